What follows belongs to an exercise in optimizing a design on an open flow for small area and a short achievable clock period; a production flow would make more cautious choices.
At most, simulation tests tie the RTL to the original design; equivalence was not proved.
Runs are listed by start time; runs that overlapped did not see each other's results, and the first one shown may already differ from the original design.
Some runs may be left out. An edit can pass the tests and still lose a function that they never use.
Function not checked in runs 4, 5, 7, 9, 13, 14, 16 and 17: the RTL went through the layout flow alone.
The clock port is modelled as an ideal driver; clocking choices that lean on that would not hold on a real chip.
No activity file was given, so power comes from the tool's default toggle rates.

[config.mk]
export PLATFORM = sky130hd
export DESIGN_NAME = sync_fifo_32x8
export DESIGN_NICKNAME = sync_fifo_32x8
export VERILOG_FILES = /design/flow/design.v
export SDC_FILE = /design/flow/constraint.sdc
export NUM_CORES = 4
export LEC_CHECK = 0
export CAP_MARGIN = 20
export CORE_MARGIN = 2
export CORE_UTILIZATION = 40
export PLACE_DENSITY = 0.6
export SETUP_SLACK_MARGIN = 0.2
export SLEW_MARGIN = 20
[constraint.sdc]
create_clock -name core_clock -period 3.3 [get_ports {clk}]
set_input_delay 0.6600 -clock core_clock [delete_from_list [all_inputs] [get_ports {clk}]]
set_output_delay 0.6600 -clock core_clock [all_outputs]
set_load 0.01 [all_outputs]
[design.v]
module sync_fifo_32x8 #(
  parameter DEPTH =32,
  parameter WIDTH = 8
) (
  input clk,rst,
  input wr_en,
  input wire [WIDTH-1:0] din,
  output full,
  input rd_en,
  output reg [WIDTH-1:0] dout,
  output empty
);
  reg [WIDTH-1:0] fifo [0:DEPTH-1];
  reg [$clog2(DEPTH):0] wr_ptr, rd_ptr;
  always @(posedge clk or posedge rst) begin
    if (rst) begin
      wr_ptr <= 0;
      rd_ptr <= 0;
      dout   <= 0;
    end
    else begin
      if (wr_en && !full) begin
        fifo[ wr_ptr[$clog2(DEPTH)-1:0] ] <= din;
        wr_ptr <= wr_ptr + 1;
      end
      if (rd_en && !empty) begin
        dout   <= fifo[ rd_ptr[$clog2(DEPTH)-1:0] ];
        rd_ptr <= rd_ptr + 1;
      end
    end
  end
  assign empty = (wr_ptr == rd_ptr);
  assign full  = ({ ~wr_ptr[$clog2(DEPTH)], wr_ptr[$clog2(DEPTH)-1:0] } == rd_ptr);
endmodule
[run.sh]
#!/bin/bash
# synth_recipe.tcl (not shown) runs the flow's synth.tcl, then flattens the netlist and writes it again
# the make line also repeats each setting of config.mk as NAME=value (left out here)
make -C /OpenROAD-flow-scripts/flow DESIGN_CONFIG=/design/flow/config.mk WORK_HOME=/design/flow/orfs CLKGATE_MAP_FILE= SYNTH_SCRIPT=/design/flow/synth_recipe.tcl finish
==> reports/qor.csv, run 1 <==
stage;metric;value;unit
job;max cap viols;0;
clock_tree;CTS tree;built;
die;Die H;171.8;µm
logic_synthesis;Synth top area share;68.22;%
clock_tree;TritonCTS Buffers;28;
route;post-route ant nets;0;
route;Detailed Route WL;35.99;mm
power;Cell Int Power;7.351;mW
final_layout;ratio of cells with drive above 1 in the final layout;16.61;%
die;total die area;29530;µm²
sta;final hold violations;0;
worst_setup_path;Worst Setup Start Kind;register;
clock_tree;H-tree levels;1;
final_layout;nets;841;
clock_tree;clock sinks;276;
logic_synthesis;Top FF cell, synth;edfxtp_1;
worst_setup_path;CP max-delay cell;a222oi_1;
worst_setup_path;critical path's largest stage delay;0.66;ns
logic_synthesis;EDFF count, synth;256;
logic_synthesis;synthesized area per cell;15.08;µm²
logic_synthesis;Yosys Warn Count;2;
logic_synthesis;largest area contributor in the netlist;edfxtp_1;
worst_setup_path;maximum fanout along the worst path;10;
clock_tree;clk buf depth;3;
sta;post-route setup TNS;0;ns
worst_setup_path;CP Cell Sequence;ha_1, buf_4, nor4bb_1, a222oi_1, o21ai_1, or4_4, nor3_4, o31ai_1;
global_routing;gr usage total;25.00;%
logic_synthesis;synth top area cells;edfxtp_1, dfrtp_1, mux2i_1;
placement;RePlAce Congestion;1.117;
logic_synthesis;post-synth cell types;59;
global_routing;largest net degree at the start of global routing;33;
die;Die X;171.8;µm
global_routing;vias in the first global route;7038;
die;Core ar.;27780;µm²
power;Sw Ratio;34.61;%
route;per-cell routed wire length;29.62;µm
final_layout;# diodes;0;
sta;RSZ-0062 raised after global routing;true;
sta;WHS;0.4769;ns
clock_tree;CTS Hold Bufs;0;
placement;DP HPWL;24.32;mm
power;P per Cell Area;845.9;nW/µm²
run_status;status;timing/DRC/antenna clean;
die;Ports;22;
power;logic gate share of total power;32.7;%
worst_hold_path;Tightest Hold Check Type;register to register;
sta;Final setup violation count;0;
power;sequential share of power;37.8;%
worst_setup_path;sum of buffers and inverters on the critical path;1;
logic_synthesis;post-synth net total;771;
sta;Slew Limit Fails;0;
worst_setup_path;CP top delay family;simple AND/OR/NAND/NOR gates;
logic_synthesis;Async SR Flop Fraction;7.246;%
clock_tree;Worst-path clk slew;0.06;ns
worst_setup_path;Crit Path Class;register to register;
sta;Fin Clk Skew;0.01117;ns
power;Clock power frac;29.4;%
route;Initial DRC Count;1201;
route;Vias/cell;6.017;
global_routing;initial antenna violation count;0;
logic_synthesis;Seq/Total Area, Yosys;72.66;%
worst_setup_path;CP required;3.71;ns
sta;Max Fclk;327.5;MHz
logic_synthesis;Post-Syn Instances;747;
power;Leak;4.482;nW
logic_synthesis;#FFs+latches synth;276;
die;Rows;61;
route;via count;7311;
die;starting density of the core;40.56;%
clock_tree;CTS root buffer;clkbuf_16;
logic_synthesis;Post-Synthesis Cell Area;11270;µm²
power;Sw Pwr;3.892;mW
route;1st-pass router iterations;7;
sta;minimum clock period;3.054;ns
sta;period utilisation layout;92.54;%
sta;worst-margin pin slew;1.158;ns
final_layout;synthesis-to-layout area growth;17.95;%
global_routing;first-pass GRT wire length;51.76;mm
route;Remaining DRCs;0;
worst_setup_path;CP endpoint kind;register;
global_routing;grt ovf;0;
clock_tree;Worst-Skew Late Latency;0.55;ns
power;peak supply drop;418.9;µV
placement;PortBufs;21;
worst_setup_path;Data arrival, critical path;3.47;ns
sta;Rel. slew slack;21.74;%
-- power groups by stage --
stage               clock network [mW]  registers (mW)  logic [mW]
detailed placement                   0            4.39        3.34
global route                      3.48            4.28        3.84
global placement                     0            4.39        3.34
finish                            3.31            4.25        3.68
floorplan                            0            4.25        2.00
CTS                               3.33            4.25        3.52
-- repair_timing --
item	4_1_cts	5_1_grt
endpoints found under the hold margin	0	0
setup endpoints to repair	2	2
setup buffers	6	0
resized for setup	4	6
pin swaps	1	1
cloned	0	0
-- sequential cells by signal, indices dropped and copies added (netlist names) --
register / flops
fifo: 256
dout: 8
wr_ptr: 6
rd_ptr: 6
-- per-stage QoR --
stage / instance area (µm²) / setup WS, ns / power [mW] / std cells / util, %
2_1_floorplan: 11270 / 0.4255 / 6.250 / 747 / -
3_3_place_gp: 12260 / 0.04829 / 7.729 / 1159 / 44.13
3_5_place_dp: 12260 / 0.03191 / 7.737 / 1159 / 44.13
4_1_cts: 13270 / 0.1847 / 11.10 / 1215 / 47.75
5_1_grt: 13290 / 0.1718 / 11.59 / 1215 / 47.84
6_report: 13290 / 0.2463 / 11.24 / 1215 / 47.84
-- worst register-to-register path: stages (launching register included) --
cell and delay [ns]:
dfrtp_1 0.47, ha_1 0.37, buf_4 0.24, nor4bb_1 0.17, a222oi_1 0.66, o21ai_1 0.17
or4_4 0.59, nor3_4 0.17, o31ai_1 0.10
-- layer usage --
| layer | up-vias | share of wire, % | GRT usage, % |
|---|---|---|---|
| met5 | - | 0 | 0 |
| met4 | 0 | 3.8 | 7.928 |
| met3 | 103 | 11 | 5.246 |
| met2 | 528 | 45 | 39.39 |
| met1 | 3603 | 40 | 34.84 |
| li1 | 3077 | - | - |
-- final timing paths --
check,from,endpoint,slack [ns],depth (start not counted)
setup / recovery,rd_ptr[0]$_DFFE_PP0P_,dout[4]$_DFFE_PP0P_,0.25,8
hold / removal,dout[1]$_DFFE_PP0P_,dout[1]$_DFFE_PP0P_,0.48,2
setup reg to reg,rd_ptr[0]$_DFFE_PP0P_,dout[4]$_DFFE_PP0P_,0.25,8
hold reg to reg,dout[1]$_DFFE_PP0P_,dout[1]$_DFFE_PP0P_,0.48,2
max in group asynchronous,rst,rd_ptr[3]$_DFFE_PP0P_,1.69,2
min in group asynchronous,rst,wr_ptr[1]$_DFFE_PP0N_,0.93,2
-- synthesized netlist by cell type (4+ instances only) --
master and instances:
edfxtp_1 256, nand3_1 43, nand2_1 42, nor2_1 35, a22oi_1 31, mux2i_1 28, clkbuf_1 22, dfrtp_1 20
buf_2 19, and2_1 18, mux2_2 15, a32oi_1 14, o21ai_0 14, inv_1 13, a22o_1 12, ha_1 12
nor3_1 12, a21oi_1 11, and3_1 10, nor4_1 10, xor2_1 10, nand4_1 8, nor2b_1 8, a32o_1 7
o22ai_1 7, o31ai_1 6, a31oi_1 5, a221oi_1 4, o211ai_1 4, xnor2_1 4
-- placed cells by master (no fill, tap or decap), types with 10 or more instances in the layout --
master and instances:
mux2_2 15, and3_1 10, xor2_1 10, ha_1 11
and2_1 18, mux2i_1 28, clkdlybuf4s50_1 21, nand3_1 43
clkbuf_16 29, a21oi_1 11, nand2_1 42, edfxtp_1 256
nor2_1 35, nor3_1 10, inv_1 13, a32oi_1 13
a22oi_1 31, o21ai_0 13, a22o_1 12, buf_4 63
dfrtp_1 16
-- logic make-up after synthesis --
group	count (synthesis)	synth area share [%]
AND/OR/NAND/NOR	207	9.549
XOR/XNOR	14	1.088
buffers and inverters	60	2.343
adder cells (fa/ha/maj)	12	1.332
AO/OA/AOI/OAI	135	9.039
flip-flops	276	72.66
multiplexers	43	3.986
-- cell type report --
class                           count  area (µm²)
Tap cell                          378       473.0
Fill cell                        2434       14490
Clock buffer                       32       737.0
Multi-Input combinational cell    411        2878
Sequential cell                   276        8198
Inverter                           13       48.80
Clock inverter                     18       214.0
Timing Repair Buffer               87       743.2
==> run 2, diff against run 1 <==
==> design.v (replaced) <==
module sync_fifo_32x8 #(
  parameter DEPTH = 32,
  parameter WIDTH = 8
) (
  input clk, rst,
  input wr_en,
  input wire [WIDTH-1:0] din,
  output full,
  input rd_en,
  output reg [WIDTH-1:0] dout,
  output empty
);
  reg [WIDTH-1:0] fifo [0:DEPTH-1];
  reg [4:0] wr_ptr, rd_ptr;
  reg full_r, empty_r;
  function [4:0] succ;
    input [4:0] p;
    succ = {p[3:0], p[4] ^ p[2] ^ (p[3:0] == 4'b0000)};
  endfunction
  wire [4:0] wr_nxt = succ(wr_ptr);
  wire [4:0] rd_nxt = succ(rd_ptr);
  wire almost_full  = (wr_nxt == rd_ptr);    
  wire almost_empty = (rd_nxt == wr_ptr);    
  wire wa = wr_en & ~full_r;
  wire ra = rd_en & ~empty_r;
  always @(posedge clk or posedge rst) begin
    if (rst) begin
      wr_ptr  <= 5'd0;
      rd_ptr  <= 5'd0;
      full_r  <= 1'b0;
      empty_r <= 1'b1;
      dout    <= {WIDTH{1'b0}};
    end else begin
      if (wa) wr_ptr <= wr_nxt;
      if (ra) rd_ptr <= rd_nxt;
      if (ra) dout <= fifo[rd_ptr];
      full_r  <= full_r  ? ~ra : (almost_full  & wa & ~ra);
      empty_r <= empty_r ? ~wa : (almost_empty & ra & ~wa);
    end
  end
  always @(posedge clk) begin
    if (wa) fifo[wr_ptr] <= din;
  end
  assign full  = full_r;
  assign empty = empty_r;
endmodule
==> reports/qor.csv, run 2 <==
stage;metric;value;unit
die;Die X;169.8;µm
logic_synthesis;most frequent cells after synthesis;edfxtp_1, mux4_2, nor2_1;
logic_synthesis;Top FF cell, synth;edfxtp_1;
logic_synthesis;largest area contributor in the netlist;edfxtp_1;
run_status;status;timing/DRC/antenna clean;
global_routing;gr usage total;17.61;%
logic_synthesis;Seq/Total Area, Yosys;74.51;%
die;total die area;28820;µm²
final_layout;utilization after layout;46.52;%
worst_setup_path;sum of buffers and inverters on the critical path;1;
logic_synthesis;Post-Synthesis Cell Area;10990;µm²
final_layout;commonest cells after routing, fill and taps aside;edfxtp_1, mux4_2, nor2_1;
clock_tree;Worst-path clk slew;0.06;ns
logic_synthesis;Async SR Flop Fraction;7.246;%
sta;final setup margin;0.8556;ns
logic_synthesis;Synth top area share;69.95;%
clock_tree;clock sinks;276;
route;Remaining DRCs;0;
die;Rows;60;
final_layout;Largest register FFs;256;
clock_tree;CTS root buffer;clkbuf_16;
worst_setup_path;CP max-delay cell;dfrtp_4;
route;Vias/cell;5.656;
logic_synthesis;post-synth net total;601;
sta;final hold violations;0;
worst_setup_path;critical path's largest stage delay;0.81;ns
final_layout;most common cell after layout, fill and taps aside;edfxtp_1;
worst_setup_path;Worst Setup Start Kind;register;
clock_tree;CTS Hold Bufs;0;
placement;PortBufs;21;
worst_hold_path;Tightest Hold Check Type;register to register;
final_layout;area of the multi-input gates;2557;µm²
power;overall power;10.32;mW
die;Core ar.;26950;µm²
sta;minimum clock period;2.444;ns
route;post-route ant nets;0;
worst_setup_path;Data arrival, critical path;2.86;ns
final_layout;# diodes;0;
logic_synthesis;post-synth cell types;34;
worst_setup_path;CP endpoint kind;register;
worst_setup_path;CP Cell Sequence;buf_12, mux4_2, nand2_1, a21oi_1, o31a_1;
global_routing;first-pass GRT wire length;37.16;mm
placement;dpl ws;0.3809;ns
final_layout;post-route cell area;12540;µm²
die;Ports;22;
global_routing;vias in the first global route;5706;
sta;Final setup violation count;0;
placement;Area after DPL;11690;µm²
die;starting density of the core;40.78;%
power;peak supply drop;498.2;µV
job;max cap viols;0;
die;Die H;169.8;µm
logic_synthesis;synth top area cells;edfxtp_1, mux4_2, dfrtp_1;
sta;Fin Clk Skew;0.009945;ns
sta;Max Fclk;409.1;MHz
sta;RSZ-0062 raised after global routing;false;
placement;DP HPWL;15.29;mm
worst_setup_path;CP top delay family;flip-flops;
clock_tree;Worst-Skew Late Latency;0.53;ns
power;Leak;4.030;nW
clock_tree;clk buf depth;3;
power;Cell Int Power;7.177;mW
final_layout;synthesis-to-layout area growth;14.07;%
clock_tree;Post-CTS Setup Bufs;0;
logic_synthesis;#FFs+latches synth;276;
logic_synthesis;cell with the most instances after synthesis;edfxtp_1;
worst_setup_path;Crit Path Class;register to register;
worst_setup_path;maximum fanout along the worst path;34;
global_routing;initial antenna violation count;0;
logic_synthesis;EDFF count, synth;256;
route;per-cell routed wire length;24.95;µm
logic_synthesis;Post-Syn Instances;589;
route;Detailed Route WL;24.83;mm
placement;RePlAce Congestion;0.8193;
sta;Rel. slew slack;27.37;%
sta;post-route setup TNS;0;ns
clock_tree;H-tree levels;1;
route;via count;5628;
sta;Slew Limit Fails;0;
worst_setup_path;CP required;3.71;ns
clock_tree;CTS tree;built;
power;Sw Ratio;30.45;%
clock_tree;post-CTS sizing;0;
sta;worst-margin pin slew;1.081;ns
final_layout;FILL cells;2225;
route;1st-pass router iterations;5;
logic_synthesis;synthesized area per cell;18.66;µm²
power;sequential share of power;44.8;%
final_layout;ratio of cells with drive above 1 in the final layout;22.63;%
power;P per Cell Area;823.1;nW/µm²
final_layout;nets;649;
final_layout;Seq. cell area;8194;µm²
global_routing;largest net degree at the start of global routing;50;
global_routing;grt ovf;0;
power;Clock power frac;28.5;%
logic_synthesis;Yosys Warn Count;1;
route;Initial DRC Count;679;
power;Sw Pwr;3.142;mW
clock_tree;TritonCTS Buffers;28;
power;logic gate share of total power;26.7;%
sta;period utilisation layout;74.07;%
[run 2: changes by cell type after synthesis, moves of 12 or more]
cell,change
a22o_1,-12
mux4_2,+55
mux2i_1,-20
nand3_1,-41
ha_1,-12
nor2_1,+13
and2_1,-16
a32oi_1,-14
a22oi_1,-31
[run 2: per-layer routing]
metal / share of wire (%) / routed length (µm) / vias up / track usage, %
li1: - / - / 2445 / -
met1: 43 / 10640 / 2929 / 25.04
met2: 49 / 12060 / 221 / 28.38
met3: 6.8 / 1679 / 33 / 3.032
met4: 1.8 / 439 / 0 / 4.682
met5: 0 / 0 / - / 0
[run 2: layout make-up]
class                   count  share of cell area [%]
multi-input cells         272                   20.40
clock inverters            13                   1.008
inverters                   3                 0.08982
clock buffers              34                   5.768
repair buffers             56                   3.972
flip-flops and latches    276                   65.36
well taps                 341                   3.403
[run 2: stage by stage]
step | hold slack (ns) | std cells
finish | 0.6049 | 995
global route | 0.6416 | 995
CTS | 0.6050 | 995
detailed placement | 0.5927 | 948
global placement | 0.5658 | 948
floorplan | 0.5637 | 589
[run 2: power by group through the flow]
stage / Combinational (mW) / Clock [mW] / Sequential, mW
2_1_floorplan: 2.25 / 0 / 4.32
3_3_place_gp: 2.73 / 0 / 4.68
3_5_place_dp: 2.78 / 0 / 4.70
4_1_cts: 2.79 / 2.99 / 4.63
5_1_grt: 2.97 / 3.13 / 4.67
6_report: 2.76 / 2.94 / 4.62
[run 2: final timing paths]
path | from | end | slack (ns) | depth (start not counted)
setup / recovery | rd_ptr[0]$_DFFE_PP0P_ | dout[4]$_DFFE_PP0P_ | 0.86 | 5
hold / removal | empty_r$_DFF_PP1_ | empty_r$_DFF_PP1_ | 0.60 | 2
setup reg to reg | rd_ptr[0]$_DFFE_PP0P_ | dout[4]$_DFFE_PP0P_ | 0.86 | 5
hold reg to reg | empty_r$_DFF_PP1_ | empty_r$_DFF_PP1_ | 0.60 | 2
max in group asynchronous | rst | rd_ptr[0]$_DFFE_PP0P_ | 2.01 | 2
min in group asynchronous | rst | dout[5]$_DFFE_PP0P_ | 0.68 | 2
[run 2: cell families after synthesis]
group	after synthesis	share of synthesized area [%]
DFF	276	74.51
and+or+nand+nor	120	4.850
muxes	80	13.88
AOI/OAI and AO/OA	62	3.745
buffers and inverters	41	2.220
xor gates and xnor gates	10	0.7969
[run 2: tightest hold or removal path, cell delays in order, from the launching register on]
cell	delay [ns]
dfstp_2	0.39
a41oi_1	0.16
nor2_1	0.05
==> run 3, diff against run 2 <==
--- a/config.mk
+++ b/config.mk
@@ -10,4 +10,4 @@
 export CORE_UTILIZATION = 40
 export PLACE_DENSITY = 0.6
-export SETUP_SLACK_MARGIN = 0.2
+export SETUP_SLACK_MARGIN = 1.8
 export SLEW_MARGIN = 20
==> reports/qor.csv, run 3 <==
stage;metric;value;unit
run_status;status;timing/DRC/antenna clean;
worst_setup_path;Crit Path Class;register to register;
global_routing;first-pass GRT wire length;38.70;mm
power;Cell Int Power;7.873;mW
sta;Final setup violation count;0;
route;per-cell routed wire length;25.26;µm
power;Leak;4.469;nW
worst_setup_path;CP endpoint;dout[4]$_DFFE_PP0P_;
route;Detailed Route WL;26.63;mm
global_routing;grt ovf;0;
placement;DP HPWL;15.23;mm
worst_setup_path;maximum fanout along the worst path;8;
sta;Max Fclk;512.6;MHz
worst_setup_path;reg2reg start;rd_ptr[0]$_DFFE_PP0P_;
route;Remaining DRCs;0;
sta;post-route setup TNS;0;ns
global_routing;gr usage total;18.42;%
logic_synthesis;post-synth net total;601;
worst_setup_path;FF-to-FF path depth;6;
die;Ports;22;
sta;final setup margin;1.349;ns
global_routing;largest net degree at the start of global routing;33;
die;Die H;169.8;µm
logic_synthesis;EDFF count, synth;256;
power;logic gate share of total power;36.8;%
logic_synthesis;Seq/Total Area, Yosys;74.51;%
die;total die area;28820;µm²
final_layout;most common cell after layout, fill and taps aside;edfxtp_1;
power;sequential share of power;38.2;%
final_layout;Finished Layout Cells;1054;
power;Sw Pwr;3.818;mW
sta;final hold violations;0;
placement;dpl ws;0.5152;ns
clock_tree;Worst-Skew Late Latency;0.53;ns
route;post-route ant nets;0;
logic_synthesis;synthesized area per cell;18.66;µm²
route;Vias/cell;5.656;
sta;RSZ-0062 raised after global routing;true;
sta;Slew Limit Fails;0;
route;Initial DRC Count;640;
logic_synthesis;Post-Synthesis Cell Area;10990;µm²
die;Rows;60;
clock_tree;clock sinks;276;
final_layout;ratio of cells with drive above 1 in the final layout;43.62;%
clock_tree;TritonCTS Buffers;27;
clock_tree;H-tree levels;1;
die;Core ar.;26950;µm²
clock_tree;CTS Hold Bufs;0;
logic_synthesis;largest area contributor in the netlist;edfxtp_1;
logic_synthesis;Async SR Flop Fraction;7.246;%
placement;PortBufs;21;
clock_tree;Worst-path clk slew;0.06;ns
power;peak supply drop;429.3;µV
final_layout;commonest cells after routing, fill and taps aside;edfxtp_1, mux4_2, buf_4;
logic_synthesis;Yosys Warn Count;1;
route;1st-pass router iterations;4;
die;starting density of the core;40.78;%
final_layout;Largest register FFs;256;
clock_tree;CTS tree;built;
global_routing;vias in the first global route;5957;
placement;RePlAce Congestion;0.8731;
worst_setup_path;CP required;3.72;ns
power;P per Cell Area;844.9;nW/µm²
worst_hold_path;Tightest Hold Check Type;input port to asynchronous set/reset pin;
logic_synthesis;most frequent cells after synthesis;edfxtp_1, mux4_2, nor2_1;
worst_setup_path;FF-to-FF End;dout[4]$_DFFE_PP0P_;
clock_tree;CTS root buffer;clkbuf_16;
sta;Rel. slew slack;45.40;%
logic_synthesis;post-synth cell types;34;
power;Sw Ratio;32.65;%
sta;period utilisation layout;59.12;%
clock_tree;clk buf depth;3;
worst_setup_path;Worst Setup Start Kind;register;
sta;Fin Clk Skew;0.01581;ns
final_layout;synthesis-to-layout area growth;25.90;%
sta;worst-margin pin slew;0.8181;ns
route;via count;5961;
logic_synthesis;synth top area cells;edfxtp_1, mux4_2, dfrtp_1;
final_layout;# diodes;0;
worst_setup_path;beginning of the critical path;rd_ptr[0]$_DFFE_PP0P_;
worst_setup_path;Data arrival, critical path;2.37;ns
worst_setup_path;R2R setup slack;1.35;ns
global_routing;initial antenna violation count;0;
placement;Inst Count DP;938;
worst_setup_path;CP endpoint kind;register;
final_layout;nets;705;
logic_synthesis;Post-Syn Instances;589;
logic_synthesis;#FFs+latches synth;276;
logic_synthesis;Top FF cell, synth;edfxtp_1;
power;Clock power frac;25.1;%
job;max cap viols;0;
logic_synthesis;Synth top area share;69.95;%
sta;minimum clock period;1.951;ns
logic_synthesis;cell with the most instances after synthesis;edfxtp_1;
die;Die X;169.8;µm
run 3: cell counts after synthesis:
No cell type changed its count.
run 3: kinds of logic after synthesis:
logic type / count (synthesis) / share of synthesized area, %
AOI/OAI and AO/OA: 62 / 3.745
xor gates and xnor gates: 10 / 0.7969
buffers and inverters: 41 / 2.220
muxes: 80 / 13.88
DFF: 276 / 74.51
and+or+nand+nor: 120 / 4.850
run 3: final cells by class:
| type | count | area (µm²) |
|---|---|---|
| clock buffers | 32 | 694.4 |
| clock inverters | 17 | 145.1 |
| fillers | 2076 | 13110 |
| inverters | 3 | 15.01 |
| multi-input cells | 272 | 3100 |
| flip-flops and latches | 276 | 8202 |
| well taps | 341 | 426.7 |
| repair buffers | 112 | 1246 |
| repair inverters | 1 | 7.507 |
run 3: worst min path at each step:
stage | to | slack (ns) | from
final | wr_ptr[3]$_DFFE_PP0P_ | 0.59 | rst
after global routing | full_r$_DFF_PP0_ | 0.66 | rst
after CTS | wr_ptr[3]$_DFFE_PP0P_ | 0.60 | rst
after detailed placement | full_r$_DFF_PP0_ | 0.57 | full_r$_DFF_PP0_
after global placement | full_r$_DFF_PP0_ | 0.56 | full_r$_DFF_PP0_
after floorplan | full_r$_DFF_PP0_ | 0.57 | full_r$_DFF_PP0_
run 3: timing repair:
item	in CTS	in global routing
setup endpoints to repair	278	277
buffers inserted	51	11
resized for setup	127	22
pin swaps	30	19
gates cloned	3	2
run 3: layer usage:
metal  up-vias  GRT usage (%)  wire length (µm)
li1       2572              -                 -
met2       246          29.67             12840
met3        41          2.146              1969
met5         -              0                 0
met4         0          5.909               714
met1      3102          26.43             11110
run 3: power groups by stage:
stage                     clock network (mW)  registers (mW)  logic, mW
after floorplan                            0            4.33       2.53
after global placement                     0            4.66       3.01
after detailed placement                   0            4.68       3.05
after CTS                               2.98            4.45       4.08
after global routing                    3.11            4.48       4.50
final                                   2.93            4.46       4.30
run 3: worst max-delay path, cell delays in order, from the launching register on:
cell	delay, ns
dfrtp_4	0.44
buf_6	0.14
buf_12	0.15
mux4_2	0.54
o22ai_2	0.21
nor2_2	0.07
o31a_1	0.29
run 3: per-stage QoR:
step	total power, mW	util (%)	hold slack, ns	cell area [µm²]
detailed placement	7.734	44.13	0.5658	11890
global placement	7.675	44.13	0.5551	11890
CTS	11.51	50.62	0.6039	13640
floorplan	6.856	-	0.5716	11340
finish	11.69	51.34	0.5949	13840
global route	12.10	51.34	0.6648	13840
==> run 4, diff against run 3 <==
==> design.v (replaced) <==
module sync_fifo_32x8 #(
  parameter DEPTH = 32,
  parameter WIDTH = 8
) (
  input clk, rst,
  input wr_en,
  input wire [WIDTH-1:0] din,
  output full,
  input rd_en,
  output reg [WIDTH-1:0] dout,
  output empty
);
  reg [WIDTH-1:0] fifo [0:DEPTH-1];
  reg [4:0] wr_ptr, rd_ptr;
  reg [7:0] rd_lo;    
  reg [3:0] rd_hi;    
  reg full_r, nempty_r;
  function [4:0] succ;
    input [4:0] p;
    succ = {p[3:0], p[4] ^ p[2] ^ (p[3:0] == 4'b0000)};
  endfunction
  wire [4:0] wr_nxt = succ(wr_ptr);
  wire [4:0] rd_nxt = succ(rd_ptr);
  wire almost_full  = (wr_nxt == rd_ptr);    
  wire almost_empty = (rd_nxt == wr_ptr);    
  wire wa = wr_en & ~full_r;
  wire ra = rd_en & nempty_r;
  reg [WIDTH-1:0] rdata;
  integer i;
  always @* begin
    rdata = {WIDTH{1'b0}};
    for (i = 0; i < DEPTH; i = i + 1)
      rdata = rdata | (fifo[i] & {WIDTH{rd_hi[i >> 3] & rd_lo[i & 7]}});
  end
  always @(posedge clk or posedge rst) begin
    if (rst) begin
      wr_ptr   <= 5'd0;
      rd_ptr   <= 5'd0;
      rd_lo    <= 8'd1;
      rd_hi    <= 4'd1;
      full_r   <= 1'b0;
      nempty_r <= 1'b0;
      dout     <= {WIDTH{1'b0}};
    end else begin
      if (wa) wr_ptr <= wr_nxt;
      if (ra) begin
        rd_ptr <= rd_nxt;
        rd_lo  <= 8'd1 << rd_nxt[2:0];
        rd_hi  <= 4'd1 << rd_nxt[4:3];
        dout   <= rdata;
      end
      full_r   <= full_r ? ~ra : (almost_full & wa & ~ra);
      nempty_r <= nempty_r ? ~(almost_empty & ra & ~wa) : wa;
    end
  end
  always @(posedge clk) begin
    if (wa) fifo[wr_ptr] <= din;
  end
  assign full  = full_r;
  assign empty = ~nempty_r;
endmodule
==> reports/qor.csv, run 4 <==
stage;metric;value;unit
global_routing;gr usage total;25.38;%
sta;period utilisation layout;60.15;%
global_routing;Top Usage Layer GRT;met2;
final_layout;# diodes;0;
die;Die H;170.1;µm
placement;PortBufs;21;
worst_setup_path;CP top delay family;compound AO/OA/AOI/OAI gates;
worst_setup_path;critical path depth;5;
worst_setup_path;CP endpoint;dout[1]$_DFFE_PP0P_;
worst_setup_path;critical path's largest stage delay;0.60;ns
final_layout;Finished Layout Cells;1174;
sta;Fin Clk Skew;0.02104;ns
global_routing;vias in the first global route;7162;
clock_tree;CTS root buffer;clkbuf_16;
clock_tree;H-tree levels;1;
job;max cap viols;0;
global_routing;GR Util met1;34.68;%
die;total die area;28950;µm²
worst_setup_path;beginning of the critical path;rd_lo[2]$_DFFE_PP0P_;
worst_setup_path;CP max-delay cell;a222oi_1;
power;peak supply drop;424.0;µV
worst_setup_path;FF-to-FF End;dout[1]$_DFFE_PP0P_;
final_layout;Largest register FFs;256;
die;Rows;60;
worst_setup_path;Worst Setup Start Kind;register;
sta;minimum clock period;1.985;ns
final_layout;commonest cells after routing, fill and taps aside;edfxtp_1, buf_4, nand2_1;
logic_synthesis;#FFs+latches synth;288;
worst_setup_path;reg2reg start;rd_lo[2]$_DFFE_PP0P_;
route;Remaining DRCs;0;
route;1st-pass router iterations;6;
worst_setup_path;maximum fanout along the worst path;4;
logic_synthesis;post-synth cell types;34;
placement;dpl ws;0.7364;ns
run_status;status;timing/DRC/antenna clean;
final_layout;area of the multi-input gates;2731;µm²
clock_tree;Worst-path clk slew;0.07;ns
power;Leak;4.811;nW
logic_synthesis;cell with the most instances after synthesis;edfxtp_1;
global_routing;met2 global-route usage;40.47;%
worst_hold_path;Tightest Hold Check Type;input port to asynchronous set/reset pin;
logic_synthesis;Post-Syn Instances;704;
clock_tree;Worst-Skew Late Latency;0.55;ns
final_layout;most common cell after layout, fill and taps aside;edfxtp_1;
clock_tree;TritonCTS Buffers;28;
logic_synthesis;synth top area cells;edfxtp_1, dfrtp_1, a22oi_1;
global_routing;met3 GRT Util;4.581;%
route;via count;7363;
die;Core ar.;27030;µm²
sta;Slew Limit Fails;0;
clock_tree;CTS tree;built;
logic_synthesis;Seq/Total Area, Yosys;76.90;%
worst_setup_path;CP endpoint kind;register;
route;per-cell routed wire length;31.14;µm
worst_setup_path;R2R setup slack;1.32;ns
sta;post-route setup TNS;0;ns
route;post-route ant nets;0;
logic_synthesis;Top FF cell, synth;edfxtp_1;
logic_synthesis;most frequent cells after synthesis;edfxtp_1, a22oi_1, nand2_1;
sta;Max Fclk;503.8;MHz
sta;Final setup violation count;0;
worst_setup_path;FF-to-FF path depth;5;
logic_synthesis;post-synth net total;716;
logic_synthesis;Async SR Flop Fraction;11.11;%
power;overall power;12.60;mW
logic_synthesis;Yosys Warn Count;1;
sta;final setup margin;1.315;ns
clock_tree;clk buf depth;3;
final_layout;ratio of cells with drive above 1 in the final layout;30.73;%
sta;worst-margin pin slew;0.6126;ns
die;starting density of the core;40.86;%
worst_setup_path;Crit Path Class;register to register;
worst_setup_path;sum of buffers and inverters on the critical path;0;
route;Vias/cell;6.272;
sta;Rel. slew slack;59.16;%
global_routing;first-pass GRT wire length;52.04;mm
final_layout;nets;824;
final_layout;synthesis-to-layout area growth;26.78;%
final_layout;Seq. cell area;8538;µm²
placement;Inst Count DP;1044;
sta;final hold violations;0;
global_routing;grt ovf;0;
worst_setup_path;CP required;3.70;ns
logic_synthesis;synthesized area per cell;15.68;µm²
worst_setup_path;CP Cell Sequence;a22o_1, a222oi_1, nand3_1, a21oi_2, a41oi_2;
sta;RSZ-0062 raised after global routing;true;
clock_tree;clock sinks;288;
power;P per Cell Area;900.2;nW/µm²
logic_synthesis;largest area contributor in the netlist;edfxtp_1;
placement;RePlAce Congestion;0.8948;
final_layout;FILL cells;2149;
global_routing;largest net degree at the start of global routing;33;
logic_synthesis;EDFF count, synth;256;
placement;DP HPWL;20.43;mm
worst_setup_path;Data arrival, critical path;2.39;ns
die;Ports;22;
logic_synthesis;Synth top area share;69.62;%
die;Die X;170.1;µm
global_routing;initial antenna violation count;0;
route;Detailed Route WL;36.56;mm
route;Initial DRC Count;1212;
logic_synthesis;Post-Synthesis Cell Area;11040;µm²
-- run 4: cell count changes in the layout (fill, tap and decap cells not counted), moves of 8 or more --
cell	delta
o32ai_2	-8
buf_4	+27
a22o_1	+43
nand3_1	+20
mux2_2	-16
a31oi_1	+8
o22ai_2	-8
a222oi_1	+26
mux4_2	-56
a22oi_1	+63
nand2_1	+34
o31a_1	-8
-- run 4: cell families after synthesis --
group,count (synthesis),share of synthesized area (%)
flip-flops,288,76.90
XOR/XNOR,13,1.099
buffers and inverters,63,2.810
AO/OA/AOI/OAI,178,12.78
AND/OR/NAND/NOR,162,6.414
-- run 4: worst register-to-register path: stages (launching register included) --
cell	delay [ns]
dfrtp_4	0.55
a22o_1	0.24
a222oi_1	0.60
nand3_1	0.19
a21oi_2	0.17
a41oi_2	0.11
-- run 4: routing by layer --
| layer | vias up | wire (µm) |
|---|---|---|
| met5 | - | 0 |
| met4 | 0 | 1866 |
| met3 | 109 | 3924 |
| met2 | 576 | 17010 |
| met1 | 3668 | 13760 |
| li1 | 3010 | - |
-- run 4: metrics by stage --
step / instance area, µm² / utilization (%) / hold slack, ns
detailed placement: 11920 / 44.12 / 0.5608
CTS: 13730 / 50.80 / 0.5291
global placement: 11920 / 44.12 / 0.5453
global route: 14000 / 51.80 / 0.5909
finish: 14000 / 51.80 / 0.5206
floorplan: 11350 / - / 0.5595
-- run 4: worst min path at each step --
stage	slack, ns	end	cells after the start	from
after floorplan	0.56	rd_hi[0]$_DFFE_PP1P_	2	rd_ptr[3]$_DFFE_PP0P_
after global placement	0.55	full_r$_DFF_PP0_	2	full_r$_DFF_PP0_
after detailed placement	0.56	full_r$_DFF_PP0_	2	full_r$_DFF_PP0_
after CTS	0.53	dout[4]$_DFFE_PP0P_	3	rst
after global routing	0.59	dout[4]$_DFFE_PP0P_	3	rst
final	0.52	dout[4]$_DFFE_PP0P_	3	rst
-- run 4: where the power goes --
part | switching (mW) | internal [mW]
Sequential | 0.542 | 4.40
Combinational | 2.43 | 1.81
Clock | 1.33 | 2.09
-- run 4: repair_timing --
action                                  4_1_cts  5_1_grt
hold buffers                                  0        0
resized for setup                           116       34
buffers inserted                             63       15
cloned                                        1        0
endpoints found under the setup margin      280      286
pin swaps                                    36       41
-- run 4: cell type report --
class / count / area share [%]
clock buffer: 42 / 5.819
inverter: 9 / 0.2413
clock inverter: 9 / 1.225
timing repair buffer: 132 / 9.162
tap: 341 / 3.048
sequential: 288 / 60.99
multi-input combinational: 353 / 19.51
==> run 5, diff against run 4 <==
--- a/config.mk
+++ b/config.mk
@@ -6,8 +6,11 @@
 export NUM_CORES = 4
 export LEC_CHECK = 0
+export ABC_CLOCK_PERIOD_IN_PS = 1200
 export CAP_MARGIN = 20
 export CORE_MARGIN = 2
-export CORE_UTILIZATION = 40
-export PLACE_DENSITY = 0.6
-export SETUP_SLACK_MARGIN = 1.8
+export CORE_UTILIZATION = 60
+export CTS_CLUSTER_DIAMETER = 60
+export CTS_CLUSTER_SIZE = 30
+export PLACE_DENSITY = 0.75
+export SETUP_SLACK_MARGIN = 1.3
 export SLEW_MARGIN = 20
==> reports/qor.csv, run 5 <==
stage;metric;value;unit
run_status;status;timing/DRC/antenna clean;
final_layout;commonest cells after routing, fill and taps aside;edfxtp_1, buf_4, a22oi_1;
final_layout;FILL cells;1146;
clock_tree;TritonCTS Buffers;19;
placement;Inst Count DP;962;
die;Die X;139.7;µm
logic_synthesis;largest family of logic cells by synthesized area;compound AO/OA/AOI/OAI gates;
sta;Slew Limit Fails;0;
route;post-route ant nets;0;
global_routing;first-pass GRT wire length;43.90;mm
clock_tree;clk buf depth;3;
global_routing;gr usage total;30.67;%
worst_setup_path;Data arrival, critical path;2.53;ns
worst_setup_path;sum of buffers and inverters on the critical path;1;
clock_tree;clock sinks;288;
logic_synthesis;Compound-Gate Fraction of Synth Area;12.78;%
worst_setup_path;critical path depth;5;
placement;Area after DPL;11730;µm²
logic_synthesis;Synth Area in Simple Gates;6.414;%
logic_synthesis;post-synthesis mux area share;0;%
worst_setup_path;maximum fanout along the worst path;24;
global_routing;initial antenna violation count;1;
route;Initial DRC Count;1363;
clock_tree;CTS Hold Bufs;0;
die;Rows;49;
global_routing;largest net degree at the start of global routing;33;
placement;RePlAce Congestion;0.9508;
final_layout;nets;782;
sta;minimum clock period;2.184;ns
die;Ports;22;
final_layout;most common cell after layout, fill and taps aside;edfxtp_1;
logic_synthesis;Synth top area share;69.62;%
worst_setup_path;CP Cell Sequence;buf_4, a22oi_1, nand2_1, a222oi_1, a21oi_1;
worst_setup_path;CP max-delay cell;dfrtp_1;
placement;DP HPWL;17.99;mm
worst_setup_path;FF-to-FF path depth;5;
global_routing;vias in the first global route;6912;
final_layout;post-route cell area;12600;µm²
worst_setup_path;Worst Setup Start Kind;register;
global_routing;grt ovf;0;
route;Vias/cell;7.031;
sta;period utilisation layout;66.17;%
sta;final hold violations;0;
logic_synthesis;Post-Syn Instances;704;
sta;post-route setup TNS;0;ns
final_layout;Largest register FFs;256;
final_layout;Finished Layout Cells;1011;
sta;worst-margin pin slew;0.8125;ns
placement;PortBufs;21;
power;peak supply drop;801.4;µV
sta;Max Fclk;457.9;MHz
sta;Rel. slew slack;45.83;%
clock_tree;CTS root buffer;clkbuf_16;
logic_synthesis;EDFF count, synth;256;
sta;WHS;0.5489;ns
logic_synthesis;synth top area cells;edfxtp_1, dfrtp_1, a22oi_1;
final_layout;synthesis-to-layout area growth;14.09;%
clock_tree;CTS tree;built;
logic_synthesis;cell with the most instances after synthesis;edfxtp_1;
route;Remaining DRCs;0;
logic_synthesis;Top FF cell, synth;edfxtp_1;
power;Leak;4.370;nW
logic_synthesis;largest area contributor in the netlist;edfxtp_1;
die;starting density of the core;61.26;%
sta;Fin Clk Skew;0.01469;ns
worst_setup_path;CP top delay family;compound AO/OA/AOI/OAI gates;
sta;Final setup violation count;0;
final_layout;# diodes;0;
final_layout;Seq. cell area;8522;µm²
logic_synthesis;Adder-Cell Fraction of Synth Area;0;%
worst_setup_path;critical path's largest stage delay;0.58;ns
logic_synthesis;post-synth net total;716;
logic_synthesis;Async SR Flop Fraction;11.11;%
power;P per Cell Area;819.2;nW/µm²
final_layout;ratio of cells with drive above 1 in the final layout;17.65;%
logic_synthesis;synthesized area per cell;15.68;µm²
clock_tree;Worst-path clk slew;0.09;ns
worst_hold_path;Tightest Hold Check Type;input port to asynchronous set/reset pin;
worst_setup_path;CP endpoint kind;register;
sta;RSZ-0062 raised after global routing;true;
logic_synthesis;Post-Synthesis Cell Area;11040;µm²
worst_setup_path;Crit Path Class;register to register;
logic_synthesis;post-synth cell types;34;
clock_tree;Worst-Skew Late Latency;0.51;ns
die;Core ar.;18020;µm²
clock_tree;H-tree levels;1;
final_layout;area of the multi-input gates;2307;µm²
route;via count;7108;
logic_synthesis;xor and xnor area share after synthesis;1.099;%
route;1st-pass router iterations;8;
die;Die H;139.7;µm
worst_setup_path;CP required;3.65;ns
logic_synthesis;Seq/Total Area, Yosys;76.90;%
die;total die area;19500;µm²
job;max cap viols;0;
route;per-cell routed wire length;29.65;µm
logic_synthesis;#FFs+latches synth;288;
route;Detailed Route WL;29.98;mm
logic_synthesis;most frequent cells after synthesis;edfxtp_1, a22oi_1, nand2_1;
logic_synthesis;Yosys Warn Count;1;
## run 5: cell counts after synthesis
Identical to the previous run, type by type.
## run 5: logic make-up after synthesis
group           after synthesis
flops                       288
compound gates              178
simple gates                162
buf+inv                      63
xor+xnor                     13
## run 5: repair_timing
action / CTS / global route
setup endpoints to repair: 186 / 226
buffers inserted: 11 / 5
gates resized for setup: 31 / 18
pin swaps: 5 / 8
gates cloned: 0 / 0
## run 5: worst reg2reg max path: stages, from the launching register on
cell	delay, ns
dfrtp_1	0.58
buf_4	0.34
a22oi_1	0.23
nand2_1	0.12
a222oi_1	0.57
a21oi_1	0.18
## run 5: cell type report
cell class                      instances  area share, %
Tap cell                              229          2.275
Timing Repair Buffer                   99          6.555
Inverter                                9         0.2682
Clock inverter                         13          1.132
Sequential cell                       288          67.65
Multi-Input combinational cell        353          18.32
Clock buffer                           20          3.804
## run 5: final timing paths
| path | start | endpoint | slack (ns) |
|---|---|---|---|
| worst max-delay path | rd_hi[3]$_DFFE_PP0P_ | dout[3]$_DFFE_PP0P_ | 1.12 |
| worst min-delay path | rst | rd_ptr[1]$_DFFE_PP0P_ | 0.55 |
| worst max register to register | rd_hi[3]$_DFFE_PP0P_ | dout[3]$_DFFE_PP0P_ | 1.12 |
| worst min register to register | dout[0]$_DFFE_PP0P_ | dout[0]$_DFFE_PP0P_ | 0.56 |
| max in group asynchronous | rst | rd_lo[0]$_DFFE_PP1P_ | 1.97 |
| min in group core_clock | dout[0]$_DFFE_PP0P_ | dout[0]$_DFFE_PP0P_ | 0.56 |
## run 5: metrics by stage
step	power [mW]	utilization [%]	setup WS [ns]
after floorplan	6.465	-	1.270
after global placement	7.483	65.06	0.5931
after detailed placement	7.567	65.06	0.5064
after CTS	10.11	69.33	1.276
after global routing	10.63	69.89	1.100
final	10.32	69.89	1.116
## run 5: layer usage
metal / track usage (%) / share of wire (%) / vias to the layer above
li1: - / - / 2908
met3: 7.536 / 13 / 109
met2: 47.55 / 46 / 596
met1: 42.66 / 36 / 3493
met5: 0 / 0.057 / -
met4: 12.21 / 4.1 / 2
## run 5: report_power, final
part           switching, mW  internal [mW]
combinational           1.70           1.12
sequential             0.652           4.37
clock                   1.28           1.20
total                   3.63           6.69
==> run 6, diff against run 5 <==
==> design.v (replaced) <==
module sync_fifo_32x8 #(
  parameter DEPTH = 32,
  parameter WIDTH = 8
) (
  input clk, rst,
  input wr_en,
  input wire [WIDTH-1:0] din,
  output full,
  input rd_en,
  output reg [WIDTH-1:0] dout,
  output empty
);
  reg [WIDTH-1:0] fifo [0:DEPTH-1];
  reg [4:0] wr_ptr, rd_ptr;
  reg full_r, empty_r;
  function [4:0] succ;
    input [4:0] p;
    succ = {p[3:0], p[4] ^ p[2] ^ (p[3:0] == 4'b0000)};
  endfunction
  wire [4:0] wr_nxt = succ(wr_ptr);
  wire [4:0] rd_nxt = succ(rd_ptr);
  wire almost_full  = (wr_nxt == rd_ptr);    
  wire almost_empty = (rd_nxt == wr_ptr);    
  wire wa = wr_en & ~full_r;
  wire ra = rd_en & ~empty_r;
  always @(posedge clk or posedge rst) begin
    if (rst) begin
      wr_ptr  <= 5'd0;
      rd_ptr  <= 5'd0;
      full_r  <= 1'b0;
      empty_r <= 1'b1;
      dout    <= {WIDTH{1'b0}};
    end else begin
      if (wa) wr_ptr <= wr_nxt;
      if (ra) rd_ptr <= rd_nxt;
      if (ra) dout <= fifo[rd_ptr];
      full_r  <= full_r  ? ~ra : (almost_full  & wa & ~ra);
      empty_r <= empty_r ? ~wa : (almost_empty & ra & ~wa);
    end
  end
  always @(posedge clk) begin
    if (wa) fifo[wr_ptr] <= din;
  end
  assign full  = full_r;
  assign empty = empty_r;
endmodule
==> reports/qor.csv, run 6 <==
stage;metric;value;unit
logic_synthesis;EDFF count, synth;256;
global_routing;grt ovf;0;
worst_setup_path;beginning of the critical path;rd_ptr[0]$_DFFE_PP0P_;
global_routing;first-pass GRT wire length;35.67;mm
worst_hold_path;Tightest Hold Check Type;input port to register;
route;met3 wire length;2.137;mm
placement;Area after DPL;11540;µm²
final_layout;synthesis-to-layout area growth;14.70;%
worst_setup_path;Crit Path Class;register to register;
global_routing;vias in the first global route;5656;
route;1st-pass router iterations;5;
final_layout;commonest cells after routing, fill and taps aside;edfxtp_1, mux4_2, nand2_1;
die;Core ar.;17960;µm²
final_layout;FILL cells;1083;
route;Remaining DRCs;0;
logic_synthesis;post-synth cell types;34;
die;starting density of the core;61.18;%
placement;PortBufs;21;
clock_tree;CTS root buffer;clkbuf_16;
clock_tree;Worst-Skew Late Latency;0.50;ns
logic_synthesis;Post-Syn Instances;589;
logic_synthesis;Synth top area share;69.95;%
logic_synthesis;Seq/Total Area, Yosys;74.51;%
logic_synthesis;#FFs+latches synth;276;
clock_tree;H-tree levels;1;
final_layout;ratio of cells with drive above 1 in the final layout;29.04;%
final_layout;Largest register FFs;256;
placement;DP HPWL;14.52;mm
logic_synthesis;post-synth net total;601;
worst_setup_path;maximum fanout along the worst path;6;
worst_hold_path;worst hold start;wr_en;
worst_setup_path;reg2reg start;rd_ptr[0]$_DFFE_PP0P_;
die;Die X;139.3;µm
die;Ports;22;
logic_synthesis;Top FF cell, synth;edfxtp_1;
route;via count;5740;
logic_synthesis;synthesized area per cell;18.66;µm²
sta;Slew Limit Fails;0;
sta;final hold violations;0;
final_layout;most common cell after layout, fill and taps aside;edfxtp_1;
sta;Max Fclk;490.9;MHz
die;Rows;49;
logic_synthesis;synth top area cells;edfxtp_1, mux4_2, dfrtp_1;
global_routing;gr usage total;24.73;%
job;max cap viols;0;
route;Vias/cell;6.575;
power;Leak;4.030;nW
clock_tree;CTS Hold Bufs;0;
clock_tree;clk buf depth;3;
run_status;status;timing/DRC/antenna clean;
sta;Rel. slew slack;43.99;%
final_layout;post-route cell area;12610;µm²
final_layout;nets;646;
worst_hold_path;Worst Hold Path Cells;3;
logic_synthesis;Yosys Warn Count;1;
placement;RePlAce Congestion;0.9216;
route;Detailed Route WL;24.22;mm
sta;worst-margin pin slew;0.8392;ns
placement;dpl ws;0.3946;ns
route;Initial DRC Count;773;
worst_setup_path;FF-to-FF path depth;5;
worst_setup_path;Worst Setup Start Kind;register;
route;WL met1;10.15;mm
route;post-route ant nets;0;
power;P per Cell Area;810.9;nW/µm²
route;per-cell routed wire length;27.74;µm
sta;WHS;0.6102;ns
logic_synthesis;Async SR Flop Fraction;7.246;%
logic_synthesis;largest area contributor in the netlist;edfxtp_1;
clock_tree;CTS tree;built;
sta;Final setup violation count;0;
power;peak supply drop;918.5;µV
worst_setup_path;Data arrival, critical path;2.42;ns
sta;period utilisation layout;61.73;%
logic_synthesis;cell with the most instances after synthesis;edfxtp_1;
sta;final setup margin;1.263;ns
sta;minimum clock period;2.037;ns
clock_tree;TritonCTS Buffers;17;
die;Die H;139.3;µm
global_routing;initial antenna violation count;0;
route;WL met2;11.35;mm
worst_setup_path;CP required;3.68;ns
logic_synthesis;Post-Synthesis Cell Area;10990;µm²
sta;Fin Clk Skew;0.02108;ns
logic_synthesis;most frequent cells after synthesis;edfxtp_1, mux4_2, nor2_1;
sta;RSZ-0062 raised after global routing;true;
clock_tree;clock sinks;276;
global_routing;largest net degree at the start of global routing;33;
worst_setup_path;CP endpoint kind;register;
die;total die area;19420;µm²
sta;post-route setup TNS;0;ns
route;top layer reached by signal wires;met4;
final_layout;# diodes;0;
clock_tree;Worst-path clk slew;0.09;ns
[run 6: final cells by class]
class / instances / area, µm² / share of cell area [%]
flip-flops and latches: 276 / 8199 / 65.04
clock buffers: 17 / 425.4 / 3.375
multi-input cells: 272 / 2805 / 22.25
inverters: 3 / 15.01 / 0.1191
repair buffers: 64 / 693.2 / 5.499
clock inverters: 12 / 181.4 / 1.439
well taps: 229 / 286.5 / 2.273
[run 6: cell families after synthesis]
family	Yosys count	share of synthesized area [%]
AOI/OAI and AO/OA	62	3.745
DFF	276	74.51
buffers and inverters	41	2.220
muxes	80	13.88
xor gates and xnor gates	10	0.7969
and+or+nand+nor	120	4.850
[run 6: what timing repair did]
item,4_1_cts,5_1_grt
cloned,0,3
gates resized for setup,41,23
setup endpoints to repair,267,233
pin swaps,2,2
buffers inserted,10,4
[run 6: stage by stage]
step                      util (%)  instances  total power [mW]
final                        70.17        873             10.22
after global placement       64.24        827             7.341
after floorplan                  -        589             6.626
after CTS                    68.96        866             9.891
after detailed placement     64.24        827             7.412
after global routing         70.17        873             10.60
[run 6: worst paths after layout]
kind,slack (ns),endpoint
setup / recovery,1.26,dout[3]$_DFFE_PP0P_
hold / removal,0.61,empty_r$_DFF_PP1_
setup reg to reg,1.26,dout[3]$_DFFE_PP0P_
hold reg to reg,0.61,empty_r$_DFF_PP1_
max in group asynchronous,2.05,rd_ptr[2]$_DFFE_PP0P_
min in group asynchronous,0.64,dout[0]$_DFFE_PP0P_
[run 6: report_power, final]
group          leakage (nW)  internal (mW)  switching, mW
clock                 0.284           1.05           1.24
combinational          1.21           1.59           1.82
sequential             2.54           4.14          0.381
[run 6: worst max-delay path, cell delays in order, from the launching register on]
cell and delay (ns):
dfrtp_4 0.50, buf_4 0.22, mux4_1 0.57, o32ai_1 0.33, a211oi_2 0.14, o31a_1 0.16
[run 6: metal layers]
layer,vias up,track usage (%)
li1,2435,-
met1,2910,37.80
met2,339,38.75
met3,56,3.889
met4,0,5.742
met5,-,0
==> run 7, diff against run 6 <==
==> design.v (replaced) <==
module sync_fifo_32x8 #(
  parameter DEPTH = 32,
  parameter WIDTH = 8
) (
  input clk, rst,
  input wr_en,
  input wire [WIDTH-1:0] din,
  output full,
  input rd_en,
  output reg [WIDTH-1:0] dout,
  output empty
);
  reg [WIDTH-1:0] fifo [0:DEPTH-1];
  reg [4:0] wr_ptr, rd_ptr;
  reg [7:0] rd_lo;             
  reg [3:0] rd_hi;             
  reg full_r, nempty_r;
  reg wr_pend, rd_byp;
  reg [WIDTH-1:0] wr_data;
  function [4:0] succ;
    input [4:0] p;
    succ = {p[3:0], p[4] ^ p[2] ^ (p[3:0] == 4'b0000)};
  endfunction
  function [4:0] pred;
    input [4:0] p;
    pred = {p[0] ^ p[3] ^ (p[4:1] == 4'b0000), p[4:1]};
  endfunction
  wire [4:0] wr_nxt = succ(wr_ptr);
  wire [4:0] rd_nxt = succ(rd_ptr);
  wire almost_full  = (wr_nxt == rd_ptr);    
  wire almost_empty = (rd_nxt == wr_ptr);    
  wire wa = wr_en & ~full_r;
  wire ra = rd_en & nempty_r;
  wire [4:0] rd_new  = ra ? rd_nxt : rd_ptr;
  wire       byp_new = wa & (~nempty_r | (almost_empty & ra));
  reg [WIDTH-1:0] rdata;
  integer i;
  always @* begin
    rdata = wr_data & {WIDTH{rd_byp}};
    for (i = 0; i < DEPTH; i = i + 1)
      rdata = rdata | (fifo[i] & {WIDTH{rd_hi[i >> 3] & rd_lo[i & 7]}});
  end
  always @(posedge clk or posedge rst) begin
    if (rst) begin
      wr_ptr   <= 5'd0;
      rd_ptr   <= 5'd0;
      rd_lo    <= 8'd1;
      rd_hi    <= 4'd1;
      full_r   <= 1'b0;
      nempty_r <= 1'b0;
      wr_pend  <= 1'b0;
      rd_byp   <= 1'b0;
      dout     <= {WIDTH{1'b0}};
    end else begin
      if (wa) wr_ptr <= wr_nxt;
      rd_ptr   <= rd_new;
      rd_lo    <= 8'd1 << rd_new[2:0];
      rd_hi    <= byp_new ? 4'd0 : (4'd1 << rd_new[4:3]);
      rd_byp   <= byp_new;
      wr_pend  <= wa;
      if (ra) dout <= rdata;
      full_r   <= full_r ? ~ra : (almost_full & wa & ~ra);
      nempty_r <= nempty_r ? ~(almost_empty & ra & ~wa) : wa;
    end
  end
  always @(posedge clk) begin
    wr_data <= din;
    if (wr_pend) fifo[pred(wr_ptr)] <= wr_data;
  end
  assign full  = full_r;
  assign empty = ~nempty_r;
endmodule
==> config.mk (replaced) <==
export PLATFORM = sky130hd
export DESIGN_NAME = sync_fifo_32x8
export DESIGN_NICKNAME = sync_fifo_32x8
export VERILOG_FILES = /design/flow/design.v
export SDC_FILE = /design/flow/constraint.sdc
export NUM_CORES = 4
export LEC_CHECK = 0
export CAP_MARGIN = 20
export CORE_MARGIN = 2
export CORE_UTILIZATION = 40
export PLACE_DENSITY = 0.6
export SETUP_SLACK_MARGIN = 1.3
export SLEW_MARGIN = 20
==> reports/qor.csv, run 7 <==
stage;metric;value;unit
job;max cap viols;0;
final_layout;Finished Layout Cells;1170;
worst_setup_path;Worst Setup Start Kind;register;
final_layout;Seq. cell area;8733;µm²
die;total die area;29290;µm²
sta;minimum clock period;2.084;ns
sta;RSZ-0062 raised after global routing;true;
run_status;status;timing/DRC/antenna clean;
sta;post-route setup TNS;0;ns
placement;DP HPWL;19.03;mm
sta;Rel. slew slack;41.99;%
global_routing;vias in the first global route;6695;
logic_synthesis;Top FF cell, synth;edfxtp_1;
die;Die X;171.2;µm
sta;Final setup violation count;0;
clock_tree;Worst-path clk slew;0.06;ns
final_layout;ratio of cells with drive above 1 in the final layout;20.20;%
logic_synthesis;Async SR Flop Fraction;11.41;%
worst_setup_path;CP required;3.47;ns
route;Remaining DRCs;0;
route;1st-pass router iterations;5;
final_layout;nets;783;
global_routing;Top Usage Layer GRT;met2;
final_layout;utilization after layout;48.37;%
logic_synthesis;largest area contributor in the netlist;edfxtp_1;
power;P per Cell Area;844.0;nW/µm²
worst_setup_path;Crit Path Class;register to register;
placement;Inst Count DP;1092;
route;Vias/cell;5.827;
logic_synthesis;synthesized area per cell;16.06;µm²
clock_tree;TritonCTS Buffers;29;
global_routing;gr usage total;21.04;%
die;Rows;61;
global_routing;largest net degree at the start of global routing;35;
clock_tree;CTS Hold Bufs;0;
final_layout;area of the multi-input gates;2371;µm²
route;Detailed Route WL;30.73;mm
logic_synthesis;Post-Syn Instances;696;
die;starting density of the core;40.45;%
sta;Slew Limit Fails;0;
worst_setup_path;Data arrival, critical path;2.25;ns
logic_synthesis;Seq/Total Area, Yosys;77.85;%
global_routing;grt ovf;0;
global_routing;met2 global-route usage;33.45;%
logic_synthesis;most frequent cells after synthesis;edfxtp_1, a22oi_1, nor2_1;
final_layout;Largest register FFs;256;
global_routing;first-pass GRT wire length;44.17;mm
sta;Fin Clk Skew;0.01692;ns
placement;RePlAce Congestion;0.8998;
worst_setup_path;maximum fanout along the worst path;11;
logic_synthesis;EDFF count, synth;256;
logic_synthesis;cell with the most instances after synthesis;edfxtp_1;
die;Ports;22;
sta;final hold violations;0;
sta;worst-margin pin slew;0.8690;ns
die;Die H;171.2;µm
worst_setup_path;CP endpoint kind;register;
logic_synthesis;Post-Synthesis Cell Area;11180;µm²
route;via count;6818;
route;post-route ant nets;0;
clock_tree;clk buf depth;3;
route;Initial DRC Count;942;
route;per-cell routed wire length;26.27;µm
final_layout;# diodes;0;
global_routing;initial antenna violation count;0;
clock_tree;clock sinks;298;
clock_tree;CTS tree;built;
logic_synthesis;Yosys Warn Count;1;
worst_setup_path;R2R setup slack;1.22;ns
placement;PortBufs;21;
sta;period utilisation layout;63.14;%
logic_synthesis;Synth top area share;68.79;%
final_layout;commonest cells after routing, fill and taps aside;edfxtp_1, a22oi_1, buf_4;
final_layout;most common cell after layout, fill and taps aside;edfxtp_1;
clock_tree;CTS root buffer;clkbuf_16;
worst_hold_path;Tightest Hold Check Type;input port to asynchronous set/reset pin;
clock_tree;H-tree levels;1;
power;Leak;4.537;nW
logic_synthesis;post-synth net total;708;
clock_tree;Worst-Skew Late Latency;0.54;ns
die;Core ar.;27630;µm²
final_layout;synthesis-to-layout area growth;19.57;%
power;peak supply drop;489.5;µV
final_layout;FILL cells;2332;
logic_synthesis;#FFs+latches synth;298;
global_routing;GR Util met1;28.04;%
sta;Max Fclk;479.9;MHz
global_routing;met3 GRT Util;4.418;%
logic_synthesis;post-synth cell types;43;
logic_synthesis;synth top area cells;edfxtp_1, dfrtp_1, a22oi_1;
## run 7: changes by cell type after synthesis, sizes merged, moves of 10 or more
cell    delta
a221oi    +10
a222oi    +17
a22o      +46
a22oi     +71
buf       -10
clkbuf    +20
dfrtp     +13
mux2      -12
mux4      -56
nand3     +22
o21ai     -12
## run 7: final cells by class
type | instances | share of cell area [%]
clock buffer | 36 | 5.627
clock inverter | 16 | 1.320
inverter | 11 | 0.3090
multi-input combinational | 339 | 17.74
sequential | 298 | 65.36
tap | 378 | 3.539
timing repair buffer | 92 | 6.105
## run 7: metal layers
metal	share of wire [%]	up-vias
met3	9.4	68
met5	0	-
met4	4.4	0
met2	47	398
met1	39	3432
li1	-	2920
## run 7: stage by stage
stage / hold WS (ns) / worst slack [ns] / cell area [µm²] / total power, mW
2_1_floorplan: 0.5489 / 1.336 / 11180 / 6.513
3_3_place_gp: 0.5644 / 0.9273 / 12020 / 7.645
4_1_cts: 0.5209 / 1.120 / 13130 / 11.08
5_1_grt: 0.5482 / 1.127 / 13360 / 11.72
6_report: 0.5313 / 1.216 / 13360 / 11.28
3_5_place_dp: 0.5663 / 0.8174 / 12020 / 7.690
## run 7: critical path: stages, from the launching register on
cell	delay, ns
dfrtp_1	0.54
nand3b_1	0.52
nor2_2	0.64
## run 7: timing repair
action,CTS,global route
setup buffers,11,15
setup endpoints to repair,133,120
resized for setup,38,29
endpoints found under the hold margin,0,0
pin swaps,3,15
## run 7: worst paths after layout
check,startpoint,end,cells after the start
worst max-delay path,wr_ptr[2]$_DFFE_PP0P_,fifo[10][0]$_DFFE_PP_,2
min in group core_clock,din[2],wr_data[2]$_DFF_P_,1
worst max register to register,wr_ptr[2]$_DFFE_PP0P_,fifo[10][0]$_DFFE_PP_,2
worst min register to register,dout[6]$_DFFE_PP0P_,dout[6]$_DFFE_PP0P_,1
max in group asynchronous,rst,rd_lo[7]$_DFF_PP0_,3
worst min-delay path,rst,rd_lo[3]$_DFF_PP0_,3
## run 7: where the power goes
group	switching, mW	total (mW)	internal (mW)
logic	1.65	2.86	1.21
clock network	1.32	3.24	1.92
registers	0.664	5.18	4.52
## run 7: logic make-up after synthesis
logic type | synth area share, %
mux | 0.6717
flops | 77.85
compound gates | 12.46
simple gates | 5.990
xor+xnor | 0.9404
buf+inv | 2.082
==> run 8, diff against run 7 <==
==> design.v (replaced) <==
module sync_fifo_32x8 #(
  parameter DEPTH = 32,
  parameter WIDTH = 8
) (
  input clk, rst,
  input wr_en,
  input wire [WIDTH-1:0] din,
  output full,
  input rd_en,
  output reg [WIDTH-1:0] dout,
  output empty
);
  reg [WIDTH-1:0] fifo [0:DEPTH-1];
  reg [4:0] wr_ptr, rd_ptr;
  reg full_r, empty_r;
  function [4:0] succ;
    input [4:0] p;
    succ = {p[3:0], p[4] ^ p[2] ^ (p[3:0] == 4'b0000)};
  endfunction
  wire [4:0] wr_nxt = succ(wr_ptr);
  wire [4:0] rd_nxt = succ(rd_ptr);
  wire almost_full  = (wr_nxt == rd_ptr);    
  wire almost_empty = (rd_nxt == wr_ptr);    
  wire wa = wr_en & ~full_r;
  wire ra = rd_en & ~empty_r;
  always @(posedge clk or posedge rst) begin
    if (rst) begin
      wr_ptr  <= 5'd0;
      rd_ptr  <= 5'd0;
      full_r  <= 1'b0;
      empty_r <= 1'b1;
      dout    <= {WIDTH{1'b0}};
    end else begin
      if (wa) wr_ptr <= wr_nxt;
      if (ra) rd_ptr <= rd_nxt;
      if (ra) dout <= fifo[rd_ptr];
      full_r  <= full_r  ? ~ra : (almost_full  & wa & ~ra);
      empty_r <= empty_r ? ~wa : (almost_empty & ra & ~wa);
    end
  end
  always @(posedge clk) begin
    if (wa) fifo[wr_ptr] <= din;
  end
  assign full  = full_r;
  assign empty = empty_r;
endmodule
==> reports/qor.csv, run 8 <==
stage;metric;value;unit
die;Rows;60;
logic_synthesis;Top FF cell, synth;edfxtp_1;
logic_synthesis;Yosys Warn Count;1;
logic_synthesis;Async SR Flop Fraction;7.246;%
sta;WHS;0.6320;ns
global_routing;largest net degree at the start of global routing;35;
final_layout;nets;659;
logic_synthesis;largest area contributor in the netlist;edfxtp_1;
logic_synthesis;EDFF count, synth;256;
die;Die H;169.8;µm
logic_synthesis;Seq/Total Area, Yosys;74.51;%
route;WL met1;10.88;mm
power;Leak;4.173;nW
sta;worst-margin pin slew;0.7675;ns
sta;Slew Limit Fails;0;
logic_synthesis;Post-Synthesis Cell Area;10990;µm²
die;starting density of the core;40.78;%
logic_synthesis;cell with the most instances after synthesis;edfxtp_1;
route;Remaining DRCs;0;
clock_tree;clk buf depth;3;
die;Die X;169.8;µm
final_layout;synthesis-to-layout area growth;17.44;%
sta;Max Fclk;505.7;MHz
sta;minimum clock period;1.977;ns
clock_tree;CTS Hold Bufs;0;
worst_hold_path;Tightest Hold Check Type;input port to register;
die;Ports;22;
route;via count;5635;
worst_setup_path;maximum fanout along the worst path;17;
route;Initial DRC Count;757;
worst_setup_path;Data arrival, critical path;2.40;ns
sta;RSZ-0062 raised after global routing;true;
sta;post-route setup TNS;0;ns
placement;PortBufs;21;
final_layout;most common cell after layout, fill and taps aside;edfxtp_1;
die;Core ar.;26950;µm²
final_layout;# diodes;0;
route;per-cell routed wire length;25.00;µm
clock_tree;TritonCTS Buffers;28;
run_status;status;timing/DRC/antenna clean;
clock_tree;CTS tree;built;
clock_tree;H-tree levels;1;
clock_tree;Worst-Skew Late Latency;0.55;ns
global_routing;grt ovf;0;
logic_synthesis;most frequent cells after synthesis;edfxtp_1, mux4_2, nor2_1;
global_routing;first-pass GRT wire length;37.09;mm
route;top layer reached by signal wires;met4;
clock_tree;Worst-path clk slew;0.06;ns
placement;RePlAce Congestion;0.8065;
global_routing;vias in the first global route;5798;
logic_synthesis;synth top area cells;edfxtp_1, mux4_2, dfrtp_1;
route;1st-pass router iterations;5;
route;Detailed Route WL;25.25;mm
power;peak supply drop;386.0;µV
logic_synthesis;Post-Syn Instances;589;
final_layout;utilization after layout;47.89;%
power;P per Cell Area;834.4;nW/µm²
logic_synthesis;post-synth net total;601;
route;Vias/cell;5.579;
sta;Final setup violation count;0;
route;post-route ant nets;0;
worst_setup_path;CP endpoint kind;register;
worst_setup_path;R2R setup slack;1.32;ns
route;WL met2;12.35;mm
sta;final hold violations;0;
route;met3 wire length;1.396;mm
placement;DP HPWL;15.25;mm
worst_setup_path;Worst Setup Start Kind;register;
logic_synthesis;synthesized area per cell;18.66;µm²
logic_synthesis;Synth top area share;69.95;%
worst_setup_path;Crit Path Class;register to register;
final_layout;ratio of cells with drive above 1 in the final layout;28.70;%
sta;period utilisation layout;59.92;%
final_layout;Largest register FFs;256;
logic_synthesis;#FFs+latches synth;276;
clock_tree;clock sinks;276;
job;max cap viols;0;
global_routing;initial antenna violation count;0;
logic_synthesis;post-synth cell types;34;
die;total die area;28820;µm²
global_routing;gr usage total;17.57;%
worst_setup_path;CP required;3.72;ns
sta;Fin Clk Skew;0.02263;ns
final_layout;commonest cells after routing, fill and taps aside;edfxtp_1, mux4_2, buf_4;
sta;Rel. slew slack;48.78;%
clock_tree;CTS root buffer;clkbuf_16;
## run 8: cell types whose count changed in the layout (fill, tap and decap cells not counted), sizes merged, moves of 10 or more
cell,before,now
a22oi,71,0
o21ai,3,15
mux2,4,16
mux4,0,56
dfrtp,32,19
a221oi,10,0
a22o,46,0
a222oi,17,0
buf,71,44
nand3,24,2
## run 8: worst paths after layout
| kind | startpoint | to | depth (start not counted) |
|---|---|---|---|
| max in group asynchronous | rst | rd_ptr[2]$_DFFE_PP0P_ | 2 |
| min in group asynchronous | rst | wr_ptr[1]$_DFFE_PP0P_ | 2 |
| hold / removal | wr_en | wr_ptr[3]$_DFFE_PP0P_ | 4 |
| hold reg to reg | full_r$_DFF_PP0_ | full_r$_DFF_PP0_ | 3 |
| setup reg to reg | rd_ptr[0]$_DFFE_PP0P_ | dout[6]$_DFFE_PP0P_ | 5 |
| setup / recovery | rd_ptr[0]$_DFFE_PP0P_ | dout[6]$_DFFE_PP0P_ | 5 |
## run 8: timing repair
item | CTS | global route
resized for setup | 21 | 26
endpoints found under the setup margin | 195 | 176
pin swaps | 1 | 1
hold endpoints to repair | 0 | 0
buffers inserted | 8 | 1
cloned | 0 | 1
## run 8: layer usage
| layer | up-vias | global-route usage (%) |
|---|---|---|
| met5 | - | 0 |
| met1 | 2928 | 24.39 |
| met3 | 39 | 2.239 |
| met4 | 0 | 4.831 |
| met2 | 196 | 29.51 |
| li1 | 2472 | - |
## run 8: cells by family (layout without fill, tap and decap cells)
logic type,count (synthesis),after routing,synth area share (%)
AO/OA/AOI/OAI,62,62,3.745
XOR/XNOR,10,10,0.7969
buffers and inverters,41,121,2.220
flip-flops,276,276,74.51
multiplexers,80,80,13.88
AND/OR/NAND/NOR,120,120,4.850
## run 8: per-stage QoR
step	worst slack [ns]	std cells	area [µm²]	total power, mW
floorplan	1.292	589	11060	6.626
CTS	1.108	1008	12760	10.64
detailed placement	0.4599	948	11750	7.524
global route	1.271	1010	12910	11.23
global placement	0.5206	948	11750	7.487
finish	1.323	1010	12910	10.77
## run 8: critical path, stage by stage (launching register included)
cell      delay [ns]
dfrtp_4         0.51
buf_16          0.21
mux4_2          0.53
mux2i_1         0.30
a211oi_1        0.15
o31a_1          0.14
## run 8: where the power goes
part	internal (mW)	leakage [nW]	switching [mW]
clock network	1.76	0.438	1.25
logic	1.50	1.20	1.78
registers	4.15	2.54	0.333
total	7.41	4.17	3.36
## run 8: layout make-up
cell class	instances	area (µm²)
clock buffer	39	803.3
clock inverter	13	85.08
fill	2217	14040
inverter	3	11.26
multi-input combinational	272	2731
sequential	276	8199
tap	341	426.7
timing repair buffer	66	650.6
==> run 9, diff against run 8 <==
==> design.v (replaced) <==
module sync_fifo_32x8 #(
  parameter DEPTH = 32,
  parameter WIDTH = 8
) (
  input clk, rst,
  input wr_en,
  input wire [WIDTH-1:0] din,
  output full,
  input rd_en,
  output reg [WIDTH-1:0] dout,
  output empty
);
  reg [WIDTH-1:0] fifo [0:DEPTH-1];
  reg [4:0] wr_ptr, rd_ptr;
  reg [7:0] rd_lo;             
  reg [3:0] rd_hi;             
  reg full_r, nempty_r;
  reg wr_pend, rd_byp;
  reg [WIDTH-1:0] wr_data;
  function [4:0] succ;
    input [4:0] p;
    succ = {p[3:0], p[4] ^ p[2] ^ (p[3:0] == 4'b0000)};
  endfunction
  function [4:0] pred;
    input [4:0] p;
    pred = {p[0] ^ p[3] ^ (p[4:1] == 4'b0000), p[4:1]};
  endfunction
  wire [4:0] wr_nxt = succ(wr_ptr);
  wire [4:0] rd_nxt = succ(rd_ptr);
  wire almost_full  = (wr_nxt == rd_ptr);    
  wire almost_empty = (rd_nxt == wr_ptr);    
  wire wa = wr_en & ~full_r;
  wire ra = rd_en & nempty_r;
  wire [4:0] rd_new  = ra ? rd_nxt : rd_ptr;
  wire       byp_new = wa & (~nempty_r | (almost_empty & ra));
  reg [WIDTH-1:0] rdata;
  integer i;
  always @* begin
    rdata = wr_data & {WIDTH{rd_byp}};
    for (i = 0; i < DEPTH; i = i + 1)
      rdata = rdata | (fifo[i] & {WIDTH{rd_hi[i >> 3] & rd_lo[i & 7]}});
  end
  always @(posedge clk or posedge rst) begin
    if (rst) begin
      wr_ptr   <= 5'd0;
      rd_ptr   <= 5'd0;
      rd_lo    <= 8'd1;
      rd_hi    <= 4'd1;
      full_r   <= 1'b0;
      nempty_r <= 1'b0;
      wr_pend  <= 1'b0;
      rd_byp   <= 1'b0;
      dout     <= {WIDTH{1'b0}};
    end else begin
      if (wa) wr_ptr <= wr_nxt;
      rd_ptr   <= rd_new;
      rd_lo    <= 8'd1 << rd_new[2:0];
      rd_hi    <= byp_new ? 4'd0 : (4'd1 << rd_new[4:3]);
      rd_byp   <= byp_new;
      wr_pend  <= wa;
      if (ra) dout <= rdata;
      full_r   <= full_r ? ~ra : (almost_full & wa & ~ra);
      nempty_r <= nempty_r ? ~(almost_empty & ra & ~wa) : wa;
    end
  end
  always @(posedge clk) begin
    wr_data <= din;
    if (wr_pend) fifo[pred(wr_ptr)] <= wr_data;
  end
  assign full  = full_r;
  assign empty = ~nempty_r;
endmodule
==> flow/run.sh (new file) <==
#!/bin/bash
# Own layout flow: the standard ORFS flow with three changes.
#  - The platform's don't-use list is extended by flow/dont_use.txt's extra
#    cells (slow single-size gates), for synthesis and for repair.
#  - The CTS step's repair is replaced by flow/post_cts.tcl, which drops the
#    clock tree's root buffer (the clock port then drives the tree's two
#    first-level buffers) and repairs timing in a few passes.
# Each step's output goes to its own log here; ORFS's per-tool logs are under
# orfs/logs/.
set -euo pipefail
W=$PWD
DU="$(tr '\n' ' ' < "$W/flow/dont_use.txt")"
bash standard.sh synth "DONT_USE_CELLS=$DU" > "$W/run_synth.log" 2>&1
bash standard.sh floorplan place "DONT_USE_CELLS=$DU" > "$W/run_place.log" 2>&1
bash standard.sh cts "DONT_USE_CELLS=$DU" SKIP_CTS_REPAIR_TIMING=1 "POST_CTS_TCL=$W/flow/post_cts.tcl" > "$W/run_cts.log" 2>&1
bash standard.sh finish "DONT_USE_CELLS=$DU" SKIP_CTS_REPAIR_TIMING=1 "POST_CTS_TCL=$W/flow/post_cts.tcl" > "$W/run_finish.log" 2>&1
==> flow/dont_use.txt (new file) <==
sky130_fd_sc_hd__probe_p_8 sky130_fd_sc_hd__probec_p_8 sky130_fd_sc_hd__lpflow_bleeder_1 sky130_fd_sc_hd__lpflow_clkbufkapwr_1 sky130_fd_sc_hd__lpflow_clkbufkapwr_16 sky130_fd_sc_hd__lpflow_clkbufkapwr_2 sky130_fd_sc_hd__lpflow_clkbufkapwr_4 sky130_fd_sc_hd__lpflow_clkbufkapwr_8 sky130_fd_sc_hd__lpflow_clkinvkapwr_1 sky130_fd_sc_hd__lpflow_clkinvkapwr_16 sky130_fd_sc_hd__lpflow_clkinvkapwr_2 sky130_fd_sc_hd__lpflow_clkinvkapwr_4 sky130_fd_sc_hd__lpflow_clkinvkapwr_8 sky130_fd_sc_hd__lpflow_decapkapwr_12 sky130_fd_sc_hd__lpflow_decapkapwr_3 sky130_fd_sc_hd__lpflow_decapkapwr_4 sky130_fd_sc_hd__lpflow_decapkapwr_6 sky130_fd_sc_hd__lpflow_decapkapwr_8 sky130_fd_sc_hd__lpflow_inputiso0n_1 sky130_fd_sc_hd__lpflow_inputiso0p_1 sky130_fd_sc_hd__lpflow_inputiso1n_1 sky130_fd_sc_hd__lpflow_inputiso1p_1 sky130_fd_sc_hd__lpflow_inputisolatch_1 sky130_fd_sc_hd__lpflow_isobufsrc_1 sky130_fd_sc_hd__lpflow_isobufsrc_16 sky130_fd_sc_hd__lpflow_isobufsrc_2 sky130_fd_sc_hd__lpflow_isobufsrc_4 sky130_fd_sc_hd__lpflow_isobufsrc_8 sky130_fd_sc_hd__lpflow_isobufsrckapwr_16 sky130_fd_sc_hd__lpflow_lsbuf_lh_hl_isowell_tap_1 sky130_fd_sc_hd__lpflow_lsbuf_lh_hl_isowell_tap_2 sky130_fd_sc_hd__lpflow_lsbuf_lh_hl_isowell_tap_4 sky130_fd_sc_hd__lpflow_lsbuf_lh_isowell_4 sky130_fd_sc_hd__lpflow_lsbuf_lh_isowell_tap_1 sky130_fd_sc_hd__lpflow_lsbuf_lh_isowell_tap_2 sky130_fd_sc_hd__lpflow_lsbuf_lh_isowell_tap_4
sky130_fd_sc_hd__a222oi_1
==> flow/post_cts.tcl (new file) <==
# Runs at the end of ORFS's CTS step (POST_CTS_TCL), with the CTS step's own
# repair skipped (SKIP_CTS_REPAIR_TIMING=1).
# 1. The clock tree's root buffer only drives the two buffers of the tree's
#    first level; drop it and let the clock port drive those two directly
#    (the port then feeds 2 cell pins). Every register keeps the same number
#    of buffers from the port, so no register's clock moves against another's.
# 2. Repair setup and hold as the CTS step would, in a few passes.
set block [ord::get_db_block]
set root [$block findInst clkbuf_0_clk]
if {$root != "NULL"} {
  set rnet [[$root findITerm X] getNet]
  set pnet [[$root findITerm A] getNet]
  set n 0
  foreach it [$rnet getITerms] {
    if {[$it getInst] != $root} { incr n }
  }
  if {$n <= 4} {
    foreach it [$rnet getITerms] {
      if {[$it getInst] != $root} { $it disconnect; $it connect $pnet }
    }
    [$root findITerm A] disconnect
    odb::dbInst_destroy $root
    odb::dbNet_destroy $rnet
    puts "post_cts: removed clkbuf_0_clk, port drives $n buffers"
  }
}
estimate_parasitics -placement
puts "post_cts: before repair WS [sta::worst_slack_cmd max]"
set npass 3
if {[info exists ::env(FLOW_REPAIR_PASSES)]} { set npass $::env(FLOW_REPAIR_PASSES) }
for {set i 0} {$i < $npass} {incr i} {
  repair_timing_helper
  puts "post_cts: pass $i WS [sta::worst_slack_cmd max]"
}
detailed_placement
check_placement -verbose
estimate_parasitics -placement
puts "post_cts: after repair WS [sta::worst_slack_cmd max]"
==> standard.sh (new file) <==
#!/bin/bash
# synth_recipe.tcl (not shown) runs the flow's synth.tcl, then flattens the netlist and writes it again
# the make line also repeats each setting of config.mk as NAME=value (left out here)
make -C /OpenROAD-flow-scripts/flow DESIGN_CONFIG=/design/flow/config.mk WORK_HOME=/design/flow/orfs CLKGATE_MAP_FILE= SYNTH_SCRIPT=/design/flow/synth_recipe.tcl "${@:-finish}"
--- a/config.mk
+++ b/config.mk
@@ -9,5 +9,7 @@
 export CORE_MARGIN = 2
 export CORE_UTILIZATION = 40
+export CTS_CLUSTER_DIAMETER = 60
+export CTS_CLUSTER_SIZE = 40
 export PLACE_DENSITY = 0.6
-export SETUP_SLACK_MARGIN = 1.3
+export SETUP_SLACK_MARGIN = 1.5
 export SLEW_MARGIN = 20
removed: run.sh
==> reports/qor.csv, run 9 <==
stage;metric;value;unit
run_status;status;timing/DRC/antenna clean;
die;Die H;171.4;µm
final_layout;utilization after layout;50.05;%
sta;final hold violations;0;
logic_synthesis;largest area contributor in the netlist;edfxtp_1;
clock_tree;CTS tree;built;
logic_synthesis;Seq/Total Area, Yosys;77.59;%
job;max cap viols;0;
route;Remaining DRCs;0;
global_routing;gr usage total;21.77;%
power;logic gate share of total power;31.9;%
global_routing;first-pass GRT wire length;46.11;mm
final_layout;nets;808;
sta;minimum clock period;1.846;ns
sta;Slew Limit Fails;0;
sta;RSZ-0062 raised after global routing;true;
worst_setup_path;critical path's largest stage delay;0.56;ns
final_layout;commonest cells after routing, fill and taps aside;edfxtp_1, a22oi_1, buf_4;
route;Detailed Route WL;31.80;mm
logic_synthesis;Post-Syn Instances;706;
logic_synthesis;EDFF count, synth;256;
clock_tree;Worst-Skew Late Latency;0.40;ns
worst_setup_path;sum of buffers and inverters on the critical path;1;
die;Die X;171.4;µm
route;1st-pass router iterations;5;
logic_synthesis;Synth top area share;68.55;%
sta;worst-margin pin slew;0.9687;ns
placement;DP HPWL;19.22;mm
placement;RePlAce Congestion;0.8653;
logic_synthesis;#FFs+latches synth;298;
logic_synthesis;cell with the most instances after synthesis;edfxtp_1;
clock_tree;clock sinks;298;
worst_setup_path;CP required;3.57;ns
logic_synthesis;most frequent cells after synthesis;edfxtp_1, a22oi_1, nor2_1;
die;Core ar.;27710;µm²
logic_synthesis;Yosys Warn Count;1;
final_layout;# diodes;0;
power;overall power;11.25;mW
sta;Final setup violation count;0;
worst_hold_path;Tightest Hold Check Type;register to register;
power;sequential share of power;45.0;%
final_layout;synthesis-to-layout area growth;23.64;%
worst_setup_path;Worst Setup Start Kind;register;
placement;Inst Count DP;1095;
die;Ports;22;
power;Sw Pwr;4.031;mW
power;P per Cell Area;811.4;nW/µm²
power;Clock power frac;23.2;%
worst_setup_path;CP endpoint kind;register;
final_layout;most common cell after layout, fill and taps aside;edfxtp_1;
worst_setup_path;CP Cell Sequence;buf_4, a22oi_1, nand2_1, a221o_1, o32a_1;
worst_setup_path;CP top delay family;compound AO/OA/AOI/OAI gates;
route;via count;6971;
final_layout;ratio of cells with drive above 1 in the final layout;29.05;%
final_layout;Largest register FFs;256;
die;Rows;61;
logic_synthesis;post-synth cell types;44;
sta;Fin Clk Skew;0.02529;ns
logic_synthesis;Post-Synthesis Cell Area;11210;µm²
die;total die area;29390;µm²
route;post-route ant nets;0;
global_routing;initial antenna violation count;0;
global_routing;largest net degree at the start of global routing;35;
power;Leak;4.591;nW
sta;period utilisation layout;55.95;%
power;Cell Int Power;7.219;mW
die;starting density of the core;40.48;%
logic_synthesis;Async SR Flop Fraction;11.41;%
power;Sw Ratio;35.83;%
logic_synthesis;synth top area cells;edfxtp_1, dfrtp_1, a22oi_1;
sta;final setup margin;1.454;ns
route;per-cell routed wire length;26.79;µm
route;Vias/cell;5.873;
final_layout;Finished Layout Cells;1187;
logic_synthesis;Top FF cell, synth;edfxtp_1;
placement;PortBufs;21;
global_routing;vias in the first global route;6946;
clock_tree;Worst-path clk slew;0.10;ns
placement;dpl ws;0.7191;ns
worst_setup_path;CP max-delay cell;dfstp_4;
power;peak supply drop;377.2;µV
sta;Rel. slew slack;35.33;%
global_routing;grt ovf;0;
sta;post-route setup TNS;0;ns
route;Initial DRC Count;767;
logic_synthesis;synthesized area per cell;15.88;µm²
worst_setup_path;Data arrival, critical path;2.12;ns
logic_synthesis;post-synth net total;718;
sta;Max Fclk;541.7;MHz
worst_setup_path;maximum fanout along the worst path;8;
worst_setup_path;Crit Path Class;register to register;
## run 9: cell types whose count changed in the layout (fill, tap and decap cells not counted), moves of 10 or more
cell,change
buf_4,+33
a221oi_2,+10
buf_12,+13
a22o_1,+41
a22oi_2,+10
a22oi_1,+73
mux4_2,-56
nor2_1,-10
nand3_1,+17
clkbuf_16,-11
mux2_2,-12
o21ai_0,-14
## run 9: power groups by stage
stage	combinational, mW	clock (mW)	sequential (mW)
floorplan	1.79	0	4.76
global placement	2.39	0	5.24
detailed placement	2.44	0	5.26
global route	3.79	2.77	5.09
finish	3.59	2.61	5.06
## run 9: final cells by class
class	count	area, µm²
Fill cell	2236	13840
Inverter	10	41.29
Clock inverter	13	183.9
Sequential cell	298	8748
Clock buffer	20	489.2
Tap cell	378	473.0
Multi-Input combinational cell	351	2765
Timing Repair Buffer	117	1165
## run 9: routing by layer
| metal | track usage (%) | part of all wire, % |
|---|---|---|
| met5 | 0 | 0 |
| met1 | 29.92 | 40 |
| met4 | 7.332 | 3.5 |
| met3 | 3.797 | 9.0 |
| met2 | 35.20 | 47 |
## run 9: tightest hold or removal path, stage by stage (launching register included)
cell and delay, ns:
dfrtp_1 0.37, a41oi_1 0.05, nor2_1 0.10
## run 9: worst paths after layout
kind,endpoint,startpoint,slack (ns),cells after the start
max,dout[6]$_DFFE_PP0P_,rd_lo[0]$_DFF_PP1_,1.45,5
min,full_r$_DFF_PP0_,full_r$_DFF_PP0_,0.55,2
max reg2reg,dout[6]$_DFFE_PP0P_,rd_lo[0]$_DFF_PP1_,1.45,5
min reg2reg,full_r$_DFF_PP0_,full_r$_DFF_PP0_,0.55,2
max in group asynchronous,wr_ptr[4]$_DFFE_PP0P_,rst,2.30,3
min in group asynchronous,rd_ptr[1]$_DFF_PP0_,rst,0.65,3
## run 9: kinds of logic (layout without fill, tap and decap cells)
| kind of cell | Yosys count | in the layout | share of synthesized area (%) |
|---|---|---|---|
| AND/OR/NAND/NOR | 150 | 150 | 6.159 |
| XOR/XNOR | 12 | 12 | 0.9372 |
| AO/OA/AOI/OAI | 182 | 182 | 12.50 |
| multiplexers | 7 | 7 | 0.6694 |
| flip-flops | 298 | 298 | 77.59 |
| buffers and inverters | 57 | 160 | 2.153 |
## run 9: per-stage QoR
| stage | hold WS (ns) | instance area [µm²] |
|---|---|---|
| finish | 0.5543 | 13870 |
| global route | 0.6104 | 13870 |
| detailed placement | 0.5424 | 12050 |
| global placement | 0.5564 | 12050 |
| floorplan | 0.5249 | 11270 |
==> run 10, diff against run 9 <==
--- a/design.v
+++ b/design.v
@@ -16,13 +16,11 @@
   reg [3:0] rd_hi;             
   reg full_r, nempty_r;
-  reg wr_pend, rd_byp;
+  reg [7:0] wr_lo;             
+  reg [3:0] wr_hi;             
+  reg rd_byp;
   reg [WIDTH-1:0] wr_data;
   function [4:0] succ;
     input [4:0] p;
     succ = {p[3:0], p[4] ^ p[2] ^ (p[3:0] == 4'b0000)};
-  endfunction
-  function [4:0] pred;
-    input [4:0] p;
-    pred = {p[0] ^ p[3] ^ (p[4:1] == 4'b0000), p[4:1]};
   endfunction
   wire [4:0] wr_nxt = succ(wr_ptr);
@@ -35,5 +33,5 @@
   wire       byp_new = wa & (~nempty_r | (almost_empty & ra));
   reg [WIDTH-1:0] rdata;
-  integer i;
+  integer i, j;
   always @* begin
     rdata = wr_data & {WIDTH{rd_byp}};
@@ -49,5 +47,5 @@
       full_r   <= 1'b0;
       nempty_r <= 1'b0;
-      wr_pend  <= 1'b0;
+      wr_hi    <= 4'd0;
       rd_byp   <= 1'b0;
       dout     <= {WIDTH{1'b0}};
@@ -58,5 +56,5 @@
       rd_hi    <= byp_new ? 4'd0 : (4'd1 << rd_new[4:3]);
       rd_byp   <= byp_new;
-      wr_pend  <= wa;
+      wr_hi    <= wa ? (4'd1 << wr_ptr[4:3]) : 4'd0;
       if (ra) dout <= rdata;
       full_r   <= full_r ? ~ra : (almost_full & wa & ~ra);
@@ -66,5 +64,7 @@
   always @(posedge clk) begin
     wr_data <= din;
-    if (wr_pend) fifo[pred(wr_ptr)] <= wr_data;
+    wr_lo   <= 8'd1 << wr_ptr[2:0];
+    for (j = 0; j < DEPTH; j = j + 1)
+      if (wr_hi[j >> 3] & wr_lo[j & 7]) fifo[j] <= wr_data;
   end
   assign full  = full_r;
--- a/flow/run.sh
+++ b/flow/run.sh
@@ -2,5 +2,6 @@
 # Own layout flow: the standard ORFS flow with three changes.
 #  - The platform's don't-use list is extended by flow/dont_use.txt's extra
-#    cells (slow single-size gates), for synthesis and for repair.
+#    cells (a slow single-size gate and the delay cells), for synthesis,
+#    port buffering and repair.
 #  - The CTS step's repair is replaced by flow/post_cts.tcl, which drops the
 #    clock tree's root buffer (the clock port then drives the tree's two
==> flow/dont_use.txt (replaced) <==
sky130_fd_sc_hd__probe_p_8 sky130_fd_sc_hd__probec_p_8 sky130_fd_sc_hd__lpflow_bleeder_1 sky130_fd_sc_hd__lpflow_clkbufkapwr_1 sky130_fd_sc_hd__lpflow_clkbufkapwr_16 sky130_fd_sc_hd__lpflow_clkbufkapwr_2 sky130_fd_sc_hd__lpflow_clkbufkapwr_4 sky130_fd_sc_hd__lpflow_clkbufkapwr_8 sky130_fd_sc_hd__lpflow_clkinvkapwr_1 sky130_fd_sc_hd__lpflow_clkinvkapwr_16 sky130_fd_sc_hd__lpflow_clkinvkapwr_2 sky130_fd_sc_hd__lpflow_clkinvkapwr_4 sky130_fd_sc_hd__lpflow_clkinvkapwr_8 sky130_fd_sc_hd__lpflow_decapkapwr_12 sky130_fd_sc_hd__lpflow_decapkapwr_3 sky130_fd_sc_hd__lpflow_decapkapwr_4 sky130_fd_sc_hd__lpflow_decapkapwr_6 sky130_fd_sc_hd__lpflow_decapkapwr_8 sky130_fd_sc_hd__lpflow_inputiso0n_1 sky130_fd_sc_hd__lpflow_inputiso0p_1 sky130_fd_sc_hd__lpflow_inputiso1n_1 sky130_fd_sc_hd__lpflow_inputiso1p_1 sky130_fd_sc_hd__lpflow_inputisolatch_1 sky130_fd_sc_hd__lpflow_isobufsrc_1 sky130_fd_sc_hd__lpflow_isobufsrc_16 sky130_fd_sc_hd__lpflow_isobufsrc_2 sky130_fd_sc_hd__lpflow_isobufsrc_4 sky130_fd_sc_hd__lpflow_isobufsrc_8 sky130_fd_sc_hd__lpflow_isobufsrckapwr_16 sky130_fd_sc_hd__lpflow_lsbuf_lh_hl_isowell_tap_1 sky130_fd_sc_hd__lpflow_lsbuf_lh_hl_isowell_tap_2 sky130_fd_sc_hd__lpflow_lsbuf_lh_hl_isowell_tap_4 sky130_fd_sc_hd__lpflow_lsbuf_lh_isowell_4 sky130_fd_sc_hd__lpflow_lsbuf_lh_isowell_tap_1 sky130_fd_sc_hd__lpflow_lsbuf_lh_isowell_tap_2 sky130_fd_sc_hd__lpflow_lsbuf_lh_isowell_tap_4
sky130_fd_sc_hd__a222oi_1
sky130_fd_sc_hd__clkdlybuf4s15_1
sky130_fd_sc_hd__clkdlybuf4s15_2
sky130_fd_sc_hd__clkdlybuf4s18_1
sky130_fd_sc_hd__clkdlybuf4s18_2
sky130_fd_sc_hd__clkdlybuf4s25_1
sky130_fd_sc_hd__clkdlybuf4s25_2
sky130_fd_sc_hd__clkdlybuf4s50_1
sky130_fd_sc_hd__clkdlybuf4s50_2
sky130_fd_sc_hd__dlygate4sd1_1
sky130_fd_sc_hd__dlygate4sd2_1
sky130_fd_sc_hd__dlygate4sd3_1
sky130_fd_sc_hd__dlymetal6s2s_1
sky130_fd_sc_hd__dlymetal6s4s_1
sky130_fd_sc_hd__dlymetal6s6s_1
--- a/config.mk
+++ b/config.mk
@@ -12,4 +12,4 @@
 export CTS_CLUSTER_SIZE = 40
 export PLACE_DENSITY = 0.6
-export SETUP_SLACK_MARGIN = 1.5
+export SETUP_SLACK_MARGIN = 1.8
 export SLEW_MARGIN = 20
==> reports/qor.csv, run 10 <==
stage;metric;value;unit
worst_hold_path;worst hold start;din[3];
global_routing;gr usage total;22.81;%
logic_synthesis;xor and xnor area share after synthesis;0.8309;%
die;starting density of the core;40.51;%
logic_synthesis;Top FF cell, synth;edfxtp_1;
worst_setup_path;Crit Path Class;register to register;
sta;minimum clock period;1.788;ns
sta;worst-margin pin slew;0.9002;ns
sta;Max Fclk;559.4;MHz
route;Vias/cell;5.858;
power;P per Cell Area;848.9;nW/µm²
logic_synthesis;synth top area cells;edfxtp_1, dfrtp_1, a22oi_1;
final_layout;most common cell after layout, fill and taps aside;edfxtp_1;
worst_setup_path;Worst Setup Start Kind;register;
logic_synthesis;Adder-Cell Fraction of Synth Area;0;%
sta;post-route setup TNS;0;ns
power;Sw Ratio;35.58;%
worst_setup_path;maximum fanout along the worst path;5;
die;Die H;174.3;µm
logic_synthesis;Compound-Gate Fraction of Synth Area;12.34;%
worst_setup_path;reg2reg start;rd_lo[5]$_DFF_PP0_;
global_routing;largest net degree at the start of global routing;38;
final_layout;Finished Layout Cells;1268;
final_layout;utilization after layout;49.07;%
power;overall power;11.92;mW
sta;Slew Limit Fails;0;
logic_synthesis;Synth Area in Simple Gates;7.575;%
route;per-cell routed wire length;27.54;µm
sta;period utilisation layout;54.17;%
route;Remaining DRCs;0;
logic_synthesis;post-synth net total;760;
logic_synthesis;#FFs+latches synth;309;
worst_setup_path;Data arrival, critical path;2.08;ns
sta;Rel. slew slack;39.90;%
sta;Final setup violation count;0;
worst_setup_path;CP endpoint kind;register;
sta;final setup margin;1.512;ns
global_routing;initial antenna violation count;0;
final_layout;synthesis-to-layout area growth;21.15;%
logic_synthesis;Async SR Flop Fraction;11.97;%
sta;Fin Clk Skew;0.03554;ns
job;max cap viols;0;
logic_synthesis;most frequent cells after synthesis;edfxtp_1, a22oi_1, nand2_1;
route;via count;7428;
route;Detailed Route WL;34.93;mm
logic_synthesis;Post-Synthesis Cell Area;11590;µm²
die;total die area;30360;µm²
die;Rows;62;
logic_synthesis;Synth top area share;66.30;%
die;Die X;174.3;µm
placement;Area after DPL;12110;µm²
logic_synthesis;Seq/Total Area, Yosys;77.07;%
placement;PortBufs;21;
global_routing;first-pass GRT wire length;50.00;mm
power;Clock power frac;26.1;%
power;sequential share of power;43.9;%
route;1st-pass router iterations;7;
final_layout;nets;878;
die;Ports;22;
sta;final hold violations;0;
logic_synthesis;largest family of logic cells by synthesized area;compound AO/OA/AOI/OAI gates;
power;Sw Pwr;4.242;mW
final_layout;commonest cells after routing, fill and taps aside;edfxtp_1, nand2_1, buf_1;
final_layout;post-route cell area;14050;µm²
final_layout;Largest register FFs;256;
power;logic gate share of total power;30.0;%
clock_tree;Worst-path clk slew;0.09;ns
placement;DP HPWL;19.78;mm
power;Leak;4.812;nW
logic_synthesis;Yosys Warn Count;2;
clock_tree;clock sinks;309;
power;peak supply drop;544.7;µV
final_layout;ratio of cells with drive above 1 in the final layout;23.19;%
logic_synthesis;cell with the most instances after synthesis;edfxtp_1;
placement;dpl ws;1.077;ns
logic_synthesis;post-synth cell types;42;
clock_tree;CTS tree;built;
final_layout;# diodes;0;
clock_tree;Worst-Skew Late Latency;0.42;ns
logic_synthesis;post-synthesis mux area share;0.08633;%
route;post-route ant nets;0;
logic_synthesis;largest area contributor in the netlist;edfxtp_1;
sta;WHS;0.3220;ns
run_status;status;timing/DRC/antenna clean;
sta;RSZ-0062 raised after global routing;true;
worst_setup_path;CP required;3.60;ns
die;Core ar.;28630;µm²
global_routing;vias in the first global route;7129;
placement;Inst Count DP;1126;
logic_synthesis;synthesized area per cell;15.50;µm²
worst_hold_path;Tightest Hold Check Type;input port to register;
placement;RePlAce Congestion;0.8661;
logic_synthesis;EDFF count, synth;256;
power;Cell Int Power;7.683;mW
global_routing;grt ovf;0;
route;Initial DRC Count;980;
worst_setup_path;beginning of the critical path;rd_lo[5]$_DFF_PP0_;
logic_synthesis;Post-Syn Instances;748;
## run 10: cell count changes in the layout (fill, tap and decap cells not counted), sizes merged, moves of 18 or more
cell,previous run,this run
nand2,41,65
and2,3,36
buf,96,141
nor2,49,21
a22o,41,59
## run 10: layer usage
layer / wire length [µm] / part of all wire (%) / global-route usage [%] / vias to the layer above
met1: 14600 / 42 / 32.96 / 3780
met4: 1353 / 3.9 / 8.193 / 0
li1: - / - / - / 3157
met2: 15940 / 46 / 34.89 / 413
met5: 0 / 0 / 0 / -
met3: 3040 / 8.7 / 3.959 / 78
## run 10: kinds of logic (layout without fill, tap and decap cells)
| logic type | count (synthesis) | after routing |
|---|---|---|
| xor+xnor | 11 | 11 |
| flops | 309 | 309 |
| simple gates | 180 | 180 |
| compound gates | 186 | 186 |
| mux | 1 | 1 |
| buf+inv | 61 | 197 |
## run 10: worst max-delay path, stage by stage (launching register included)
cell	delay, ns
dfrtp_4	0.55
buf_8	0.17
a22oi_2	0.15
nand4_1	0.28
a211oi_2	0.41
a31oi_1	0.12
## run 10: power groups by stage
stage               clock (mW)  combinational (mW)  sequential [mW]
finish                    3.11                3.58             5.23
global route              3.28                3.76             5.27
detailed placement           0                2.10             5.56
global placement             0                2.09             5.56
floorplan                    0                1.78             4.93
## run 10: worst paths after layout
| check | slack [ns] | endpoint | cells after the start |
|---|---|---|---|
| max in group asynchronous | 2.21 | rd_hi[1]$_DFF_PP0_ | 2 |
| max reg2reg | 1.51 | dout[6]$_DFFE_PP0P_ | 5 |
| min reg2reg | 0.58 | wr_hi[1]$_DFF_PP0_ | 1 |
| max | 1.51 | dout[6]$_DFFE_PP0P_ | 5 |
| min in group asynchronous | 0.43 | dout[1]$_DFFE_PP0P_ | 2 |
| min | 0.32 | wr_data[3]$_DFF_P_ | 1 |
## run 10: final cells by class
cell class | count | area, µm²
multi-input cells | 378 | 2699
clock buffers | 24 | 600.6
fillers | 2395 | 14580
inverters | 8 | 32.53
well taps | 384 | 480.5
repair buffers | 145 | 982.2
flip-flops and latches | 309 | 8994
clock inverters | 20 | 259.0
==> run 11, diff against run 10 <==
--- a/config.mk
+++ b/config.mk
@@ -12,4 +12,4 @@
 export CTS_CLUSTER_SIZE = 40
 export PLACE_DENSITY = 0.6
-export SETUP_SLACK_MARGIN = 1.8
+export SETUP_SLACK_MARGIN = 1.5
 export SLEW_MARGIN = 20
==> reports/qor.csv, run 11 <==
stage;metric;value;unit
run_status;status;timing/DRC/antenna clean;
logic_synthesis;synthesized area per cell;15.50;µm²
worst_setup_path;reg2reg start;rd_hi[2]$_DFF_PP0_;
logic_synthesis;Synth top area share;66.30;%
placement;RePlAce Congestion;0.8424;
worst_hold_path;Tightest Hold Check Type;input port to asynchronous set/reset pin;
global_routing;vias in the first global route;6841;
global_routing;met2 global-route usage;34.62;%
logic_synthesis;#FFs+latches synth;309;
sta;post-route setup TNS;0;ns
logic_synthesis;Seq/Total Area, Yosys;77.07;%
die;Die H;174.3;µm
final_layout;most common cell after layout, fill and taps aside;edfxtp_1;
clock_tree;Worst-path clk slew;0.11;ns
final_layout;nets;815;
global_routing;grt ovf;0;
sta;RSZ-0062 raised after global routing;true;
sta;Max Fclk;552.3;MHz
die;Rows;62;
worst_setup_path;FF-to-FF End;dout[2]$_DFFE_PP0P_;
final_layout;area of the multi-input gates;2505;µm²
placement;Inst Count DP;1130;
worst_setup_path;FF-to-FF path depth;6;
sta;Rel. slew slack;36.88;%
logic_synthesis;Post-Synthesis Cell Area;11590;µm²
worst_setup_path;sum of buffers and inverters on the critical path;1;
logic_synthesis;most frequent cells after synthesis;edfxtp_1, a22oi_1, nand2_1;
worst_setup_path;CP max-delay cell;dfrtp_4;
logic_synthesis;post-synth cell types;42;
placement;PortBufs;21;
route;Vias/cell;5.844;
sta;Fin Clk Skew;0.02412;ns
die;Core ar.;28630;µm²
die;starting density of the core;40.51;%
clock_tree;CTS tree;built;
route;per-cell routed wire length;27.64;µm
worst_setup_path;beginning of the critical path;rd_hi[2]$_DFF_PP0_;
global_routing;GR Util met1;30.70;%
power;peak supply drop;548.2;µV
job;max cap viols;0;
final_layout;Seq. cell area;8979;µm²
worst_setup_path;CP required;3.56;ns
worst_setup_path;R2R setup slack;1.49;ns
route;Detailed Route WL;33.22;mm
worst_setup_path;Worst Setup Start Kind;register;
route;Remaining DRCs;0;
logic_synthesis;Top FF cell, synth;edfxtp_1;
global_routing;gr usage total;21.70;%
global_routing;first-pass GRT wire length;47.58;mm
logic_synthesis;largest area contributor in the netlist;edfxtp_1;
final_layout;FILL cells;2482;
placement;DP HPWL;19.93;mm
worst_setup_path;CP endpoint kind;register;
route;post-route ant nets;0;
clock_tree;Worst-Skew Late Latency;0.41;ns
final_layout;post-route cell area;13180;µm²
worst_setup_path;maximum fanout along the worst path;6;
clock_tree;clock sinks;309;
worst_setup_path;Crit Path Class;register to register;
global_routing;Top Usage Layer GRT;met2;
logic_synthesis;EDFF count, synth;256;
final_layout;commonest cells after routing, fill and taps aside;edfxtp_1, a22oi_1, nand2_1;
worst_setup_path;Data arrival, critical path;2.07;ns
final_layout;ratio of cells with drive above 1 in the final layout;14.30;%
global_routing;initial antenna violation count;2;
die;Ports;22;
sta;WHS;0.2436;ns
route;via count;7024;
worst_setup_path;CP Cell Sequence;buf_1, a22o_1, a22oi_2, nand2_1, nor3_1, a31oi_1;
placement;Area after DPL;12100;µm²
logic_synthesis;post-synth net total;760;
placement;dpl ws;1.157;ns
power;overall power;10.65;mW
logic_synthesis;cell with the most instances after synthesis;edfxtp_1;
sta;minimum clock period;1.811;ns
sta;Slew Limit Fails;0;
logic_synthesis;Yosys Warn Count;2;
sta;worst-margin pin slew;0.9454;ns
final_layout;Largest register FFs;256;
power;P per Cell Area;808.2;nW/µm²
logic_synthesis;Async SR Flop Fraction;11.97;%
worst_setup_path;critical path's largest stage delay;0.55;ns
sta;final hold violations;0;
global_routing;largest net degree at the start of global routing;33;
logic_synthesis;synth top area cells;edfxtp_1, dfrtp_1, a22oi_1;
final_layout;utilization after layout;46.03;%
sta;Final setup violation count;0;
logic_synthesis;Post-Syn Instances;748;
global_routing;met3 GRT Util;3.193;%
final_layout;Finished Layout Cells;1202;
die;total die area;30360;µm²
route;1st-pass router iterations;5;
die;Die X;174.3;µm
sta;period utilisation layout;54.87;%
final_layout;# diodes;0;
sta;final setup margin;1.489;ns
worst_setup_path;CP top delay family;compound AO/OA/AOI/OAI gates;
route;Initial DRC Count;949;
power;Leak;4.454;nW
final_layout;synthesis-to-layout area growth;13.64;%
-- run 11: cell counts after synthesis --
No cell type changed its count.
-- run 11: layout make-up --
type | instances | area share (%)
Clock buffer | 20 | 3.798
Clock inverter | 17 | 1.358
Inverter | 8 | 0.2374
Multi-Input combinational cell | 378 | 19.01
Sequential cell | 309 | 68.14
Tap cell | 384 | 3.646
Timing Repair Buffer | 86 | 3.808
-- run 11: routing by layer --
| layer | share of wire (%) | up-vias |
|---|---|---|
| li1 | - | 3022 |
| met1 | 41 | 3573 |
| met2 | 47 | 353 |
| met3 | 9.1 | 74 |
| met4 | 3.5 | 2 |
| met5 | 0.039 | - |
-- run 11: cell families after synthesis --
| kind of cell | synth area share, % |
|---|---|
| AO/OA/AOI/OAI | 12.35 |
| XOR/XNOR | 0.8309 |
| buffers and inverters | 2.093 |
| flip-flops | 77.07 |
| multiplexers | 0.08633 |
| AND/OR/NAND/NOR | 7.575 |
-- run 11: where the power goes --
part / internal (mW) / switching [mW] / leakage (nW)
logic: 1.05 / 1.72 / 1.24
clock network: 1.21 / 1.44 / 0.327
registers: 4.69 / 0.540 / 2.88
total: 6.95 / 3.70 / 4.45
-- run 11: worst max-delay path by stage --
stage | to | depth (start not counted)
final | dout[2]$_DFFE_PP0P_ | 6
after floorplan | rd_lo[6]$_DFF_PP0_ | 7
after detailed placement | dout[7]$_DFFE_PP0P_ | 5
after global placement | dout[7]$_DFFE_PP0P_ | 4
after global routing | dout[2]$_DFFE_PP0P_ | 5
==> run 12, diff against run 11 <==
--- a/config.mk
+++ b/config.mk
@@ -8,8 +8,8 @@
 export CAP_MARGIN = 20
 export CORE_MARGIN = 2
-export CORE_UTILIZATION = 40
+export CORE_UTILIZATION = 55
 export CTS_CLUSTER_DIAMETER = 60
 export CTS_CLUSTER_SIZE = 40
-export PLACE_DENSITY = 0.6
+export PLACE_DENSITY = 0.7
 export SETUP_SLACK_MARGIN = 1.5
 export SLEW_MARGIN = 20
==> reports/qor.csv, run 12 <==
stage;metric;value;unit
final_layout;most common cell after layout, fill and taps aside;edfxtp_1;
worst_setup_path;CP endpoint kind;register;
clock_tree;clock sinks;309;
sta;Final setup violation count;0;
power;peak supply drop;530.6;µV
sta;Fin Clk Skew;0.02141;ns
route;Detailed Route WL;32.04;mm
worst_setup_path;R2R setup slack;1.45;ns
job;max cap viols;0;
sta;minimum clock period;1.854;ns
global_routing;vias in the first global route;7133;
global_routing;first-pass GRT wire length;46.89;mm
clock_tree;CTS tree;built;
route;Vias/cell;6.735;
final_layout;nets;810;
sta;final hold violations;0;
sta;period utilisation layout;56.18;%
worst_setup_path;reg2reg start;rd_hi[2]$_DFF_PP0_;
logic_synthesis;post-synth cell types;42;
die;Die X;149.2;µm
sta;worst-margin pin slew;1.096;ns
final_layout;Finished Layout Cells;1084;
logic_synthesis;cell with the most instances after synthesis;edfxtp_1;
final_layout;FILL cells;1503;
die;total die area;22260;µm²
route;1st-pass router iterations;5;
power;Leak;4.353;nW
global_routing;gr usage total;29.42;%
final_layout;ratio of cells with drive above 1 in the final layout;11.50;%
worst_setup_path;maximum fanout along the worst path;10;
placement;DP HPWL;19.32;mm
sta;Max Fclk;539.4;MHz
final_layout;commonest cells after routing, fill and taps aside;edfxtp_1, a22oi_1, nand2_1;
route;per-cell routed wire length;29.55;µm
power;P per Cell Area;804.5;nW/µm²
die;Ports;22;
run_status;status;timing/DRC/antenna clean;
worst_setup_path;FF-to-FF End;dout[7]$_DFFE_PP0P_;
logic_synthesis;Yosys Warn Count;2;
sta;RSZ-0062 raised after global routing;true;
logic_synthesis;#FFs+latches synth;309;
die;Rows;53;
logic_synthesis;Post-Synthesis Cell Area;11590;µm²
route;post-route ant nets;0;
logic_synthesis;Synth top area share;66.30;%
logic_synthesis;EDFF count, synth;256;
placement;PortBufs;21;
worst_setup_path;CP max-delay cell;dfrtp_4;
logic_synthesis;Async SR Flop Fraction;11.97;%
global_routing;largest net degree at the start of global routing;36;
worst_setup_path;critical path's largest stage delay;0.54;ns
logic_synthesis;most frequent cells after synthesis;edfxtp_1, a22oi_1, nand2_1;
logic_synthesis;largest area contributor in the netlist;edfxtp_1;
worst_setup_path;CP required;3.59;ns
placement;RePlAce Congestion;0.9153;
worst_hold_path;Tightest Hold Check Type;input port to asynchronous set/reset pin;
final_layout;synthesis-to-layout area growth;10.92;%
logic_synthesis;post-synth net total;760;
die;starting density of the core;55.68;%
sta;Slew Limit Fails;0;
worst_setup_path;CP Cell Sequence;buf_6, a22o_1, a22oi_1, nand4_1, o32a_1;
logic_synthesis;synthesized area per cell;15.50;µm²
logic_synthesis;Seq/Total Area, Yosys;77.07;%
worst_setup_path;Crit Path Class;register to register;
die;Die H;149.2;µm
final_layout;# diodes;0;
global_routing;grt ovf;0;
placement;Inst Count DP;1018;
worst_setup_path;Worst Setup Start Kind;register;
route;Remaining DRCs;0;
logic_synthesis;synth top area cells;edfxtp_1, dfrtp_1, a22oi_1;
global_routing;initial antenna violation count;1;
sta;post-route setup TNS;0;ns
die;Core ar.;20820;µm²
logic_synthesis;Post-Syn Instances;748;
clock_tree;Worst-path clk slew;0.11;ns
final_layout;Largest register FFs;256;
worst_setup_path;Data arrival, critical path;2.14;ns
route;via count;7301;
logic_synthesis;Top FF cell, synth;edfxtp_1;
sta;Rel. slew slack;26.85;%
worst_setup_path;FF-to-FF path depth;5;
clock_tree;Worst-Skew Late Latency;0.39;ns
route;Initial DRC Count;1106;
## run 12: changes by cell type in the layout (fill, tap and decap cells not counted), moves of 5 or more
cell,change
buf_1,+10
buf_6,-5
a22oi_1,+6
a22oi_2,-6
## run 12: layout make-up
| class | instances | area, µm² | area share, % |
|---|---|---|---|
| Clock inverter | 13 | 193.9 | 1.508 |
| Tap cell | 275 | 344.1 | 2.675 |
| Sequential cell | 309 | 8980 | 69.82 |
| Clock buffer | 16 | 400.4 | 3.113 |
| Timing Repair Buffer | 85 | 435.4 | 3.386 |
| Inverter | 8 | 30.03 | 0.2335 |
| Multi-Input combinational cell | 378 | 2477 | 19.26 |
## run 12: report_power, final
group	internal [mW]	switching, mW	leakage (nW)	total, mW
Clock	1.02	1.39	0.283	2.41
Combinational	0.985	1.57	1.19	2.55
Sequential	4.69	0.697	2.88	5.38
## run 12: kinds of logic after synthesis
kind of cell	synth area share, %
muxes	0.08633
DFF	77.07
AOI/OAI and AO/OA	12.35
and+or+nand+nor	7.575
xor gates and xnor gates	0.8309
buffers and inverters	2.093
## run 12: worst max path at each step
stage | from | to | depth (start not counted)
2_1_floorplan | rd_en | rd_lo[6]$_DFF_PP0_ | 7
3_3_place_gp | rd_lo[6]$_DFF_PP0_ | dout[1]$_DFFE_PP0P_ | 5
3_5_place_dp | rd_lo[6]$_DFF_PP0_ | dout[1]$_DFFE_PP0P_ | 5
5_1_grt | rd_hi[3]$_DFF_PP0_ | dout[3]$_DFFE_PP0P_ | 6
6_report | rd_hi[2]$_DFF_PP0_ | dout[7]$_DFFE_PP0P_ | 5
## run 12: critical path, delay by kind of cell (launching register included)
kind	cells	cell delay, ns
compound gates	3	0.86
buf+inv	1	0.18
flops	1	0.54
simple gates	1	0.17
## run 12: stage by stage
stage	hold slack [ns]	setup WS (ns)	area (µm²)	utilization, %	total power [mW]
detailed placement	0.5323	1.009	11940	57.34	7.566
global placement	0.5498	1.046	11940	57.34	7.487
floorplan	0.5401	1.539	11600	-	6.635
global route	0.3411	1.430	12860	61.77	10.68
finish	0.3229	1.446	12860	61.77	10.35
## run 12: routing by layer
layer	track usage, %	vias to the layer above	wire length (µm)
met5	0	-	0
met4	12.10	0	1628
met3	6.483	118	3794
met2	46.36	545	14900
met1	40.29	3629	11710
li1	-	3009	-
==> run 13, diff against run 12 <==
--- a/design.v
+++ b/design.v
@@ -13,6 +13,5 @@
   reg [WIDTH-1:0] fifo [0:DEPTH-1];
   reg [4:0] wr_ptr, rd_ptr;
-  reg [7:0] rd_lo;             
-  reg [3:0] rd_hi;             
+  reg [DEPTH-1:0] rd_sel;      
   reg full_r, nempty_r;
   reg [7:0] wr_lo;             
@@ -31,4 +30,6 @@
   wire ra = rd_en & nempty_r;
   wire [4:0] rd_new  = ra ? rd_nxt : rd_ptr;
+  wire [DEPTH-1:0] sel_cur = {{(DEPTH-1){1'b0}}, 1'b1} << rd_ptr;
+  wire [DEPTH-1:0] sel_nxt = {{(DEPTH-1){1'b0}}, 1'b1} << rd_nxt;
   wire       byp_new = wa & (~nempty_r | (almost_empty & ra));
   reg [WIDTH-1:0] rdata;
@@ -37,5 +38,5 @@
     rdata = wr_data & {WIDTH{rd_byp}};
     for (i = 0; i < DEPTH; i = i + 1)
-      rdata = rdata | (fifo[i] & {WIDTH{rd_hi[i >> 3] & rd_lo[i & 7]}});
+      rdata = rdata | (fifo[i] & {WIDTH{rd_sel[i]}});
   end
   always @(posedge clk or posedge rst) begin
@@ -43,6 +44,5 @@
       wr_ptr   <= 5'd0;
       rd_ptr   <= 5'd0;
-      rd_lo    <= 8'd1;
-      rd_hi    <= 4'd1;
+      rd_sel   <= {{(DEPTH-1){1'b0}}, 1'b1};
       full_r   <= 1'b0;
       nempty_r <= 1'b0;
@@ -53,6 +53,5 @@
       if (wa) wr_ptr <= wr_nxt;
       rd_ptr   <= rd_new;
-      rd_lo    <= 8'd1 << rd_new[2:0];
-      rd_hi    <= byp_new ? 4'd0 : (4'd1 << rd_new[4:3]);
+      rd_sel   <= (ra ? sel_nxt : sel_cur) & {DEPTH{~byp_new}};
       rd_byp   <= byp_new;
       wr_hi    <= wa ? (4'd1 << wr_ptr[4:3]) : 4'd0;
--- a/config.mk
+++ b/config.mk
@@ -8,8 +8,8 @@
 export CAP_MARGIN = 20
 export CORE_MARGIN = 2
-export CORE_UTILIZATION = 55
+export CORE_UTILIZATION = 40
 export CTS_CLUSTER_DIAMETER = 60
 export CTS_CLUSTER_SIZE = 40
-export PLACE_DENSITY = 0.7
-export SETUP_SLACK_MARGIN = 1.5
+export PLACE_DENSITY = 0.6
+export SETUP_SLACK_MARGIN = 1.8
 export SLEW_MARGIN = 20
==> reports/qor.csv, run 13 <==
stage;metric;value;unit
worst_setup_path;FF-to-FF path depth;6;
logic_synthesis;largest area contributor in the netlist;edfxtp_1;
die;Rows;63;
placement;DP HPWL;22.10;mm
logic_synthesis;Post-Synthesis Cell Area;12200;µm²
final_layout;Largest register FFs;256;
worst_setup_path;CP Cell Sequence;or3_4, a2111o_1, and2_4, buf_1, buf_2, a2111oi_4;
worst_setup_path;Worst Setup Start Kind;register;
worst_setup_path;CP required;3.59;ns
global_routing;largest net degree at the start of global routing;41;
sta;final setup margin;1.337;ns
placement;Area after DPL;12630;µm²
route;Initial DRC Count;843;
logic_synthesis;Synth top area share;63.02;%
final_layout;synthesis-to-layout area growth;18.30;%
route;via count;7421;
sta;Fin Clk Skew;0.02892;ns
worst_setup_path;Data arrival, critical path;2.25;ns
logic_synthesis;cell with the most instances after synthesis;edfxtp_1;
worst_setup_path;CP max-delay cell;a2111o_1;
sta;period utilisation layout;59.47;%
worst_hold_path;end of the worst hold path;wr_data[4]$_DFF_P_;
global_routing;vias in the first global route;7002;
worst_setup_path;Crit Path Class;register to register;
route;Remaining DRCs;0;
logic_synthesis;Seq/Total Area, Yosys;77.35;%
logic_synthesis;synthesized area per cell;16.22;µm²
power;P per Cell Area;776.4;nW/µm²
sta;Slew Limit Fails;0;
sta;final hold violations;0;
global_routing;grt ovf;0;
die;total die area;31910;µm²
die;Ports;22;
die;Die X;178.6;µm
run_status;status;timing/DRC/antenna clean;
logic_synthesis;Async SR Flop Fraction;17.33;%
sta;Final setup violation count;0;
sta;post-route setup TNS;0;ns
final_layout;nets;847;
placement;dpl ws;0.5098;ns
logic_synthesis;synth top area cells;edfxtp_1, dfrtp_1, a22oi_1;
logic_synthesis;#FFs+latches synth;329;
die;Core ar.;29800;µm²
clock_tree;Worst-path clk slew;0.11;ns
sta;worst-margin pin slew;0.7082;ns
worst_setup_path;FF-to-FF End;rd_sel[3]$_DFF_PP0_;
sta;Max Fclk;509.5;MHz
worst_hold_path;Worst Hold Path Cells;1;
worst_setup_path;maximum fanout along the worst path;7;
die;Die H;178.6;µm
sta;Rel. slew slack;52.79;%
power;peak supply drop;609.9;µV
route;Detailed Route WL;35.60;mm
global_routing;first-pass GRT wire length;50.05;mm
sta;minimum clock period;1.963;ns
logic_synthesis;EDFF count, synth;256;
final_layout;most common cell after layout, fill and taps aside;edfxtp_1;
worst_hold_path;worst hold start;din[4];
final_layout;# diodes;0;
logic_synthesis;Yosys Warn Count;2;
clock_tree;Worst-Skew Late Latency;0.40;ns
sta;WHS;0.3373;ns
logic_synthesis;most frequent cells after synthesis;edfxtp_1, a22oi_1, dfrtp_1;
placement;PortBufs;21;
route;1st-pass router iterations;5;
final_layout;utilization after layout;48.43;%
global_routing;gr usage total;22.51;%
worst_setup_path;R2R setup slack;1.34;ns
global_routing;initial antenna violation count;0;
worst_setup_path;reg2reg start;rd_ptr[0]$_DFFE_PP0P_;
worst_setup_path;critical path's largest stage delay;0.46;ns
final_layout;commonest cells after routing, fill and taps aside;edfxtp_1, a22oi_1, buf_1;
route;Vias/cell;5.990;
route;post-route ant nets;0;
sta;RSZ-0062 raised after global routing;true;
clock_tree;CTS tree;built;
logic_synthesis;post-synth net total;764;
clock_tree;clock sinks;329;
placement;RePlAce Congestion;0.8534;
route;per-cell routed wire length;28.73;µm
worst_hold_path;Tightest Hold Check Type;input port to register;
logic_synthesis;Top FF cell, synth;edfxtp_1;
logic_synthesis;post-synth cell types;46;
final_layout;post-route cell area;14430;µm²
power;Leak;4.746;nW
worst_setup_path;CP endpoint kind;register;
final_layout;ratio of cells with drive above 1 in the final layout;27.80;%
job;max cap viols;0;
logic_synthesis;Post-Syn Instances;752;
die;starting density of the core;40.94;%
[run 13: cell type report]
type	instances	area (µm²)
fillers	2558	15370
well taps	390	488.0
clock buffers	20	500.5
inverters	6	38.79
multi-input cells	358	2947
clock inverters	15	209.0
repair buffers	121	747.0
flip-flops and latches	329	9500
[run 13: where the power goes]
| group | total [mW] | switching [mW] | internal (mW) |
|---|---|---|---|
| clock network | 2.82 | 1.54 | 1.28 |
| registers | 5.54 | 0.614 | 4.92 |
| logic | 2.85 | 1.65 | 1.20 |
[run 13: critical path: cells and delay by family (launching register included)]
family                 cells  cell delay, ns
and+or+nand+nor            2            0.58
buffers and inverters      2            0.21
AOI/OAI and AO/OA          2            0.64
DFF                        1            0.43
[run 13: how the worst max path moves through the flow]
stage	end	from	slack, ns	cells past startpoint
after floorplan	rd_sel[27]$_DFF_PP0_	rd_ptr[0]$_DFFE_PP0P_	1.28	7
after global placement	rd_sel[28]$_DFF_PP0_	rd_en	0.63	6
after detailed placement	rd_sel[28]$_DFF_PP0_	rd_en	0.51	6
after global routing	rd_sel[3]$_DFF_PP0_	rd_ptr[0]$_DFFE_PP0P_	1.27	6
final	rd_sel[3]$_DFF_PP0_	rd_ptr[0]$_DFFE_PP0P_	1.34	6
[run 13: per-stage QoR]
stage,power [mW],cells
2_1_floorplan,6.855,752
5_1_grt,11.58,1239
3_3_place_gp,7.556,1116
6_report,11.20,1239
3_5_place_dp,7.575,1116
[run 13: cells by family after synthesis]
kind of cell    share of synthesized area [%]
compound gates                          12.62
xor+xnor                               0.7180
buf+inv                                 2.390
flops                                   77.35
mux                                   0.08206
simple gates                            6.842
[run 13: per-layer routing]
layer  part of all wire, %  GRT usage (%)
met1                    40          29.98
met2                    47          36.02
met3                   7.9          4.135
met4                   5.1          10.26
met5                     0              0
==> run 14, diff against run 13 <==
--- a/config.mk
+++ b/config.mk
@@ -12,4 +12,4 @@
 export CTS_CLUSTER_SIZE = 40
 export PLACE_DENSITY = 0.6
-export SETUP_SLACK_MARGIN = 1.8
+export SETUP_SLACK_MARGIN = 1.5
 export SLEW_MARGIN = 20
==> reports/qor.csv, run 14 <==
stage;metric;value;unit
logic_synthesis;#FFs+latches synth;329;
die;Die X;178.6;µm
route;Detailed Route WL;35.69;mm
global_routing;initial antenna violation count;1;
logic_synthesis;Yosys Warn Count;2;
worst_setup_path;R2R setup slack;1.35;ns
route;1st-pass router iterations;5;
power;sequential share of power;49.2;%
sta;Max Fclk;511.5;MHz
final_layout;area of the multi-input gates;2764;µm²
clock_tree;clock sinks;329;
placement;DP HPWL;22.62;mm
worst_setup_path;maximum fanout along the worst path;5;
logic_synthesis;synth top area cells;edfxtp_1, dfrtp_1, a22oi_1;
global_routing;largest net degree at the start of global routing;39;
worst_setup_path;beginning of the critical path;rd_ptr[0]$_DFFE_PP0P_;
power;Sw Ratio;33.65;%
logic_synthesis;Async SR Flop Fraction;17.33;%
final_layout;commonest cells after routing, fill and taps aside;edfxtp_1, a22oi_1, buf_1;
logic_synthesis;EDFF count, synth;256;
worst_setup_path;FF-to-FF End;rd_sel[9]$_DFF_PP0_;
placement;PortBufs;21;
sta;Slew Limit Fails;0;
logic_synthesis;synthesized area per cell;16.22;µm²
die;starting density of the core;40.94;%
final_layout;post-route cell area;14230;µm²
logic_synthesis;Seq/Total Area, Yosys;77.35;%
sta;minimum clock period;1.955;ns
power;P per Cell Area;791.4;nW/µm²
logic_synthesis;largest area contributor in the netlist;edfxtp_1;
logic_synthesis;Post-Syn Instances;752;
logic_synthesis;Synth top area share;63.02;%
power;Cell Int Power;7.470;mW
die;Ports;22;
die;total die area;31910;µm²
route;Remaining DRCs;0;
route;Vias/cell;5.968;
global_routing;first-pass GRT wire length;50.11;mm
global_routing;vias in the first global route;7014;
worst_setup_path;Worst Setup Start Kind;register;
worst_setup_path;CP endpoint kind;register;
placement;RePlAce Congestion;0.9000;
sta;Rel. slew slack;35.06;%
power;Clock power frac;27.3;%
worst_hold_path;Tightest Hold Check Type;input port to register;
route;post-route ant nets;0;
final_layout;most common cell after layout, fill and taps aside;edfxtp_1;
clock_tree;Worst-path clk slew;0.10;ns
route;via count;7376;
worst_setup_path;Data arrival, critical path;2.19;ns
final_layout;Largest register FFs;256;
power;peak supply drop;635.4;µV
sta;period utilisation layout;59.24;%
sta;WHS;0.3296;ns
final_layout;nets;841;
logic_synthesis;post-synth cell types;46;
logic_synthesis;Top FF cell, synth;edfxtp_1;
job;max cap viols;0;
logic_synthesis;most frequent cells after synthesis;edfxtp_1, a22oi_1, dfrtp_1;
clock_tree;Worst-Skew Late Latency;0.41;ns
worst_setup_path;CP endpoint;rd_sel[9]$_DFF_PP0_;
worst_setup_path;FF-to-FF path depth;6;
sta;final hold violations;0;
route;per-cell routed wire length;28.87;µm
route;Initial DRC Count;916;
power;Leak;4.672;nW
sta;post-route setup TNS;0;ns
sta;Final setup violation count;0;
run_status;status;timing/DRC/antenna clean;
global_routing;gr usage total;22.64;%
final_layout;FILL cells;2566;
final_layout;synthesis-to-layout area growth;16.64;%
sta;Fin Clk Skew;0.02623;ns
logic_synthesis;cell with the most instances after synthesis;edfxtp_1;
power;logic gate share of total power;23.5;%
die;Rows;63;
final_layout;Seq. cell area;9480;µm²
final_layout;ratio of cells with drive above 1 in the final layout;21.89;%
worst_setup_path;reg2reg start;rd_ptr[0]$_DFFE_PP0P_;
die;Core ar.;29800;µm²
clock_tree;CTS tree;built;
worst_setup_path;Crit Path Class;register to register;
sta;worst-margin pin slew;0.9728;ns
placement;Area after DPL;12620;µm²
logic_synthesis;post-synth net total;764;
global_routing;grt ovf;0;
sta;RSZ-0062 raised after global routing;true;
logic_synthesis;Post-Synthesis Cell Area;12200;µm²
worst_setup_path;CP required;3.54;ns
power;Sw Pwr;3.789;mW
die;Die H;178.6;µm
==> run 14: per-stage QoR <==
| stage | setup WS [ns] | instances | util (%) | total power [mW] |
|---|---|---|---|---|
| after global routing | 1.301 | 1235 | 47.74 | 11.66 |
| final | 1.345 | 1236 | 47.75 | 11.26 |
| after global placement | 0.6807 | 1120 | 42.37 | 7.580 |
| after floorplan | 1.276 | 752 | - | 6.839 |
| after detailed placement | 0.6098 | 1120 | 42.37 | 7.604 |
==> run 14: critical path, cell delays in order (launching register included) <==
cell,delay (ns)
dfrtp_2,0.41
or3_4,0.40
and3_4,0.20
o41ai_4,0.38
buf_6,0.18
clkbuf_16,0.15
a2111oi_2,0.06
==> run 14: cell type report <==
type,instances,area share (%)
flip-flops and latches,329,66.63
well taps,390,3.430
clock inverters,16,1.829
diodes,1,0.01759
clock buffers,23,3.896
multi-input cells,357,19.43
repair buffers,114,4.529
inverters,6,0.2374
==> run 14: kinds of logic after synthesis <==
logic type,count (synthesis),share of synthesized area (%)
AO/OA/AOI/OAI,189,12.62
XOR/XNOR,10,0.7180
buffers and inverters,66,2.390
flip-flops,329,77.35
multiplexers,1,0.08206
AND/OR/NAND/NOR,157,6.842
==> run 14: how the worst min path moves through the flow <==
| stage | start | cells after the start | to |
|---|---|---|---|
| after floorplan | dout[0]$_DFFE_PP0P_ | 1 | dout[0]$_DFFE_PP0P_ |
| after global placement | dout[2]$_DFFE_PP0P_ | 1 | dout[2]$_DFFE_PP0P_ |
| after detailed placement | dout[2]$_DFFE_PP0P_ | 1 | dout[2]$_DFFE_PP0P_ |
| after global routing | din[3] | 1 | wr_data[3]$_DFF_P_ |
| final | din[3] | 1 | wr_data[3]$_DFF_P_ |
==> run 14: metal layers <==
layer | global-route usage, % | vias to the layer above | wire length [µm]
met3 | 4.390 | 62 | 2951
li1 | - | 3149 | -
met4 | 7.114 | 0 | 1329
met1 | 30.30 | 3814 | 14040
met2 | 37.44 | 351 | 17370
met5 | 0 | - | 0
==> run 14: power groups by stage <==
stage / clock network (mW) / logic [mW] / registers (mW)
floorplan: 0 / 1.68 / 5.16
global placement: 0 / 1.90 / 5.68
detailed placement: 0 / 1.92 / 5.68
global route: 3.25 / 2.84 / 5.57
finish: 3.07 / 2.65 / 5.54
==> run 15, diff against run 14 <==
--- a/design.v
+++ b/design.v
@@ -13,5 +13,6 @@
   reg [WIDTH-1:0] fifo [0:DEPTH-1];
   reg [4:0] wr_ptr, rd_ptr;
-  reg [DEPTH-1:0] rd_sel;      
+  reg [7:0] rd_lo;             
+  reg [3:0] rd_hi;             
   reg full_r, nempty_r;
   reg [7:0] wr_lo;             
@@ -30,6 +31,4 @@
   wire ra = rd_en & nempty_r;
   wire [4:0] rd_new  = ra ? rd_nxt : rd_ptr;
-  wire [DEPTH-1:0] sel_cur = {{(DEPTH-1){1'b0}}, 1'b1} << rd_ptr;
-  wire [DEPTH-1:0] sel_nxt = {{(DEPTH-1){1'b0}}, 1'b1} << rd_nxt;
   wire       byp_new = wa & (~nempty_r | (almost_empty & ra));
   reg [WIDTH-1:0] rdata;
@@ -38,5 +37,5 @@
     rdata = wr_data & {WIDTH{rd_byp}};
     for (i = 0; i < DEPTH; i = i + 1)
-      rdata = rdata | (fifo[i] & {WIDTH{rd_sel[i]}});
+      rdata = rdata | (fifo[i] & {WIDTH{rd_hi[i >> 3] & rd_lo[i & 7]}});
   end
   always @(posedge clk or posedge rst) begin
@@ -44,5 +43,6 @@
       wr_ptr   <= 5'd0;
       rd_ptr   <= 5'd0;
-      rd_sel   <= {{(DEPTH-1){1'b0}}, 1'b1};
+      rd_lo    <= 8'd1;
+      rd_hi    <= 4'd1;
       full_r   <= 1'b0;
       nempty_r <= 1'b0;
@@ -53,5 +53,6 @@
       if (wa) wr_ptr <= wr_nxt;
       rd_ptr   <= rd_new;
-      rd_sel   <= (ra ? sel_nxt : sel_cur) & {DEPTH{~byp_new}};
+      rd_lo    <= 8'd1 << rd_new[2:0];
+      rd_hi    <= byp_new ? 4'd0 : (4'd1 << rd_new[4:3]);
       rd_byp   <= byp_new;
       wr_hi    <= wa ? (4'd1 << wr_ptr[4:3]) : 4'd0;
--- a/config.mk
+++ b/config.mk
@@ -12,4 +12,4 @@
 export CTS_CLUSTER_SIZE = 40
 export PLACE_DENSITY = 0.6
-export SETUP_SLACK_MARGIN = 1.5
+export SETUP_SLACK_MARGIN = 1.65
 export SLEW_MARGIN = 20
==> reports/qor.csv, run 15 <==
stage;metric;value;unit
run_status;status;timing/DRC/antenna clean;
sta;worst-margin pin slew;0.9386;ns
worst_setup_path;CP top delay family;compound AO/OA/AOI/OAI gates;
global_routing;first-pass GRT wire length;49.37;mm
power;P per Cell Area;836.5;nW/µm²
route;Initial DRC Count;1008;
final_layout;synthesis-to-layout area growth;19.43;%
logic_synthesis;most frequent cells after synthesis;edfxtp_1, a22oi_1, nand2_1;
logic_synthesis;cell with the most instances after synthesis;edfxtp_1;
power;Cell Int Power;7.566;mW
route;Vias/cell;5.864;
placement;PortBufs;21;
worst_setup_path;CP Cell Sequence;buf_8, a22o_1, a22oi_2, nand4_1, a21oi_2, a31oi_1;
worst_setup_path;R2R setup slack;1.52;ns
power;Clock power frac;26.0;%
logic_synthesis;post-synth net total;760;
power;Leak;4.710;nW
sta;Fin Clk Skew;0.02170;ns
logic_synthesis;synth top area cells;edfxtp_1, dfrtp_1, a22oi_1;
die;starting density of the core;40.51;%
worst_setup_path;Data arrival, critical path;2.04;ns
global_routing;grt ovf;0;
sta;period utilisation layout;53.91;%
global_routing;largest net degree at the start of global routing;33;
logic_synthesis;Synth top area share;66.30;%
sta;Slew Limit Fails;0;
clock_tree;Worst-Skew Late Latency;0.41;ns
logic_synthesis;EDFF count, synth;256;
logic_synthesis;Post-Syn Instances;748;
job;max cap viols;0;
route;via count;7266;
logic_synthesis;synthesized area per cell;15.50;µm²
sta;minimum clock period;1.779;ns
worst_setup_path;reg2reg start;rd_hi[1]$_DFF_PP0_;
final_layout;nets;850;
final_layout;Largest register FFs;256;
logic_synthesis;Yosys Warn Count;2;
global_routing;vias in the first global route;6958;
power;sequential share of power;45.3;%
worst_setup_path;CP max-delay cell;dfrtp_4;
worst_setup_path;Crit Path Class;register to register;
route;Remaining DRCs;0;
worst_setup_path;FF-to-FF path depth;6;
route;per-cell routed wire length;27.83;µm
die;Die X;174.3;µm
sta;Max Fclk;562.1;MHz
final_layout;ratio of cells with drive above 1 in the final layout;21.90;%
logic_synthesis;#FFs+latches synth;309;
worst_setup_path;critical path's largest stage delay;0.55;ns
global_routing;gr usage total;22.51;%
clock_tree;Worst-path clk slew;0.10;ns
worst_hold_path;Tightest Hold Check Type;input port to asynchronous set/reset pin;
worst_setup_path;maximum fanout along the worst path;6;
sta;post-route setup TNS;0;ns
worst_setup_path;FF-to-FF End;dout[5]$_DFFE_PP0P_;
logic_synthesis;Async SR Flop Fraction;11.97;%
worst_setup_path;CP required;3.57;ns
sta;RSZ-0062 raised after global routing;true;
logic_synthesis;largest area contributor in the netlist;edfxtp_1;
clock_tree;CTS tree;built;
logic_synthesis;Post-Synthesis Cell Area;11590;µm²
die;Core ar.;28630;µm²
power;Sw Pwr;4.018;mW
placement;RePlAce Congestion;0.8531;
final_layout;utilization after layout;48.38;%
logic_synthesis;Top FF cell, synth;edfxtp_1;
final_layout;most common cell after layout, fill and taps aside;edfxtp_1;
route;1st-pass router iterations;5;
die;Ports;22;
logic_synthesis;Seq/Total Area, Yosys;77.07;%
power;logic gate share of total power;28.7;%
worst_setup_path;Worst Setup Start Kind;register;
global_routing;initial antenna violation count;1;
die;Rows;62;
sta;Final setup violation count;0;
sta;final hold violations;0;
route;post-route ant nets;0;
die;total die area;30360;µm²
logic_synthesis;post-synth cell types;42;
placement;DP HPWL;19.72;mm
power;peak supply drop;522.2;µV
clock_tree;clock sinks;309;
worst_setup_path;sum of buffers and inverters on the critical path;1;
sta;Rel. slew slack;37.04;%
die;Die H;174.3;µm
worst_setup_path;CP endpoint kind;register;
final_layout;commonest cells after routing, fill and taps aside;edfxtp_1, nand2_1, a22o_1;
route;Detailed Route WL;34.48;mm
power;Sw Ratio;34.69;%
run 15: cell count changes in the layout (fill, tap and decap cells not counted), sizes merged, moves of 9 or more:
cell / before / now
a2111oi: 20 / 0
dfrtp: 56 / 35
a221oi: 16 / 7
a21oi: 4 / 13
nand2: 43 / 65
a22o: 16 / 59
nor2: 12 / 21
a211oi: 13 / 1
a22oi: 96 / 80
run 15: worst max-delay path by stage:
stage / depth (start not counted) / slack (ns) / to / from
2_1_floorplan: 7 / 1.60 / rd_lo[6]$_DFF_PP0_ / rd_en
3_3_place_gp: 5 / 1.17 / dout[6]$_DFFE_PP0P_ / rd_hi[1]$_DFF_PP0_
3_5_place_dp: 5 / 1.15 / dout[5]$_DFFE_PP0P_ / rd_hi[1]$_DFF_PP0_
5_1_grt: 5 / 1.48 / dout[7]$_DFFE_PP0P_ / rd_lo[1]$_DFF_PP0_
6_report: 6 / 1.52 / dout[5]$_DFFE_PP0P_ / rd_hi[1]$_DFF_PP0_
run 15: kinds of logic (layout without fill, tap and decap cells):
group / Yosys count / after routing / share of synthesized area [%]
and+or+nand+nor: 180 / 180 / 7.575
xor gates and xnor gates: 11 / 11 / 0.8309
other: 0 / 1 / 0
AOI/OAI and AO/OA: 186 / 186 / 12.35
muxes: 1 / 1 / 0.08633
DFF: 309 / 309 / 77.07
buffers and inverters: 61 / 167 / 2.093
run 15: worst register-to-register path, stage by stage (launching register included):
cell and delay (ns):
dfrtp_4 0.55, buf_8 0.17, a22o_1 0.19, a22oi_2 0.30, nand4_1 0.21, a21oi_2 0.14
a31oi_1 0.09
run 15: cell type report:
cell class | instances | area, µm²
diodes | 1 | 2.502
clock buffers | 22 | 550.5
multi-input cells | 378 | 2694
repair buffers | 120 | 853.3
flip-flops and latches | 309 | 8989
fillers | 2427 | 14780
well taps | 384 | 480.5
inverters | 8 | 30.03
clock inverters | 17 | 249.0
run 15: power by group through the flow:
stage | logic, mW | registers [mW] | clock network [mW]
after floorplan | 1.71 | 4.93 | 0
after global placement | 1.95 | 5.63 | 0
after detailed placement | 1.96 | 5.63 | 0
after global routing | 3.53 | 5.30 | 3.18
final | 3.33 | 5.25 | 3.01
run 15: per-layer routing:
| layer | GRT usage (%) | share of wire (%) | up-vias |
|---|---|---|---|
| met5 | 0 | 0 | - |
| met4 | 6.373 | 3.5 | 0 |
| met3 | 3.631 | 10 | 67 |
| met2 | 35.88 | 46 | 434 |
| met1 | 32.10 | 40 | 3673 |
| li1 | - | - | 3092 |
run 15: metrics by stage:
stage / power (mW) / setup slack (ns) / std cells / instance area (µm²) / hold slack, ns
after floorplan: 6.644 / 1.599 / 748 / 11610 / 0.5401
after global placement: 7.572 / 1.170 / 1128 / 12090 / 0.5366
after detailed placement: 7.588 / 1.150 / 1128 / 12090 / 0.5401
after global routing: 12.01 / 1.478 / 1238 / 13850 / 0.3364
final: 11.58 / 1.521 / 1239 / 13850 / 0.3128
==> run 16, diff against run 15 <==
--- a/design.v
+++ b/design.v
@@ -31,4 +31,7 @@
   wire ra = rd_en & nempty_r;
   wire [4:0] rd_new  = ra ? rd_nxt : rd_ptr;
+  wire [7:0] lo_nxt = 8'd1 << rd_nxt[2:0];
+  wire [3:0] hi_nxt = 4'd1 << rd_nxt[4:3];
+  wire [3:0] hi_cur = 4'd1 << rd_ptr[4:3];
   wire       byp_new = wa & (~nempty_r | (almost_empty & ra));
   reg [WIDTH-1:0] rdata;
@@ -53,6 +56,6 @@
       if (wa) wr_ptr <= wr_nxt;
       rd_ptr   <= rd_new;
-      rd_lo    <= 8'd1 << rd_new[2:0];
-      rd_hi    <= byp_new ? 4'd0 : (4'd1 << rd_new[4:3]);
+      if (ra) rd_lo <= lo_nxt;
+      rd_hi    <= (ra ? hi_nxt : hi_cur) & {4{~byp_new}};
       rd_byp   <= byp_new;
       wr_hi    <= wa ? (4'd1 << wr_ptr[4:3]) : 4'd0;
--- a/config.mk
+++ b/config.mk
@@ -8,8 +8,8 @@
 export CAP_MARGIN = 20
 export CORE_MARGIN = 2
-export CORE_UTILIZATION = 40
+export CORE_UTILIZATION = 50
 export CTS_CLUSTER_DIAMETER = 60
 export CTS_CLUSTER_SIZE = 40
-export PLACE_DENSITY = 0.6
-export SETUP_SLACK_MARGIN = 1.65
+export PLACE_DENSITY = 0.65
+export SETUP_SLACK_MARGIN = 1.5
 export SLEW_MARGIN = 20
==> reports/qor.csv, run 16 <==
stage;metric;value;unit
power;logic gate share of total power;25.2;%
power;Cell Int Power;7.012;mW
worst_setup_path;FF-to-FF path depth;5;
placement;RePlAce Congestion;0.8577;
die;total die area;24510;µm²
sta;final hold violations;0;
global_routing;gr usage total;25.77;%
worst_setup_path;R2R setup slack;1.51;ns
die;Die X;156.5;µm
logic_synthesis;synth top area cells;edfxtp_1, dfrtp_1, a22oi_1;
sta;WHS;0.3516;ns
worst_hold_path;Tightest Hold Check Type;input port to register;
sta;worst-margin pin slew;1.057;ns
worst_setup_path;Crit Path Class;register to register;
worst_setup_path;FF-to-FF End;dout[1]$_DFFE_PP0P_;
final_layout;commonest cells after routing, fill and taps aside;edfxtp_1, nand2_1, a22oi_1;
final_layout;Finished Layout Cells;1075;
job;max cap viols;0;
logic_synthesis;EDFF count, synth;256;
power;P per Cell Area;834.8;nW/µm²
route;Vias/cell;6.626;
worst_setup_path;CP required;3.56;ns
clock_tree;clock sinks;309;
logic_synthesis;Async SR Flop Fraction;11.97;%
final_layout;most common cell after layout, fill and taps aside;edfxtp_1;
logic_synthesis;Post-Syn Instances;745;
logic_synthesis;cell with the most instances after synthesis;edfxtp_1;
global_routing;vias in the first global route;6872;
worst_setup_path;maximum fanout along the worst path;15;
worst_setup_path;Data arrival, critical path;2.05;ns
die;Core ar.;22710;µm²
power;Clock power frac;24.4;%
route;1st-pass router iterations;5;
worst_hold_path;Worst Hold Path Cells;1;
final_layout;ratio of cells with drive above 1 in the final layout;11.90;%
route;Detailed Route WL;31.48;mm
logic_synthesis;synthesized area per cell;15.62;µm²
power;Leak;4.314;nW
sta;Max Fclk;558.4;MHz
worst_setup_path;CP endpoint kind;register;
power;Sw Pwr;3.729;mW
global_routing;grt ovf;0;
final_layout;Largest register FFs;256;
logic_synthesis;largest area contributor in the netlist;edfxtp_1;
power;sequential share of power;50.4;%
logic_synthesis;post-synth cell types;42;
logic_synthesis;Seq/Total Area, Yosys;76.80;%
route;per-cell routed wire length;29.28;µm
power;peak supply drop;659.4;µV
die;starting density of the core;51.23;%
final_layout;nets;788;
sta;minimum clock period;1.791;ns
sta;period utilisation layout;54.27;%
clock_tree;Worst-path clk slew;0.09;ns
sta;Rel. slew slack;29.46;%
final_layout;synthesis-to-layout area growth;10.59;%
global_routing;largest net degree at the start of global routing;38;
logic_synthesis;Synth top area share;66.07;%
sta;Slew Limit Fails;0;
clock_tree;Worst-Skew Late Latency;0.39;ns
worst_setup_path;reg2reg start;rd_hi[1]$_DFF_PP0_;
route;via count;7123;
worst_setup_path;Worst Setup Start Kind;register;
placement;dpl ws;1.106;ns
placement;Inst Count DP;1022;
logic_synthesis;Top FF cell, synth;edfxtp_1;
die;Ports;22;
route;post-route ant nets;0;
sta;Final setup violation count;0;
sta;RSZ-0062 raised after global routing;true;
worst_hold_path;end of the worst hold path;wr_data[1]$_DFF_P_;
die;Die H;156.5;µm
logic_synthesis;Post-Synthesis Cell Area;11630;µm²
power;Sw Ratio;34.72;%
logic_synthesis;post-synth net total;757;
die;Rows;55;
sta;post-route setup TNS;0;ns
route;Remaining DRCs;0;
sta;Fin Clk Skew;0.01796;ns
global_routing;first-pass GRT wire length;45.55;mm
worst_hold_path;worst hold start;din[1];
logic_synthesis;most frequent cells after synthesis;edfxtp_1, a22oi_1, nand2_1;
sta;final setup margin;1.509;ns
final_layout;# diodes;0;
route;Initial DRC Count;1012;
clock_tree;CTS tree;built;
placement;PortBufs;21;
placement;DP HPWL;18.87;mm
logic_synthesis;Yosys Warn Count;2;
global_routing;initial antenna violation count;0;
logic_synthesis;#FFs+latches synth;309;
run_status;status;timing/DRC/antenna clean;
-- run 16: cell count changes after synthesis, sizes merged, moves of 4 or more --
cell and delta:
nor2 -7, buf +21, a221oi +4, clkbuf -23
a22o -13, inv -6, o21ai +4, nor3 -5
nand3 +10, nand2 +13
-- run 16: per-layer routing --
layer	vias up	part of all wire [%]	GRT usage, %	routed length [µm]
met5	-	0	0	0
met4	0	4.5	10.83	1406
met3	88	10	3.683	3233
met2	463	46	40.05	14510
met1	3600	39	36.92	12320
li1	2972	-	-	-
-- run 16: stage by stage --
step / util [%] / power [mW] / instance area (µm²)
final: 56.66 / 10.74 / 12870
after global routing: 56.66 / 11.10 / 12870
after detailed placement: 52.65 / 7.833 / 11960
after global placement: 52.58 / 7.748 / 11940
after floorplan: - / 6.844 / 11630
-- run 16: cells by family after synthesis --
kind of cell | Yosys count | synth area share (%)
simple gates | 188 | 7.969
flops | 309 | 76.80
buf+inv | 53 | 2.086
xor+xnor | 13 | 1.108
compound gates | 182 | 12.03
-- run 16: area by class of cell --
class                   instances  area, µm²
flip-flops and latches        309       8976
clock buffers                  25      529.3
multi-input cells             383       2532
inverters                       2      7.507
fillers                      1739       9842
well taps                     285      356.6
clock inverters                10      143.9
repair buffers                 61      321.6
-- run 16: power groups by stage --
stage	Clock, mW	Combinational (mW)	Sequential, mW
after floorplan	0	1.90	4.94
after global placement	0	2.14	5.61
after detailed placement	0	2.22	5.62
after global routing	2.76	2.88	5.46
final	2.62	2.70	5.41
-- run 16: how the worst max path moves through the flow --
stage	start	end
after floorplan	rd_en	dout[3]$_DFFE_PP0P_
after global routing	rd_lo[2]$_DFFE_PP0P_	dout[0]$_DFFE_PP0P_
final	rd_hi[1]$_DFF_PP0_	dout[1]$_DFFE_PP0P_
after detailed placement	rd_en	rd_hi[2]$_DFF_PP0_
after global placement	rd_en	dout[3]$_DFFE_PP0P_
-- run 16: worst max-delay path, stage by stage (launching register included) --
cell and delay (ns):
dfrtp_4 0.61, clkbuf_4 0.30, a22oi_1 0.22, nand2_1 0.12, a21oi_1 0.26, a31oi_1 0.13
==> run 17, diff against run 16 <==
--- a/config.mk
+++ b/config.mk
@@ -8,8 +8,8 @@
 export CAP_MARGIN = 20
 export CORE_MARGIN = 2
-export CORE_UTILIZATION = 50
+export CORE_UTILIZATION = 40
 export CTS_CLUSTER_DIAMETER = 60
 export CTS_CLUSTER_SIZE = 40
-export PLACE_DENSITY = 0.65
+export PLACE_DENSITY = 0.6
 export SETUP_SLACK_MARGIN = 1.5
 export SLEW_MARGIN = 20
==> reports/qor.csv, run 17 <==
stage;metric;value;unit
run_status;status;timing/DRC/antenna clean;
power;Sw Ratio;34.46;%
logic_synthesis;EDFF count, synth;256;
global_routing;first-pass GRT wire length;47.43;mm
final_layout;nets;809;
logic_synthesis;largest family of logic cells by synthesized area;compound AO/OA/AOI/OAI gates;
sta;Max Fclk;540.6;MHz
die;Core ar.;28700;µm²
worst_setup_path;sum of buffers and inverters on the critical path;1;
power;peak supply drop;528.4;µV
global_routing;gr usage total;21.45;%
sta;Rel. slew slack;37.76;%
logic_synthesis;Synth top area share;66.07;%
power;Clock power frac;26.9;%
route;Vias/cell;5.842;
power;P per Cell Area;849.2;nW/µm²
logic_synthesis;synth top area cells;edfxtp_1, dfrtp_1, a22oi_1;
logic_synthesis;post-synthesis mux area share;0;%
final_layout;synthesis-to-layout area growth;13.98;%
power;logic gate share of total power;25.4;%
logic_synthesis;Post-Syn Instances;745;
worst_setup_path;Crit Path Class;register to register;
logic_synthesis;most frequent cells after synthesis;edfxtp_1, a22oi_1, nand2_1;
route;1st-pass router iterations;5;
route;Detailed Route WL;32.56;mm
logic_synthesis;post-synth net total;757;
worst_setup_path;maximum fanout along the worst path;10;
logic_synthesis;Synth Area in Simple Gates;7.969;%
sta;WHS;0.2979;ns
logic_synthesis;#FFs+latches synth;309;
sta;final hold violations;0;
clock_tree;CTS tree;built;
route;via count;7004;
die;total die area;30470;µm²
worst_setup_path;critical path's largest stage delay;0.54;ns
worst_setup_path;CP endpoint kind;register;
global_routing;grt ovf;0;
route;Remaining DRCs;0;
placement;PortBufs;21;
logic_synthesis;Yosys Warn Count;2;
worst_setup_path;reg2reg start;rd_lo[3]$_DFFE_PP0P_;
worst_setup_path;Worst Setup Start Kind;register;
logic_synthesis;cell with the most instances after synthesis;edfxtp_1;
route;per-cell routed wire length;27.15;µm
final_layout;commonest cells after routing, fill and taps aside;edfxtp_1, a22oi_1, nand2_1;
global_routing;largest net degree at the start of global routing;34;
worst_hold_path;Tightest Hold Check Type;input port to asynchronous set/reset pin;
sta;period utilisation layout;56.05;%
die;starting density of the core;40.54;%
global_routing;vias in the first global route;6938;
logic_synthesis;Seq/Total Area, Yosys;76.80;%
logic_synthesis;Top FF cell, synth;edfxtp_1;
final_layout;FILL cells;2531;
final_layout;ratio of cells with drive above 1 in the final layout;13.62;%
sta;RSZ-0062 raised after global routing;true;
final_layout;post-route cell area;13260;µm²
die;Die X;174.6;µm
die;Rows;62;
sta;worst-margin pin slew;0.9324;ns
worst_setup_path;CP max-delay cell;dfrtp_4;
placement;DP HPWL;20.03;mm
power;overall power;11.26;mW
global_routing;initial antenna violation count;0;
final_layout;most common cell after layout, fill and taps aside;edfxtp_1;
final_layout;Largest register FFs;256;
sta;minimum clock period;1.850;ns
placement;RePlAce Congestion;0.8630;
logic_synthesis;Compound-Gate Fraction of Synth Area;12.03;%
logic_synthesis;Post-Synthesis Cell Area;11630;µm²
die;Die H;174.6;µm
placement;Area after DPL;12110;µm²
worst_setup_path;CP Cell Sequence;buf_12, a22oi_1, nand3_1, a221o_1, o32a_1;
worst_setup_path;CP top delay family;compound AO/OA/AOI/OAI gates;
worst_setup_path;beginning of the critical path;rd_lo[3]$_DFFE_PP0P_;
route;post-route ant nets;0;
worst_setup_path;Data arrival, critical path;2.12;ns
die;Ports;22;
clock_tree;Worst-path clk slew;0.08;ns
logic_synthesis;largest area contributor in the netlist;edfxtp_1;
power;sequential share of power;47.7;%
logic_synthesis;post-synth cell types;42;
final_layout;area of the multi-input gates;2521;µm²
final_layout;# diodes;0;
logic_synthesis;synthesized area per cell;15.62;µm²
clock_tree;clock sinks;309;
power;Sw Pwr;3.881;mW
sta;Slew Limit Fails;0;
power;Cell Int Power;7.381;mW
power;Leak;4.458;nW
sta;Final setup violation count;0;
final_layout;Seq. cell area;8979;µm²
logic_synthesis;xor and xnor area share after synthesis;1.108;%
worst_setup_path;CP required;3.57;ns
clock_tree;Worst-Skew Late Latency;0.40;ns
logic_synthesis;Async SR Flop Fraction;11.97;%
job;max cap viols;0;
logic_synthesis;Adder-Cell Fraction of Synth Area;0;%
sta;Fin Clk Skew;0.02010;ns
route;Initial DRC Count;910;
sta;post-route setup TNS;0;ns
[run 17: cell types whose count changed in the layout (fill, tap and decap cells not counted), sizes merged]
| cell | before | now |
|---|---|---|
| inv | 7 | 12 |
| clkinvlp | 0 | 1 |
| clkinv | 4 | 3 |
| buf | 56 | 76 |
[run 17: power groups by stage]
stage / Combinational (mW) / Sequential (mW) / Clock [mW]
global route: 3.08 / 5.43 / 3.20
finish: 2.86 / 5.38 / 3.03
detailed placement: 2.31 / 5.60 / 0
floorplan: 1.90 / 4.94 / 0
global placement: 2.28 / 5.60 / 0
[run 17: kinds of logic (layout without fill, tap and decap cells)]
| kind of cell | Yosys count | after routing |
|---|---|---|
| AND/OR/NAND/NOR | 188 | 188 |
| flip-flops | 309 | 309 |
| buffers and inverters | 53 | 123 |
| AO/OA/AOI/OAI | 182 | 182 |
| XOR/XNOR | 13 | 13 |
[run 17: through the flow]
step | worst slack, ns | util (%) | instances
final | 1.450 | 46.20 | 1199
after global routing | 1.447 | 46.20 | 1199
after detailed placement | 1.043 | 42.21 | 1129
after global placement | 1.063 | 42.21 | 1129
after floorplan | 1.619 | - | 745
[run 17: final timing paths]
kind	to	slack [ns]	cells after the start
hold reg to reg	full_r$_DFF_PP0_	0.56	2
min in group core_clock	wr_data[3]$_DFF_P_	0.35	1
max in group asynchronous	rd_lo[0]$_DFFE_PP1P_	2.28	3
hold / removal	wr_hi[3]$_DFF_PP0_	0.30	2
setup / recovery	dout[3]$_DFFE_PP0P_	1.45	5
setup reg to reg	dout[3]$_DFFE_PP0P_	1.45	5
[run 17: area by class of cell]
cell class	instances	area share, %
flip-flops and latches	309	67.70
multi-input cells	383	19.01
clock buffers	29	4.897
well taps	384	3.623
repair buffers	77	3.397
clock inverters	15	1.311
inverters	2	0.05661
[run 17: layer usage]
metal | up-vias | part of all wire [%] | track usage, % | wire, µm
li1 | 3013 | - | - | -
met1 | 3599 | 43 | 31.16 | 13890
met2 | 334 | 46 | 33.83 | 15050
met3 | 58 | 8.2 | 3.915 | 2678
met4 | 0 | 2.9 | 4.931 | 933
met5 | - | 0 | 0 | 0
==> run 18, diff against run 17 <==
--- a/design.v
+++ b/design.v
@@ -31,7 +31,4 @@
   wire ra = rd_en & nempty_r;
   wire [4:0] rd_new  = ra ? rd_nxt : rd_ptr;
-  wire [7:0] lo_nxt = 8'd1 << rd_nxt[2:0];
-  wire [3:0] hi_nxt = 4'd1 << rd_nxt[4:3];
-  wire [3:0] hi_cur = 4'd1 << rd_ptr[4:3];
   wire       byp_new = wa & (~nempty_r | (almost_empty & ra));
   reg [WIDTH-1:0] rdata;
@@ -56,6 +53,6 @@
       if (wa) wr_ptr <= wr_nxt;
       rd_ptr   <= rd_new;
-      if (ra) rd_lo <= lo_nxt;
-      rd_hi    <= (ra ? hi_nxt : hi_cur) & {4{~byp_new}};
+      rd_lo    <= 8'd1 << rd_new[2:0];
+      rd_hi    <= byp_new ? 4'd0 : (4'd1 << rd_new[4:3]);
       rd_byp   <= byp_new;
       wr_hi    <= wa ? (4'd1 << wr_ptr[4:3]) : 4'd0;
--- a/config.mk
+++ b/config.mk
@@ -9,7 +9,7 @@
 export CORE_MARGIN = 2
 export CORE_UTILIZATION = 40
-export CTS_CLUSTER_DIAMETER = 60
-export CTS_CLUSTER_SIZE = 40
+export CTS_CLUSTER_DIAMETER = 80
+export CTS_CLUSTER_SIZE = 50
 export PLACE_DENSITY = 0.6
-export SETUP_SLACK_MARGIN = 1.5
+export SETUP_SLACK_MARGIN = 1.6
 export SLEW_MARGIN = 20
==> reports/qor.csv, run 18 <==
stage;metric;value;unit
final_layout;commonest cells after routing, fill and taps aside;edfxtp_1, nand2_1, a22o_1;
logic_synthesis;EDFF count, synth;256;
sta;minimum clock period;1.810;ns
sta;post-route setup TNS;0;ns
logic_synthesis;Yosys Warn Count;2;
global_routing;gr usage total;22.24;%
worst_setup_path;Crit Path Class;register to register;
route;Detailed Route WL;33.89;mm
final_layout;# diodes;0;
final_layout;post-route cell area;13310;µm²
power;Clock power frac;20.3;%
logic_synthesis;Seq/Total Area, Yosys;77.07;%
final_layout;Largest register FFs;256;
die;Rows;62;
worst_setup_path;Data arrival, critical path;2.07;ns
worst_setup_path;beginning of the critical path;rd_hi[1]$_DFF_PP0_;
route;post-route ant nets;0;
power;logic gate share of total power;29.7;%
logic_synthesis;synth top area cells;edfxtp_1, dfrtp_1, a22oi_1;
clock_tree;Worst-path clk slew;0.12;ns
sta;final setup margin;1.490;ns
die;Die H;174.3;µm
worst_hold_path;worst hold start;din[1];
route;per-cell routed wire length;27.99;µm
die;total die area;30360;µm²
placement;RePlAce Congestion;0.8417;
final_layout;Finished Layout Cells;1211;
worst_setup_path;CP Cell Sequence;buf_12, a22o_1, a22oi_2, nand4_1, o32a_1;
final_layout;most common cell after layout, fill and taps aside;edfxtp_1;
die;starting density of the core;40.51;%
sta;Max Fclk;552.6;MHz
final_layout;Seq. cell area;8987;µm²
sta;Slew Limit Fails;0;
worst_setup_path;CP top delay family;compound AO/OA/AOI/OAI gates;
worst_setup_path;maximum fanout along the worst path;8;
worst_setup_path;CP max-delay cell;dfrtp_4;
placement;Area after DPL;12100;µm²
power;P per Cell Area;789.0;nW/µm²
logic_synthesis;post-synth cell types;42;
sta;worst-margin pin slew;0.9417;ns
logic_synthesis;most frequent cells after synthesis;edfxtp_1, a22oi_1, nand2_1;
sta;final hold violations;0;
route;via count;7177;
global_routing;vias in the first global route;6865;
clock_tree;CTS tree;built;
logic_synthesis;Async SR Flop Fraction;11.97;%
final_layout;synthesis-to-layout area growth;14.78;%
sta;Fin Clk Skew;0.03043;ns
worst_hold_path;Tightest Hold Check Type;input port to register;
logic_synthesis;synthesized area per cell;15.50;µm²
global_routing;first-pass GRT wire length;48.71;mm
power;Leak;4.445;nW
placement;Inst Count DP;1128;
logic_synthesis;post-synth net total;760;
power;Cell Int Power;6.840;mW
die;Ports;22;
logic_synthesis;largest area contributor in the netlist;edfxtp_1;
global_routing;grt ovf;0;
route;Initial DRC Count;1051;
final_layout;FILL cells;2470;
worst_setup_path;reg2reg start;rd_hi[1]$_DFF_PP0_;
worst_setup_path;Worst Setup Start Kind;register;
sta;Rel. slew slack;37.14;%
die;Die X;174.3;µm
worst_setup_path;CP required;3.56;ns
logic_synthesis;Post-Synthesis Cell Area;11590;µm²
placement;DP HPWL;20.29;mm
clock_tree;Worst-Skew Late Latency;0.38;ns
logic_synthesis;Post-Syn Instances;748;
route;Vias/cell;5.927;
power;peak supply drop;455.4;µV
placement;PortBufs;21;
worst_setup_path;critical path's largest stage delay;0.53;ns
placement;dpl ws;1.060;ns
worst_setup_path;sum of buffers and inverters on the critical path;1;
logic_synthesis;#FFs+latches synth;309;
power;Sw Pwr;3.661;mW
final_layout;nets;831;
die;Core ar.;28630;µm²
sta;Final setup violation count;0;
sta;period utilisation layout;54.84;%
final_layout;ratio of cells with drive above 1 in the final layout;17.53;%
power;sequential share of power;50.0;%
logic_synthesis;Synth top area share;66.30;%
global_routing;initial antenna violation count;0;
power;Sw Ratio;34.86;%
logic_synthesis;Top FF cell, synth;edfxtp_1;
route;Remaining DRCs;0;
job;max cap viols;0;
logic_synthesis;cell with the most instances after synthesis;edfxtp_1;
worst_setup_path;CP endpoint kind;register;
power;overall power;10.50;mW
sta;RSZ-0062 raised after global routing;true;
clock_tree;clock sinks;309;
final_layout;area of the multi-input gates;2648;µm²
global_routing;largest net degree at the start of global routing;38;
route;1st-pass router iterations;5;
run_status;status;timing/DRC/antenna clean;
-- run 18: changes by cell type in the layout (fill, tap and decap cells not counted), moves of 7 or more --
| cell | before | now |
|---|---|---|
| buf_2 | 15 | 22 |
| buf_6 | 6 | 20 |
| nor2_1 | 13 | 21 |
| clkbuf_16 | 24 | 14 |
| buf_1 | 42 | 54 |
| a22o_1 | 45 | 59 |
| nand2_1 | 76 | 62 |
| nand3_1 | 33 | 22 |
| a22oi_1 | 80 | 52 |
| a22oi_2 | 2 | 28 |
-- run 18: logic make-up after synthesis --
family | count (synthesis) | share of synthesized area, %
flip-flops | 309 | 77.07
AO/OA/AOI/OAI | 186 | 12.35
multiplexers | 1 | 0.08633
buffers and inverters | 61 | 2.093
AND/OR/NAND/NOR | 180 | 7.575
XOR/XNOR | 11 | 0.8309
-- run 18: path summary, 6_finish.rpt --
| check | endpoint | cells after the start | slack [ns] |
|---|---|---|---|
| worst min register to register | dout[7]$_DFFE_PP0P_ | 1 | 0.59 |
| worst min-delay path | wr_data[1]$_DFF_P_ | 1 | 0.36 |
| worst max register to register | dout[7]$_DFFE_PP0P_ | 5 | 1.49 |
| worst max-delay path | dout[7]$_DFFE_PP0P_ | 5 | 1.49 |
| min in group asynchronous | rd_ptr[1]$_DFF_PP0_ | 2 | 0.43 |
| max in group asynchronous | rd_lo[5]$_DFF_PP0_ | 2 | 2.20 |
-- run 18: area by class of cell --
cell class,instances,area share [%]
multi-input combinational,378,19.89
clock inverter,9,0.8367
clock buffer,15,2.661
tap,384,3.610
sequential,309,67.53
inverter,8,0.2256
timing repair buffer,108,5.246
-- run 18: layer usage --
metal / up-vias / share of wire [%] / global-route usage (%) / wire [µm]
li1: 3040 / - / - / -
met1: 3645 / 41 / 31.88 / 13760
met2: 415 / 46 / 34.66 / 15670
met3: 77 / 9.5 / 3.981 / 3225
met4: 0 / 3.6 / 6.968 / 1227
met5: - / 0 / 0 / 0
-- run 18: per-stage QoR --
stage | util, % | hold slack (ns)
after floorplan | - | 0.5401
after global placement | 42.26 | 0.5629
after detailed placement | 42.26 | 0.5500
after global routing | 46.49 | 0.3573
final | 46.49 | 0.3594
-- run 18: power by group through the flow --
stage / Combinational [mW] / Clock [mW] / Sequential [mW]
final: 3.11 / 2.14 / 5.25
after global placement: 2.07 / 0 / 5.55
after floorplan: 1.71 / 0 / 4.93
after detailed placement: 2.09 / 0 / 5.55
after global routing: 3.32 / 2.28 / 5.29
==> run 19, diff against run 18 <==
--- a/config.mk
+++ b/config.mk
@@ -12,4 +12,4 @@
 export CTS_CLUSTER_SIZE = 50
 export PLACE_DENSITY = 0.6
-export SETUP_SLACK_MARGIN = 1.6
+export SETUP_SLACK_MARGIN = 1.5
 export SLEW_MARGIN = 20
==> reports/qor.csv, run 19 <==
stage;metric;value;unit
run_status;status;timing/DRC/antenna clean;
die;total die area;30360;µm²
worst_hold_path;Tightest Hold Check Type;input port to asynchronous set/reset pin;
final_layout;utilization after layout;44.90;%
logic_synthesis;Post-Synthesis Cell Area;11590;µm²
placement;RePlAce Congestion;0.8424;
logic_synthesis;Synth top area share;66.30;%
global_routing;grt ovf;0;
placement;Area after DPL;12100;µm²
worst_setup_path;R2R setup slack;1.50;ns
route;WL met1;13.39;mm
sta;WHS;0.2874;ns
final_layout;nets;805;
power;Sw Pwr;3.431;mW
sta;final hold violations;0;
final_layout;most common cell after layout, fill and taps aside;edfxtp_1;
route;1st-pass router iterations;5;
worst_setup_path;CP required;3.55;ns
power;overall power;9.976;mW
sta;RSZ-0062 raised after global routing;true;
global_routing;gr usage total;21.53;%
power;Sw Ratio;34.39;%
route;Vias/cell;5.904;
clock_tree;clock sinks;309;
global_routing;first-pass GRT wire length;47.19;mm
logic_synthesis;post-synth cell types;42;
job;max cap viols;0;
logic_synthesis;Async SR Flop Fraction;11.97;%
logic_synthesis;Yosys Warn Count;2;
power;Clock power frac;20.6;%
global_routing;initial antenna violation count;1;
route;Detailed Route WL;32.79;mm
die;Rows;62;
power;P per Cell Area;776.1;nW/µm²
logic_synthesis;synthesized area per cell;15.50;µm²
placement;DP HPWL;19.93;mm
die;starting density of the core;40.51;%
logic_synthesis;Post-Syn Instances;748;
route;Initial DRC Count;886;
power;peak supply drop;424.8;µV
worst_setup_path;reg2reg start;rd_lo[2]$_DFF_PP0_;
final_layout;FILL cells;2536;
power;Leak;4.299;nW
route;via count;7002;
global_routing;largest net degree at the start of global routing;33;
sta;Fin Clk Skew;0.01664;ns
route;met3 wire length;3.023;mm
clock_tree;Worst-Skew Late Latency;0.37;ns
final_layout;Largest register FFs;256;
sta;worst-margin pin slew;0.9162;ns
logic_synthesis;EDFF count, synth;256;
sta;period utilisation layout;54.59;%
route;Remaining DRCs;0;
route;post-route ant nets;0;
worst_setup_path;FF-to-FF End;dout[4]$_DFFE_PP0P_;
die;Die H;174.3;µm
sta;Slew Limit Fails;0;
final_layout;area of the multi-input gates;2470;µm²
worst_setup_path;Worst Setup Start Kind;register;
global_routing;vias in the first global route;6781;
logic_synthesis;#FFs+latches synth;309;
power;sequential share of power;53.1;%
logic_synthesis;Seq/Total Area, Yosys;77.07;%
worst_setup_path;Data arrival, critical path;2.05;ns
sta;Rel. slew slack;38.83;%
die;Die X;174.3;µm
power;logic gate share of total power;26.3;%
final_layout;commonest cells after routing, fill and taps aside;edfxtp_1, a22oi_1, nand2_1;
clock_tree;Worst-path clk slew;0.11;ns
die;Core ar.;28630;µm²
sta;minimum clock period;1.802;ns
clock_tree;CTS tree;built;
placement;PortBufs;21;
logic_synthesis;post-synth net total;760;
worst_setup_path;CP endpoint kind;register;
logic_synthesis;synth top area cells;edfxtp_1, dfrtp_1, a22oi_1;
final_layout;post-route cell area;12850;µm²
die;Ports;22;
worst_setup_path;Crit Path Class;register to register;
route;top layer reached by signal wires;met4;
worst_setup_path;FF-to-FF path depth;5;
logic_synthesis;most frequent cells after synthesis;edfxtp_1, a22oi_1, nand2_1;
final_layout;synthesis-to-layout area growth;10.86;%
worst_setup_path;maximum fanout along the worst path;11;
final_layout;Seq. cell area;8980;µm²
logic_synthesis;cell with the most instances after synthesis;edfxtp_1;
sta;Final setup violation count;0;
route;WL met2;15.03;mm
route;per-cell routed wire length;27.65;µm
power;Cell Int Power;6.545;mW
final_layout;ratio of cells with drive above 1 in the final layout;11.11;%
sta;post-route setup TNS;0;ns
sta;Max Fclk;555.1;MHz
logic_synthesis;Top FF cell, synth;edfxtp_1;
logic_synthesis;largest area contributor in the netlist;edfxtp_1;
-- run 19: cell counts after synthesis --
No cell type changed its count.
-- run 19: area by class of cell --
cell class                      instances  share of cell area (%)
Clock inverter                          6                  0.4770
Inverter                                8                  0.2434
Multi-Input combinational cell        378                   19.22
Antenna cell                            1                 0.01947
Clock buffer                           18                   2.920
Tap cell                              384                   3.738
Sequential cell                       309                   69.86
Timing Repair Buffer                   82                   3.524
-- run 19: routing by layer --
metal / GRT usage, % / vias to the layer above
met3: 3.018 / 83
met5: 0 / -
met4: 7.948 / 0
li1: - / 2995
met2: 34.31 / 371
met1: 30.28 / 3553
-- run 19: how the worst max path moves through the flow --
stage,startpoint,endpoint,cells after the start
final,rd_lo[2]$_DFF_PP0_,dout[4]$_DFFE_PP0P_,5
after global routing,rd_lo[1]$_DFF_PP0_,dout[3]$_DFFE_PP0P_,7
after detailed placement,rd_hi[1]$_DFF_PP0_,dout[7]$_DFFE_PP0P_,5
after global placement,rd_hi[3]$_DFF_PP0_,dout[7]$_DFFE_PP0P_,4
after floorplan,rd_en,rd_lo[6]$_DFF_PP0_,7
-- run 19: power by group through the flow --
stage	logic [mW]	registers, mW	clock network (mW)
global route	2.82	5.34	2.21
finish	2.62	5.29	2.06
floorplan	1.71	4.93	0
global placement	2.09	5.54	0
detailed placement	2.11	5.54	0
-- run 19: cell families (layout without fill, tap and decap cells) --
group / Yosys count / after routing / synth area share [%]
AOI/OAI and AO/OA: 186 / 186 / 12.35
other: 0 / 1 / 0
muxes: 1 / 1 / 0.08633
and+or+nand+nor: 180 / 180 / 7.575
buffers and inverters: 61 / 114 / 2.093
DFF: 309 / 309 / 77.07
xor gates and xnor gates: 11 / 11 / 0.8309
-- run 19: metrics by stage --
| stage | worst slack (ns) | std cells |
|---|---|---|
| 2_1_floorplan | 1.539 | 748 |
| 3_3_place_gp | 1.130 | 1130 |
| 3_5_place_dp | 1.157 | 1130 |
| 5_1_grt | 1.463 | 1186 |
| 6_report | 1.498 | 1186 |
-- run 19: critical path: stages (launching register included) --
cell     delay (ns)
dfrtp_4        0.56
buf_4          0.23
a22oi_1        0.25
nand3_1        0.13
a22oi_1        0.38
a31oi_1        0.14
==> run 20, diff against run 19 <==
--- a/config.mk
+++ b/config.mk
@@ -8,8 +8,8 @@
 export CAP_MARGIN = 20
 export CORE_MARGIN = 2
-export CORE_UTILIZATION = 40
-export CTS_CLUSTER_DIAMETER = 80
-export CTS_CLUSTER_SIZE = 50
-export PLACE_DENSITY = 0.6
+export CORE_UTILIZATION = 45
+export CTS_CLUSTER_DIAMETER = 70
+export CTS_CLUSTER_SIZE = 45
+export PLACE_DENSITY = 0.65
 export SETUP_SLACK_MARGIN = 1.5
 export SLEW_MARGIN = 20
==> reports/qor.csv, run 20 <==
stage;metric;value;unit
logic_synthesis;Post-Synthesis Cell Area;11590;µm²
logic_synthesis;EDFF count, synth;256;
die;Die X;164.5;µm
route;1st-pass router iterations;5;
worst_setup_path;critical path's largest stage delay;0.61;ns
power;logic gate share of total power;24.3;%
route;via count;7098;
power;P per Cell Area;790.4;nW/µm²
sta;Max Fclk;555.6;MHz
worst_hold_path;Tightest Hold Check Type;input port to asynchronous set/reset pin;
logic_synthesis;largest area contributor in the netlist;edfxtp_1;
logic_synthesis;Top FF cell, synth;edfxtp_1;
power;peak supply drop;364.9;µV
route;Detailed Route WL;32.76;mm
final_layout;Seq. cell area;8981;µm²
power;Cell Int Power;6.612;mW
die;Rows;58;
sta;period utilisation layout;54.54;%
route;per-cell routed wire length;28.96;µm
worst_setup_path;CP Cell Sequence;buf_4, a22oi_1, nand4_1, o32a_1;
logic_synthesis;most frequent cells after synthesis;edfxtp_1, a22oi_1, nand2_1;
placement;RePlAce Congestion;0.9330;
global_routing;largest net degree at the start of global routing;33;
worst_setup_path;beginning of the critical path;rd_lo[3]$_DFF_PP0_;
job;max cap viols;0;
logic_synthesis;synthesized area per cell;15.50;µm²
power;sequential share of power;53.2;%
die;Ports;22;
logic_synthesis;post-synth cell types;42;
placement;PortBufs;21;
final_layout;area of the multi-input gates;2449;µm²
die;starting density of the core;45.91;%
final_layout;FILL cells;2094;
worst_setup_path;maximum fanout along the worst path;14;
route;Vias/cell;6.276;
worst_setup_path;reg2reg start;rd_lo[3]$_DFF_PP0_;
worst_setup_path;Data arrival, critical path;2.08;ns
placement;DP HPWL;20.14;mm
clock_tree;CTS tree;built;
final_layout;Largest register FFs;256;
power;Clock power frac;22.5;%
sta;final hold violations;0;
clock_tree;Worst-path clk slew;0.12;ns
logic_synthesis;synth top area cells;edfxtp_1, dfrtp_1, a22oi_1;
final_layout;nets;803;
final_layout;commonest cells after routing, fill and taps aside;edfxtp_1, a22oi_1, nand2_1;
final_layout;most common cell after layout, fill and taps aside;edfxtp_1;
clock_tree;Worst-Skew Late Latency;0.39;ns
logic_synthesis;Post-Syn Instances;748;
logic_synthesis;#FFs+latches synth;309;
global_routing;first-pass GRT wire length;46.69;mm
worst_setup_path;Crit Path Class;register to register;
clock_tree;clock sinks;309;
logic_synthesis;post-synth net total;760;
final_layout;ratio of cells with drive above 1 in the final layout;11.24;%
sta;Rel. slew slack;39.58;%
die;Die H;164.5;µm
logic_synthesis;Seq/Total Area, Yosys;77.07;%
route;post-route ant nets;0;
global_routing;vias in the first global route;6827;
die;Core ar.;25250;µm²
run_status;status;timing/DRC/antenna clean;
global_routing;gr usage total;24.21;%
power;Leak;4.334;nW
die;total die area;27070;µm²
global_routing;initial antenna violation count;0;
global_routing;grt ovf;0;
worst_setup_path;CP required;3.58;ns
power;Sw Pwr;3.518;mW
sta;post-route setup TNS;0;ns
sta;RSZ-0062 raised after global routing;true;
logic_synthesis;Async SR Flop Fraction;11.97;%
route;Remaining DRCs;0;
worst_setup_path;Worst Setup Start Kind;register;
sta;Fin Clk Skew;0.01960;ns
sta;Final setup violation count;0;
power;overall power;10.13;mW
route;Initial DRC Count;989;
worst_setup_path;CP endpoint kind;register;
final_layout;# diodes;0;
worst_setup_path;CP max-delay cell;dfrtp_4;
logic_synthesis;cell with the most instances after synthesis;edfxtp_1;
sta;Slew Limit Fails;0;
logic_synthesis;Yosys Warn Count;2;
final_layout;synthesis-to-layout area growth;10.54;%
logic_synthesis;Synth top area share;66.30;%
sta;worst-margin pin slew;0.9050;ns
power;Sw Ratio;34.73;%
sta;minimum clock period;1.800;ns
## run 20: cell counts after synthesis
No cell type changed its count.
## run 20: per-layer routing
metal	wire length [µm]	share of wire, %	GRT usage (%)	vias up
met2	15190	46	38.63	422
met5	0	0	0	-
li1	-	-	-	2992
met4	1337	4.1	7.984	0
met1	13090	40	33.57	3624
met3	3150	9.6	4.922	60
## run 20: worst paths after layout
check / end / slack (ns) / cells after the start
setup / recovery: dout[7]$_DFFE_PP0P_ / 1.50 / 4
hold / removal: dout[5]$_DFFE_PP0P_ / 0.27 / 2
setup reg to reg: dout[7]$_DFFE_PP0P_ / 1.50 / 4
hold reg to reg: dout[4]$_DFFE_PP0P_ / 0.61 / 2
max in group asynchronous: rd_hi[0]$_DFF_PP1_ / 2.21 / 4
min in group core_clock: wr_data[0]$_DFF_P_ / 0.37 / 1
## run 20: worst max-delay path: cells and delay by family (launching register included)
family                 cells  cell delay, ns
buffers and inverters      1            0.27
flip-flops                 1            0.61
AO/OA/AOI/OAI              2            0.62
AND/OR/NAND/NOR            1            0.20
## run 20: stage by stage
step,hold WS [ns],setup WS [ns],instances,area [µm²],utilization (%)
5_1_grt,0.2996,1.478,1131,12820,50.75
2_1_floorplan,0.5401,1.539,748,11600,-
3_3_place_gp,0.5875,1.089,1068,11980,47.44
3_5_place_dp,0.5597,1.074,1069,12000,47.53
6_report,0.2734,1.500,1131,12820,50.75
## run 20: cell type report
cell class                      instances  area share [%]
Timing Repair Buffer                   79           3.290
Sequential cell                       309           70.07
Clock buffer                           17           3.153
Inverter                                8          0.2343
Clock inverter                         10          0.9274
Tap cell                              330           3.221
Multi-Input combinational cell        378           19.10
## run 20: logic make-up (layout without fill, tap and decap cells)
group           count (synthesis)  count (layout)  synth area share (%)
simple gates                  180             180                 7.575
flops                         309             309                 77.07
buf+inv                        61             114                 2.093
compound gates                186             186                 12.35
xor+xnor                       11              11                0.8309
mux                             1               1               0.08633
## run 20: power groups by stage
stage | sequential (mW) | combinational, mW | clock [mW]
after floorplan | 4.93 | 1.71 | 0
after global placement | 5.57 | 1.93 | 0
after detailed placement | 5.60 | 1.98 | 0
after global routing | 5.44 | 2.64 | 2.43
final | 5.39 | 2.46 | 2.27
==> run 21, diff against run 20 <==
--- a/config.mk
+++ b/config.mk
@@ -8,8 +8,8 @@
 export CAP_MARGIN = 20
 export CORE_MARGIN = 2
-export CORE_UTILIZATION = 45
-export CTS_CLUSTER_DIAMETER = 70
-export CTS_CLUSTER_SIZE = 45
-export PLACE_DENSITY = 0.65
+export CORE_UTILIZATION = 60
+export CTS_CLUSTER_DIAMETER = 60
+export CTS_CLUSTER_SIZE = 40
+export PLACE_DENSITY = 0.72
 export SETUP_SLACK_MARGIN = 1.5
 export SLEW_MARGIN = 20
==> reports/qor.csv, run 21 <==
stage;metric;value;unit
run_status;status;timing/DRC/antenna clean;
final_layout;most common cell after layout, fill and taps aside;edfxtp_1;
global_routing;grt ovf;0;
placement;Inst Count DP;1004;
final_layout;# diodes;0;
sta;Max Fclk;543.9;MHz
worst_hold_path;Tightest Hold Check Type;input port to asynchronous set/reset pin;
clock_tree;CTS tree;built;
route;Remaining DRCs;0;
placement;PortBufs;21;
worst_setup_path;sum of buffers and inverters on the critical path;1;
sta;post-route setup TNS;0;ns
logic_synthesis;Post-Syn Instances;748;
final_layout;Finished Layout Cells;1063;
logic_synthesis;post-synth cell types;42;
power;overall power;10.56;mW
worst_setup_path;CP required;3.57;ns
global_routing;largest net degree at the start of global routing;33;
die;starting density of the core;61.57;%
final_layout;FILL cells;1228;
power;peak supply drop;561.7;µV
worst_setup_path;critical path's largest stage delay;0.53;ns
sta;Final setup violation count;0;
sta;Slew Limit Fails;0;
clock_tree;Worst-path clk slew;0.10;ns
logic_synthesis;cell with the most instances after synthesis;edfxtp_1;
final_layout;synthesis-to-layout area growth;11.36;%
power;Leak;4.404;nW
logic_synthesis;EDFF count, synth;256;
logic_synthesis;Async SR Flop Fraction;11.97;%
final_layout;Largest register FFs;256;
sta;Rel. slew slack;27.31;%
sta;Fin Clk Skew;0.01562;ns
logic_synthesis;Yosys Warn Count;2;
placement;RePlAce Congestion;0.9380;
route;Detailed Route WL;31.13;mm
logic_synthesis;synthesized area per cell;15.50;µm²
route;Initial DRC Count;1116;
final_layout;Seq. cell area;8982;µm²
route;1st-pass router iterations;5;
global_routing;initial antenna violation count;0;
job;max cap viols;0;
global_routing;vias in the first global route;7039;
sta;period utilisation layout;55.71;%
die;Die H;143.0;µm
worst_setup_path;CP top delay family;compound AO/OA/AOI/OAI gates;
final_layout;utilization after layout;68.57;%
worst_setup_path;maximum fanout along the worst path;12;
placement;Area after DPL;11930;µm²
final_layout;area of the multi-input gates;2489;µm²
die;Rows;50;
worst_setup_path;CP Cell Sequence;buf_4, a22o_1, a22oi_1, nand4_1, o32a_1;
logic_synthesis;Seq/Total Area, Yosys;77.07;%
logic_synthesis;most frequent cells after synthesis;edfxtp_1, a22oi_1, nand2_1;
clock_tree;clock sinks;309;
die;Die X;143.0;µm
logic_synthesis;post-synth net total;760;
placement;DP HPWL;19.00;mm
route;Vias/cell;6.797;
clock_tree;Worst-Skew Late Latency;0.40;ns
route;post-route ant nets;0;
worst_setup_path;CP max-delay cell;dfrtp_4;
logic_synthesis;#FFs+latches synth;309;
power;P per Cell Area;818.0;nW/µm²
route;per-cell routed wire length;29.29;µm
placement;dpl ws;0.9284;ns
sta;final setup margin;1.462;ns
worst_setup_path;Worst Setup Start Kind;register;
logic_synthesis;Synth top area share;66.30;%
sta;final hold violations;0;
die;Core ar.;18830;µm²
logic_synthesis;Post-Synthesis Cell Area;11590;µm²
route;via count;7225;
final_layout;commonest cells after routing, fill and taps aside;edfxtp_1, a22oi_1, nand2_1;
worst_setup_path;Crit Path Class;register to register;
worst_setup_path;CP endpoint kind;register;
worst_setup_path;Data arrival, critical path;2.11;ns
final_layout;nets;801;
sta;WHS;0.3233;ns
global_routing;gr usage total;31.23;%
logic_synthesis;largest area contributor in the netlist;edfxtp_1;
sta;minimum clock period;1.838;ns
global_routing;first-pass GRT wire length;45.40;mm
final_layout;ratio of cells with drive above 1 in the final layout;13.20;%
logic_synthesis;synth top area cells;edfxtp_1, dfrtp_1, a22oi_1;
die;Ports;22;
sta;RSZ-0062 raised after global routing;true;
die;total die area;20450;µm²
sta;worst-margin pin slew;1.089;ns
logic_synthesis;Top FF cell, synth;edfxtp_1;
final_layout;post-route cell area;12910;µm²
[run 21: cell counts after synthesis]
Identical to the previous run, type by type.
[run 21: where the power goes]
| part | switching, mW | total [mW] | internal, mW |
|---|---|---|---|
| combinational | 1.50 | 2.46 | 0.958 |
| sequential | 0.696 | 5.39 | 4.69 |
| clock | 1.48 | 2.72 | 1.24 |
| total | 3.67 | 10.6 | 6.89 |
[run 21: final timing paths]
check	from	end	slack, ns	cells past startpoint
max	rd_hi[2]$_DFF_PP0_	dout[7]$_DFFE_PP0P_	1.46	5
min	rst	wr_hi[1]$_DFF_PP0_	0.32	2
max reg2reg	rd_hi[2]$_DFF_PP0_	dout[7]$_DFFE_PP0P_	1.46	5
min reg2reg	wr_data[5]$_DFF_P_	fifo[29][5]$_DFFE_PP_	0.54	0
max in group asynchronous	rst	rd_hi[0]$_DFF_PP1_	2.12	3
min in group core_clock	din[5]	wr_data[5]$_DFF_P_	0.35	1
[run 21: kinds of logic after synthesis]
kind of cell	count (synthesis)	share of synthesized area, %
XOR/XNOR	11	0.8309
buffers and inverters	61	2.093
multiplexers	1	0.08633
flip-flops	309	77.07
AO/OA/AOI/OAI	186	12.35
AND/OR/NAND/NOR	180	7.575
[run 21: final cells by class]
class | count | share of cell area (%)
Clock buffer | 20 | 3.876
Timing Repair Buffer | 73 | 2.975
Multi-Input combinational cell | 378 | 19.27
Inverter | 8 | 0.2326
Clock inverter | 15 | 1.560
Sequential cell | 309 | 69.56
Tap cell | 260 | 2.519
[run 21: layer usage]
metal  vias to the layer above  wire (µm)  track usage [%]
met2                       554      14210            47.72
met5                         -          0                0
met1                      3559      11450            43.48
met3                       119       3786            6.372
li1                       2993          -                -
met4                         0       1688            15.42
==> run 22, diff against run 21 <==
--- a/config.mk
+++ b/config.mk
@@ -8,8 +8,9 @@
 export CAP_MARGIN = 20
 export CORE_MARGIN = 2
-export CORE_UTILIZATION = 60
+export CORE_UTILIZATION = 40
 export CTS_CLUSTER_DIAMETER = 60
 export CTS_CLUSTER_SIZE = 40
-export PLACE_DENSITY = 0.72
+export GPL_ROUTABILITY_DRIVEN = 0
+export PLACE_DENSITY = 0.6
 export SETUP_SLACK_MARGIN = 1.5
 export SLEW_MARGIN = 20
==> reports/qor.csv, run 22 <==
stage;metric;value;unit
sta;Final setup violation count;0;
logic_synthesis;synthesized area per cell;15.50;µm²
power;logic gate share of total power;26.1;%
worst_setup_path;critical path's largest stage delay;0.55;ns
die;Core ar.;28630;µm²
global_routing;gr usage total;21.70;%
power;P per Cell Area;808.2;nW/µm²
die;total die area;30360;µm²
job;max cap viols;0;
logic_synthesis;largest area contributor in the netlist;edfxtp_1;
power;Leak;4.454;nW
worst_setup_path;critical path depth;6;
logic_synthesis;EDFF count, synth;256;
worst_setup_path;CP max-delay cell;dfrtp_4;
worst_setup_path;R2R setup slack;1.49;ns
power;sequential share of power;49.1;%
worst_setup_path;CP Cell Sequence;buf_1, a22o_1, a22oi_2, nand2_1, nor3_1, a31oi_1;
clock_tree;CTS tree;built;
final_layout;ratio of cells with drive above 1 in the final layout;14.30;%
placement;DP HPWL;19.93;mm
global_routing;first-pass GRT wire length;47.58;mm
route;Detailed Route WL;33.22;mm
run_status;status;timing/DRC/antenna clean;
worst_setup_path;CP top delay family;compound AO/OA/AOI/OAI gates;
placement;PortBufs;21;
logic_synthesis;Post-Synthesis Cell Area;11590;µm²
logic_synthesis;Synth top area share;66.30;%
sta;Fin Clk Skew;0.02412;ns
route;Initial DRC Count;949;
worst_setup_path;CP endpoint kind;register;
worst_setup_path;Data arrival, critical path;2.07;ns
sta;period utilisation layout;54.87;%
final_layout;most common cell after layout, fill and taps aside;edfxtp_1;
logic_synthesis;cell with the most instances after synthesis;edfxtp_1;
power;Cell Int Power;6.949;mW
logic_synthesis;Async SR Flop Fraction;11.97;%
worst_setup_path;maximum fanout along the worst path;6;
worst_setup_path;sum of buffers and inverters on the critical path;1;
worst_setup_path;beginning of the critical path;rd_hi[2]$_DFF_PP0_;
sta;WHS;0.2436;ns
worst_setup_path;Worst Setup Start Kind;register;
final_layout;Finished Layout Cells;1202;
sta;Max Fclk;552.3;MHz
die;starting density of the core;40.51;%
logic_synthesis;Yosys Warn Count;2;
route;post-route ant nets;0;
clock_tree;Worst-path clk slew;0.11;ns
final_layout;# diodes;0;
clock_tree;clock sinks;309;
worst_setup_path;Crit Path Class;register to register;
die;Ports;22;
final_layout;FILL cells;2482;
sta;RSZ-0062 raised after global routing;true;
worst_setup_path;CP endpoint;dout[2]$_DFFE_PP0P_;
sta;worst-margin pin slew;0.9454;ns
die;Die X;174.3;µm
global_routing;initial antenna violation count;2;
power;Sw Ratio;34.75;%
logic_synthesis;synth top area cells;edfxtp_1, dfrtp_1, a22oi_1;
global_routing;largest net degree at the start of global routing;33;
worst_setup_path;FF-to-FF End;dout[2]$_DFFE_PP0P_;
global_routing;grt ovf;0;
route;via count;7024;
sta;Rel. slew slack;36.88;%
logic_synthesis;Top FF cell, synth;edfxtp_1;
route;per-cell routed wire length;27.64;µm
final_layout;nets;815;
die;Die H;174.3;µm
route;1st-pass router iterations;5;
placement;Inst Count DP;1130;
logic_synthesis;most frequent cells after synthesis;edfxtp_1, a22oi_1, nand2_1;
power;Clock power frac;24.8;%
worst_setup_path;reg2reg start;rd_hi[2]$_DFF_PP0_;
worst_hold_path;Tightest Hold Check Type;input port to asynchronous set/reset pin;
power;peak supply drop;548.2;µV
route;Remaining DRCs;0;
logic_synthesis;post-synth net total;760;
worst_setup_path;CP required;3.56;ns
final_layout;synthesis-to-layout area growth;13.64;%
power;Sw Pwr;3.701;mW
worst_setup_path;FF-to-FF path depth;6;
die;Rows;62;
logic_synthesis;Post-Syn Instances;748;
sta;post-route setup TNS;0;ns
logic_synthesis;Seq/Total Area, Yosys;77.07;%
logic_synthesis;#FFs+latches synth;309;
sta;minimum clock period;1.811;ns
final_layout;Largest register FFs;256;
logic_synthesis;post-synth cell types;42;
final_layout;commonest cells after routing, fill and taps aside;edfxtp_1, a22oi_1, nand2_1;
clock_tree;Worst-Skew Late Latency;0.41;ns
global_routing;vias in the first global route;6841;
sta;final hold violations;0;
sta;Slew Limit Fails;0;
route;Vias/cell;5.844;
-- run 22: per-layer routing --
metal | track usage, % | share of wire, %
met2 | 34.62 | 47
met5 | 0 | 0.039
met3 | 3.193 | 9.1
met4 | 7.248 | 3.5
met1 | 30.70 | 41
-- run 22: worst min path at each step --
stage | from | end | slack [ns] | depth (start not counted)
floorplan | dout[7]$_DFFE_PP0P_ | dout[7]$_DFFE_PP0P_ | 0.54 | 1
global placement | dout[7]$_DFFE_PP0P_ | dout[7]$_DFFE_PP0P_ | 0.57 | 1
detailed placement | full_r$_DFF_PP0_ | full_r$_DFF_PP0_ | 0.54 | 2
global route | rst | rd_ptr[1]$_DFF_PP0_ | 0.28 | 2
finish | rst | rd_ptr[0]$_DFF_PP0_ | 0.24 | 2
-- run 22: cells by family (layout without fill, tap and decap cells) --
family / Yosys count / in the layout / share of synthesized area (%)
flops: 309 / 309 / 77.07
compound gates: 186 / 186 / 12.35
simple gates: 180 / 180 / 7.575
buf+inv: 61 / 131 / 2.093
xor+xnor: 11 / 11 / 0.8309
mux: 1 / 1 / 0.08633
-- run 22: cell type report --
class                           instances  area (µm²)  share of cell area (%)
Clock inverter                         17       178.9                   1.358
Sequential cell                       309        8979                   68.14
Multi-Input combinational cell        378        2505                   19.01
Inverter                                8       31.28                  0.2374
Tap cell                              384       480.5                   3.646
Clock buffer                           20       500.5                   3.798
Timing Repair Buffer                   86       501.7                   3.808
-- run 22: worst register-to-register path, cell delays in order, from the launching register on --
cell and delay (ns):
dfrtp_4 0.55, buf_1 0.20, a22o_1 0.25, a22oi_2 0.27, nand2_1 0.08, nor3_1 0.20, a31oi_1 0.11
-- run 22: stage by stage --
stage               instance area, µm²  total power, mW  setup WS [ns]  utilization, %
floorplan                        11600            6.635          1.539               -
global placement                 12100            7.629          1.130           42.28
detailed placement               12100            7.650          1.157           42.29
global route                     13180            11.06          1.452           46.03
finish                           13180            10.65          1.489           46.03
-- run 22: power groups by stage --
stage,combinational [mW],clock [mW],sequential [mW]
after global routing,2.97,2.82,5.28
after global placement,2.09,0,5.54
after floorplan,1.71,0,4.93
final,2.78,2.64,5.23
after detailed placement,2.11,0,5.54
==> run 23, diff against run 22 <==
--- a/config.mk
+++ b/config.mk
@@ -6,4 +6,5 @@
 export NUM_CORES = 4
 export LEC_CHECK = 0
+export ABC_AREA = 1
 export CAP_MARGIN = 20
 export CORE_MARGIN = 2
@@ -11,5 +12,4 @@
 export CTS_CLUSTER_DIAMETER = 60
 export CTS_CLUSTER_SIZE = 40
-export GPL_ROUTABILITY_DRIVEN = 0
 export PLACE_DENSITY = 0.6
 export SETUP_SLACK_MARGIN = 1.5
==> reports/qor.csv, run 23 <==
stage;metric;value;unit
logic_synthesis;EDFF count, synth;256;
final_layout;synthesis-to-layout area growth;12.89;%
worst_setup_path;CP endpoint kind;register;
worst_setup_path;CP top delay family;simple AND/OR/NAND/NOR gates;
die;total die area;31430;µm²
die;Core ar.;29640;µm²
worst_setup_path;maximum fanout along the worst path;4;
die;starting density of the core;40.52;%
sta;period utilisation layout;54.16;%
final_layout;Largest register FFs;256;
sta;final hold violations;0;
final_layout;ratio of cells with drive above 1 in the final layout;8.778;%
logic_synthesis;post-synth net total;1090;
die;Rows;63;
die;Ports;22;
placement;DP HPWL;24.83;mm
worst_setup_path;critical path's largest stage delay;0.46;ns
sta;Slew Limit Fails;0;
job;max cap viols;0;
route;1st-pass router iterations;6;
global_routing;grt ovf;0;
route;Vias/cell;5.050;
final_layout;Seq. cell area;8941;µm²
logic_synthesis;post-synthesis mux area share;0;%
worst_setup_path;CP Cell Sequence;nand2_1, clkinvlp_4, buf_1, nand2_1, nand4_1, nor2_1, nand3_1, nand2_1, inv_1;
worst_setup_path;sum of buffers and inverters on the critical path;3;
worst_setup_path;R2R setup slack;1.51;ns
worst_hold_path;Worst Hold Path Cells;1;
worst_setup_path;FF-to-FF path depth;9;
global_routing;vias in the first global route;7424;
clock_tree;Worst-Skew Late Latency;0.41;ns
clock_tree;CTS tree;built;
logic_synthesis;Top FF cell, synth;edfxtp_1;
logic_synthesis;Synth Area in Simple Gates;20.46;%
logic_synthesis;synthesized area per cell;11.14;µm²
global_routing;first-pass GRT wire length;50.98;mm
placement;RePlAce Congestion;0.9215;
worst_hold_path;worst hold start;din[5];
logic_synthesis;Post-Synthesis Cell Area;12010;µm²
logic_synthesis;Adder-Cell Fraction of Synth Area;0;%
worst_setup_path;FF-to-FF End;dout[1]$_DFFE_PP0P_;
route;Initial DRC Count;973;
worst_hold_path;end of the worst hold path;wr_data[5]$_DFF_P_;
logic_synthesis;xor and xnor area share after synthesis;0.2188;%
worst_setup_path;Crit Path Class;register to register;
logic_synthesis;largest area contributor in the netlist;edfxtp_1;
logic_synthesis;Async SR Flop Fraction;11.97;%
logic_synthesis;cell with the most instances after synthesis;nand2_1;
clock_tree;clock sinks;309;
worst_setup_path;CP max-delay cell;dfrtp_2;
logic_synthesis;Compound-Gate Fraction of Synth Area;1.344;%
sta;Final setup violation count;0;
route;post-route ant nets;0;
route;Detailed Route WL;35.49;mm
sta;Max Fclk;559.5;MHz
die;Die H;177.3;µm
worst_setup_path;reg2reg start;rd_lo[4]$_DFF_PP0_;
logic_synthesis;Yosys Warn Count;2;
route;via count;7837;
logic_synthesis;largest family of logic cells by synthesized area;simple AND/OR/NAND/NOR gates;
placement;PortBufs;21;
logic_synthesis;#FFs+latches synth;309;
global_routing;largest net degree at the start of global routing;38;
final_layout;area of the multi-input gates;2674;µm²
logic_synthesis;Post-Syn Instances;1078;
route;Remaining DRCs;0;
power;peak supply drop;557.4;µV
final_layout;most common cell after layout, fill and taps aside;nand2_1;
power;overall power;10.17;mW
final_layout;FILL cells;2777;
sta;worst-margin pin slew;1.011;ns
worst_setup_path;CP required;3.60;ns
logic_synthesis;synth top area cells;edfxtp_1, nand2_1, dfrtp_1;
sta;minimum clock period;1.787;ns
logic_synthesis;Synth top area share;64.01;%
worst_setup_path;most used cell along the critical path;nand2_1;
worst_setup_path;Data arrival, critical path;2.09;ns
worst_setup_path;Worst Setup Start Kind;register;
die;Die X;177.3;µm
sta;post-route setup TNS;0;ns
final_layout;nets;1155;
logic_synthesis;most frequent cells after synthesis;nand2_1, edfxtp_1, nor2_1;
run_status;status;timing/DRC/antenna clean;
worst_hold_path;Tightest Hold Check Type;input port to register;
logic_synthesis;Seq/Total Area, Yosys;74.40;%
route;per-cell routed wire length;22.87;µm
clock_tree;Worst-path clk slew;0.07;ns
logic_synthesis;post-synth cell types;22;
sta;RSZ-0062 raised after global routing;false;
power;Leak;5.612;nW
final_layout;commonest cells after routing, fill and taps aside;nand2_1, edfxtp_1, nor2_1;
sta;Fin Clk Skew;0.02409;ns
power;P per Cell Area;750.0;nW/µm²
final_layout;# diodes;0;
global_routing;initial antenna violation count;0;
sta;Rel. slew slack;32.53;%
global_routing;gr usage total;22.94;%
run 23: cells by family (layout without fill, tap and decap cells):
group / after synthesis / count (layout)
DFF: 309 / 309
buffers and inverters: 108 / 192
xor gates and xnor gates: 3 / 3
AOI/OAI and AO/OA: 29 / 29
and+or+nand+nor: 629 / 629
run 23: power breakdown:
| part | switching (mW) | internal, mW |
|---|---|---|
| Combinational | 1.39 | 0.556 |
| Clock | 1.44 | 1.63 |
| Sequential | 0.501 | 4.65 |
| Total | 3.33 | 6.84 |
run 23: worst max-delay path by stage:
stage                       start                   to  slack (ns)  cells past startpoint
3_5_place_dp                rd_en   rd_lo[6]$_DFF_PP0_        1.28                      8
3_3_place_gp                rd_en   rd_lo[6]$_DFF_PP0_        1.29                      8
6_report       rd_lo[4]$_DFF_PP0_  dout[1]$_DFFE_PP0P_        1.51                      9
2_1_floorplan                 rst  dout[0]$_DFFE_PP0P_        1.81                      1
5_1_grt        rd_lo[4]$_DFF_PP0_  dout[2]$_DFFE_PP0P_        1.49                     11
run 23: metrics by stage:
step | worst slack, ns | std cells | instance area, µm² | hold WS (ns) | utilization (%)
after floorplan | 1.811 | 1078 | 12010 | 0.4811 | -
after global placement | 1.289 | 1486 | 12560 | 0.5345 | 42.38
after detailed placement | 1.279 | 1486 | 12560 | 0.5413 | 42.38
after global routing | 1.490 | 1552 | 13560 | 0.3421 | 45.74
final | 1.513 | 1552 | 13560 | 0.3558 | 45.74
run 23: routing by layer:
layer	vias to the layer above	wire length, µm	global-route usage (%)
met2	365	16050	35.41
met1	3764	15160	32.44
met3	71	2923	4.296
li1	3637	-	-
met4	0	1353	8.504
met5	-	0	0
run 23: worst register-to-register path: cells and delay by family, from the launching register on:
| family | cells | cell delay [ns] |
|---|---|---|
| buffers and inverters | 3 | 0.38 |
| flip-flops | 1 | 0.46 |
| AND/OR/NAND/NOR | 6 | 0.87 |
run 23: cell type report:
type | count | area share (%)
Clock buffer | 27 | 4.513
Clock inverter | 18 | 1.652
Inverter | 94 | 2.713
Multi-Input combinational cell | 661 | 19.72
Sequential cell | 309 | 65.95
Tap cell | 390 | 3.599
Timing Repair Buffer | 53 | 1.855
==> run 24, diff against run 23 <==
--- a/flow/post_cts.tcl
+++ b/flow/post_cts.tcl
@@ -5,5 +5,7 @@
 #    (the port then feeds 2 cell pins). Every register keeps the same number
 #    of buffers from the port, so no register's clock moves against another's.
-# 2. Repair setup and hold as the CTS step would, in a few passes.
+# 2. Repair setup and hold as the CTS step would, in a few passes, but
+#    letting the resizer pick cells of any footprint (detailed placement
+#    legalizes the result).
 set block [ord::get_db_block]
 set root [$block findInst clkbuf_0_clk]
@@ -30,5 +32,6 @@
 if {[info exists ::env(FLOW_REPAIR_PASSES)]} { set npass $::env(FLOW_REPAIR_PASSES) }
 for {set i 0} {$i < $npass} {incr i} {
-  repair_timing_helper
+  repair_timing -setup_margin $::env(SETUP_SLACK_MARGIN) -hold_margin 0 \
+    -repair_tns 100 -verbose
   puts "post_cts: pass $i WS [sta::worst_slack_cmd max]"
 }
--- a/config.mk
+++ b/config.mk
@@ -6,5 +6,4 @@
 export NUM_CORES = 4
 export LEC_CHECK = 0
-export ABC_AREA = 1
 export CAP_MARGIN = 20
 export CORE_MARGIN = 2
==> reports/qor.csv, run 24 <==
stage;metric;value;unit
global_routing;Top Usage Layer GRT;met2;
worst_setup_path;maximum fanout along the worst path;6;
global_routing;vias in the first global route;6841;
logic_synthesis;Top FF cell, synth;edfxtp_1;
sta;Rel. slew slack;38.45;%
logic_synthesis;Async SR Flop Fraction;11.97;%
sta;RSZ-0062 raised after global routing;true;
worst_setup_path;Data arrival, critical path;2.11;ns
logic_synthesis;Post-Syn Instances;748;
sta;post-route setup TNS;0;ns
global_routing;met3 GRT Util;3.281;%
route;per-cell routed wire length;27.54;µm
global_routing;largest net degree at the start of global routing;33;
worst_setup_path;CP top delay family;compound AO/OA/AOI/OAI gates;
power;Leak;4.437;nW
power;peak supply drop;531.5;µV
logic_synthesis;Seq/Total Area, Yosys;77.07;%
clock_tree;clock sinks;309;
die;Die X;174.3;µm
final_layout;Largest register FFs;256;
final_layout;nets;816;
logic_synthesis;cell with the most instances after synthesis;edfxtp_1;
worst_setup_path;Crit Path Class;register to register;
die;Ports;22;
global_routing;initial antenna violation count;2;
final_layout;ratio of cells with drive above 1 in the final layout;13.31;%
route;post-route ant nets;0;
final_layout;post-route cell area;13140;µm²
worst_setup_path;critical path's largest stage delay;0.53;ns
die;starting density of the core;40.51;%
power;overall power;10.61;mW
worst_setup_path;CP required;3.59;ns
run_status;status;timing/DRC/antenna clean;
worst_hold_path;Tightest Hold Check Type;input port to asynchronous set/reset pin;
power;P per Cell Area;807.4;nW/µm²
placement;RePlAce Congestion;0.8424;
logic_synthesis;most frequent cells after synthesis;edfxtp_1, a22oi_1, nand2_1;
sta;Fin Clk Skew;0.01443;ns
worst_setup_path;sum of buffers and inverters on the critical path;1;
placement;dpl ws;1.157;ns
route;1st-pass router iterations;7;
logic_synthesis;Synth top area share;66.30;%
sta;final setup margin;1.481;ns
logic_synthesis;Post-Synthesis Cell Area;11590;µm²
logic_synthesis;post-synth cell types;42;
worst_setup_path;R2R setup slack;1.48;ns
placement;PortBufs;21;
logic_synthesis;post-synth net total;760;
placement;Area after DPL;12100;µm²
route;via count;7037;
die;Rows;62;
sta;minimum clock period;1.819;ns
die;Die H;174.3;µm
worst_setup_path;CP endpoint kind;register;
final_layout;most common cell after layout, fill and taps aside;edfxtp_1;
sta;final hold violations;0;
sta;Max Fclk;549.9;MHz
final_layout;FILL cells;2484;
worst_setup_path;CP Cell Sequence;buf_2, a22o_1, a22oi_2, nand4_1, o32a_1;
logic_synthesis;#FFs+latches synth;309;
logic_synthesis;synthesized area per cell;15.50;µm²
clock_tree;Worst-path clk slew;0.09;ns
sta;Final setup violation count;0;
global_routing;first-pass GRT wire length;47.42;mm
global_routing;GR Util met1;30.43;%
global_routing;gr usage total;21.61;%
sta;WHS;0.2518;ns
placement;DP HPWL;19.93;mm
job;max cap viols;0;
clock_tree;Worst-Skew Late Latency;0.40;ns
logic_synthesis;largest area contributor in the netlist;edfxtp_1;
route;Initial DRC Count;859;
final_layout;synthesis-to-layout area growth;13.36;%
sta;Slew Limit Fails;0;
worst_setup_path;reg2reg start;rd_hi[1]$_DFF_PP0_;
route;Vias/cell;5.850;
route;Remaining DRCs;0;
clock_tree;CTS tree;built;
logic_synthesis;Yosys Warn Count;2;
logic_synthesis;synth top area cells;edfxtp_1, dfrtp_1, a22oi_1;
global_routing;grt ovf;0;
global_routing;met2 global-route usage;34.57;%
die;total die area;30360;µm²
sta;worst-margin pin slew;0.9220;ns
route;Detailed Route WL;33.14;mm
worst_setup_path;Worst Setup Start Kind;register;
logic_synthesis;EDFF count, synth;256;
final_layout;# diodes;0;
sta;period utilisation layout;55.11;%
worst_setup_path;FF-to-FF path depth;5;
die;Core ar.;28630;µm²
worst_setup_path;FF-to-FF End;dout[7]$_DFFE_PP0P_;
worst_setup_path;CP max-delay cell;dfrtp_4;
final_layout;commonest cells after routing, fill and taps aside;edfxtp_1, a22oi_1, nand2_1;
run 24: cell count changes after synthesis, sizes merged, moves of 8 or more:
| cell | change |
|---|---|
| clkbuf | +33 |
| and2 | +36 |
| a31oi | +8 |
| nand2 | -420 |
| a22oi | +80 |
| nor2 | -69 |
| a22o | +59 |
| inv | -86 |
run 24: routing by layer:
metal / vias up / wire length [µm]
li1: 3025 / -
met5: - / 13
met4: 2 / 1060
met3: 62 / 2981
met1: 3595 / 13530
met2: 353 / 15550
run 24: report_power, final:
part / leakage, nW / internal (mW) / switching [mW]
clock: 0.327 / 1.21 / 1.44
sequential: 2.88 / 4.69 / 0.579
combinational: 1.23 / 1.03 / 1.67
total: 4.44 / 6.93 / 3.69
run 24: layout make-up:
type                    instances  area [µm²]  share of cell area (%)
repair buffers                 87       489.2                   3.722
multi-input cells             378        2485                   18.91
well taps                     384       480.5                   3.655
flip-flops and latches        309        8979                   68.31
clock buffers                  20       500.5                   3.808
clock inverters                17       178.9                   1.361
inverters                       8       31.28                  0.2380
run 24: stage by stage:
stage | instances | utilization (%)
floorplan | 748 | -
global placement | 1130 | 42.28
detailed placement | 1130 | 42.29
global route | 1203 | 45.92
finish | 1203 | 45.92
run 24: how the worst max path moves through the flow:
| stage | from | endpoint | slack (ns) | cells after the start |
|---|---|---|---|---|
| after global routing | rd_lo[6]$_DFF_PP0_ | dout[2]$_DFFE_PP0P_ | 1.43 | 5 |
| after floorplan | rd_en | rd_lo[6]$_DFF_PP0_ | 1.54 | 7 |
| final | rd_hi[1]$_DFF_PP0_ | dout[7]$_DFFE_PP0P_ | 1.48 | 5 |
| after detailed placement | rd_hi[1]$_DFF_PP0_ | dout[7]$_DFFE_PP0P_ | 1.16 | 5 |
| after global placement | rd_hi[3]$_DFF_PP0_ | dout[7]$_DFFE_PP0P_ | 1.13 | 4 |
run 24: worst reg2reg max path, cell delays in order, from the launching register on:
cell and delay (ns):
dfrtp_4 0.53, buf_2 0.19, a22o_1 0.25, a22oi_2 0.22, nand4_1 0.16, o32a_1 0.36
run 24: logic make-up (layout without fill, tap and decap cells):
group / after synthesis / in the layout / synth area share (%)
DFF: 309 / 309 / 77.07
muxes: 1 / 1 / 0.08633
and+or+nand+nor: 180 / 180 / 7.575
AOI/OAI and AO/OA: 186 / 186 / 12.35
buffers and inverters: 61 / 132 / 2.093
xor gates and xnor gates: 11 / 11 / 0.8309
==> run 25, diff against run 24 <==
--- a/config.mk
+++ b/config.mk
@@ -9,6 +9,6 @@
 export CORE_MARGIN = 2
 export CORE_UTILIZATION = 40
-export CTS_CLUSTER_DIAMETER = 60
-export CTS_CLUSTER_SIZE = 40
+export CTS_CLUSTER_DIAMETER = 80
+export CTS_CLUSTER_SIZE = 50
 export PLACE_DENSITY = 0.6
 export SETUP_SLACK_MARGIN = 1.5
==> reports/qor.csv, run 25 <==
stage;metric;value;unit
logic_synthesis;Yosys Warn Count;2;
global_routing;largest net degree at the start of global routing;33;
clock_tree;CTS tree;built;
global_routing;first-pass GRT wire length;47.18;mm
die;Rows;62;
route;post-route ant nets;0;
sta;Max Fclk;552.5;MHz
logic_synthesis;cell with the most instances after synthesis;edfxtp_1;
global_routing;gr usage total;21.54;%
power;Sw Ratio;34.45;%
final_layout;Seq. cell area;8980;µm²
power;Clock power frac;20.5;%
power;Leak;4.293;nW
logic_synthesis;EDFF count, synth;256;
die;Ports;22;
logic_synthesis;Post-Synthesis Cell Area;11590;µm²
sta;period utilisation layout;54.85;%
logic_synthesis;Synth top area share;66.30;%
final_layout;FILL cells;2532;
logic_synthesis;Seq/Total Area, Yosys;77.07;%
global_routing;grt ovf;0;
final_layout;nets;804;
final_layout;area of the multi-input gates;2470;µm²
sta;Rel. slew slack;37.53;%
logic_synthesis;post-synth net total;760;
final_layout;synthesis-to-layout area growth;10.77;%
placement;DP HPWL;19.93;mm
worst_setup_path;most used cell along the critical path;a22oi_1;
logic_synthesis;synth top area cells;edfxtp_1, dfrtp_1, a22oi_1;
worst_setup_path;CP top delay family;compound AO/OA/AOI/OAI gates;
sta;worst-margin pin slew;0.9358;ns
final_layout;most common cell after layout, fill and taps aside;edfxtp_1;
sta;post-route setup TNS;0;ns
power;sequential share of power;53.0;%
die;Die X;174.3;µm
logic_synthesis;synthesized area per cell;15.50;µm²
die;Die H;174.3;µm
route;via count;7015;
sta;RSZ-0062 raised after global routing;true;
logic_synthesis;Post-Syn Instances;748;
worst_setup_path;CP max-delay cell;dfrtp_4;
placement;PortBufs;21;
sta;Final setup violation count;0;
global_routing;vias in the first global route;6792;
placement;RePlAce Congestion;0.8424;
worst_setup_path;sum of buffers and inverters on the critical path;1;
run_status;status;timing/DRC/antenna clean;
final_layout;commonest cells after routing, fill and taps aside;edfxtp_1, a22oi_1, nand2_1;
route;Remaining DRCs;0;
worst_hold_path;Tightest Hold Check Type;input port to asynchronous set/reset pin;
logic_synthesis;most frequent cells after synthesis;edfxtp_1, a22oi_1, nand2_1;
sta;final hold violations;0;
sta;minimum clock period;1.810;ns
worst_setup_path;critical path's largest stage delay;0.56;ns
sta;Fin Clk Skew;0.01287;ns
power;Cell Int Power;6.541;mW
final_layout;Largest register FFs;256;
job;max cap viols;0;
power;peak supply drop;423.0;µV
worst_setup_path;Data arrival, critical path;2.05;ns
clock_tree;clock sinks;309;
logic_synthesis;#FFs+latches synth;309;
worst_setup_path;Worst Setup Start Kind;register;
logic_synthesis;Top FF cell, synth;edfxtp_1;
die;Core ar.;28630;µm²
worst_setup_path;CP required;3.54;ns
die;starting density of the core;40.51;%
worst_setup_path;maximum fanout along the worst path;5;
power;P per Cell Area;777.0;nW/µm²
route;per-cell routed wire length;27.84;µm
worst_setup_path;CP Cell Sequence;clkbuf_2, a22oi_1, nand4_1, a22oi_1, a31oi_1;
global_routing;initial antenna violation count;1;
logic_synthesis;largest area contributor in the netlist;edfxtp_1;
power;Sw Pwr;3.438;mW
route;Initial DRC Count;866;
final_layout;ratio of cells with drive above 1 in the final layout;11.00;%
clock_tree;Worst-path clk slew;0.11;ns
final_layout;# diodes;0;
worst_setup_path;CP endpoint kind;register;
worst_setup_path;Crit Path Class;register to register;
logic_synthesis;post-synth cell types;42;
power;logic gate share of total power;26.5;%
logic_synthesis;Async SR Flop Fraction;11.97;%
clock_tree;Worst-Skew Late Latency;0.37;ns
sta;Slew Limit Fails;0;
final_layout;utilization after layout;44.87;%
route;Vias/cell;5.925;
die;total die area;30360;µm²
route;Detailed Route WL;32.97;mm
route;1st-pass router iterations;5;
[run 25: metrics by stage]
stage               area (µm²)  power, mW  instances  hold WS [ns]  setup slack (ns)
global route             12840      10.37       1184        0.3276             1.457
finish                   12840      9.979       1184        0.2862             1.490
detailed placement       12100      7.650       1130        0.5407             1.157
floorplan                11600      6.635        748        0.5401             1.539
global placement         12100      7.629       1130        0.5734             1.130
[run 25: final cells by class]
class                           count  share of cell area [%]
Multi-Input combinational cell    378                   19.23
Timing Repair Buffer               81                   3.468
Sequential cell                   309                   69.92
Clock inverter                      6                  0.4773
Tap cell                          384                   3.741
Clock buffer                       18                   2.923
Inverter                            8                  0.2435
[run 25: worst register-to-register path, delay by kind of cell (launching register included)]
kind / cells / cell delay [ns]
AO/OA/AOI/OAI: 3 / 0.77
flip-flops: 1 / 0.56
buffers and inverters: 1 / 0.23
AND/OR/NAND/NOR: 1 / 0.14
[run 25: path summary, 6_finish.rpt]
| path | from | end | slack [ns] | cells after the start |
|---|---|---|---|---|
| setup / recovery | rd_lo[2]$_DFF_PP0_ | dout[4]$_DFFE_PP0P_ | 1.49 | 5 |
| hold / removal | rst | wr_ptr[3]$_DFFE_PP0P_ | 0.29 | 2 |
| setup reg to reg | rd_lo[2]$_DFF_PP0_ | dout[4]$_DFFE_PP0P_ | 1.49 | 5 |
| hold reg to reg | full_r$_DFF_PP0_ | full_r$_DFF_PP0_ | 0.58 | 2 |
| max in group asynchronous | rst | wr_ptr[0]$_DFFE_PP0P_ | 2.35 | 3 |
| min in group core_clock | din[3] | wr_data[3]$_DFF_P_ | 0.37 | 1 |
[run 25: power by group through the flow]
stage          Clock, mW  Combinational [mW]  Sequential [mW]
2_1_floorplan          0                1.71             4.93
3_3_place_gp           0                2.09             5.54
3_5_place_dp           0                2.11             5.54
5_1_grt             2.21                2.82             5.35
6_report            2.05                2.64             5.29
[run 25: kinds of logic (layout without fill, tap and decap cells)]
kind of cell / Yosys count / in the layout / synth area share [%]
AND/OR/NAND/NOR: 180 / 180 / 7.575
AO/OA/AOI/OAI: 186 / 186 / 12.35
XOR/XNOR: 11 / 11 / 0.8309
flip-flops: 309 / 309 / 77.07
buffers and inverters: 61 / 113 / 2.093
multiplexers: 1 / 1 / 0.08633
[run 25: metal layers]
layer	part of all wire, %	global-route usage, %
met5	0	0
met4	3.9	7.913
met3	8.2	3.018
met2	46	34.16
met1	42	30.44
==> run 26, diff against run 25 <==
--- a/flow/post_cts.tcl
+++ b/flow/post_cts.tcl
@@ -5,7 +5,5 @@
 #    (the port then feeds 2 cell pins). Every register keeps the same number
 #    of buffers from the port, so no register's clock moves against another's.
-# 2. Repair setup and hold as the CTS step would, in a few passes, but
-#    letting the resizer pick cells of any footprint (detailed placement
-#    legalizes the result).
+# 2. Repair setup and hold as the CTS step would, in a few passes.
 set block [ord::get_db_block]
 set root [$block findInst clkbuf_0_clk]
@@ -32,6 +30,5 @@
 if {[info exists ::env(FLOW_REPAIR_PASSES)]} { set npass $::env(FLOW_REPAIR_PASSES) }
 for {set i 0} {$i < $npass} {incr i} {
-  repair_timing -setup_margin $::env(SETUP_SLACK_MARGIN) -hold_margin 0 \
-    -repair_tns 100 -verbose
+  repair_timing_helper
   puts "post_cts: pass $i WS [sta::worst_slack_cmd max]"
 }
--- a/config.mk
+++ b/config.mk
@@ -8,8 +8,8 @@
 export CAP_MARGIN = 20
 export CORE_MARGIN = 2
-export CORE_UTILIZATION = 40
-export CTS_CLUSTER_DIAMETER = 80
-export CTS_CLUSTER_SIZE = 50
-export PLACE_DENSITY = 0.6
-export SETUP_SLACK_MARGIN = 1.5
+export CORE_UTILIZATION = 45
+export CTS_CLUSTER_DIAMETER = 70
+export CTS_CLUSTER_SIZE = 45
+export PLACE_DENSITY = 0.65
+export SETUP_SLACK_MARGIN = 1.4
 export SLEW_MARGIN = 20
==> reports/qor.csv, run 26 <==
stage;metric;value;unit
run_status;status;timing/DRC/antenna clean;
die;Die X;164.5;µm
sta;WHS;0.3437;ns
clock_tree;Worst-Skew Late Latency;0.38;ns
clock_tree;clock sinks;309;
die;starting density of the core;45.91;%
logic_synthesis;most frequent cells after synthesis;edfxtp_1, a22oi_1, nand2_1;
final_layout;synthesis-to-layout area growth;9.108;%
worst_setup_path;maximum fanout along the worst path;12;
logic_synthesis;EDFF count, synth;256;
placement;DP HPWL;20.03;mm
die;Die H;164.5;µm
global_routing;gr usage total;24.01;%
final_layout;nets;783;
worst_setup_path;Data arrival, critical path;2.15;ns
logic_synthesis;largest area contributor in the netlist;edfxtp_1;
final_layout;most common cell after layout, fill and taps aside;edfxtp_1;
final_layout;area of the multi-input gates;2436;µm²
logic_synthesis;#FFs+latches synth;309;
logic_synthesis;synthesized area per cell;15.50;µm²
die;total die area;27070;µm²
worst_setup_path;CP required;3.54;ns
worst_setup_path;critical path's largest stage delay;0.62;ns
sta;final hold violations;0;
sta;Rel. slew slack;35.00;%
global_routing;vias in the first global route;6936;
logic_synthesis;post-synth cell types;42;
die;Ports;22;
job;max cap viols;0;
logic_synthesis;Synth Area in Simple Gates;7.575;%
placement;RePlAce Congestion;0.9366;
die;Core ar.;25250;µm²
placement;PortBufs;21;
route;post-route ant nets;0;
logic_synthesis;largest family of logic cells by synthesized area;compound AO/OA/AOI/OAI gates;
sta;Fin Clk Skew;0.02654;ns
worst_setup_path;Worst Setup Start Kind;register;
worst_setup_path;sum of buffers and inverters on the critical path;1;
route;Initial DRC Count;1192;
logic_synthesis;post-synth net total;760;
power;peak supply drop;346.5;µV
final_layout;ratio of cells with drive above 1 in the final layout;9.091;%
logic_synthesis;Synth top area share;66.30;%
sta;worst-margin pin slew;0.9736;ns
final_layout;commonest cells after routing, fill and taps aside;edfxtp_1, a22oi_1, nand2_1;
worst_setup_path;CP Cell Sequence;clkbuf_4, a22oi_1, nand3_1, a21oi_1, a31oi_1;
power;Leak;4.237;nW
worst_setup_path;CP endpoint kind;register;
logic_synthesis;synth top area cells;edfxtp_1, dfrtp_1, a22oi_1;
route;Vias/cell;6.299;
die;Rows;58;
global_routing;grt ovf;0;
logic_synthesis;Seq/Total Area, Yosys;77.07;%
global_routing;largest net degree at the start of global routing;34;
logic_synthesis;Compound-Gate Fraction of Synth Area;12.34;%
sta;Final setup violation count;0;
sta;Slew Limit Fails;0;
final_layout;Seq. cell area;8970;µm²
worst_setup_path;CP max-delay cell;dfrtp_4;
worst_setup_path;Crit Path Class;register to register;
global_routing;initial antenna violation count;1;
clock_tree;Worst-path clk slew;0.11;ns
sta;post-route setup TNS;0;ns
power;P per Cell Area;787.5;nW/µm²
route;1st-pass router iterations;7;
logic_synthesis;Post-Synthesis Cell Area;11590;µm²
sta;RSZ-0062 raised after global routing;true;
logic_synthesis;cell with the most instances after synthesis;edfxtp_1;
route;per-cell routed wire length;28.76;µm
worst_setup_path;CP top delay family;compound AO/OA/AOI/OAI gates;
logic_synthesis;Adder-Cell Fraction of Synth Area;0;%
logic_synthesis;post-synthesis mux area share;0.08633;%
route;Remaining DRCs;0;
worst_hold_path;Tightest Hold Check Type;input port to asynchronous set/reset pin;
logic_synthesis;xor and xnor area share after synthesis;0.8309;%
sta;period utilisation layout;57.76;%
final_layout;FILL cells;2091;
power;overall power;9.963;mW
route;Detailed Route WL;31.98;mm
logic_synthesis;Yosys Warn Count;2;
logic_synthesis;Post-Syn Instances;748;
final_layout;Largest register FFs;256;
logic_synthesis;Top FF cell, synth;edfxtp_1;
global_routing;first-pass GRT wire length;46.54;mm
route;via count;7005;
sta;Max Fclk;524.6;MHz
logic_synthesis;Async SR Flop Fraction;11.97;%
clock_tree;CTS tree;built;
sta;minimum clock period;1.906;ns
-- run 26: final timing paths --
kind,start,end,slack [ns],depth (start not counted)
worst max-delay path,rd_lo[2]$_DFF_PP0_,dout[0]$_DFFE_PP0P_,1.39,5
worst min-delay path,rst,dout[7]$_DFFE_PP0P_,0.34,2
worst max register to register,rd_lo[2]$_DFF_PP0_,dout[0]$_DFFE_PP0P_,1.39,5
worst min register to register,dout[7]$_DFFE_PP0P_,dout[7]$_DFFE_PP0P_,0.54,1
max in group asynchronous,rst,wr_ptr[0]$_DFFE_PP0P_,2.23,3
min in group core_clock,din[7],wr_data[7]$_DFF_P_,0.36,1
-- run 26: where the power goes --
group	internal (mW)	switching, mW
clock network	0.964	1.29
registers	4.68	0.800
logic	0.865	1.37
total	6.51	3.46
-- run 26: per-layer routing --
metal	GRT usage [%]	wire, µm	share of wire [%]	vias up
met5	0	0	0	-
met4	8.300	1080	3.4	0
met3	5.123	3717	12	69
met2	38.27	15010	47	474
met1	33.02	12170	38	3515
li1	-	-	-	2947
-- run 26: cell families after synthesis --
group,count (synthesis)
flip-flops,309
AO/OA/AOI/OAI,186
AND/OR/NAND/NOR,180
buffers and inverters,61
XOR/XNOR,11
multiplexers,1
-- run 26: cell type report --
cell class                      instances  share of cell area, %
Antenna cell                            1                0.01978
Clock buffer                           16                  3.165
Clock inverter                         11                 0.9890
Inverter                                8                 0.2374
Multi-Input combinational cell        378                  19.26
Sequential cell                       309                  70.90
Tap cell                              330                  3.264
Timing Repair Buffer                   59                  2.166
-- run 26: per-stage QoR --
stage	utilization (%)	area, µm²	setup WS [ns]	std cells
floorplan	-	11590	1.474	748
global placement	47.45	11980	0.8765	1068
detailed placement	47.46	11990	1.022	1068
global route	50.08	12650	1.315	1111
finish	50.09	12650	1.394	1112
==> run 27, diff against run 26 <==
--- a/config.mk
+++ b/config.mk
@@ -8,8 +8,8 @@
 export CAP_MARGIN = 20
 export CORE_MARGIN = 2
-export CORE_UTILIZATION = 45
-export CTS_CLUSTER_DIAMETER = 70
-export CTS_CLUSTER_SIZE = 45
-export PLACE_DENSITY = 0.65
+export CORE_UTILIZATION = 40
+export CTS_CLUSTER_DIAMETER = 60
+export CTS_CLUSTER_SIZE = 40
+export PLACE_DENSITY = 0.6
 export SETUP_SLACK_MARGIN = 1.4
 export SLEW_MARGIN = 20
==> reports/qor.csv, run 27 <==
stage;metric;value;unit
run_status;status;timing/DRC/antenna clean;
worst_setup_path;CP endpoint;dout[4]$_DFFE_PP0P_;
sta;Max Fclk;532.7;MHz
route;per-cell routed wire length;27.22;µm
die;Die H;174.3;µm
clock_tree;Worst-path clk slew;0.09;ns
worst_setup_path;FF-to-FF End;dout[4]$_DFFE_PP0P_;
final_layout;ratio of cells with drive above 1 in the final layout;10.14;%
final_layout;nets;795;
route;post-route ant nets;0;
worst_setup_path;CP max-delay cell;dfrtp_4;
route;Vias/cell;5.809;
worst_setup_path;CP required;3.58;ns
sta;period utilisation layout;56.89;%
clock_tree;CTS tree;built;
logic_synthesis;post-synth cell types;42;
placement;dpl ws;1.018;ns
worst_setup_path;reg2reg start;rd_lo[1]$_DFF_PP0_;
logic_synthesis;Async SR Flop Fraction;11.97;%
logic_synthesis;Compound-Gate Fraction of Synth Area;12.34;%
logic_synthesis;Top FF cell, synth;edfxtp_1;
sta;final setup margin;1.423;ns
sta;Slew Limit Fails;0;
sta;minimum clock period;1.877;ns
logic_synthesis;Synth top area share;66.30;%
logic_synthesis;post-synth net total;760;
global_routing;gr usage total;21.01;%
global_routing;vias in the first global route;6811;
worst_setup_path;beginning of the critical path;rd_lo[1]$_DFF_PP0_;
placement;Area after DPL;12090;µm²
global_routing;initial antenna violation count;0;
route;via count;6872;
worst_setup_path;CP endpoint kind;register;
sta;RSZ-0062 raised after global routing;true;
logic_synthesis;Seq/Total Area, Yosys;77.07;%
clock_tree;Worst-Skew Late Latency;0.40;ns
final_layout;commonest cells after routing, fill and taps aside;edfxtp_1, a22oi_1, nand2_1;
power;P per Cell Area;810.8;nW/µm²
route;Initial DRC Count;943;
die;Die X;174.3;µm
sta;worst-margin pin slew;0.8951;ns
die;total die area;30360;µm²
final_layout;synthesis-to-layout area growth;11.98;%
worst_setup_path;critical path's largest stage delay;0.63;ns
logic_synthesis;Yosys Warn Count;2;
sta;Rel. slew slack;39.96;%
job;max cap viols;0;
placement;DP HPWL;19.65;mm
sta;Final setup violation count;0;
worst_setup_path;CP Cell Sequence;buf_4, a22oi_1, nand4_1, a221oi_1, a31oi_1;
placement;RePlAce Congestion;0.8491;
logic_synthesis;most frequent cells after synthesis;edfxtp_1, a22oi_1, nand2_1;
worst_setup_path;Data arrival, critical path;2.16;ns
clock_tree;clock sinks;309;
logic_synthesis;Adder-Cell Fraction of Synth Area;0;%
global_routing;largest net degree at the start of global routing;33;
logic_synthesis;Synth Area in Simple Gates;7.575;%
worst_hold_path;Tightest Hold Check Type;input port to asynchronous set/reset pin;
route;Remaining DRCs;0;
die;starting density of the core;40.51;%
die;Rows;62;
route;Detailed Route WL;32.20;mm
logic_synthesis;cell with the most instances after synthesis;edfxtp_1;
placement;PortBufs;21;
logic_synthesis;EDFF count, synth;256;
logic_synthesis;#FFs+latches synth;309;
logic_synthesis;largest area contributor in the netlist;edfxtp_1;
worst_setup_path;R2R setup slack;1.42;ns
sta;Fin Clk Skew;0.02076;ns
worst_setup_path;FF-to-FF path depth;5;
route;1st-pass router iterations;5;
die;Ports;22;
worst_setup_path;sum of buffers and inverters on the critical path;1;
logic_synthesis;xor and xnor area share after synthesis;0.8309;%
final_layout;# diodes;0;
sta;final hold violations;0;
worst_setup_path;Crit Path Class;register to register;
logic_synthesis;post-synthesis mux area share;0.08633;%
global_routing;first-pass GRT wire length;46.13;mm
final_layout;FILL cells;2520;
die;Core ar.;28630;µm²
logic_synthesis;largest family of logic cells by synthesized area;compound AO/OA/AOI/OAI gates;
global_routing;grt ovf;0;
power;Leak;4.349;nW
logic_synthesis;Post-Synthesis Cell Area;11590;µm²
logic_synthesis;synthesized area per cell;15.50;µm²
final_layout;most common cell after layout, fill and taps aside;edfxtp_1;
worst_setup_path;CP top delay family;compound AO/OA/AOI/OAI gates;
sta;post-route setup TNS;0;ns
power;peak supply drop;513.8;µV
worst_setup_path;Worst Setup Start Kind;register;
final_layout;Largest register FFs;256;
worst_setup_path;maximum fanout along the worst path;16;
final_layout;post-route cell area;12980;µm²
worst_setup_path;critical path depth;5;
logic_synthesis;synth top area cells;edfxtp_1, dfrtp_1, a22oi_1;
logic_synthesis;Post-Syn Instances;748;
[run 27: cell type report]
| cell class | count | area, µm² | area share (%) |
|---|---|---|---|
| clock inverters | 12 | 147.6 | 1.137 |
| flip-flops and latches | 309 | 8982 | 69.18 |
| repair buffers | 65 | 320.3 | 2.467 |
| clock buffers | 27 | 589.3 | 4.539 |
| multi-input cells | 378 | 2434 | 18.74 |
| inverters | 8 | 30.03 | 0.2313 |
| well taps | 384 | 480.5 | 3.700 |
[run 27: metrics by stage]
| step | hold WS (ns) | total power [mW] | util (%) | std cells |
|---|---|---|---|---|
| finish | 0.3168 | 10.53 | 45.36 | 1183 |
| global route | 0.3412 | 10.93 | 45.36 | 1183 |
| global placement | 0.5100 | 7.613 | 42.22 | 1127 |
| floorplan | 0.5401 | 6.634 | - | 748 |
| detailed placement | 0.5180 | 7.635 | 42.22 | 1127 |
[run 27: how the worst min path moves through the flow]
stage,start,to,slack [ns],cells past startpoint
2_1_floorplan,dout[7]$_DFFE_PP0P_,dout[7]$_DFFE_PP0P_,0.54,1
3_3_place_gp,wr_data[7]$_DFF_P_,fifo[24][7]$_DFFE_PP_,0.51,0
3_5_place_dp,wr_data[7]$_DFF_P_,fifo[24][7]$_DFFE_PP_,0.52,0
5_1_grt,din[3],wr_data[3]$_DFF_P_,0.34,1
6_report,rst,rd_ptr[1]$_DFF_PP0_,0.32,2
[run 27: report_power, final]
part           leakage, nW  switching (mW)  internal (mW)
Clock                0.350            1.39           1.40
Combinational         1.12            1.36          0.887
Sequential            2.88           0.792           4.69
Total                 4.35            3.55           6.98
[run 27: routing by layer]
metal | part of all wire (%) | GRT usage [%]
met5 | 0 | 0
met4 | 3.7 | 6.793
met3 | 8.6 | 4.156
met2 | 47 | 33.91
met1 | 41 | 28.72
[run 27: cell families after synthesis]
group	count (synthesis)
buffers and inverters	61
muxes	1
DFF	309
and+or+nand+nor	180
AOI/OAI and AO/OA	186
xor gates and xnor gates	11
[run 27: worst register-to-register path, cell delays in order (launching register included)]
cell      delay (ns)
dfrtp_4         0.63
buf_4           0.25
a22oi_1         0.20
nand4_1         0.16
a221oi_1        0.40
a31oi_1         0.13

[separate check: timing with driven ports]
How much do the figures lean on ideal ports? The routed layouts below were timed once more, with nothing changed but the port constraints.
Step 1, drivers: a clkbuf_16 drives clk and a buf_2 each remaining input, both assumed.
Step 2 moves the port delays by t, midway between the first and last clock arrival at a register: inputs arrive t later, outputs are due t later. That takes back most of the time a late clock gives input paths.
Slacks: ideal ports / drivers / drivers and shift; pairs: ideal ports / drivers.
| run | t (ns) | slack for setup (ns) | latest minus earliest clock arrival (ns) | worst register clock-pin slew, ns | worst slew at a driven data input, ns |
|---|---|---|---|---|---|
| run 1 | 0.594 | 0.246 / 0.246 / 0.246 | 0.011 / 0.012 | 0.07 / 0.07 | 0.03 |
| run 2 | 0.575 | 0.856 / 0.856 / 0.370 | 0.011 / 0.011 | 0.06 / 0.06 | 0.03 |
| run 3 | 0.571 | 1.349 / 1.349 / 1.028 | 0.017 / 0.017 | 0.07 / 0.07 | 0.03 |
| run 4 | 0.593 | 1.315 / 1.315 / 1.171 | 0.021 / 0.021 | 0.07 / 0.07 | 0.04 |
| run 5 | 0.550 | 1.116 / 1.116 / 0.800 | 0.021 / 0.021 | 0.09 / 0.09 | 0.04 |
| run 6 | 0.530 | 1.263 / 1.263 / 0.851 | 0.027 / 0.028 | 0.11 / 0.11 | 0.03 |
| run 7 | 0.583 | 1.216 / 1.216 / 0.912 | 0.018 / 0.018 | 0.07 / 0.07 | 0.04 |
| run 8 | 0.577 | 1.323 / 1.313 / 0.820 | 0.024 / 0.025 | 0.06 / 0.06 | 0.03 |
| run 9 | 0.445 | 1.454 / 1.454 / 1.238 | 0.026 / 0.026 | 0.11 / 0.11 | 0.04 |
| run 10 | 0.466 | 1.512 / 1.513 / 1.446 | 0.036 / 0.036 | 0.09 / 0.09 | 0.03 |
| run 11 | 0.456 | 1.489 / 1.490 / 1.198 | 0.025 / 0.024 | 0.11 / 0.11 | 0.04 |
| run 12 | 0.442 | 1.446 / 1.446 / 1.230 | 0.023 / 0.023 | 0.12 / 0.12 | 0.03 |
| run 13 | 0.453 | 1.337 / 1.337 / 1.189 | 0.040 / 0.040 | 0.12 / 0.12 | 0.03 |
| run 14 | 0.460 | 1.345 / 1.345 / 1.074 | 0.032 / 0.033 | 0.11 / 0.11 | 0.04 |
| run 15 | 0.456 | 1.521 / 1.521 / 1.371 | 0.027 / 0.026 | 0.10 / 0.10 | 0.03 |
| run 16 | 0.442 | 1.509 / 1.509 / 1.293 | 0.019 / 0.019 | 0.10 / 0.10 | 0.03 |
| run 17 | 0.456 | 1.450 / 1.450 / 1.242 | 0.021 / 0.022 | 0.09 / 0.09 | 0.03 |
| run 18 | 0.428 | 1.490 / 1.490 / 1.377 | 0.033 / 0.033 | 0.12 / 0.12 | 0.04 |
| run 19 | 0.425 | 1.498 / 1.498 / 1.198 | 0.017 / 0.017 | 0.11 / 0.11 | 0.04 |
| run 20 | 0.442 | 1.500 / 1.500 / 1.200 | 0.021 / 0.021 | 0.12 / 0.12 | 0.04 |
| run 21 | 0.452 | 1.462 / 1.462 / 1.188 | 0.018 / 0.019 | 0.10 / 0.10 | 0.03 |
| run 22 | 0.456 | 1.489 / 1.490 / 1.198 | 0.025 / 0.024 | 0.11 / 0.11 | 0.04 |
| run 23 | 0.461 | 1.513 / 1.513 / 1.360 | 0.028 / 0.027 | 0.08 / 0.08 | 0.03 |
| run 24 | 0.456 | 1.481 / 1.481 / 1.224 | 0.014 / 0.015 | 0.10 / 0.10 | 0.04 |
| run 25 | 0.424 | 1.490 / 1.490 / 1.192 | 0.016 / 0.016 | 0.11 / 0.11 | 0.04 |
| run 26 | 0.432 | 1.394 / 1.394 / 1.125 | 0.030 / 0.031 | 0.12 / 0.12 | 0.04 |
| run 27 | 0.448 | 1.423 / 1.423 / 1.056 | 0.024 / 0.024 | 0.09 / 0.09 | 0.03 |
After both steps every run listed still meets setup and hold. For run 8, which loses most, drivers alone change the setup slack by -0.010 ns; drivers and shift together by -0.503 ns.
